This design comes from an exercise in tuning for small area on the open sky130 flow, not from production work.
Where RTL was checked, it was by simulation tests only, not by an equivalence proof against the original.
Runs are listed by start time; runs that overlapped did not see each other's results, and the first one shown may already differ from the original design.
Not every run is shown, and edits may drop behaviour that the tests do not exercise.
The RTL of runs 3 to 8 was laid out without a check of its function.
In runs 10 to 18 the design's own scripts or RTL, not TritonCTS, make the clock network.
The flow treats the clock pin as an ideal source. Dropping or thinning the clock tree relies on that and would not hold on a real chip.
Power is estimated from default activity; no workload was simulated.

==> design/flow/design.v <==
`timescale 1ns/1ps
module uart_rx (
    input clk_i,
    input rst_ni,
    input rx_i,
    input [13:0] divider_i,
    output [7:0] data_o,
    output ready_o
);
logic [7:0] data_out, data_out_next;
always_ff @(posedge clk_i or negedge rst_ni) begin
    if (!rst_ni) begin
        data_out <= 8'b0;
    end else begin
        data_out <= data_out_next;
    end
end
assign data_o = data_out;
logic ready, ready_next;
always_ff @(posedge clk_i or negedge rst_ni) begin
    if (!rst_ni) begin
        ready <= 1'b0;
    end else begin
        ready <= ready_next;
    end
end
assign ready_o = ready;
logic [2:0] data_clean;
always_ff @(posedge clk_i or negedge rst_ni) begin
    if (!rst_ni) begin
        data_clean <= 3'b0;
    end else begin
        data_clean <= {data_clean[1:0], rx_i};
    end
end
logic [13:0] count, count_next;
always_ff @(posedge clk_i or negedge rst_ni) begin
    if (!rst_ni) begin
        count <= 14'd0;
    end else begin
        count <= count_next;
    end
end
logic [2:0] bit_count, bit_count_next;
always_ff @(posedge clk_i or negedge rst_ni) begin
    if (!rst_ni) begin
        bit_count <= 3'b0;
    end else begin
       bit_count <= bit_count_next;
    end
end
typedef enum {
    IDLE,
    START,
    DATA,
    STOP
} state_t;
state_t state, state_next;
always_ff @(posedge clk_i or negedge rst_ni) begin
    if (!rst_ni) begin
        state <= IDLE;
    end else begin
        state <= state_next;
    end
end
always_comb begin
    state_next = state;
    data_out_next = data_out;
    count_next = count;
    bit_count_next = bit_count;
    ready_next = 1'b0;
    case (state)
        IDLE: begin
            if (data_clean[2:1] == 2'b10) begin
                state_next = START;
                count_next = divider_i >> 1;
            end
        end
        START: begin
            count_next = count - 1;
            if (count == 0) begin            
                state_next = DATA;
                count_next = divider_i;
                bit_count_next = 3'b0;
                if (data_clean[2:1] != 2'b00) begin
                    state_next = IDLE;
                end
            end
        end
        DATA: begin
            count_next = count - 1;
            if (count == 0) begin
                data_out_next = {data_clean[2], data_out[7:1]};
                bit_count_next = bit_count + 1;
                count_next = divider_i;
                if (bit_count == 7) begin
                    state_next = STOP;
                    count_next = divider_i;
                end
            end
        end
        STOP: begin
            count_next = count - 1;
            if (count == 0) begin
                state_next = IDLE;
                count_next = 0;
                ready_next = 1'b1;
            end
        end
        default: begin
            state_next = IDLE;
        end
    endcase
end
endmodule
`timescale 1ns/1ps
module uart_tx (
    input clk_i,
    input rst_ni,
    input [13:0] divider_i,
    input [7:0] data_i,
    input ready_i,
    output busy_o,
    output tx_o
);
logic [9:0] data_out, data_out_next;
always_ff @(posedge clk_i or negedge rst_ni) begin
    if (!rst_ni) begin
        data_out <= 10'b1;
    end else begin
        data_out <= data_out_next;
    end
end
assign tx_o = data_out[0];
logic [13:0] count, count_next;
always_ff @(posedge clk_i or negedge rst_ni) begin
    if (!rst_ni) begin
        count <= 14'b0;
    end else begin
        count <= count_next;
    end
end
logic [3:0] bit_count, bit_count_next;
always_ff @(posedge clk_i or negedge rst_ni) begin
    if (!rst_ni) begin
        bit_count <= 4'b0;
    end else begin
       bit_count <= bit_count_next;
    end
end
typedef enum {
    IDLE,
    SEND
} state_t;
state_t state, state_next;
always_ff @(posedge clk_i or negedge rst_ni) begin
    if (!rst_ni) begin
        state <= IDLE;
    end else begin
        state <= state_next;
    end
end
assign busy_o = (state != IDLE);
always_comb begin
    state_next = state;
    data_out_next = data_out;
    count_next = count;
    bit_count_next = bit_count;
    case (state)
        IDLE: begin
            if (ready_i) begin
                data_out_next = {1'b1, data_i, 1'b0};
                state_next = SEND;
                count_next = divider_i;
                bit_count_next = 4'b0;
            end
        end
        SEND: begin
            count_next = count - 1;
            if (count == 0) begin
                data_out_next = data_out >> 1;
                bit_count_next = bit_count + 1;
                count_next = divider_i;
                if (bit_count == 9) begin
                    state_next = IDLE;
                    data_out_next = 10'b1;
                end
            end
        end
        default: begin
            state_next = IDLE;
        end
    endcase
end
endmodule
`timescale 1ns/1ps
module uart (
    input clk_i,
    input rst_ni,
    input [13:0] divider_i,
    input rx_i,
    output tx_o,
    input [7:0] data_i,
    input ready_i,
    output [7:0] data_o,
    output ready_o
);
logic [7:0] data_out;
logic data_ready;
logic empty;
logic rd_enable;
logic ready;
assign rd_enable = !empty;
assign ready_o = ready;
always_ff @(posedge clk_i or negedge rst_ni) begin
    if (!rst_ni) begin
        ready <= 1'b0;
    end else begin
        ready <= rd_enable;
    end
end
uart_rx uart_rx (
    .clk_i(clk_i),
    .rst_ni(rst_ni),
    .rx_i(rx_i),
    .divider_i(divider_i),
    .data_o(data_out),
    .ready_o(data_ready)
);
fifo fifo_rx (
    .clk_i(clk_i),
    .rst_ni(rst_ni),
    .wr_en_i(data_ready),
    .rd_en_i(rd_enable),
    .data_i(data_out),
    .data_o(data_o),
    .empty_o(empty),
    .full_o()
);
logic uart_tx_busy;
logic [7:0] fifo_tx_data;
logic uart_tx_ready, uart_tx_ready2;
logic fifo_tx_empty;
always_ff @(posedge clk_i or negedge rst_ni) begin
    if (!rst_ni) begin
        uart_tx_ready <= 1'b0;
    end else begin
        uart_tx_ready <= !fifo_tx_empty && !uart_tx_busy;
    end
end
assign uart_tx_ready2 = uart_tx_ready && !uart_tx_busy;
uart_tx uart_tx (
    .clk_i(clk_i),
    .rst_ni(rst_ni),
    .divider_i(divider_i),
    .data_i(fifo_tx_data),
    .ready_i(uart_tx_ready2),
    .busy_o(uart_tx_busy),
    .tx_o(tx_o)
);
fifo fifo_tx (
    .clk_i(clk_i),
    .rst_ni(rst_ni),
    .wr_en_i(ready_i),
    .rd_en_i(uart_tx_ready2),
    .data_i(data_i),
    .data_o(fifo_tx_data),
    .empty_o(fifo_tx_empty),
    .full_o()
);
endmodule
`timescale 1ns/1ps
module top (
  input clk_i,
  input rst_ni,
  input uart_rx_i,
  output uart_tx_o,
  output LED_R,
  output LED_G,
  output LED_B
);
logic [7:0] uart_data_out;
logic uart_ready_out;
logic uart_ready_in;
logic [7:0] data_out;
uart uart (
  .clk_i(clk_i),
  .rst_ni(rst_ni),
  .divider_i(14'd104),
  .rx_i(uart_rx_i),
  .tx_o(uart_tx_o),
  .data_o(uart_data_out),
  .ready_o(uart_ready_out),
  .data_i(data_out),
  .ready_i(uart_ready_in)
);
always_ff @(posedge clk_i or negedge rst_ni) begin
  if (!rst_ni) begin
    data_out <= 8'h00;
    uart_ready_in <= 1'b0;
  end else begin
    uart_ready_in <= 1'b0;
    if (uart_ready_out) begin
      data_out <= uart_data_out;
      uart_ready_in <= 1'b1;
    end
  end
end
assign LED_R = data_out[2];
assign LED_G = data_out[1];
assign LED_B = data_out[0];
endmodule
`timescale 1ns/1ps
`default_nettype none
module fifo #(parameter DATA_WIDTH = 8, parameter DEPTH = 16) (
    input logic clk_i,
    input logic rst_ni,
    input logic [DATA_WIDTH-1:0] data_i,
    input logic wr_en_i,
    output logic full_o,
    output logic [DATA_WIDTH-1:0] data_o,
    input logic rd_en_i,
    output logic empty_o
);
logic [DATA_WIDTH-1:0] mem [DEPTH-1:0];
logic [$clog2(DEPTH)-1:0] wr_ptr;
logic [$clog2(DEPTH)-1:0] rd_ptr;
logic [$clog2(DEPTH):0] count;
logic wr_en, rd_en;
assign wr_en = wr_en_i && !full_o;
assign rd_en = rd_en_i && !empty_o;
always_ff @(posedge clk_i or negedge rst_ni) begin
    if (!rst_ni) begin
        wr_ptr <= 0;
        rd_ptr <= 0;
    end else begin
        if (wr_en) begin
            wr_ptr <= wr_ptr + 1;
        end
        if (rd_en) begin
            rd_ptr <= rd_ptr + 1;
        end
    end
end
always_ff @(posedge clk_i or negedge rst_ni) begin
    if (!rst_ni) begin
       count <= 0;
    end else begin
        if (wr_en && !rd_en) begin
            count <= count + 1;
        end else if (rd_en && !wr_en) begin
            count <= count - 1;
        end else begin 
            count <= count;
        end
    end
end
always @(posedge clk_i) begin
    if (wr_en) begin
        mem[wr_ptr] <= data_i;
    end
end
always @(posedge clk_i) begin
    data_o <= mem[rd_ptr];
end
always_comb begin
    empty_o = (count == 0);
    full_o = (count == DEPTH);
end
endmodule
==> design/flow/run.sh <==
#!/bin/bash
# synth_recipe.tcl (not shown) runs the flow's synth.tcl, then flattens the netlist and writes it again
# the make line also repeats each setting of config.mk as NAME=value (left out here)
make -C /OpenROAD-flow-scripts/flow DESIGN_CONFIG=/design/flow/config.mk WORK_HOME=/design/flow/orfs CLKGATE_MAP_FILE= SYNTH_SCRIPT=/design/flow/synth_recipe.tcl finish
==> design/flow/config.mk <==
export PLATFORM = sky130hd
export DESIGN_NAME = top
export DESIGN_NICKNAME = top
export VERILOG_FILES = /design/flow/design.v
export SDC_FILE = /design/flow/constraint.sdc
export NUM_CORES = 4
export LEC_CHECK = 0
export CAP_MARGIN = 20
export CORE_MARGIN = 2
export CORE_UTILIZATION = 40
export SLEW_MARGIN = 20
==> design/flow/constraint.sdc <==
create_clock -name core_clock -period 10.0 [get_ports {clk_i}]
set_input_delay 2.0000 -clock core_clock [delete_from_list [all_inputs] [get_ports {clk_i}]]
set_output_delay 2.0000 -clock core_clock [all_outputs]
set_load 0.01 [all_outputs]
==> results.txt, run 1 <==
Net Count, Synth=909; Net Sw Power=roughly 1.4 mW; DP Area=between 0.015 and 0.02 mm2; CP Launch Point=data_out[0]; Primary FF master, synth=edfxtp_1; Die W=between 150 and 200 um; Starting Density=40.7%; number of synthesis warnings=5; 1st-iter DRT viols=472; DRT antenna net count=0; top cell type by total area after synthesis=edfxtp_1; via count=between 7000 and 8000; normalized max-slew margin=around a quarter; WS Path Type=reg2out; clock skew=about 0.018 ns; share of cells above drive strength 1=12.8%; Power Density=around 280 mW/mm2; worst skew pair latency=roughly 0.52 ns; DRC violations left=0; Total Wirelength=28500 um; most frequent cells after synthesis=edfxtp_1 (256), dfrtp_1 (96), mux4_1 (60), nand2_1 (44), nor2_1 (44); cell area after synthesis=0.0153 mm2; area grow syn2layout=11.6%; crit path DAT=between 1.5 and 2 ns; drt via density=5.28; max-cap check violation count=0; Placer Congestion=about 0.8; # port buffers=6; total area of sequential cells=0.0104 mm2; Syn Inst Count=between 800 and 900; I/O pin total=7; CTS tree=built; total of fill cells in the finished design=approximately 3300; critical path, cell by cell=clkdlybuf4s50_1; DP Cell Count=between 1000 and 1500; Seq cells post-synth=approximately 370; switching fraction of total power=between 20 and 30%; number of core rows=71; clock power share=29.0%; met1 track demand over resource=a little over a fifth; Max Buffers Root-to-Sink=3; Worst Setup Start Kind=register; worst r2r src=uart.fifo_tx.count[0]; setup TNS=0 ns; fraction of the yosys area taken by sequential cells=between 60% and 70%; ANT cells=0; TritonCTS buffer count=39; cell family with most CP delay=flip-flops; RSZ-0062 raised after global routing=no; root buf cell=clkbuf_16; logic gate share of total power=around 22%; CP Capture Type=output pin; Die Ht=approximately 200 um; peak supply drop=160 uV; Syn Area/Cell=17.5 um2; Synth area leaders=edfxtp_1 (50%), dfrtp_1 (16%), mux4_1 (10%), mux4_2 (2.9%), ha_1 (2.4%); Synth cell types=between 70 and 80; number of synthesized flops with an enable pin=roughly 260; clk slew on worst S/H paths=approximately 0.060 ns; worst hold path type=reg2reg; CTS resizes=0; fin util=around 45%; Worst Hold Launch=uart.uart_rx.data_clean[0]; Buf+Inv Stages, Crit Path=1; CP max-delay cell=dfrtp_1; CTS sink cnt=369; multi-input logic area=about 0.0046 mm2; CTS H-tree lvls=2; Reg power frac=about 49%; status=complete, no violations; # hold bufs at CTS=0; initial antenna violation count=0; first-pass GRT wire length=about 45000 um; final hold slack=around 0.35 ns; Leak=6.16 nW; Critical Path RT=~8.0 ns; WL/cell=about 20 um; vias in the first global route=between 7000 and 8000; met2 global-route usage=24.4%; post-CTS setup buffers=0; final hold vios=0; Worst path max stage delay=between 0.6 and 0.7 ns; Final Setup Violations=0; fin crit share=38.1%; Nets=about 900; most frequent cell after synthesis=edfxtp_1; die area=between 0.03 and 0.04 mm2; final instance count without filler cells=1432; Peak Freq=around 260 MHz; met3 GRT Util=around 2.6%; gr usage total=14.9%; DR pass1 iterations=4; GR peak layer=met2; actual slew at the worst max-slew pin=approximately 1.1 ns; ys async rst share=26.3%; Congestion Overflow GR=0; fin crit period=approximately 3.8 ns; Int Pwr=3.36 mW; fin. max-slew vios=0; largest fanout on the critical path=18; largest net degree at the start of global routing=70; detailed placement HPWL=between 15000 and 20000 um; post-route cell area=roughly 0.017 mm2; Core Region=0.0377 mm2; Yosys top cell area share=between 50% and 60%
[power groups by stage]
stage | combinational [mW] | sequential [mW] | clock [mW]
after floorplan | 0.945 | 2.19 | 0
after global placement | 1.04 | 2.38 | 0
after detailed placement | 1.05 | 2.40 | 0
after CTS | 1.05 | 2.37 | 1.42
after global routing | 1.15 | 2.42 | 1.49
final | 1.04 | 2.36 | 1.39
[stage by stage]
stage | worst slack [ns] | power, mW
5_1_grt | 6.10 | 5.06
3_5_place_dp | 6.64 | 3.45
4_1_cts | 6.17 | 4.85
3_3_place_gp | 6.64 | 3.41
6_report | 6.19 | 4.78
2_1_floorplan | 7.37 | 3.13
[worst paths after layout]
kind	to	slack [ns]	cells after the start
worst max-delay path	LED_B	6.19	1
worst min-delay path	uart.uart_rx.data_clean[1]	0.35	0
worst max register to register	uart.fifo_tx.count[4]	7.13	10
worst min register to register	uart.uart_rx.data_clean[1]	0.35	0
max in group asynchronous	uart.fifo_rx.rd_ptr[1]	7.31	2
min in group asynchronous	uart.uart_tx.data_out[1]	1.40	1
[cell type report]
cell class | count | area share [%]
Timing Repair Buffer | 13 | 0.644
Clock inverter | 16 | 0.929
Sequential cell | 369 | 61.1
Clock buffer | 54 | 6.22
Tap cell | 511 | 3.74
Multi-Input combinational cell | 444 | 26.9
Inverter | 25 | 0.549
[per-layer routing]
layer	part of all wire [%]	routed length (um)
met1	46	13100
met5	0	0
met2	49	13900
met4	1.7	486
met3	3.7	1060
[flip-flops by register name, indices dropped and copies added (netlist names), 5 cells and up]
| register | count |
|---|---|
| uart.uart_tx.count | 14 |
| uart.uart_rx.count | 14 |
| uart.fifo_rx.data_o | 8 |
| data_out | 8 |
| uart.fifo_tx.count | 5 |
| uart.uart_tx.data_out | 10 |
| uart.fifo_rx.mem | 128 |
| uart.fifo_tx.mem | 128 |
| uart.fifo_tx.data_o | 8 |
| uart.fifo_rx.count | 5 |
| uart.uart_rx.data_out | 8 |
[placed cells by master (no fill, tap or decap), drive strengths merged, types with 13 or more instances in the layout]
cell type | Yosys | layout
dfxtp | 16 | 16
dfrtp | 96 | 96
edfxtp | 256 | 256
inv | 25 | 27
nor2 | 44 | 44
nor4 | 16 | 16
mux4 | 80 | 80
ha | 29 | 29
o21ai | 27 | 27
a21oi | 16 | 16
clkbuf | 20 | 54
xnor2 | 18 | 18
mux2 | 18 | 18
nor3 | 21 | 21
nand2 | 45 | 45
o22ai | 13 | 13
[logic make-up (layout without fill, tap and decap cells)]
group,after synthesis,count (layout),share of synthesized area (%)
AO/OA/AOI/OAI,111,111,4.98
buffers and inverters,63,108,2.05
XOR/XNOR,24,24,1.37
AND/OR/NAND/NOR,175,175,6.06
flip-flops,369,369,68.1
adder cells (fa/ha/maj),30,30,2.50
multiplexers,104,104,14.9
==> run 2: changes to the inputs <==
==> design/flow/design.v (replaced) <==
`timescale 1ns/1ps
module top (
  input clk_i,
  input rst_ni,
  input uart_rx_i,
  output uart_tx_o,
  output LED_R,
  output LED_G,
  output LED_B
);
logic [2:0] sync;
always_ff @(posedge clk_i or negedge rst_ni) begin
  if (!rst_ni) sync <= 3'b0;
  else         sync <= {sync[1:0], uart_rx_i};
end
localparam logic [1:0] R_IDLE = 2'd0, R_START = 2'd1, R_DATA = 2'd2, R_STOP = 2'd3;
logic [1:0] rstate;
logic [6:0] rcnt;
logic [2:0] rbit;
logic [7:0] rdata;
logic       rzero;
assign rzero = (rcnt == 7'd0);
always_ff @(posedge clk_i or negedge rst_ni) begin
  if (!rst_ni) begin
    rstate <= R_IDLE;
  end else begin
    case (rstate)
      R_IDLE:  if (sync[2:1] == 2'b10) rstate <= R_START;
      R_START: if (rzero) rstate <= (sync[2:1] == 2'b00) ? R_DATA : R_IDLE;
      R_DATA:  if (rzero && rbit == 3'd7) rstate <= R_STOP;
      R_STOP:  if (rzero) rstate <= R_IDLE;
    endcase
  end
end
always_ff @(posedge clk_i) begin
  if (rstate == R_IDLE) rcnt <= 7'd52;
  else if (rzero)       rcnt <= 7'd104;
  else                  rcnt <= rcnt - 7'd1;
  if (rstate == R_START)                rbit <= 3'd0;
  else if (rstate == R_DATA && rzero)   rbit <= rbit + 3'd1;
  if (rstate == R_DATA && rzero) rdata <= {sync[2], rdata[7:1]};
end
logic p1, p2, p3, p4;
logic [2:0] led;
always_ff @(posedge clk_i or negedge rst_ni) begin
  if (!rst_ni) begin
    {p1, p2, p3, p4} <= 4'b0;
    led <= 3'b0;
  end else begin
    p1 <= (rstate == R_STOP) && rzero;
    p2 <= p1;
    p3 <= p2;
    p4 <= p3;
    if (p3) led <= rdata[2:0];
  end
end
assign LED_R = led[2];
assign LED_G = led[1];
assign LED_B = led[0];
logic [7:0] ring [0:16];
logic [4:0] wdist, rdist, wdist_dec, rdist_dec;
logic empty, full, commit, load, ins;
assign wdist_dec = (wdist == 5'd0) ? 5'd16 : wdist - 5'd1;
assign rdist_dec = (rdist == 5'd0) ? 5'd16 : rdist - 5'd1;
assign empty  = (wdist == rdist);
assign full   = (wdist == rdist_dec);
assign commit = p4 && !full;
logic wvalid;
assign ins    = wvalid && (wdist == 5'd1);
always_ff @(posedge clk_i) begin
  ring[0] <= ins ? rdata : ring[16];
  for (int i = 1; i < 17; i++) ring[i] <= ring[i-1];
end
always_ff @(posedge clk_i or negedge rst_ni) begin
  if (!rst_ni) begin
    wdist <= 5'd0;
    rdist <= 5'd0;
    wvalid <= 1'b0;
  end else begin
    if (commit) wvalid <= 1'b1;
    else if (rstate == R_DATA && rzero) wvalid <= 1'b0;
    if (!commit) wdist <= wdist_dec;
    if (!load)   rdist <= rdist_dec;
  end
end
logic tbusy, tready, txo, pre;
logic [6:0] tcnt;
logic [3:0] tbit;
logic tzero;
assign tzero = (tcnt == 7'd0);
assign load  = tready && !tbusy;
always_ff @(posedge clk_i) begin
  if (rdist == 5'd1) pre <= ring[16][tbit[2:0]];
  if (!tbusy || tzero) tcnt <= 7'd104;
  else                 tcnt <= tcnt - 7'd1;
  if (!tbusy)     tbit <= 4'd0;
  else if (tzero) tbit <= tbit + 4'd1;
end
always_ff @(posedge clk_i or negedge rst_ni) begin
  if (!rst_ni) begin
    tbusy  <= 1'b0;
    tready <= 1'b0;
    txo    <= 1'b1;
  end else begin
    tready <= !empty && !tbusy;
    if (!tbusy) begin
      if (load) begin
        tbusy <= 1'b1;
        txo   <= 1'b0;
      end
    end else if (tzero) begin
      txo <= tbit[3] ? 1'b1 : pre;
      if (tbit == 4'd9) tbusy <= 1'b0;
    end
  end
end
assign uart_tx_o = txo;
endmodule
==> run 2 against run 1 <==
Net effect: maximum frequency grew 9.4%; sequential power shrank 61%; synthesized area shrank 64%; utilization grew 1.2 points; critical path depth is the same; clock power shrank 52%; first-iteration DRC count shrank 75%; sequential cell count shrank 177; count of clock-buffer cells in the layout shrank 37; worst hold slack lost 0.026 ns; critical path type unchanged; critical endpoint is now uart_tx_o.
==> results.txt, run 2 <==
status=complete, no violations; drt via density=between 4 and 5; TritonCTS buffer count=17; Max Buffers Root-to-Sink=2; max-cap check violation count=0; dpl ws=6.96 ns; Nets=between 400 and 500; cell family with most CP delay=flip-flops; Largest Register=ring; crit path DAT=between 1 and 1.5 ns; biggest regs=ring (136), rdata (8); I/O pin total=7; top cell type by total area after synthesis=dfxtp_1; final hold vios=0; Primary FF master, synth=dfxtp_1; number of synthesis warnings=2; post-CTS setup buffers=0; Final Setup Violations=0; Buf+Inv Stages, Crit Path=1; detailed placement HPWL=roughly 4800 um; area grow syn2layout=15.0%; Synth cell types=55; fin. max-slew vios=0; worst hold path type=reg2reg; largest fanout on the critical path=2; WL/cell=12.5 um; final hold slack=about 0.32 ns; RSZ-0062 raised after global routing=no; largest net degree at the start of global routing=27; normalized max-slew margin=37.5%; DRC violations left=0; total power=around 1.9 mW; DR pass1 iterations=4; # hold bufs at CTS=0; critical path, cell by cell=clkdlybuf4s50_1; leading cell type in the layout, fill and taps excluded=dfxtp_1; share of cells above drive strength 1=13.5%; Worst path max stage delay=between 0.5 and 0.6 ns; root buf cell=clkbuf_16; Leak=roughly 2.6 nW; clock skew=0.00909 ns; Congestion Overflow GR=0; clk slew on worst S/H paths=about 0.080 ns; CTS H-tree lvls=4; fraction of the yosys area taken by sequential cells=73.2%; die area=roughly 0.015 mm2; gr usage total=a little under an eighth; Worst Setup Start Kind=register; CP Capture Type=output pin; Core Region=roughly 0.014 mm2; worst skew pair latency=0.42 ns; vias in the first global route=about 2700; Net Count, Synth=between 400 and 500; Syn Area/Cell=about 14 um2; Peak Freq=roughly 290 MHz; Die W=roughly 120 um; via count=approximately 2800; number of synthesized flops with an enable pin=9; CTS tree=built; most frequent cells after synthesis=dfxtp_1 (157), dfrtp_1 (25), nand2_1 (19), nor2_1 (15), mux2_2 (13); fin crit share=a little over a third; initial antenna violation count=0; number of core rows=43; Starting Density=approximately two fifths; Total Wirelength=approximately 7500 um; # port buffers=6; actual slew at the worst max-slew pin=between 0.9 and 1 ns; commonest non-fill, non-tap cells in the layout=dfxtp_1 (157), dfrtp_1 (25), nand2_1 (19), clkbuf_16 (17), nor2_1 (15); ANT cells=0; Synth area leaders=dfxtp_1 (57%), dfrtp_1 (11%), edfxtp_1 (4.9%), ha_1 (2.7%), mux2_2 (2.6%); Yosys top cell area share=a little under three fifths; CTS sink cnt=roughly 190; ys async rst share=roughly 14%; Die Ht=between 100 and 150 um; Syn Inst Count=approximately 400; CP max-delay cell=dfstp_2; peak supply drop=132 uV; WS Path Type=reg2out; cell area after synthesis=0.00555 mm2; Largest register FFs=136; setup TNS=0 ns; DRT antenna net count=0; fin crit period=around 3.5 ns; CTS resizes=0; 1st-iter DRT viols=~120; Final WS setup=~6.5 ns; first-pass GRT wire length=approximately 13000 um; Power Density=about 290 mW/mm2; Seq cells post-synth=192; most frequent cell after synthesis=dfxtp_1; Placer Congestion=slightly below 0.8; Critical Path RT=about 8.0 ns
run 2: cell types whose count changed after synthesis, moves of 17 or more:
cell	before	now
dfrtp_1	96	25
dfxtp_1	16	157
edfxtp_1	256	9
ha_1	29	12
mux4_1	60	0
mux4_2	20	2
nand2_1	44	19
nor2_1	44	15
o21ai_0	23	3
run 2: metrics by stage:
stage	instances	util, %	area, um2
CTS	603	46.6	6390
global route	603	46.6	6390
detailed placement	571	42.2	5780
global placement	571	42.2	5780
floorplan	398	-	5550
finish	603	46.6	6390
run 2: worst reg2reg max path, cell delays in order (launching register included):
cell     delay (ns)
dfrtp_1        0.46
inv_1          0.17
ha_1           0.20
or4b_1         0.58
a21oi_1        0.21
o32ai_2        0.17
o31ai_4        0.34
mux2_1         0.35
run 2: worst paths after layout:
path,endpoint,from,slack [ns],cells after the start
worst max register to register,wdist[0],rdist[0],7.40,7
worst min register to register,ring[16][3],ring[15][3],0.32,0
min in group asynchronous,rdist[2],rst_ni,1.95,2
worst min-delay path,ring[16][3],ring[15][3],0.32,0
worst max-delay path,uart_tx_o,txo,6.52,1
max in group asynchronous,txo,rst_ni,7.75,2
run 2: metal layers:
layer | global-route usage (%) | vias to the layer above | wire length [um]
li1 | - | 1408 | -
met1 | 15.6 | 1354 | 3820
met2 | 16.4 | 25 | 3370
met3 | 4.35 | 9 | 228
met4 | 5.82 | 0 | 123
met5 | 0 | - | 0
run 2: logic make-up (layout without fill, tap and decap cells):
logic type	after synthesis	in the layout	synth area share, %
AO/OA/AOI/OAI	47	47	6.76
XOR/XNOR	19	19	3.00
adder cells (fa/ha/maj)	12	12	2.70
buffers and inverters	26	51	2.01
flip-flops	192	192	73.2
multiplexers	18	18	4.05
AND/OR/NAND/NOR	84	84	8.29
run 2: final cells by class:
class	count	area, um2
clock inverter	15	178
fill	1219	7330
multi-input combinational	180	1380
inverter	11	41.3
timing repair buffer	8	75.1
tap	180	225
clock buffer	17	425
sequential	192	4070
run 2: where the power goes:
group	internal, mW	switching [mW]	total, mW
clock	0.341	0.320	0.661
sequential	0.829	0.0928	0.922
combinational	0.143	0.152	0.294
total	1.31	0.565	1.88
==> run 3: changes to the inputs <==
==> design/flow/design.v (replaced) <==
`timescale 1ns/1ps
module top (
  input clk_i,
  input rst_ni,
  input uart_rx_i,
  output uart_tx_o,
  output LED_R,
  output LED_G,
  output LED_B
);
localparam logic [6:0] LF_END = 7'b0000001;
localparam logic [6:0] LF_104 = 7'b0111100;   
localparam logic [6:0] LF_52  = 7'b1101011;   
function automatic logic [6:0] lf_next(input logic [6:0] x);
  lf_next = {x[5:0], x[6] ^ x[5]};
endfunction
logic [2:0] sync;
always_ff @(posedge clk_i or negedge rst_ni) begin
  if (!rst_ni) sync <= 3'b0;
  else         sync <= {sync[1:0], uart_rx_i};
end
localparam logic [1:0] R_IDLE = 2'd0, R_START = 2'd1, R_DATA = 2'd2, R_STOP = 2'd3;
logic [1:0] rstate;
logic [6:0] rcnt;
logic [2:0] rbit;
logic [7:0] rdata;
logic       rzero, offer, wpulse;
assign rzero  = (rcnt == LF_END);
assign offer  = !rstate[1] && (rbit == 3'd6);
assign wpulse = !rstate[1] && (rbit == 3'd7);
always_ff @(posedge clk_i or negedge rst_ni) begin
  if (!rst_ni) begin
    rstate <= R_IDLE;
    rbit   <= 3'd0;
  end else begin
    case (rstate)
      R_IDLE:  if (sync[2:1] == 2'b10) rstate <= R_START;
      R_START: if (rzero) rstate <= (sync[2:1] == 2'b00) ? R_DATA : R_IDLE;
      R_DATA:  if (rzero && rbit == 3'd7) rstate <= R_STOP;
      R_STOP:  if (rzero) rstate <= R_IDLE;
    endcase
    if (rstate == R_STOP) begin
      if (rzero) rbit <= 3'd4;
    end else if (rstate == R_DATA) begin
      if (rzero) rbit <= rbit + 3'd1;
    end else if (rbit != 3'd0) begin
      rbit <= rbit + 3'd1;
    end
  end
end
always_ff @(posedge clk_i) begin
  if (rstate == R_IDLE) rcnt <= LF_52;
  else if (rzero)       rcnt <= LF_104;
  else                  rcnt <= lf_next(rcnt);
  if (rstate == R_DATA && rzero) rdata <= {sync[2], rdata[7:1]};
end
logic [2:0] led;
always_ff @(posedge clk_i or negedge rst_ni) begin
  if (!rst_ni)    led <= 3'b0;
  else if (offer) led <= rdata[2:0];
end
assign LED_R = led[2];
assign LED_G = led[1];
assign LED_B = led[0];
logic [7:0] ring [0:15];
logic [3:0] wdist, rdist;
logic same, lastw, full, empty, commit, load, ins, wvalid, startbit;
assign same   = (wdist == rdist);
assign full   = same && lastw;
assign empty  = same && !lastw;
assign commit = wpulse && !full;
assign ins    = wvalid && (wdist == 4'd1) && !(full && startbit);
always_ff @(posedge clk_i) begin
  ring[0] <= ins ? rdata : ring[15];
  for (int i = 1; i < 16; i++) ring[i] <= ring[i-1];
end
always_ff @(posedge clk_i or negedge rst_ni) begin
  if (!rst_ni) begin
    wdist  <= 4'd0;
    rdist  <= 4'd0;
    lastw  <= 1'b0;
    wvalid <= 1'b0;
  end else begin
    if (commit) wvalid <= 1'b1;
    else if (rstate == R_DATA && rzero) wvalid <= 1'b0;
    if (commit)    lastw <= 1'b1;
    else if (load) lastw <= 1'b0;
    if (!commit) wdist <= wdist - 4'd1;
    if (!load)   rdist <= rdist - 4'd1;
  end
end
logic tbusy, tready, txo;
logic [7:0] tbyte;
logic [6:0] tcnt;
logic [3:0] tbit;
logic tzero;
assign tzero    = (tcnt == LF_END);
assign load     = tready && !tbusy;
assign startbit = tbusy && (tbit == 4'd0);
always_ff @(posedge clk_i) begin
  if (startbit && rdist == 4'd1) tbyte <= ring[15];
  if (!tbusy || tzero) tcnt <= LF_104;
  else                 tcnt <= lf_next(tcnt);
  if (!tbusy)     tbit <= 4'd0;
  else if (tzero) tbit <= tbit + 4'd1;
end
always_ff @(posedge clk_i or negedge rst_ni) begin
  if (!rst_ni) begin
    tbusy  <= 1'b0;
    tready <= 1'b0;
    txo    <= 1'b1;
  end else begin
    tready <= !empty && !tbusy;
    if (!tbusy) begin
      if (load) begin
        tbusy <= 1'b1;
        txo   <= 1'b0;
      end
    end else if (tzero) begin
      txo <= tbit[3] ? 1'b1 : tbyte[tbit[2:0]];
      if (tbit == 4'd9) tbusy <= 1'b0;
    end
  end
end
assign uart_tx_o = txo;
endmodule
--- a/design/flow/config.mk
+++ b/design/flow/config.mk
@@ -7,5 +7,9 @@
 export LEC_CHECK = 0
+export ABC_AREA = 1
 export CAP_MARGIN = 20
 export CORE_MARGIN = 2
-export CORE_UTILIZATION = 40
+export CORE_UTILIZATION = 60
+export CTS_BUF_LIST = sky130_fd_sc_hd__clkbuf_4 sky130_fd_sc_hd__clkbuf_8 sky130_fd_sc_hd__clkbuf_16
+export CTS_CLUSTER_DIAMETER = 80
+export CTS_CLUSTER_SIZE = 30
 export SLEW_MARGIN = 20
==> run 3 against run 2 <==
Net effect: worst hold slack gained 0.0040 ns; sequential cell count fell by 6; maximum frequency decreased by 2.7%; non-clock buffer count shrank 2; clock skew about the same; largest power group unchanged; utilization grew 25 points; sequential share of layout area grew 3.7 points.
==> results.txt, run 3 <==
status=complete, no violations; fin. max-slew vios=0; Total Wirelength=between 6000 and 7000 um; ys async rst share=about an eighth; top cell type by total area after synthesis=dfxtp_1; Power Density=about 320 mW/mm2; number of synthesized flops with an enable pin=16; logic gate share of total power=roughly 15%; initial antenna violation count=0; critical path, cell by cell=clkdlybuf4s50_1; clock power share=about a third; most frequent cell after synthesis=dfxtp_1; actual slew at the worst max-slew pin=around 1 ns; M1 WL=approximately 3400 um; CP max-delay cell=dfstp_2; Int Pwr=1.34 mW; number of core rows=33; Synth area leaders=dfxtp_1 (57%), dfrtp_1 (11%), edfxtp_1 (9.3%), nand2_1 (6.0%), ha_1 (2.7%); CP Capture Type=output pin; DR pass1 iterations=4; area grow syn2layout=15.2%; crit path DAT=about 1.6 ns; WHS Path Cells=0; Largest register FFs=between 100 and 150; Top Layer Used=met4; WS Path Type=reg2out; post-route cell area=0.00595 mm2; Placer Congestion=a little under 0.8; biggest regs=ring (128), rdata (8), tbyte (8); met3 wire length=195 um; CTS H-tree lvls=4; most frequent cells after synthesis=dfxtp_1 (146), nand2_1 (82), inv_1 (35), nand3_1 (24), dfrtp_1 (23); Net Count, Synth=about 430; worst r2r src=tbit[0]; Worst Hold Launch=ring[4][3]; DRC violations left=0; I/O pin total=7; Synth cell types=26; Final Setup Violations=0; switching fraction of total power=approximately 30%; drt via density=approximately 4.8; CTS tree=built; number of synthesis warnings=2; normalized max-slew margin=~33%; Buf+Inv Stages, Crit Path=1; Syn Area/Cell=~13 um2; Primary FF master, synth=dfxtp_1; DRT antenna net count=0; ANT cells=0; Post-Synth Adder-Cell Area=approximately 2.7%; hold worst-path end=ring[5][3]; Peak Freq=279 MHz; final hold vios=0; Synth Area in XOR/XNOR=slightly above 1%; Reg power frac=just over 50%; via count=between 2000 and 3000; largest fanout on the critical path=2; Critical Path RT=about 8 ns; worst skew pair latency=about 0.52 ns; clock skew=around 0.0095 ns; Core Region=0.00830 mm2; Largest Register=ring; Seq cells post-synth=about 190; max-cap check violation count=0; fraction of the yosys area taken by sequential cells=around 78%; cell area after synthesis=0.00516 mm2; clk slew on worst S/H paths=about 0.080 ns; post-CTS setup buffers=0; cell family with most CP delay=flip-flops; worst hold path type=reg2reg; Yosys top cell area share=56.6%; peak supply drop=171 uV; Leak=2.64 nW; die area=about 0.0094 mm2; fin crit period=roughly 3.6 ns; simple logic cell fraction of the synthesized area=13.5%; commonest non-fill, non-tap cells in the layout=dfxtp_1 (146), nand2_1 (82), inv_1 (35), nand3_1 (24), dfrtp_1 (23); Nets=451; TritonCTS buffer count=17; mux contribution to synthesized area=0.654%; WL/cell=around 13 um; setup TNS=0 ns; root buf cell=clkbuf_8; largest net degree at the start of global routing=25; Congestion Overflow GR=0; # hold bufs at CTS=0; Worst Setup Start Kind=register; Die W=~97 um; Net Sw Power=about 0.57 mW; Worst Reg2Reg Path Length in Cells=4; share of cells above drive strength 1=12.4%; vias in the first global route=about 2700; Syn Inst Count=413; fin crit share=roughly 36%; RR Endpoint=tbyte[4]; Max Buffers Root-to-Sink=2; Starting Density=between 60% and 70%; gr usage total=17.0%; first-pass GRT wire length=12500 um; Worst path max stage delay=between 0.5 and 0.6 ns; detailed placement HPWL=4380 um; Synth Area in Compound Gates=roughly 1.7%; leading cell type in the layout, fill and taps excluded=dfxtp_1; CTS resizes=0; 1st-iter DRT viols=between 80 and 90; # port buffers=6; Die Ht=96.8 um; DP Area=around 0.0054 mm2; met2 wire len=3260 um; flop2flop setup slack=around 8.0 ns; final hold slack=0.326 ns; main combinational cell family by area after synthesis=simple AND/OR/NAND/NOR gates; RSZ-0062 raised after global routing=no; CTS sink cnt=between 150 and 200
==> run 3: changes by cell type after synthesis, sizes merged, moves of 11 or more <==
| cell | previous run | this run |
|---|---|---|
| nand2 | 19 | 85 |
| inv | 11 | 38 |
| nand3 | 6 | 26 |
| mux2 | 16 | 3 |
| dfxtp | 157 | 146 |
| o21ai | 3 | 14 |
==> run 3: layout make-up <==
cell class	instances	area, um2
clock inverters	15	190
inverters	38	143
clock buffers	17	414
flip-flops and latches	186	4010
fillers	568	2350
well taps	105	131
repair buffers	6	55.1
multi-input cells	188	1010
==> run 3: per-layer routing <==
layer / up-vias / global-route usage [%]
met3: 13 / 4.77
met1: 1236 / 22.6
met2: 35 / 26.3
met4: 0 / 7.48
li1: 1357 / -
met5: - / 0
==> run 3: worst register-to-register path, cell delays in order (launching register included) <==
cell and delay (ns):
dfxtp_1 0.38, inv_1 0.19, ha_1 0.17, nand2_1 0.08, nor3_1 0.81
==> run 3: power by group through the flow <==
stage / clock network (mW) / registers [mW] / logic [mW]
after floorplan: 0 / 0.959 / 0.233
after global placement: 0 / 0.975 / 0.286
after detailed placement: 0 / 0.979 / 0.295
after CTS: 0.668 / 0.966 / 0.297
after global routing: 0.694 / 0.982 / 0.343
final: 0.653 / 0.965 / 0.292
==> run 3: cells by family after synthesis <==
| family | Yosys count |
|---|---|
| flip-flops | 186 |
| AND/OR/NAND/NOR | 150 |
| buffers and inverters | 39 |
| AO/OA/AOI/OAI | 18 |
| adder cells (fa/ha/maj) | 11 |
| XOR/XNOR | 6 |
| multiplexers | 3 |
==> run 3: how the worst max path moves through the flow <==
stage                       from        end  slack [ns]  depth (start not counted)
after floorplan              txo  uart_tx_o        7.47                          0
after global placement    rst_ni      tbusy        6.67                          1
after detailed placement  rst_ni      tbusy        6.64                          1
after CTS                    txo  uart_tx_o        6.40                          1
after global routing         txo  uart_tx_o        6.37                          1
final                        txo  uart_tx_o        6.42                          1
==> run 3: metrics by stage <==
stage | setup WS (ns) | util (%) | cells | total power, mW
6_report | 6.42 | 71.7 | 555 | 1.91
5_1_grt | 6.37 | 71.7 | 555 | 2.02
4_1_cts | 6.40 | 71.7 | 555 | 1.93
3_5_place_dp | 6.64 | 64.5 | 523 | 1.27
3_3_place_gp | 6.67 | 64.5 | 523 | 1.26
2_1_floorplan | 7.47 | - | 413 | 1.19
==> run 4: changes to the inputs <==
--- a/design/flow/config.mk
+++ b/design/flow/config.mk
@@ -11,5 +11,5 @@
 export CORE_UTILIZATION = 60
-export CTS_BUF_LIST = sky130_fd_sc_hd__clkbuf_4 sky130_fd_sc_hd__clkbuf_8 sky130_fd_sc_hd__clkbuf_16
-export CTS_CLUSTER_DIAMETER = 80
-export CTS_CLUSTER_SIZE = 30
+export CTS_BUF_LIST = sky130_fd_sc_hd__clkbuf_8
+export CTS_CLUSTER_DIAMETER = 100
+export CTS_CLUSTER_SIZE = 40
 export SLEW_MARGIN = 20
==> run 4 against run 3 <==
Net effect: worst setup slack improved by 0.081 ns; still clean; highest routed layer unchanged; power fell by 8.6%; synthesized cell count did not move; sequential share of layout area rose by 2.1 points; worst hold slack got worse by 0.0029 ns; critical path type unchanged; clock skew rose by 0.0017 ns.
==> results.txt, run 4 <==
Largest Register=ring; Net Count, Synth=between 400 and 500; Die Ht=~97 um; I/O pin total=7; Syn Area/Cell=~13 um2; Primary FF master, synth=dfxtp_1; Total Wirelength=~6600 um; Buf+Inv Stages, Crit Path=1; fin crit share=a little over a third; Worst Setup Start Kind=register; Synth cell types=26; max-cap check violation count=0; # hold bufs at CTS=0; TritonCTS buffer count=17; CTS H-tree lvls=4; Worst Hold Launch=ring[11][6]; final hold slack=around 0.32 ns; worst r2r src=tbit[0]; biggest regs=ring (128), rdata (8), tbyte (8); Core Region=a little over 0.008 mm2; area grow syn2layout=11.7%; Int Pwr=roughly 1.2 mW; gr usage total=between 10% and 20%; leading cell type in the layout, fill and taps excluded=dfxtp_1; worst skew pair latency=between 0.4 and 0.5 ns; total power=1.75 mW; Peak Freq=approximately 290 MHz; CTS resizes=0; DP Cell Count=523; final hold vios=0; DRC violations left=0; drt via density=4.69; clock power share=about 28%; CTS tree=built; worst hold path type=reg2reg; Worst path max stage delay=approximately 0.55 ns; critical path, cell by cell=clkdlybuf4s50_1; normalized max-slew margin=around a third; number of synthesized flops with an enable pin=16; setup TNS=0 ns; top cell type by total area after synthesis=dfxtp_1; fraction of the yosys area taken by sequential cells=between 70% and 80%; peak supply drop=163 uV; Final Setup Violations=0; Final WS setup=~6.5 ns; via count=about 2600; CP Capture Type=output pin; met1 track demand over resource=22.2%; detailed placement HPWL=about 4400 um; most frequent cell after synthesis=dfxtp_1; number of synthesis warnings=2; status=complete, no violations; largest net degree at the start of global routing=25; Seq cells post-synth=approximately 190; actual slew at the worst max-slew pin=0.982 ns; most frequent cells after synthesis=dfxtp_1 (146), nand2_1 (82), inv_1 (35), nand3_1 (24), dfrtp_1 (23); dpl ws=roughly 6.6 ns; root buf cell=clkbuf_8; Die W=96.8 um; cell family with most CP delay=flip-flops; Synth area leaders=dfxtp_1 (57%), dfrtp_1 (11%), edfxtp_1 (9.3%), nand2_1 (6.0%), ha_1 (2.7%); share of cells above drive strength 1=about an eighth; Placer Congestion=around 0.79; logic gate share of total power=around 17%; Net Sw Power=about 0.54 mW; ys async rst share=about 13%; Starting Density=62.2%; CTS sink cnt=186; DP Area=~0.0054 mm2; Leak=approximately 2.6 nW; initial antenna violation count=0; post-route cell area=0.00577 mm2; Nets=approximately 450; first-pass GRT wire length=12000 um; final instance count without filler cells=555; fin util=69.5%; Critical Path RT=roughly 8.0 ns; 1st-iter DRT viols=80; DRT antenna net count=0; largest fanout on the critical path=2; Max Buffers Root-to-Sink=2; Yosys top cell area share=a little under three fifths; fin crit period=approximately 3.5 ns; cell area after synthesis=just over 0.005 mm2; Reg power frac=roughly 55%; GR peak layer=met2; number of core rows=33; CP Launch Point=txo; ANT cells=0; met2 global-route usage=24.1%; clk slew on worst S/H paths=approximately 0.11 ns; CP max-delay cell=dfstp_2; clock skew=between 0.01 and 0.015 ns; DR pass1 iterations=5; WL/cell=11.8 um; commonest non-fill, non-tap cells in the layout=dfxtp_1 (146), nand2_1 (82), inv_1 (35), nand3_1 (24), dfrtp_1 (23); switching fraction of total power=31.0%; crit path DAT=about 1.5 ns; post-CTS setup buffers=0; fin. max-slew vios=0; RSZ-0062 raised after global routing=no; Congestion Overflow GR=0; die area=~0.0094 mm2; # port buffers=6; vias in the first global route=around 2600; met3 GRT Util=approximately 4.8%; Largest register FFs=approximately 130; WS Path Type=reg2out; Syn Inst Count=413; Power Density=between 300 and 400 mW/mm2
[run 4: cell counts after synthesis]
No cell type changed its count.
[run 4: per-layer routing]
metal	wire, um	vias up
li1	-	1363
met1	3350	1211
met2	3010	28
met3	162	2
met4	46	0
met5	0	-
[run 4: path summary, 6_finish.rpt]
| kind | end | slack (ns) | cells past startpoint |
|---|---|---|---|
| max reg2reg | tbyte[3] | 7.99 | 4 |
| min reg2reg | ring[12][6] | 0.32 | 0 |
| max | uart_tx_o | 6.50 | 1 |
| max in group asynchronous | txo | 8.10 | 1 |
| min | ring[12][6] | 0.32 | 0 |
| min in group asynchronous | rbit[1] | 1.53 | 1 |
[run 4: cell type report]
type | instances | area (um2)
flip-flops and latches | 186 | 4010
clock inverters | 15 | 190
repair buffers | 6 | 55.1
well taps | 105 | 131
multi-input cells | 188 | 1010
clock buffers | 17 | 234
inverters | 38 | 143
fillers | 596 | 2530
[run 4: cells by family (layout without fill, tap and decap cells)]
kind of cell,count (synthesis),after routing,share of synthesized area (%)
muxes,3,3,0.654
xor gates and xnor gates,6,6,1.02
DFF,186,186,77.6
AOI/OAI and AO/OA,18,18,1.74
adders and majority gates,11,11,2.67
and+or+nand+nor,150,150,13.5
buffers and inverters,39,76,2.86
[run 4: power groups by stage]
stage | Combinational, mW | Clock, mW | Sequential, mW
2_1_floorplan | 0.233 | 0 | 0.959
3_3_place_gp | 0.286 | 0 | 0.975
3_5_place_dp | 0.295 | 0 | 0.979
4_1_cts | 0.296 | 0.506 | 0.964
5_1_grt | 0.344 | 0.534 | 0.980
6_report | 0.292 | 0.492 | 0.962
==> run 5: changes to the inputs <==
--- a/design/flow/design.v
+++ b/design/flow/design.v
@@ -10,7 +10,7 @@
 );
-localparam logic [6:0] LF_END = 7'b0000001;
-localparam logic [6:0] LF_104 = 7'b0111100;   
-localparam logic [6:0] LF_52  = 7'b1101011;   
-function automatic logic [6:0] lf_next(input logic [6:0] x);
-  lf_next = {x[5:0], x[6] ^ x[5]};
+localparam logic [6:0] BT_END  = 7'b0000001;
+localparam logic [6:0] BT_BIT  = 7'b0000011;   
+localparam logic [6:0] BT_HALF = 7'b0100110;   
+function automatic logic [6:0] bt_next(input logic [6:0] x);
+  bt_next = {x[5:0], x[6] ^ x[5] ^ x[1] ^ x[0]};
 endfunction
@@ -27,3 +27,3 @@
 logic       rzero, offer, wpulse;
-assign rzero  = (rcnt == LF_END);
+assign rzero  = (rcnt == BT_END);
 assign offer  = !rstate[1] && (rbit == 3'd6);
@@ -51,5 +51,4 @@
 always_ff @(posedge clk_i) begin
-  if (rstate == R_IDLE) rcnt <= LF_52;
-  else if (rzero)       rcnt <= LF_104;
-  else                  rcnt <= lf_next(rcnt);
+  if (rstate == R_IDLE) rcnt <= BT_HALF;
+  else                  rcnt <= bt_next(rcnt);
   if (rstate == R_DATA && rzero) rdata <= {sync[2], rdata[7:1]};
@@ -66,3 +65,3 @@
 logic [3:0] wdist, rdist;
-logic same, lastw, full, empty, commit, load, ins, wvalid, startbit;
+logic same, lastw, full, empty, commit, load, ins, wvalid, tstart;
 assign same   = (wdist == rdist);
@@ -71,3 +70,3 @@
 assign commit = wpulse && !full;
-assign ins    = wvalid && (wdist == 4'd1) && !(full && startbit);
+assign ins    = wvalid && (wdist == 4'd1) && !(full && tstart);
 always_ff @(posedge clk_i) begin
@@ -91,16 +90,14 @@
 end
-logic tbusy, tready, txo;
-logic [7:0] tbyte;
+logic tbusy, tready;
+logic [9:0] tsr;
 logic [6:0] tcnt;
-logic [3:0] tbit;
-logic tzero;
-assign tzero    = (tcnt == LF_END);
-assign load     = tready && !tbusy;
-assign startbit = tbusy && (tbit == 4'd0);
+logic tzero, tlast;
+assign tzero = (tcnt == BT_END);
+assign tlast = (tsr[9:1] == 9'd0);
+assign load  = tready && !tbusy;
 always_ff @(posedge clk_i) begin
-  if (startbit && rdist == 4'd1) tbyte <= ring[15];
-  if (!tbusy || tzero) tcnt <= LF_104;
-  else                 tcnt <= lf_next(tcnt);
-  if (!tbusy)     tbit <= 4'd0;
-  else if (tzero) tbit <= tbit + 4'd1;
+  if (tbusy && tzero)                tsr[9:1] <= {1'b0, tsr[9:2]};
+  else if (tstart && rdist == 4'd1)  tsr[9:1] <= {1'b1, ring[15]};
+  if (!tbusy) tcnt <= BT_BIT;
+  else        tcnt <= bt_next(tcnt);
 end
@@ -109,4 +106,5 @@
     tbusy  <= 1'b0;
+    tstart <= 1'b0;
     tready <= 1'b0;
-    txo    <= 1'b1;
+    tsr[0] <= 1'b1;
   end else begin
@@ -115,8 +113,10 @@
       if (load) begin
-        tbusy <= 1'b1;
-        txo   <= 1'b0;
+        tbusy  <= 1'b1;
+        tstart <= 1'b1;
+        tsr[0] <= 1'b0;
       end
     end else if (tzero) begin
-      txo <= tbit[3] ? 1'b1 : tbyte[tbit[2:0]];
-      if (tbit == 4'd9) tbusy <= 1'b0;
+      tstart <= 1'b0;
+      if (tlast) tbusy  <= 1'b0;
+      else       tsr[0] <= tsr[1];
     end
@@ -124,3 +124,3 @@
 end
-assign uart_tx_o = txo;
+assign uart_tx_o = tsr[0];
 endmodule
==> design/flow/flow/run.sh (new file) <==
#!/bin/bash
export CTS_ARGS="-sink_clustering_enable -repair_clock_nets -dont_use_dummy_load -buf_list sky130_fd_sc_hd__clkbuf_16 -sink_clustering_size 64 -sink_clustering_max_diameter 300"
bash standard.sh finish > standard.log 2>&1
==> design/flow/standard.sh (new file) <==
#!/bin/bash
# synth_recipe.tcl (not shown) runs the flow's synth.tcl, then flattens the netlist and writes it again
# the make line also repeats each setting of config.mk as NAME=value (left out here)
make -C /OpenROAD-flow-scripts/flow DESIGN_CONFIG=/design/flow/config.mk WORK_HOME=/design/flow/orfs CLKGATE_MAP_FILE= SYNTH_SCRIPT=/design/flow/synth_recipe.tcl "${@:-finish}"
--- a/design/flow/config.mk
+++ b/design/flow/config.mk
@@ -11,5 +11,2 @@
 export CORE_UTILIZATION = 60
-export CTS_BUF_LIST = sky130_fd_sc_hd__clkbuf_8
-export CTS_CLUSTER_DIAMETER = 100
-export CTS_CLUSTER_SIZE = 40
 export SLEW_MARGIN = 20
removed: design/flow/run.sh
==> run 5 against run 4 <==
Net effect: still clean; via count fell by 4.0%; power is 8.3% higher; synthesized cell count is 1.7% lower; combinational power increased by 8.9%; sequential power is 9% higher; utilization decreased by 0.52 points; cell area down 1.7%; synthesized area shrank 1.4%; global-route usage rose by 0.61 points; count of clock-buffer cells in the layout unchanged; clock skew is 0.018 ns higher; critical endpoint unchanged; largest power group unchanged.
==> results.txt, run 5 <==
Syn Area/Cell=about 13 um2; clk slew on worst S/H paths=approximately 0.07 ns; crit path DAT=around 1.4 ns; cell area after synthesis=about 0.0051 mm2; DRC violations left=0; fin crit share=between 30% and 40%; Peak Freq=291 MHz; critical path, cell by cell=clkdlybuf4s50_1; Placer Congestion=slightly above 0.8; Yosys top cell area share=56.2%; worst hold path type=reg2reg; Leak=2.51 nW; peak supply drop=about 210 uV; number of core rows=33; root buf cell=clkbuf_16; most frequent cells after synthesis=dfxtp_1 (143), nand2_1 (95), inv_1 (27), dfrtp_1 (24), nor2_1 (17); fraction of the yosys area taken by sequential cells=78.0%; fin crit period=around 3.4 ns; status=complete, no violations; Largest Register=ring; cell family with most CP delay=flip-flops; # port buffers=6; top cell type by total area after synthesis=dfxtp_1; Synth area leaders=dfxtp_1 (56%), dfrtp_1 (12%), edfxtp_1 (9.4%), nand2_1 (7.0%), inv_1 (2.0%); normalized max-slew margin=between 50% and 60%; Total Wirelength=around 6600 um; Die W=96.1 um; Largest register FFs=128; ANT cells=0; CTS H-tree lvls=4; Final Setup Violations=0; WS Path Type=reg2out; CP max-delay cell=dfstp_2; Power Density=333 mW/mm2; Worst Setup Start Kind=register; final hold vios=0; RSZ-0062 raised after global routing=no; CTS resizes=0; vias in the first global route=between 2000 and 2500; Nets=roughly 440; Synth cell types=30; total power=~1.9 mW; WL/cell=roughly 12 um; post-CTS setup buffers=0; Primary FF master, synth=dfxtp_1; Congestion Overflow GR=0; number of synthesis warnings=2; DR pass1 iterations=4; Final WS setup=6.56 ns; flop2flop setup slack=approximately 8 ns; die area=0.00924 mm2; actual slew at the worst max-slew pin=around 0.62 ns; CTS tree=built; initial antenna violation count=0; drt via density=between 4 and 5; Worst path max stage delay=0.52 ns; dpl ws=between 6 and 7 ns; CTS sink cnt=approximately 180; Core Region=0.00822 mm2; first-pass GRT wire length=approximately 11000 um; worst skew pair latency=around 0.42 ns; largest net degree at the start of global routing=26; max-cap check violation count=0; detailed placement HPWL=around 4100 um; WP depth=1; CP Capture Type=output pin; Seq cells post-synth=between 150 and 200; Worst Reg2Reg Path Length in Cells=6; Syn Inst Count=406; Max Buffers Root-to-Sink=2; setup TNS=0 ns; 1st-iter DRT viols=60; most frequent cell after synthesis=dfxtp_1; via count=around 2500; # hold bufs at CTS=0; I/O pin total=7; Buf+Inv Stages, Crit Path=1; fin. max-slew vios=0; Starting Density=62.0%; Critical Path RT=approximately 8 ns; Net Count, Synth=417; fin util=between 60% and 70%; Die Ht=roughly 96 um; ys async rst share=13.6%; DRT antenna net count=0; total of fill cells in the finished design=~600; biggest regs=ring (128), tsr (10), rdata (8); gr usage total=between 10% and 20%; clock skew=0.0292 ns; share of cells above drive strength 1=8.71%; largest fanout on the critical path=2; TritonCTS buffer count=17; WHS Path Cells=0; number of synthesized flops with an enable pin=16; commonest non-fill, non-tap cells in the layout=dfxtp_1 (143), nand2_1 (95), inv_1 (27), dfrtp_1 (24); leading cell type in the layout, fill and taps excluded=dfxtp_1; area grow syn2layout=11.3%
==> run 5: changes by cell type in the layout (fill, tap and decap cells not counted), moves of 4 or more <==
cell / previous run / this run
clkbuf_16: 0 / 17
clkinv_8: 4 / 0
nand2_1: 82 / 95
o21ai_1: 0 / 9
inv_2: 3 / 8
clkbuf_8: 17 / 0
o21ai_0: 14 / 3
inv_8: 4 / 0
inv_1: 35 / 27
nand3_1: 24 / 13
==> run 5: per-stage QoR <==
stage	hold WS, ns	std cells	area [um2]
2_1_floorplan	0.310	406	5090
3_3_place_gp	0.310	513	5250
3_5_place_dp	0.312	513	5240
4_1_cts	0.303	530	5670
5_1_grt	0.303	530	5670
6_report	0.301	530	5670
==> run 5: area by class of cell <==
cell class / instances / area, um2 / share of cell area, %
Clock buffer: 17 / 425 / 7.50
Inverter: 35 / 131 / 2.32
Multi-Input combinational cell: 183 / 956 / 16.9
Sequential cell: 184 / 3970 / 70.0
Tap cell: 105 / 131 / 2.32
Timing Repair Buffer: 6 / 55.1 / 0.971
==> run 5: power by group <==
group          internal [mW]  switching, mW  leakage [nW]  total, mW
sequential             0.962         0.0928          1.60       1.05
clock                  0.295          0.222         0.209      0.517
combinational          0.124          0.194         0.702      0.318
total                   1.38          0.509          2.51       1.89
==> run 5: path summary, 6_finish.rpt <==
kind,end,startpoint
worst max-delay path,uart_tx_o,tsr[0]
worst min-delay path,ring[4][0],ring[3][0]
worst max register to register,tsr[6],tbusy
worst min register to register,ring[4][0],ring[3][0]
max in group asynchronous,tsr[0],rst_ni
min in group asynchronous,rbit[0],rst_ni
==> run 5: logic make-up (layout without fill, tap and decap cells) <==
group	count (synthesis)	after routing	synth area share (%)
AOI/OAI and AO/OA	17	17	1.67
xor gates and xnor gates	7	7	1.20
adders and majority gates	8	8	1.97
buffers and inverters	39	58	3.27
DFF	184	184	78.0
muxes	3	3	0.663
and+or+nand+nor	148	148	13.3
==> run 5: layer usage <==
layer  global-route usage (%)  up-vias  share of wire (%)
met5                        0        -                  0
met4                     9.76        0                2.0
met3                     5.72       12                2.8
met2                     23.6       25                 43
met1                     22.4     1159                 52
li1                         -     1305                  -
==> run 6: changes to the inputs <==
==> design/flow/flow/run.sh (replaced) <==
#!/bin/bash
# Standard ORFS layout; clock tree built without dummy loads.
export CTS_ARGS="-sink_clustering_enable -repair_clock_nets -dont_use_dummy_load -buf_list sky130_fd_sc_hd__clkbuf_8 -sink_clustering_size 40 -sink_clustering_max_diameter 100"
bash standard.sh finish > standard.log 2>&1
==> run 6 against run 5 <==
Net effect: still clean on timing, DRC and antenna; sequential cell count unchanged; maximum frequency down 0.31%; synthesized cell count unchanged; critical path depth unchanged; cell area down 3.4%; clock power down 32%; global-route usage down 0.68 points; sequential power about the same; via count down 0.88%.
==> results.txt, run 6 <==
Largest Register=ring; CP Capture Type=output pin; Max Buffers Root-to-Sink=2; Congestion Overflow GR=0; RR Endpoint=tsr[6]; CTS tree=built; I/O pin total=7; clk slew on worst S/H paths=roughly 0.090 ns; Yosys top cell area share=a little under three fifths; CP Launch Point=tsr[0]; 1st-iter DRT viols=just under 90; initial antenna violation count=0; via count=2479; largest net degree at the start of global routing=26; worst setup path endpoint=uart_tx_o; die area=0.00924 mm2; fin. max-slew vios=0; CP max-delay cell=dfstp_2; root buf cell=clkbuf_8; vias in the first global route=~2300; # port buffers=6; max-cap check violation count=0; DRC violations left=0; Placer Congestion=between 0.8 and 0.9; first-pass GRT wire length=~11000 um; crit path DAT=1.45 ns; DR pass1 iterations=6; CTS resizes=0; cell area after synthesis=0.00509 mm2; worst skew pair latency=0.44 ns; CTS sink cnt=184; ys async rst share=a little over an eighth; post-CTS setup buffers=0; Primary FF master, synth=dfxtp_1; final hold vios=0; number of synthesized flops with an enable pin=16; Leak=between 2 and 2.5 nW; Final Setup Violations=0; WL/cell=12.0 um; Seq cells post-synth=roughly 180; Buf+Inv Stages, Crit Path=1; Peak Freq=a little under 300 MHz; status=complete, no violations; largest fanout on the critical path=2; CTS H-tree lvls=4; TritonCTS buffer count=17; commonest non-fill, non-tap cells in the layout=dfxtp_1 (143), nand2_1 (95), inv_1 (27), dfrtp_1 (24); normalized max-slew margin=between 50% and 60%; worst r2r src=tbusy; Worst Setup Start Kind=register; most frequent cell after synthesis=dfxtp_1; Net Count, Synth=around 420; RSZ-0062 raised after global routing=no; # hold bufs at CTS=0; top cell type by total area after synthesis=dfxtp_1; drt via density=between 4 and 5; fin util=between 60% and 70%; Starting Density=62.0%; Die W=~96 um; Worst path max stage delay=roughly 0.53 ns; Nets=438; gr usage total=16.0%; leading cell type in the layout, fill and taps excluded=dfxtp_1; biggest regs=ring (128), tsr (10), rdata (8); Synth cell types=30; critical path, cell by cell=clkdlybuf4s50_1; DRT antenna net count=0; Synth area leaders=dfxtp_1 (56%), dfrtp_1 (12%), edfxtp_1 (9.4%), nand2_1 (7.0%), inv_1 (2.0%); fin crit period=around 3.4 ns; clock skew=about 0.045 ns; worst hold path type=reg2reg; Largest register FFs=128; share of cells above drive strength 1=8.71%; ANT cells=0; Power Density=between 300 and 400 mW/mm2; Critical Path RT=~8.0 ns; detailed placement HPWL=4150 um; cell family with most CP delay=flip-flops; fraction of the yosys area taken by sequential cells=around 78%; setup TNS=0 ns; Core Region=0.00822 mm2; WS Path Type=reg2out; Die Ht=about 96 um; peak supply drop=163 uV; actual slew at the worst max-slew pin=0.634 ns; flop2flop setup slack=between 7 and 8 ns; most frequent cells after synthesis=dfxtp_1 (143), nand2_1 (95), inv_1 (27), dfrtp_1 (24), nor2_1 (17); Syn Area/Cell=12.5 um2; number of core rows=33; area grow syn2layout=7.57%; Total Wirelength=about 6400 um; WP depth=1; Worst Reg2Reg Path Length in Cells=6; fin crit share=34.5%; Syn Inst Count=around 410; number of synthesis warnings=2
==> run 6: cell counts after synthesis <==
No cell type changed its count.
==> run 6: worst min-delay path by stage <==
stage / slack [ns] / endpoint / depth (start not counted) / start
5_1_grt: 0.29 / ring[4][0] / 0 / ring[3][0]
3_3_place_gp: 0.31 / ring[10][7] / 0 / ring[9][7]
3_5_place_dp: 0.31 / ring[12][4] / 0 / ring[11][4]
6_report: 0.29 / ring[4][0] / 0 / ring[3][0]
4_1_cts: 0.29 / ring[4][0] / 0 / ring[3][0]
2_1_floorplan: 0.31 / ring[10][0] / 0 / ring[9][0]
==> run 6: stage by stage <==
| stage | std cells | power (mW) | cell area (um2) | setup WS, ns | hold slack, ns |
|---|---|---|---|---|---|
| final | 530 | 1.72 | 5480 | 6.55 | 0.290 |
| after detailed placement | 513 | 1.39 | 5240 | 6.97 | 0.312 |
| after CTS | 530 | 1.74 | 5480 | 6.52 | 0.293 |
| after global placement | 513 | 1.38 | 5250 | 6.61 | 0.310 |
| after global routing | 530 | 1.84 | 5480 | 6.49 | 0.294 |
| after floorplan | 406 | 1.30 | 5090 | 7.47 | 0.310 |
==> run 6: area by class of cell <==
type / count / area (um2)
Clock buffer: 17 / 234
Fill cell: 618 / 2740
Inverter: 35 / 131
Multi-Input combinational cell: 183 / 956
Sequential cell: 184 / 3970
Tap cell: 105 / 131
Timing Repair Buffer: 6 / 55.1
==> run 6: kinds of logic (layout without fill, tap and decap cells) <==
| logic type | count (synthesis) | in the layout | synth area share (%) |
|---|---|---|---|
| muxes | 3 | 3 | 0.663 |
| AOI/OAI and AO/OA | 17 | 17 | 1.67 |
| and+or+nand+nor | 148 | 148 | 13.3 |
| adders and majority gates | 8 | 8 | 1.97 |
| buffers and inverters | 39 | 58 | 3.27 |
| xor gates and xnor gates | 7 | 7 | 1.20 |
| DFF | 184 | 184 | 78.0 |
==> run 6: where the power goes <==
group          internal [mW]  leakage (nW)  switching (mW)
sequential             0.960          1.60          0.0915
clock                  0.151         0.122           0.199
combinational          0.124         0.702           0.195
==> run 6: routing by layer <==
metal  vias up  share of wire (%)  track usage, %
li1       1304                  -               -
met1      1142                 52            21.8
met2        23                 43            22.5
met3        10                3.1            6.34
met4         0                1.7            7.62
met5         -                  0               0
==> run 7: changes to the inputs <==
==> design/flow/flow/run.sh (replaced) <==
#!/bin/bash
export CTS_ARGS="-repair_clock_nets -dont_use_dummy_load -buf_list sky130_fd_sc_hd__clkbuf_16"
bash standard.sh finish > standard.log 2>&1
==> run 7 against run 6 <==
Net effect: still clean; cell area grew 3.5%; sequential share of layout area fell by 2.4 points; worst hold slack better by 0.012 ns; global-route usage is 0.68 points higher; critical path depth unchanged; worst setup slack better by 0.011 ns; clock skew is 0.015 ns lower; utilization increased by 2.3 points; wire length rose by 2.9%; critical path type unchanged.
==> results.txt, run 7 <==
Placer Congestion=slightly above 0.8; cell area after synthesis=0.00509 mm2; worst setup path endpoint=uart_tx_o; die area=0.00924 mm2; setup TNS=0 ns; worst skew pair latency=0.42 ns; normalized max-slew margin=58.2%; fin util=between 60% and 70%; number of synthesized flops with an enable pin=16; biggest regs=ring (128), tsr (10), rdata (8); Seq cells post-synth=roughly 180; final hold vios=0; Syn Area/Cell=about 13 um2; Die Ht=about 96 um; ANT cells=0; RSZ-0062 raised after global routing=no; clock skew=between 0.02 and 0.03 ns; CP Capture Type=output pin; area grow syn2layout=11.3%; largest fanout on the critical path=2; CTS tree=built; final hold slack=about 0.30 ns; detailed placement HPWL=4150 um; most frequent cells after synthesis=dfxtp_1 (143), nand2_1 (95), inv_1 (27), dfrtp_1 (24), nor2_1 (17); root buf cell=clkbuf_16; Worst Reg2Reg Path Length in Cells=6; Nets=approximately 440; first-pass GRT wire length=~11000 um; clk slew on worst S/H paths=roughly 0.070 ns; M1 WL=~3400 um; fin crit share=about a third; vias in the first global route=2396; actual slew at the worst max-slew pin=0.624 ns; ys async rst share=13.6%; Die W=96.1 um; Starting Density=62.0%; # port buffers=6; top cell type by total area after synthesis=dfxtp_1; flop2flop setup slack=8.01 ns; TritonCTS buffer count=17; RR Endpoint=tsr[6]; drt via density=approximately 4.7; Worst Setup Start Kind=register; Syn Inst Count=between 400 and 500; worst r2r src=tbusy; fin crit period=between 3 and 4 ns; Worst path max stage delay=roughly 0.52 ns; gr usage total=16.7%; CP Launch Point=tsr[0]; Synth area leaders=dfxtp_1 (56%), dfrtp_1 (12%), edfxtp_1 (9.4%), nand2_1 (7.0%), inv_1 (2.0%); Critical Path RT=~8 ns; DP Cell Count=slightly above 500; Power Density=roughly 330 mW/mm2; Final WS setup=around 6.6 ns; Leak=2.51 nW; Max Buffers Root-to-Sink=2; crit path DAT=about 1.4 ns; final instance count without filler cells=530; initial antenna violation count=0; commonest non-fill, non-tap cells in the layout=dfxtp_1 (143), nand2_1 (95), inv_1 (27), dfrtp_1 (24); WS Path Type=reg2out; via count=around 2500; WL/cell=12.4 um; Congestion Overflow GR=0; I/O pin total=7; Largest Register=ring; WP depth=1; fin. max-slew vios=0; 1st-iter DRT viols=60; DP Area=between 0.005 and 0.006 mm2; DRC violations left=0; DRT antenna net count=0; worst hold path type=reg2reg; Primary FF master, synth=dfxtp_1; number of synthesis warnings=2; leading cell type in the layout, fill and taps excluded=dfxtp_1; CP max-delay cell=dfstp_2; critical path, cell by cell=clkdlybuf4s50_1; dpl ws=about 7 ns; CTS resizes=0; Buf+Inv Stages, Crit Path=1; cell family with most CP delay=flip-flops; largest net degree at the start of global routing=26; Top Layer Used=met4; CTS H-tree lvls=4; # hold bufs at CTS=0; max-cap check violation count=0; post-CTS setup buffers=0; CTS sink cnt=between 150 and 200; most frequent cell after synthesis=dfxtp_1; Final Setup Violations=0; met3 wire length=approximately 190 um; Peak Freq=~290 MHz; Yosys top cell area share=a little under three fifths; met2 wire len=2850 um; status=complete, no violations; share of cells above drive strength 1=slightly below 9%; Total Wirelength=6570 um; Largest register FFs=roughly 130; peak supply drop=approximately 210 uV; DR pass1 iterations=4; number of core rows=33; Synth cell types=30; Net Count, Synth=around 420; fraction of the yosys area taken by sequential cells=78.0%; total power=between 1.5 and 2 mW; post-route cell area=about 0.0057 mm2; Core Region=0.00822 mm2
-- run 7: cell counts after synthesis --
No cell type changed its count.
-- run 7: area by class of cell --
cell class	count	area [um2]
Multi-Input combinational cell	183	956
Timing Repair Buffer	6	55.1
Fill cell	603	2550
Sequential cell	184	3970
Tap cell	105	131
Clock buffer	17	425
Inverter	35	131
-- run 7: cells by family after synthesis --
kind of cell | after synthesis | synth area share [%]
adder cells (fa/ha/maj) | 8 | 1.97
multiplexers | 3 | 0.663
flip-flops | 184 | 78.0
buffers and inverters | 39 | 3.27
AND/OR/NAND/NOR | 148 | 13.3
AO/OA/AOI/OAI | 17 | 1.67
XOR/XNOR | 7 | 1.20
-- run 7: metal layers --
metal | vias to the layer above | track usage [%]
li1 | 1305 | -
met1 | 1159 | 22.4
met2 | 25 | 23.6
met3 | 12 | 5.72
met4 | 0 | 9.76
met5 | - | 0
-- run 7: worst min path at each step --
| stage | startpoint | end | slack [ns] | cells past startpoint |
|---|---|---|---|---|
| floorplan | ring[9][0] | ring[10][0] | 0.31 | 0 |
| global placement | ring[9][7] | ring[10][7] | 0.31 | 0 |
| detailed placement | ring[11][4] | ring[12][4] | 0.31 | 0 |
| CTS | ring[3][0] | ring[4][0] | 0.30 | 0 |
| global route | ring[3][0] | ring[4][0] | 0.30 | 0 |
| finish | ring[3][0] | ring[4][0] | 0.30 | 0 |
-- run 7: report_power, final --
part | switching [mW] | leakage [nW] | total [mW] | internal (mW)
logic | 0.194 | 0.702 | 0.318 | 0.124
clock network | 0.222 | 0.209 | 0.517 | 0.295
registers | 0.0928 | 1.60 | 1.05 | 0.962
==> run 8: changes to the inputs <==
==> design/flow/flow/run.sh (replaced) <==
#!/bin/bash
export CTS_ARGS="-repair_clock_nets -dont_use_dummy_load -buf_list sky130_fd_sc_hd__clkbuf_8 -sink_clustering_levels 1"
bash standard.sh finish > standard.log 2>&1
==> run 8 against run 7 <==
Net effect: largest cell class unchanged; global-route usage fell by 0.68 points; utilization is 2.3 points lower; register-to-register slack lost 0.02 ns; non-clock buffer count did not move; cell area down 3.4%; wire length decreased by 2.8%; sequential cell count stayed put; cell count unchanged; critical endpoint unchanged; die area unchanged; worst setup slack worse by 0.011 ns; largest power group unchanged; first-iteration DRC count increased by 47%; maximum frequency is 0.31% lower.
==> results.txt, run 8 <==
status=complete, no violations; CP max-delay cell=dfstp_2; Synth area leaders=dfxtp_1 (56%), dfrtp_1 (12%), edfxtp_1 (9.4%), nand2_1 (7.0%), inv_1 (2.0%); cell area after synthesis=0.00509 mm2; 1st-iter DRT viols=between 80 and 90; via count=2479; number of synthesized flops with an enable pin=16; Die Ht=just under 100 um; root buf cell=clkbuf_8; Net Sw Power=slightly below 0.5 mW; actual slew at the worst max-slew pin=~0.63 ns; fin. max-slew vios=0; final instance count without filler cells=530; Final Setup Violations=0; normalized max-slew margin=a little under three fifths; DP Cell Count=513; first-pass GRT wire length=10800 um; CTS sink cnt=~180; most frequent cell after synthesis=dfxtp_1; flop2flop setup slack=between 7 and 8 ns; crit path DAT=about 1.5 ns; Total Wirelength=~6400 um; biggest regs=ring (128), tsr (10), rdata (8); dpl ws=about 7.0 ns; Starting Density=just over 60%; Buf+Inv Stages, Crit Path=1; ANT cells=0; Seq cells post-synth=roughly 180; Primary FF master, synth=dfxtp_1; DR pass1 iterations=6; cell family with most CP delay=flip-flops; Net Count, Synth=~420; RR Endpoint=tsr[6]; RSZ-0062 raised after global routing=no; CTS H-tree lvls=4; fraction of the yosys area taken by sequential cells=78.0%; vias in the first global route=2329; clk slew on worst S/H paths=0.09 ns; hold worst-path end=ring[4][0]; leading cell type in the layout, fill and taps excluded=dfxtp_1; largest fanout on the critical path=2; Worst Hold Launch=ring[3][0]; gr usage total=~16%; DRC violations left=0; Max Buffers Root-to-Sink=2; fin crit period=around 3.4 ns; drt via density=4.68; initial antenna violation count=0; worst hold path type=reg2reg; Worst Setup Start Kind=register; number of synthesis warnings=2; final hold vios=0; Worst path max stage delay=approximately 0.53 ns; WS Path Type=reg2out; CTS tree=built; Peak Freq=290 MHz; largest net degree at the start of global routing=26; I/O pin total=7; Congestion Overflow GR=0; Synth cell types=30; total power=roughly 1.7 mW; Largest Register=ring; Placer Congestion=~0.82; logic gate share of total power=18.5%; area grow syn2layout=7.57%; Power Density=about 310 mW/mm2; die area=0.00924 mm2; Core Region=between 0.008 and 0.009 mm2; critical path, cell by cell=clkdlybuf4s50_1; # hold bufs at CTS=0; setup TNS=0 ns; peak supply drop=163 uV; fin crit share=34.5%; switching fraction of total power=28.2%; Syn Area/Cell=between 10 and 15 um2; top cell type by total area after synthesis=dfxtp_1; worst skew pair latency=0.44 ns; detailed placement HPWL=4150 um; Die W=96.1 um; most frequent cells after synthesis=dfxtp_1 (143), nand2_1 (95), inv_1 (27), dfrtp_1 (24), nor2_1 (17); fin util=between 60 and 70%; CP Capture Type=output pin; max-cap check violation count=0; DRT antenna net count=0; Syn Inst Count=about 400; Final WS setup=~6.6 ns; WHS Path Cells=0; post-CTS setup buffers=0; ys async rst share=between 10 and 15%; Nets=438; clock power share=around 20%; Critical Path RT=8.00 ns; Int Pwr=~1.2 mW; CTS resizes=0; number of core rows=33; TritonCTS buffer count=17; # port buffers=6; Worst Reg2Reg Path Length in Cells=6; commonest non-fill, non-tap cells in the layout=dfxtp_1 (143), nand2_1 (95), inv_1 (27), dfrtp_1 (24); Yosys top cell area share=between 50 and 60%; clock skew=0.0445 ns; WL/cell=around 12 um; Reg power frac=between 60% and 70%; share of cells above drive strength 1=8.71%; Leak=approximately 2.4 nW; worst r2r src=tbusy; Largest register FFs=~130
run 8: cell count changes in the layout (fill, tap and decap cells not counted):
cell / before / now
clkbuf_8: 0 / 17
clkbuf_16: 17 / 0
run 8: area by class of cell:
cell class	instances	area (um2)
clock buffers	17	234
fillers	618	2740
inverters	35	131
multi-input cells	183	956
flip-flops and latches	184	3970
well taps	105	131
repair buffers	6	55.1
run 8: power groups by stage:
| stage | combinational [mW] | sequential [mW] | clock (mW) |
|---|---|---|---|
| after detailed placement | 0.323 | 1.07 | 0 |
| after CTS | 0.324 | 1.05 | 0.365 |
| final | 0.319 | 1.05 | 0.350 |
| after global routing | 0.373 | 1.07 | 0.390 |
| after global placement | 0.313 | 1.06 | 0 |
| after floorplan | 0.259 | 1.04 | 0 |
run 8: how the worst max path moves through the flow:
stage / start / end / slack [ns] / depth (start not counted)
final: tsr[0] / uart_tx_o / 6.55 / 1
after global routing: tsr[0] / uart_tx_o / 6.49 / 1
after CTS: tsr[0] / uart_tx_o / 6.52 / 1
after detailed placement: tsr[0] / uart_tx_o / 6.97 / 1
after global placement: rst_ni / tbusy / 6.61 / 1
after floorplan: tsr[0] / uart_tx_o / 7.47 / 0
run 8: stage by stage:
step / area [um2] / hold slack (ns)
global placement: 5250 / 0.310
detailed placement: 5240 / 0.312
finish: 5480 / 0.290
CTS: 5480 / 0.293
floorplan: 5090 / 0.310
global route: 5480 / 0.294
run 8: cell families (layout without fill, tap and decap cells):
| logic type | Yosys count | after routing | synth area share [%] |
|---|---|---|---|
| buf+inv | 39 | 58 | 3.27 |
| compound gates | 17 | 17 | 1.67 |
| mux | 3 | 3 | 0.663 |
| fa+ha+maj | 8 | 8 | 1.97 |
| xor+xnor | 7 | 7 | 1.20 |
| simple gates | 148 | 148 | 13.3 |
| flops | 184 | 184 | 78.0 |
run 8: layer usage:
layer / global-route usage [%] / vias up / share of wire, %
met2: 22.5 / 23 / 43
met5: 0 / - / 0
met3: 6.34 / 10 / 3.1
li1: - / 1304 / -
met4: 7.62 / 0 / 1.7
met1: 21.8 / 1142 / 52
==> run 9: changes to the inputs <==
--- a/design/flow/design.v
+++ b/design/flow/design.v
@@ -70,3 +70,3 @@
 assign commit = wpulse && !full;
-assign ins    = wvalid && (wdist == 4'd1) && !(full && tstart);
+assign ins    = wvalid && (wdist == 4'd1) && !(lastw && tstart);
 always_ff @(posedge clk_i) begin
==> design/flow/flow/run.sh (replaced) <==
#!/bin/bash
# Standard ORFS layout; clock tree built without dummy loads.
export CTS_ARGS="-sink_clustering_enable -repair_clock_nets -dont_use_dummy_load -buf_list sky130_fd_sc_hd__clkbuf_8 -sink_clustering_size 40 -sink_clustering_max_diameter 100"
bash standard.sh finish > standard.log 2>&1
==> run 9 against run 8 <==
Net effect: cell area up 0.21%; combinational power down 9.1%; clock power about the same; wire length up 0.31%; sequential cell count unchanged; global-route usage down 0.16 points; clock skew up 0.0020 ns; via count up 0.12%; sequential share of layout area down 0.15 points; count of clock-buffer cells in the layout unchanged; register-to-register slack better by 0.28 ns; critical path type unchanged.
==> results.txt, run 9 <==
Congestion Overflow GR=0; ANT cells=0; CTS tree=built; commonest non-fill, non-tap cells in the layout=dfxtp_1 (143), nand2_1 (80), inv_1 (39), dfrtp_1 (24), nor2_1 (19); WS Path Type=reg2out; drt via density=about 4.7; fin crit share=34.6%; normalized max-slew margin=between 50% and 60%; number of core rows=33; worst skew pair latency=0.44 ns; Worst Reg2Reg Path Length in Cells=4; DR pass1 iterations=4; Critical Path RT=around 8.0 ns; most frequent cells after synthesis=dfxtp_1 (143), nand2_1 (80), inv_1 (39), dfrtp_1 (24), nor2_1 (19); DRT antenna net count=0; Core Region=between 0.008 and 0.009 mm2; Power Density=295 mW/mm2; WHS Path Cells=0; DRC violations left=0; Die Ht=a little under 100 um; Max Buffers Root-to-Sink=2; dpl ws=6.97 ns; status=complete, no violations; top cell type by total area after synthesis=dfxtp_1; 1st-iter DRT viols=69; cell area after synthesis=0.00509 mm2; RSZ-0062 raised after global routing=no; setup TNS=0 ns; crit path DAT=around 1.5 ns; # hold bufs at CTS=0; Final WS setup=6.54 ns; # port buffers=6; fin. max-slew vios=0; first-pass GRT wire length=approximately 11000 um; via count=around 2500; detailed placement HPWL=between 4000 and 5000 um; Worst Setup Start Kind=register; final hold slack=around 0.29 ns; ys async rst share=between 10% and 20%; largest fanout on the critical path=2; WL/cell=between 10 and 15 um; final hold vios=0; Primary FF master, synth=dfxtp_1; Yosys top cell area share=between 50% and 60%; post-route cell area=about 0.0055 mm2; most frequent cell after synthesis=dfxtp_1; fin crit period=roughly 3.5 ns; number of synthesis warnings=2; Seq cells post-synth=about 180; TritonCTS buffer count=17; Largest register FFs=approximately 130; biggest regs=ring (128), tsr (10), rdata (8); root buf cell=clkbuf_8; Die W=slightly below 100 um; vias in the first global route=~2400; Total Wirelength=between 6000 and 7000 um; max-cap check violation count=0; clock skew=between 0.04 and 0.05 ns; peak supply drop=146 uV; DP Area=between 0.005 and 0.006 mm2; die area=0.00923 mm2; Starting Density=slightly above 60%; Placer Congestion=0.760; gr usage total=about 16%; initial antenna violation count=0; CTS resizes=0; post-CTS setup buffers=0; Net Count, Synth=about 410; share of cells above drive strength 1=roughly a tenth; area grow syn2layout=7.87%; Final Setup Violations=0; largest net degree at the start of global routing=26; CP Capture Type=output pin; Syn Inst Count=~400; DP Cell Count=roughly 510; Worst path max stage delay=approximately 0.53 ns; Synth cell types=33; Nets=434; leading cell type in the layout, fill and taps excluded=dfxtp_1; Buf+Inv Stages, Crit Path=1; CTS sink cnt=between 150 and 200; critical path, cell by cell=clkdlybuf4s50_1; Syn Area/Cell=12.7 um2; fraction of the yosys area taken by sequential cells=a little under 80%; cell family with most CP delay=flip-flops; Synth area leaders=dfxtp_1 (56%), dfrtp_1 (12%), edfxtp_1 (9.4%), nand2_1 (5.9%), inv_1 (2.9%); CP max-delay cell=dfstp_2; actual slew at the worst max-slew pin=0.708 ns; clk slew on worst S/H paths=around 0.12 ns; number of synthesized flops with an enable pin=16; Leak=roughly 2.5 nW; CTS H-tree lvls=4; WP depth=1; Largest Register=ring; Peak Freq=around 290 MHz; worst hold path type=reg2reg; final instance count without filler cells=around 530; I/O pin total=7
run 9: changes by cell type after synthesis, sizes merged:
cell    previous run  this run
or2                3         1
nand2             96        84
nand4              8         4
nand3b             1         0
inv               35        42
a21oi              5         4
nor2              21        23
xnor2              0         2
mux2               3         5
a31oi              0         1
nand3             15        12
nor3               3         1
o22a               0         1
o21ai             12        17
run 9: path summary, 6_finish.rpt:
check | from | endpoint | slack (ns)
worst min register to register | ring[3][2] | ring[4][2] | 0.29
worst max-delay path | tsr[0] | uart_tx_o | 6.54
worst max register to register | wdist[1] | ring[0][2] | 8.27
min in group asynchronous | rst_ni | led[2] | 1.94
worst min-delay path | ring[3][2] | ring[4][2] | 0.29
max in group asynchronous | rst_ni | tsr[0] | 7.75
run 9: layer usage:
metal / part of all wire [%] / vias up / routed length, um / global-route usage (%)
li1: - / 1274 / - / -
met1: 51 / 1168 / 3270 / 20.8
met2: 44 / 27 / 2830 / 24.1
met3: 2.7 / 13 / 176 / 4.93
met4: 1.9 / 0 / 124 / 7.86
met5: 0 / - / 0 / 0
run 9: stage by stage:
stage / power [mW] / utilization [%]
6_report: 1.62 / 66.8
5_1_grt: 1.73 / 66.8
4_1_cts: 1.64 / 66.8
3_5_place_dp: 1.29 / 64.0
3_3_place_gp: 1.28 / 64.0
2_1_floorplan: 1.21 / -
run 9: layout make-up:
type                       count  area, um2
multi-input combinational    171        921
inverter                      42        165
clock buffer                  17        234
sequential                   184       3970
timing repair buffer           7       67.6
fill                         633       2730
tap                          105        131
run 9: where the power goes:
part           internal [mW]  leakage, nW  total (mW)  switching [mW]
clock network          0.151        0.122       0.350           0.199
registers              0.901         1.59       0.981          0.0800
logic                  0.119        0.736       0.290           0.171
total                   1.17         2.45        1.62           0.451
run 9: cells by family (layout without fill, tap and decap cells):
logic type	Yosys count	after routing	share of synthesized area (%)
multiplexers	5	5	1.11
XOR/XNOR	9	9	1.55
adder cells (fa/ha/maj)	8	8	1.97
buffers and inverters	46	66	3.88
AO/OA/AOI/OAI	23	23	2.61
flip-flops	184	184	78.0
AND/OR/NAND/NOR	126	126	10.9
==> run 10: changes to the inputs <==
==> design/flow/flow/run.sh (replaced) <==
#!/bin/bash
# Standard ORFS layout, except that the clock tree is a small hand-built one
# (flow/clock_tree.tcl) instead of TritonCTS's.
set -e
here=$(pwd)
cp -r "$FLOW_HOME/scripts" "$here/scripts"
python3 - "$here/scripts/cts.tcl" "$here/flow/clock_tree.tcl" <<'PY'
import sys
p, tree = sys.argv[1], sys.argv[2]
s = open(p).read()
old = "log_cmd clock_tree_synthesis {*}$cts_args"
assert old in s
s = s.replace(old, "source " + tree)
open(p, "w").write(s)
PY
export CT_LEAVES=10 CT_ROOT_CELL=sky130_fd_sc_hd__clkbuf_16
bash standard.sh SCRIPTS_DIR="$here/scripts" finish > standard.log 2>&1
==> design/flow/flow/clock_tree.tcl (new file) <==
# Small clock tree in place of TritonCTS: one root buffer next to the clock
# port driving a few leaf buffers, each at the centre of a k-means cluster of
# the flip-flops it clocks.
proc my_clock_tree {} {
  set nleaf [expr {[info exists ::env(CT_LEAVES)] ? $::env(CT_LEAVES) : 4}]
  set leafcell [expr {[info exists ::env(CT_LEAF_CELL)] ? $::env(CT_LEAF_CELL) : "sky130_fd_sc_hd__clkbuf_8"}]
  set rootcell [expr {[info exists ::env(CT_ROOT_CELL)] ? $::env(CT_ROOT_CELL) : "sky130_fd_sc_hd__clkbuf_8"}]
  set db [ord::get_db]
  set block [ord::get_db_block]
  set clk [$block findNet clk_i]
  set sinks {}
  foreach it [$clk getITerms] {
    set bb [[$it getInst] getBBox]
    lappend sinks [list $it [expr {([$bb xMin] + [$bb xMax]) / 2.0}] [expr {([$bb yMin] + [$bb yMax]) / 2.0}]]
  }
  set n [llength $sinks]
  puts "my_clock_tree: $n sinks, $nleaf leaves"
  # k-means, seeded along the x order
  set sorted [lsort -real -index 1 $sinks]
  set cx {}; set cy {}
  for {set k 0} {$k < $nleaf} {incr k} {
    set s [lindex $sorted [expr {int(($k + 0.5) * $n / $nleaf)}]]
    lappend cx [lindex $s 1]; lappend cy [lindex $s 2]
  }
  for {set iter 0} {$iter < 30} {incr iter} {
    set sx [lrepeat $nleaf 0.0]; set sy [lrepeat $nleaf 0.0]; set sn [lrepeat $nleaf 0]
    set assign {}
    foreach s $sinks {
      set best 0; set bd 1e30
      for {set k 0} {$k < $nleaf} {incr k} {
        set d [expr {abs([lindex $s 1] - [lindex $cx $k]) + abs([lindex $s 2] - [lindex $cy $k])}]
        if {$d < $bd} { set bd $d; set best $k }
      }
      lappend assign $best
      lset sx $best [expr {[lindex $sx $best] + [lindex $s 1]}]
      lset sy $best [expr {[lindex $sy $best] + [lindex $s 2]}]
      lset sn $best [expr {[lindex $sn $best] + 1}]
    }
    for {set k 0} {$k < $nleaf} {incr k} {
      if {[lindex $sn $k] > 0} {
        lset cx $k [expr {[lindex $sx $k] / [lindex $sn $k]}]
        lset cy $k [expr {[lindex $sy $k] / [lindex $sn $k]}]
      }
    }
  }
  # root buffer at the centroid of the leaves
  set rx 0.0; set ry 0.0
  for {set k 0} {$k < $nleaf} {incr k} { set rx [expr {$rx + [lindex $cx $k]}]; set ry [expr {$ry + [lindex $cy $k]}] }
  set rx [expr {int($rx / $nleaf)}]; set ry [expr {int($ry / $nleaf)}]
  set root [odb::dbInst_create $block [$db findMaster $rootcell] clkbuf_root]
  set rnet [odb::dbNet_create $block clknet_root]
  $rnet setSigType CLOCK
  [$root findITerm A] connect $clk
  [$root findITerm X] connect $rnet
  $root setLocation $rx $ry
  $root setPlacementStatus PLACED
  set leaves {}
  for {set k 0} {$k < $nleaf} {incr k} {
    set inst [odb::dbInst_create $block [$db findMaster $leafcell] clkbuf_leaf_$k]
    set net [odb::dbNet_create $block clknet_leaf_$k]
    $net setSigType CLOCK
    [$inst findITerm A] connect $rnet
    [$inst findITerm X] connect $net
    $inst setLocation [expr {int([lindex $cx $k])}] [expr {int([lindex $cy $k])}]
    $inst setPlacementStatus PLACED
    lappend leaves $net
  }
  foreach s $sinks a $assign {
    set it [lindex $s 0]
    $it disconnect
    $it connect [lindex $leaves $a]
  }
  puts "my_clock_tree: cluster sizes [lrepeat 1 $sn]"
  set_propagated_clock [all_clocks]
}
my_clock_tree
--- a/design/flow/config.mk
+++ b/design/flow/config.mk
@@ -10,3 +10,3 @@
 export CORE_MARGIN = 2
-export CORE_UTILIZATION = 60
+export CORE_UTILIZATION = 70
 export SLEW_MARGIN = 20
==> run 10 against run 9 <==
Net effect: synthesized cell count is the same; power is 3.1% lower; cell area is 1.4% lower; sequential power about the same; synthesized area unchanged; highest routed layer unchanged; wire length is essentially flat; still clean on timing, DRC and antenna; worst hold slack improved by 0.016 ns; clock skew shrank 0.0087 ns.
==> results.txt, run 10 <==
die area=~0.0080 mm2; clock skew=approximately 0.038 ns; Worst Reg2Reg Path Length in Cells=4; WS Path Type=reg2out; most frequent cell after synthesis=dfxtp_1; total of fill cells in the finished design=about 490; Worst path max stage delay=0.54 ns; number of core rows=31; WL/cell=~12 um; most frequent cells after synthesis=dfxtp_1 (143), nand2_1 (80), inv_1 (39), dfrtp_1 (24), nor2_1 (19); RSZ-0062 raised after global routing=no; clk slew on worst S/H paths=0.11 ns; ys async rst share=a little over an eighth; I/O pin total=7; Yosys top cell area share=between 50% and 60%; CP max-delay cell=dfstp_2; Peak Freq=just under 300 MHz; Largest register FFs=128; Congestion Overflow GR=0; max-cap check violation count=0; # hold bufs at CTS=0; # port buffers=6; setup TNS=0 ns; Primary FF master, synth=dfxtp_1; CP Capture Type=output pin; Die Ht=approximately 90 um; status=complete, no violations; critical path, cell by cell=clkdlybuf4s50_1; CTS resizes=0; largest fanout on the critical path=2; 1st-iter DRT viols=just under 80; cell family with most CP delay=flip-flops; cell area after synthesis=0.00509 mm2; total area of sequential cells=a little under 0.004 mm2; hold worst-path end=ring[9][6]; final hold vios=0; WHS Path Cells=0; Final Setup Violations=0; top cell type by total area after synthesis=dfxtp_1; fin crit share=34.1%; Starting Density=between 70% and 80%; leading cell type in the layout, fill and taps excluded=dfxtp_1; vias in the first global route=2246; Synth area leaders=dfxtp_1 (56%), dfrtp_1 (12%), edfxtp_1 (9.4%), nand2_1 (5.9%), inv_1 (2.9%); drt via density=between 4 and 5; RR Endpoint=rdata[3]; fin. max-slew vios=0; area grow syn2layout=6.32%; gr usage total=17.1%; Syn Inst Count=between 400 and 500; flop2flop setup slack=8.27 ns; Placer Congestion=~0.8; detailed placement HPWL=4330 um; Net Count, Synth=approximately 410; peak supply drop=slightly below 200 uV; commonest non-fill, non-tap cells in the layout=dfxtp_1 (143), nand2_1 (80), inv_1 (39), dfrtp_1 (24), nor2_1 (19); fin crit period=between 3 and 4 ns; Buf+Inv Stages, Crit Path=1; first-pass GRT wire length=about 11000 um; Worst Hold Launch=ring[8][6]; ANT cells=0; DRT antenna net count=0; crit path DAT=between 1 and 1.5 ns; Power Density=290 mW/mm2; post-CTS setup buffers=0; largest net degree at the start of global routing=26; normalized max-slew margin=54.4%; Worst Setup Start Kind=register; via count=between 2000 and 2500; Die W=slightly below 90 um; worst skew pair latency=~0.36 ns; Nets=428; initial antenna violation count=0; Largest Register=ring; Syn Area/Cell=12.7 um2; actual slew at the worst max-slew pin=0.682 ns; DRC violations left=0; Critical Path RT=8.00 ns; Synth cell types=33; multi-input logic area=approximately 920 um2; number of synthesized flops with an enable pin=16; worst hold path type=reg2reg; Leak=between 2 and 2.5 nW; Total Wirelength=approximately 6400 um; number of synthesis warnings=2; biggest regs=ring (128), tsr (10), rdata (8); total power=roughly 1.6 mW; fraction of the yosys area taken by sequential cells=78.0%; DR pass1 iterations=4; share of cells above drive strength 1=about 8.4%; Core Region=between 0.007 and 0.008 mm2; Seq cells post-synth=184
==> run 10: cell count changes in the layout (fill, tap and decap cells not counted), sizes merged <==
cell	before	now
clkbuf	17	11
==> run 10: worst max path at each step <==
stage,start,endpoint,cells after the start
global route,tsr[0],uart_tx_o,1
global placement,tsr[0],uart_tx_o,1
finish,tsr[0],uart_tx_o,1
floorplan,tsr[0],uart_tx_o,0
detailed placement,tsr[0],uart_tx_o,1
CTS,tsr[0],uart_tx_o,1
==> run 10: cell families after synthesis <==
kind of cell	count (synthesis)	share of synthesized area, %
AO/OA/AOI/OAI	23	2.61
XOR/XNOR	9	1.55
adder cells (fa/ha/maj)	8	1.97
buffers and inverters	46	3.88
flip-flops	184	78.0
multiplexers	5	1.11
AND/OR/NAND/NOR	126	10.9
==> run 10: metrics by stage <==
stage / hold WS, ns / worst slack [ns] / instance area [um2] / util (%) / cells
after floorplan: 0.310 / 7.47 / 5090 / - / 401
after global placement: 0.311 / 6.97 / 5250 / 73.5 / 503
after detailed placement: 0.312 / 6.97 / 5250 / 73.5 / 503
after CTS: 0.315 / 6.57 / 5410 / 75.8 / 514
after global routing: 0.319 / 6.54 / 5410 / 75.8 / 514
final: 0.308 / 6.59 / 5410 / 75.8 / 514
==> run 10: where the power goes <==
part	switching, mW	internal [mW]
clock network	0.189	0.109
logic	0.171	0.119
registers	0.0819	0.901
==> run 10: area by class of cell <==
| cell class | count | share of cell area, % |
|---|---|---|
| plain buffers | 11 | 3.01 |
| inverters | 42 | 3.05 |
| multi-input cells | 171 | 17.0 |
| flip-flops and latches | 184 | 73.4 |
| well taps | 99 | 2.29 |
| repair buffers | 7 | 1.25 |
==> run 10: layer usage <==
layer  vias up  share of wire, %  global-route usage [%]  wire length (um)
met5         -                 0                       0                 0
met4         0               1.0                    2.17                65
met3         6               3.8                    2.86               241
met2        20                45                    26.6              2870
met1      1155                50                    26.7              3220
li1       1268                 -                       -                 -
==> run 11: changes to the inputs <==
--- a/design/flow/flow/run.sh
+++ b/design/flow/flow/run.sh
@@ -15,3 +15,3 @@
 PY
-export CT_LEAVES=10 CT_ROOT_CELL=sky130_fd_sc_hd__clkbuf_16
+export CT_LEAVES=10 BUFFER_PORTS_ARGS="-buffer_cell sky130_fd_sc_hd__buf_1"
 bash standard.sh SCRIPTS_DIR="$here/scripts" finish > standard.log 2>&1
==> design/flow/flow/clock_tree.tcl (replaced) <==
# Small clock tree in place of TritonCTS: one root buffer driving a few leaf
# buffers, each at the centre of a group of flip-flops. The groups come from
# recursive bisection of the flip-flop positions, so they are of equal size.
proc my_ct_split {sinks k} {
  if {$k <= 1} { return [list $sinks] }
  set xs {}; set ys {}
  foreach s $sinks { lappend xs [lindex $s 1]; lappend ys [lindex $s 2] }
  set xs [lsort -real $xs]; set ys [lsort -real $ys]
  set dx [expr {[lindex $xs end] - [lindex $xs 0]}]
  set dy [expr {[lindex $ys end] - [lindex $ys 0]}]
  set idx [expr {$dx >= $dy ? 1 : 2}]
  set sorted [lsort -real -index $idx $sinks]
  set k1 [expr {$k / 2}]
  set n1 [expr {int(round([llength $sinks] * double($k1) / $k))}]
  return [concat [my_ct_split [lrange $sorted 0 [expr {$n1 - 1}]] $k1] \
                 [my_ct_split [lrange $sorted $n1 end] [expr {$k - $k1}]]]
}
proc my_clock_tree {} {
  set nleaf [expr {[info exists ::env(CT_LEAVES)] ? $::env(CT_LEAVES) : 8}]
  set leafcell [expr {[info exists ::env(CT_LEAF_CELL)] ? $::env(CT_LEAF_CELL) : "sky130_fd_sc_hd__clkbuf_8"}]
  set rootcell [expr {[info exists ::env(CT_ROOT_CELL)] ? $::env(CT_ROOT_CELL) : "sky130_fd_sc_hd__clkbuf_16"}]
  set db [ord::get_db]
  set block [ord::get_db_block]
  set clk [$block findNet clk_i]
  set sinks {}
  foreach it [$clk getITerms] {
    set bb [[$it getInst] getBBox]
    lappend sinks [list $it [expr {([$bb xMin] + [$bb xMax]) / 2.0}] [expr {([$bb yMin] + [$bb yMax]) / 2.0}]]
  }
  puts "my_clock_tree: [llength $sinks] sinks, $nleaf leaves"
  set groups [my_ct_split $sinks $nleaf]
  set root [odb::dbInst_create $block [$db findMaster $rootcell] clkbuf_root]
  set rnet [odb::dbNet_create $block clknet_root]
  $rnet setSigType CLOCK
  [$root findITerm A] connect $clk
  [$root findITerm X] connect $rnet
  set rx 0.0; set ry 0.0
  set k 0
  foreach g $groups {
    set sx 0.0; set sy 0.0
    foreach s $g { set sx [expr {$sx + [lindex $s 1]}]; set sy [expr {$sy + [lindex $s 2]}] }
    set cx [expr {$sx / [llength $g]}]; set cy [expr {$sy / [llength $g]}]
    set rx [expr {$rx + $cx}]; set ry [expr {$ry + $cy}]
    set inst [odb::dbInst_create $block [$db findMaster $leafcell] clkbuf_leaf_$k]
    set net [odb::dbNet_create $block clknet_leaf_$k]
    $net setSigType CLOCK
    [$inst findITerm A] connect $rnet
    [$inst findITerm X] connect $net
    $inst setLocation [expr {int($cx)}] [expr {int($cy)}]
    $inst setPlacementStatus PLACED
    foreach s $g {
      set it [lindex $s 0]
      $it disconnect
      $it connect $net
    }
    puts "my_clock_tree: leaf $k drives [llength $g] sinks"
    incr k
  }
  $root setLocation [expr {int($rx / $k)}] [expr {int($ry / $k)}]
  $root setPlacementStatus PLACED
  set_propagated_clock [all_clocks]
}
my_clock_tree
==> run 11 against run 10 <==
Net effect: die area did not move; utilization fell by 0.53 points; via count fell by 0.12%; combinational power fell by 3%; register-to-register slack improved by 0.03 ns; sequential cell count did not move; critical path depth did not move; clock power rose by 2%; first-iteration DRC count rose by 58%; worst setup slack improved by 0.37 ns.
==> results.txt, run 11 <==
Largest Register=ring; CP Capture Type=output pin; max-cap check violation count=0; Buf+Inv Stages, Crit Path=1; # hold bufs at CTS=0; number of core rows=31; Worst Reg2Reg Path Length in Cells=6; Power Density=between 200 and 300 mW/mm2; fin. max-slew vios=0; WHS Path Cells=0; Die Ht=roughly 89 um; Congestion Overflow GR=0; GR peak layer=met2; met2 global-route usage=between 30% and 40%; peak supply drop=213 uV; Final Setup Violations=0; post-CTS setup buffers=0; setup TNS=0 ns; WP depth=1; clock skew=around 0.012 ns; dpl ws=7.35 ns; biggest regs=ring (128), tsr (10), rdata (8); Worst Hold Launch=ring[9][6]; worst hold path type=reg2reg; Worst path max stage delay=0.54 ns; CP max-delay cell=dfstp_2; met3 GRT Util=1.48%; met1 track demand over resource=about 27%; via count=between 2000 and 2500; die area=~0.0080 mm2; Die W=between 80 and 90 um; Core Region=between 0.007 and 0.008 mm2; gr usage total=about 18%; Leak=between 2 and 2.5 nW; most frequent cell after synthesis=dfxtp_1; Net Count, Synth=approximately 410; actual slew at the worst max-slew pin=0.643 ns; worst r2r src=tbusy; number of synthesis warnings=2; clk slew on worst S/H paths=around 0.11 ns; Peak Freq=about 330 MHz; area grow syn2layout=5.58%; fin crit period=3.04 ns; first-pass GRT wire length=roughly 11000 um; DR pass1 iterations=4; total of fill cells in the finished design=506; I/O pin total=7; Critical Path RT=about 8 ns; DP Area=around 0.0052 mm2; drt via density=4.76; top cell type by total area after synthesis=dfxtp_1; # port buffers=6; fin crit share=~30%; share of cells above drive strength 1=8.43%; Synth area leaders=dfxtp_1 (56%), dfrtp_1 (12%), edfxtp_1 (9.4%), nand2_1 (5.9%), inv_1 (2.9%); Syn Inst Count=around 400; initial antenna violation count=0; final hold slack=around 0.33 ns; largest fanout on the critical path=2; RSZ-0062 raised after global routing=no; status=complete, no violations; 1st-iter DRT viols=approximately 120; Nets=roughly 430; Final WS setup=approximately 7 ns; critical path, cell by cell=buf_1; largest net degree at the start of global routing=26; ys async rst share=a little over an eighth; Largest register FFs=128; cell family with most CP delay=flip-flops; leading cell type in the layout, fill and taps excluded=dfxtp_1; commonest non-fill, non-tap cells in the layout=dfxtp_1 (143), nand2_1 (80), inv_1 (39), dfrtp_1 (24), nor2_1 (19); most frequent cells after synthesis=dfxtp_1 (143), nand2_1 (80), inv_1 (39), dfrtp_1 (24), nor2_1 (19); Starting Density=approximately 70%; final hold vios=0; Total Wirelength=6740 um; CTS resizes=0; vias in the first global route=between 2000 and 2500; Synth cell types=33; ANT cells=0; cell area after synthesis=~0.005 mm2; DRC violations left=0; DRT antenna net count=0; Placer Congestion=0.771; Worst Setup Start Kind=register; detailed placement HPWL=roughly 4400 um; WS Path Type=reg2out; normalized max-slew margin=between 50% and 60%; Seq cells post-synth=between 150 and 200; Yosys top cell area share=56.3%; crit path DAT=between 1 and 1.5 ns; WL/cell=between 10 and 15 um; worst skew pair latency=0.36 ns; number of synthesized flops with an enable pin=16; Primary FF master, synth=dfxtp_1; fraction of the yosys area taken by sequential cells=about four fifths; post-route cell area=approximately 0.0054 mm2; CP Launch Point=tsr[0]; Syn Area/Cell=about 13 um2
run 11: cell families after synthesis:
kind of cell | Yosys count | synth area share, %
xor gates and xnor gates | 9 | 1.55
buffers and inverters | 46 | 3.88
and+or+nand+nor | 126 | 10.9
adders and majority gates | 8 | 1.97
muxes | 5 | 1.11
AOI/OAI and AO/OA | 23 | 2.61
DFF | 184 | 78.0
run 11: area by class of cell:
cell class	instances	area, um2	share of cell area, %
sequential	184	3970	73.9
multi-input combinational	171	921	17.1
inverter	42	165	3.07
buffer	11	163	3.03
tap	99	124	2.31
timing repair buffer	7	30.0	0.559
run 11: worst paths after layout:
check	end	slack, ns
worst max-delay path	uart_tx_o	6.96
worst min-delay path	ring[10][6]	0.33
worst max register to register	tsr[5]	8.30
worst min register to register	ring[10][6]	0.33
max in group asynchronous	tsr[0]	8.10
min in group asynchronous	wdist[0]	1.61
run 11: per-layer routing:
| layer | up-vias | wire [um] |
|---|---|---|
| li1 | 1266 | - |
| met1 | 1148 | 3270 |
| met2 | 22 | 3180 |
| met3 | 10 | 148 |
| met4 | 0 | 133 |
| met5 | - | 0 |
run 11: stage by stage:
stage / util, % / power [mW] / cells
2_1_floorplan: - / 1.21 / 401
3_3_place_gp: 73.0 / 1.26 / 503
3_5_place_dp: 73.0 / 1.29 / 503
4_1_cts: 75.3 / 1.59 / 514
5_1_grt: 75.3 / 1.67 / 514
6_report: 75.3 / 1.57 / 514
run 11: where the power goes:
group	total [mW]	switching (mW)	internal, mW
registers	0.984	0.0832	0.900
clock network	0.303	0.193	0.109
logic	0.282	0.172	0.110
total	1.57	0.448	1.12
==> run 12: changes to the inputs <==
--- a/design/flow/flow/run.sh
+++ b/design/flow/flow/run.sh
@@ -15,3 +15,3 @@
 PY
-export CT_LEAVES=10 BUFFER_PORTS_ARGS="-buffer_cell sky130_fd_sc_hd__buf_1"
+export CT_LEAVES=8
 bash standard.sh SCRIPTS_DIR="$here/scripts" finish > standard.log 2>&1
==> run 12 against run 11 <==
Net effect: still clean on timing, DRC and antenna; die area is the same; sequential share of layout area fell by 0.14 points; maximum frequency fell by 11%; worst setup slack worse by 0.38 ns; sequential power barely moved; clock power decreased by 8.3%; largest cell class unchanged; register-to-register slack got worse by 0.03 ns; combinational power grew 4%; synthesized cell count is the same; wire length down 4.0%.
==> results.txt, run 12 <==
status=complete, no violations; Reg power frac=between 60% and 70%; met1 track demand over resource=27.2%; Primary FF master, synth=dfxtp_1; Die W=between 80 and 90 um; Buf+Inv Stages, Crit Path=1; # port buffers=6; gr usage total=between 10% and 20%; Syn Area/Cell=between 10 and 15 um2; most frequent cell after synthesis=dfxtp_1; RSZ-0062 raised after global routing=no; Worst Setup Start Kind=register; worst hold path type=reg2reg; CP max-delay cell=dfstp_2; WHS Path Cells=0; commonest non-fill, non-tap cells in the layout=dfxtp_1 (143), nand2_1 (80), inv_1 (39), dfrtp_1 (24), nor2_1 (19); leading cell type in the layout, fill and taps excluded=dfxtp_1; WS Path Type=reg2out; Synth area leaders=dfxtp_1 (56%), dfrtp_1 (12%), edfxtp_1 (9.4%), nand2_1 (5.9%), inv_1 (2.9%); ys async rst share=between 10 and 15%; met2 global-route usage=26.5%; Seq cells post-synth=about 180; number of core rows=31; fin crit share=roughly 34%; Critical Path RT=approximately 8.0 ns; setup TNS=0 ns; final hold vios=0; Worst Hold Launch=ring[2][2]; worst r2r src=tbusy; Peak Freq=around 290 MHz; Largest register FFs=approximately 130; area grow syn2layout=5.78%; flop2flop setup slack=between 8 and 9 ns; DRT antenna net count=0; cell area after synthesis=0.00509 mm2; Worst path max stage delay=between 0.5 and 0.6 ns; Core Region=~0.007 mm2; detailed placement HPWL=~4300 um; max-cap check violation count=0; final instance count without filler cells=a little over 500; actual slew at the worst max-slew pin=between 0.6 and 0.7 ns; met3 GRT Util=approximately 1.9%; DRC violations left=0; crit path DAT=approximately 1.4 ns; peak supply drop=between 150 and 200 uV; switching fraction of total power=28.4%; DP Area=roughly 0.0052 mm2; via count=~2500; # hold bufs at CTS=0; clock skew=approximately 0.012 ns; Yosys top cell area share=a little under three fifths; Starting Density=71.3%; Net Count, Synth=approximately 410; ANT cells=0; Syn Inst Count=roughly 400; I/O pin total=7; Total Wirelength=6470 um; Power Density=approximately 290 mW/mm2; DP Cell Count=around 500; WP depth=1; fin crit period=3.42 ns; fin util=approximately three quarters; Synth cell types=33; CTS resizes=0; cell family with most CP delay=flip-flops; die area=between 0.007 and 0.008 mm2; worst setup path endpoint=uart_tx_o; number of synthesis warnings=2; GR peak layer=met1; largest net degree at the start of global routing=26; first-pass GRT wire length=10700 um; drt via density=between 4 and 5; fin. max-slew vios=0; share of cells above drive strength 1=7.99%; initial antenna violation count=0; Leak=between 2 and 2.5 nW; normalized max-slew margin=53.5%; post-route cell area=0.00538 mm2; logic gate share of total power=a little under a fifth; DR pass1 iterations=4; worst skew pair latency=0.35 ns; Die Ht=~89 um; post-CTS setup buffers=0; Int Pwr=between 1 and 1.5 mW; Nets=426; Net Sw Power=approximately 0.44 mW; largest fanout on the critical path=2; top cell type by total area after synthesis=dfxtp_1; biggest regs=ring (128), tsr (10), rdata (8); WL/cell=approximately 13 um; Largest Register=ring; Placer Congestion=0.780; most frequent cells after synthesis=dfxtp_1 (143), nand2_1 (80), inv_1 (39), dfrtp_1 (24), nor2_1 (19); clock power share=approximately 18%; RR Endpoint=tsr[3]; Worst Reg2Reg Path Length in Cells=6; Final Setup Violations=0; fraction of the yosys area taken by sequential cells=78.0%; clk slew on worst S/H paths=0.13 ns; vias in the first global route=2251; CP Capture Type=output pin; Congestion Overflow GR=0; 1st-iter DRT viols=101; number of synthesized flops with an enable pin=16; critical path, cell by cell=clkdlybuf4s50_1; CP Launch Point=tsr[0]
==> run 12: cell counts after synthesis <==
No cell type changed its count.
==> run 12: worst min path at each step <==
stage / end
after global placement: ring[4][0]
after CTS: ring[13][7]
final: ring[3][2]
after global routing: ring[7][0]
after detailed placement: ring[15][4]
after floorplan: ring[10][0]
==> run 12: cell type report <==
class	instances	area, um2
well taps	99	124
repair buffers	7	67.6
inverters	42	165
flip-flops and latches	184	3970
fillers	486	1750
plain buffers	9	135
multi-input cells	171	921
==> run 12: logic make-up (layout without fill, tap and decap cells) <==
kind of cell / count (synthesis) / count (layout) / synth area share (%)
mux: 5 / 5 / 1.11
simple gates: 126 / 126 / 10.9
compound gates: 23 / 23 / 2.61
fa+ha+maj: 8 / 8 / 1.97
buf+inv: 46 / 58 / 3.88
xor+xnor: 9 / 9 / 1.55
flops: 184 / 184 / 78.0
==> run 12: through the flow <==
step / setup WS, ns / hold slack, ns / total power, mW
finish: 6.58 / 0.332 / 1.55
detailed placement: 6.97 / 0.312 / 1.29
floorplan: 7.47 / 0.310 / 1.21
global placement: 6.97 / 0.311 / 1.27
global route: 6.52 / 0.337 / 1.66
CTS: 6.55 / 0.333 / 1.57
==> run 12: power by group through the flow <==
stage          Clock [mW]  Combinational [mW]  Sequential, mW
2_1_floorplan           0               0.238           0.973
3_3_place_gp            0               0.279           0.992
3_5_place_dp            0               0.295           0.999
4_1_cts             0.288               0.297           0.984
5_1_grt             0.310               0.343            1.00
6_report            0.278               0.293           0.982
==> run 12: metal layers <==
metal | up-vias | wire length (um)
met5 | - | 0
met4 | 0 | 110
met3 | 8 | 172
met2 | 25 | 2820
met1 | 1160 | 3360
li1 | 1262 | -
==> run 12: worst register-to-register path, delay by kind of cell, from the launching register on <==
| kind | cells | cell delay (ns) |
|---|---|---|
| AND/OR/NAND/NOR | 4 | 0.64 |
| flip-flops | 1 | 0.59 |
| buffers and inverters | 2 | 0.18 |
==> run 13: changes to the inputs <==
--- a/design/flow/flow/run.sh
+++ b/design/flow/flow/run.sh
@@ -15,3 +15,3 @@
 PY
-export CT_LEAVES=8
+export CT_LEAVES=9 BUFFER_PORTS_ARGS="-buffer_cell sky130_fd_sc_hd__buf_1"
 bash standard.sh SCRIPTS_DIR="$here/scripts" finish > standard.log 2>&1
==> run 13 against run 12 <==
Net effect: still clean on timing, DRC and antenna; utilization down 0.33 points; clock power grew 4%; critical path type unchanged; power about the same; critical path depth did not move; die area unchanged.
==> results.txt, run 13 <==
Syn Inst Count=~400; switching fraction of total power=between 20 and 30%; Total Wirelength=6630 um; Placer Congestion=about 0.77; Seq cells post-synth=roughly 180; biggest regs=ring (128), tsr (10), rdata (8); setup TNS=0 ns; Largest register FFs=around 130; cell area after synthesis=just over 0.005 mm2; Buf+Inv Stages, Crit Path=1; Starting Density=roughly 70%; status=complete, no violations; post-CTS setup buffers=0; CP max-delay cell=dfstp_2; Peak Freq=between 300 and 400 MHz; WS Path Type=reg2out; met3 wire length=~190 um; Nets=approximately 430; Leak=2.39 nW; Largest Register=ring; 1st-iter DRT viols=between 80 and 90; gr usage total=around 18%; Synth area leaders=dfxtp_1 (56%), dfrtp_1 (12%), edfxtp_1 (9.4%), nand2_1 (5.9%), inv_1 (2.9%); drt via density=4.77; die area=between 0.007 and 0.008 mm2; Power Density=a little under 300 mW/mm2; number of synthesized flops with an enable pin=16; Congestion Overflow GR=0; flop2flop setup slack=between 8 and 9 ns; Die Ht=89.3 um; M1 WL=~3200 um; Yosys top cell area share=between 50 and 60%; number of synthesis warnings=2; Synth cell types=33; fraction of the yosys area taken by sequential cells=between 70 and 80%; RSZ-0062 raised after global routing=no; DRT antenna net count=0; actual slew at the worst max-slew pin=roughly 0.65 ns; Final Setup Violations=0; CP Capture Type=output pin; cell family with most CP delay=flip-flops; # port buffers=6; # hold bufs at CTS=0; DRC violations left=0; normalized max-slew margin=56.8%; fin util=between 70% and 80%; largest net degree at the start of global routing=26; fin. max-slew vios=0; Int Pwr=roughly 1.1 mW; vias in the first global route=between 2000 and 2500; crit path DAT=between 1 and 1.5 ns; DR pass1 iterations=4; Primary FF master, synth=dfxtp_1; ANT cells=0; commonest non-fill, non-tap cells in the layout=dfxtp_1 (143), nand2_1 (80), inv_1 (39), dfrtp_1 (24), nor2_1 (19); Top Layer Used=met4; initial antenna violation count=0; fin crit period=approximately 3.0 ns; Reg power frac=63.2%; first-pass GRT wire length=~11000 um; Worst Setup Start Kind=register; logic gate share of total power=between 10% and 20%; most frequent cells after synthesis=dfxtp_1 (143), nand2_1 (80), inv_1 (39), dfrtp_1 (24), nor2_1 (19); most frequent cell after synthesis=dfxtp_1; number of core rows=31; top cell type by total area after synthesis=dfxtp_1; met2 wire len=about 3100 um; leading cell type in the layout, fill and taps excluded=dfxtp_1; peak supply drop=~220 uV; Syn Area/Cell=~13 um2; Core Region=about 0.007 mm2; largest fanout on the critical path=2; detailed placement HPWL=4410 um; I/O pin total=7; clk slew on worst S/H paths=approximately 0.11 ns; Critical Path RT=8.00 ns; clock skew=0.00769 ns; max-cap check violation count=0; Worst path max stage delay=between 0.5 and 0.6 ns; Die W=slightly below 90 um; via count=2449; CTS resizes=0; clock power share=between 10% and 20%; WL/cell=around 13 um; share of cells above drive strength 1=under 10%; ys async rst share=13.6%; worst skew pair latency=approximately 0.36 ns; fin crit share=between 30% and 40%; critical path, cell by cell=buf_1; final hold vios=0; Net Sw Power=0.442 mW; worst hold path type=reg2reg; area grow syn2layout=5.31%; Net Count, Synth=412
run 13: changes by cell type in the layout (fill, tap and decap cells not counted), sizes merged:
cell and delta:
clkdlybuf4s50 -6, buf +6, clkbuf +1
run 13: layer usage:
layer	global-route usage (%)	vias up
li1	-	1267
met1	26.9	1146
met2	28.8	25
met3	1.75	11
met4	3.39	0
met5	0	-
run 13: path summary, 6_finish.rpt:
kind / startpoint / to / depth (start not counted)
min in group asynchronous: rst_ni / sync[0] / 2
worst min register to register: ring[12][6] / ring[13][6] / 0
worst max-delay path: tsr[0] / uart_tx_o / 1
worst min-delay path: ring[12][6] / ring[13][6] / 0
max in group asynchronous: rst_ni / tsr[0] / 2
worst max register to register: tbusy / tsr[2] / 6
run 13: metrics by stage:
step | cells | hold slack [ns] | worst slack, ns | instance area (um2) | total power, mW
finish | 513 | 0.329 | 6.95 | 5360 | 1.55
global route | 513 | 0.337 | 6.90 | 5360 | 1.66
CTS | 513 | 0.330 | 6.93 | 5360 | 1.57
detailed placement | 503 | 0.312 | 7.35 | 5210 | 1.29
global placement | 503 | 0.310 | 7.35 | 5210 | 1.26
floorplan | 401 | 0.310 | 7.47 | 5090 | 1.21
run 13: cell type report:
cell class | count | area (um2)
fill | 515 | 1780
buffer | 10 | 149
tap | 99 | 124
multi-input combinational | 171 | 921
timing repair buffer | 7 | 30.0
sequential | 184 | 3970
inverter | 42 | 165
run 13: power by group through the flow:
stage | sequential [mW] | combinational, mW | clock (mW)
2_1_floorplan | 0.973 | 0.238 | 0
3_3_place_gp | 0.993 | 0.272 | 0
3_5_place_dp | 0.998 | 0.287 | 0
4_1_cts | 0.984 | 0.288 | 0.298
5_1_grt | 1.00 | 0.335 | 0.323
6_report | 0.982 | 0.282 | 0.288
run 13: cell families (layout without fill, tap and decap cells):
kind of cell | Yosys count | after routing | synth area share [%]
xor+xnor | 9 | 9 | 1.55
fa+ha+maj | 8 | 8 | 1.97
buf+inv | 46 | 59 | 3.88
mux | 5 | 5 | 1.11
compound gates | 23 | 23 | 2.61
flops | 184 | 184 | 78.0
simple gates | 126 | 126 | 10.9
run 13: worst reg2reg max path, delay by kind of cell, from the launching register on:
| kind | cells | cell delay, ns |
|---|---|---|
| DFF | 1 | 0.58 |
| buffers and inverters | 2 | 0.18 |
| and+or+nand+nor | 4 | 0.63 |
==> run 14: changes to the inputs <==
--- a/design/flow/config.mk
+++ b/design/flow/config.mk
@@ -10,3 +10,3 @@
 export CORE_MARGIN = 2
-export CORE_UTILIZATION = 70
+export CORE_UTILIZATION = 85
 export SLEW_MARGIN = 20
==> run 14 against run 13 <==
Net effect: clock power grew 5%; sequential cell count unchanged; worst hold slack about the same; synthesized area did not move; wire length increased by 69%; sequential power barely moved.
==> results.txt, run 14 <==
share of cells above drive strength 1=~8.2%; Worst Setup Start Kind=register; worst skew pair latency=roughly 0.36 ns; I/O pin total=7; total power=1.68 mW; ys async rst share=13.6%; die area=around 0.0066 mm2; Primary FF master, synth=dfxtp_1; WL/cell=22.9 um; fin crit share=a little under a third; Leak=2.39 nW; gr usage total=between 30 and 40%; Die Ht=about 81 um; top cell type by total area after synthesis=dfxtp_1; Die W=slightly above 80 um; fin. max-slew vios=0; clock skew=about 0.018 ns; DP Cell Count=between 400 and 500; status=complete, no violations; initial antenna violation count=0; Starting Density=about 87%; fin util=91.1%; actual slew at the worst max-slew pin=just under 0.8 ns; CP Capture Type=output pin; first-pass GRT wire length=17200 um; number of synthesized flops with an enable pin=16; critical path, cell by cell=buf_1; normalized max-slew margin=a little under half; DP Area=~0.0052 mm2; fraction of the yosys area taken by sequential cells=approximately four fifths; ANT cells=0; Net Count, Synth=between 400 and 500; DRC violations left=0; biggest regs=ring (128), tsr (10), rdata (8); Final WS setup=between 6 and 7 ns; peak supply drop=292 uV; commonest non-fill, non-tap cells in the layout=dfxtp_1 (143), nand2_1 (80), inv_1 (39), dfrtp_1 (24), nor2_1 (19); vias in the first global route=slightly above 3000; Buf+Inv Stages, Crit Path=1; Synth area leaders=dfxtp_1 (56%), dfrtp_1 (12%), edfxtp_1 (9.4%), nand2_1 (5.9%), inv_1 (2.9%); post-CTS setup buffers=0; CP max-delay cell=dfstp_2; fin crit period=3.10 ns; Power Density=approximately 310 mW/mm2; most frequent cell after synthesis=dfxtp_1; final hold slack=between 0.3 and 0.4 ns; setup TNS=0 ns; worst hold path type=reg2reg; Total Wirelength=between 10000 and 15000 um; CTS resizes=0; number of synthesis warnings=2; Core Region=0.00585 mm2; DR pass1 iterations=5; WS Path Type=reg2out; max-cap check violation count=0; clk slew on worst S/H paths=around 0.11 ns; 1st-iter DRT viols=about 330; post-route cell area=~0.0053 mm2; Congestion Overflow GR=0; Syn Inst Count=around 400; largest fanout on the critical path=2; crit path DAT=1.10 ns; drt via density=slightly above 6; # port buffers=6; Final Setup Violations=0; final hold vios=0; RSZ-0062 raised after global routing=no; Peak Freq=approximately 320 MHz; cell area after synthesis=approximately 0.0051 mm2; number of core rows=28; Syn Area/Cell=about 13 um2; leading cell type in the layout, fill and taps excluded=dfxtp_1; via count=~3000; dpl ws=around 7.3 ns; Nets=about 430; flop2flop setup slack=7.87 ns; # hold bufs at CTS=0; Largest Register=ring; Worst path max stage delay=approximately 0.56 ns; Critical Path RT=approximately 8 ns; most frequent cells after synthesis=dfxtp_1 (143), nand2_1 (80), inv_1 (39), dfrtp_1 (24), nor2_1 (19); Synth cell types=33; cell family with most CP delay=flip-flops; area grow syn2layout=4.72%; Placer Congestion=roughly 0.77; DRT antenna net count=0; Largest register FFs=approximately 130; largest net degree at the start of global routing=26; Yosys top cell area share=56.3%; Seq cells post-synth=~180; detailed placement HPWL=around 6300 um; final instance count without filler cells=slightly below 500
[run 14: cell counts after synthesis]
Identical to the previous run, type by type.
[run 14: worst paths after layout]
check | start | endpoint | cells past startpoint
min reg2reg | ring[9][1] | ring[10][1] | 0
min | ring[9][1] | ring[10][1] | 0
min in group asynchronous | rst_ni | sync[0] | 2
max reg2reg | register | rdata[1] | 4
max in group asynchronous | rst_ni | tsr[0] | 2
max | tsr[0] | uart_tx_o | 1
[run 14: layout make-up]
cell class                      instances  area [um2]
Multi-Input combinational cell        171         921
Tap cell                               75        93.8
Fill cell                             178         522
Timing Repair Buffer                    7        30.0
Inverter                               42         165
Sequential cell                       184        3970
Buffer                                 10         149
[run 14: layer usage]
layer | share of wire (%) | track usage (%) | up-vias
met3 | 6.6 | 4.33 | 52
li1 | - | - | 1268
met1 | 36 | 42.9 | 1485
met4 | 5.9 | 17.5 | 0
met2 | 52 | 66.9 | 186
met5 | 0 | 0 | -
[run 14: report_power, final]
group	total, mW	internal (mW)	leakage (nW)	switching, mW
clock network	0.302	0.101	0.0770	0.201
logic	0.363	0.115	0.720	0.248
registers	1.01	0.901	1.59	0.110
total	1.68	1.12	2.39	0.559
[run 14: cell families (layout without fill, tap and decap cells)]
kind of cell             count (synthesis)  after routing  share of synthesized area (%)
AO/OA/AOI/OAI                           23             23                           2.61
XOR/XNOR                                 9              9                           1.55
adder cells (fa/ha/maj)                  8              8                           1.97
buffers and inverters                   46             59                           3.88
flip-flops                             184            184                           78.0
multiplexers                             5              5                           1.11
AND/OR/NAND/NOR                        126            126                           10.9
==> run 15: changes to the inputs <==
--- a/design/flow/design.v
+++ b/design/flow/design.v
@@ -16,7 +16,9 @@
 endfunction
-logic [2:0] sync;
+logic rxd;
 always_ff @(posedge clk_i or negedge rst_ni) begin
-  if (!rst_ni) sync <= 3'b0;
-  else         sync <= {sync[1:0], uart_rx_i};
+  if (!rst_ni) rxd <= 1'b0;
+  else         rxd <= uart_rx_i;
 end
+logic [1:0] line;
+assign line = {rxd, uart_rx_i};
 localparam logic [1:0] R_IDLE = 2'd0, R_START = 2'd1, R_DATA = 2'd2, R_STOP = 2'd3;
@@ -36,4 +38,4 @@
     case (rstate)
-      R_IDLE:  if (sync[2:1] == 2'b10) rstate <= R_START;
-      R_START: if (rzero) rstate <= (sync[2:1] == 2'b00) ? R_DATA : R_IDLE;
+      R_IDLE:  if (line == 2'b10) rstate <= R_START;
+      R_START: if (rzero) rstate <= (line == 2'b00) ? R_DATA : R_IDLE;
       R_DATA:  if (rzero && rbit == 3'd7) rstate <= R_STOP;
@@ -42,3 +44,3 @@
     if (rstate == R_STOP) begin
-      if (rzero) rbit <= 3'd4;
+      if (rzero) rbit <= 3'd2;
     end else if (rstate == R_DATA) begin
@@ -53,3 +55,3 @@
   else                  rcnt <= bt_next(rcnt);
-  if (rstate == R_DATA && rzero) rdata <= {sync[2], rdata[7:1]};
+  if (rstate == R_DATA && rzero) rdata <= {rxd, rdata[7:1]};
 end
--- a/design/flow/config.mk
+++ b/design/flow/config.mk
@@ -10,3 +10,3 @@
 export CORE_MARGIN = 2
-export CORE_UTILIZATION = 85
+export CORE_UTILIZATION = 70
 export SLEW_MARGIN = 20
==> run 15 against run 14 <==
Net effect: die area rose by 20%; clock skew down 0.0039 ns; cell count up 4.3%; highest routed layer unchanged.
==> results.txt, run 15 <==
status=complete, no violations; worst hold path type=reg2reg; Critical Path RT=about 8 ns; number of synthesis warnings=2; area grow syn2layout=5.27%; biggest regs=ring (128), tsr (10), rdata (8); Worst Reg2Reg Path Length in Cells=4; largest net degree at the start of global routing=24; commonest non-fill, non-tap cells in the layout=dfxtp_1 (143), nand2_1 (78), inv_1 (40), dfrtp_1 (22), nor2_1 (19); ANT cells=0; Net Count, Synth=412; CP Capture Type=output pin; RSZ-0062 raised after global routing=no; I/O pin total=7; Largest Register=ring; Final Setup Violations=0; WS Path Type=reg2out; Congestion Overflow GR=0; # hold bufs at CTS=0; first-pass GRT wire length=10900 um; most frequent cell after synthesis=dfxtp_1; gr usage total=~18%; initial antenna violation count=0; Seq cells post-synth=around 180; Synth area leaders=dfxtp_1 (57%), dfrtp_1 (11%), edfxtp_1 (9.5%), nand2_1 (5.8%), inv_1 (3.0%); number of core rows=30; Die Ht=89.0 um; share of cells above drive strength 1=around 8%; cell area after synthesis=0.00505 mm2; fin crit period=between 3 and 4 ns; Core Region=around 0.007 mm2; vias in the first global route=~2300; Primary FF master, synth=dfxtp_1; actual slew at the worst max-slew pin=~0.71 ns; leading cell type in the layout, fill and taps excluded=dfxtp_1; worst skew pair latency=between 0.3 and 0.4 ns; WHS Path Cells=0; die area=between 0.007 and 0.008 mm2; Syn Inst Count=approximately 400; setup TNS=0 ns; post-CTS setup buffers=0; Syn Area/Cell=about 13 um2; clock skew=around 0.014 ns; flop2flop setup slack=roughly 8 ns; normalized max-slew margin=around 53%; Largest register FFs=between 100 and 150; Starting Density=roughly three quarters; cell family with most CP delay=flip-flops; max-cap check violation count=0; largest fanout on the critical path=2; RR Endpoint=rdata[6]; fraction of the yosys area taken by sequential cells=77.5%; 1st-iter DRT viols=92; DR pass1 iterations=4; fin. max-slew vios=0; fin crit share=between 30% and 40%; Worst Setup Start Kind=register; detailed placement HPWL=4370 um; DRC violations left=0; total of fill cells in the finished design=442; CP max-delay cell=dfstp_2; number of synthesized flops with an enable pin=16; Worst path max stage delay=0.55 ns; WL/cell=around 13 um; # port buffers=6; Buf+Inv Stages, Crit Path=1; Peak Freq=between 300 and 400 MHz; Total Wirelength=~6700 um; hold worst-path end=ring[14][4]; Die W=about 89 um; DRT antenna net count=0; Placer Congestion=0.792; critical path, cell by cell=buf_1; CTS resizes=0; ys async rst share=12.6%; drt via density=4.72; top cell type by total area after synthesis=dfxtp_1; Synth cell types=34; final hold vios=0; via count=about 2400; clk slew on worst S/H paths=around 0.12 ns; Yosys top cell area share=56.6%; most frequent cells after synthesis=dfxtp_1 (143), nand2_1 (78), inv_1 (40), dfrtp_1 (22), nor2_1 (19); Worst Hold Launch=ring[13][4]; crit path DAT=1.05 ns; Nets=around 430
==> run 15: final cells by class <==
| cell class | instances | area, um2 | share of cell area, % |
|---|---|---|---|
| Sequential cell | 182 | 3920 | 73.7 |
| Multi-Input combinational cell | 172 | 933 | 17.5 |
| Inverter | 43 | 169 | 3.17 |
| Buffer | 10 | 149 | 2.80 |
| Tap cell | 96 | 120 | 2.26 |
| Timing Repair Buffer | 7 | 30.0 | 0.564 |
==> run 15: kinds of logic (layout without fill, tap and decap cells) <==
group                    Yosys count  after routing  synth area share [%]
flip-flops                       182            182                  77.5
AND/OR/NAND/NOR                  129            129                  11.3
buffers and inverters             47             60                  3.99
AO/OA/AOI/OAI                     21             21                  2.48
XOR/XNOR                           9              9                  1.56
adder cells (fa/ha/maj)            8              8                  1.98
multiplexers                       5              5                  1.11
==> run 15: layer usage <==
| layer | track usage, % | up-vias | part of all wire, % |
|---|---|---|---|
| met5 | 0 | - | 0 |
| met4 | 2.44 | 0 | 1.6 |
| met3 | 1.94 | 9 | 4.1 |
| met2 | 28.1 | 33 | 44 |
| met1 | 27.1 | 1098 | 51 |
| li1 | - | 1268 | - |
==> run 15: per-stage QoR <==
stage               cells  area [um2]  worst slack [ns]  hold slack, ns  util (%)
detailed placement    500        5170              7.34           0.312      74.9
global route          510        5320              6.90           0.333      77.0
global placement      500        5170              7.36           0.311      74.9
finish                510        5320              6.95           0.334      77.0
floorplan             401        5050              7.47           0.310         -
CTS                   510        5320              6.94           0.330      77.0
==> run 15: worst max-delay path by stage <==
stage	startpoint	end	depth (start not counted)	slack, ns
detailed placement	uart_rx_i	rstate[0]	6	7.34
finish	tsr[0]	uart_tx_o	1	6.95
global placement	tsr[0]	uart_tx_o	1	7.36
CTS	tsr[0]	uart_tx_o	1	6.94
global route	tsr[0]	uart_tx_o	1	6.90
floorplan	tsr[0]	uart_tx_o	0	7.47
Power of run 15 is not shown: the default activity estimate is doubtful for this run.
==> run 16: changes to the inputs <==
--- a/design/flow/flow/run.sh
+++ b/design/flow/flow/run.sh
@@ -15,3 +15,3 @@
 PY
-export CT_LEAVES=9 BUFFER_PORTS_ARGS="-buffer_cell sky130_fd_sc_hd__buf_1"
+export PRE_FLOORPLAN_TCL="$here/flow/downsize.tcl" CT_LEAVES=9 BUFFER_PORTS_ARGS="-buffer_cell sky130_fd_sc_hd__buf_1"
 bash standard.sh SCRIPTS_DIR="$here/scripts" finish > standard.log 2>&1
==> design/flow/flow/downsize.tcl (new file) <==
# Before floorplanning: give every cell the smallest-area drive strength of
# its function (ABC sizes cells for speed; the clock period leaves lots of
# slack). Later repair steps still fix any slew or capacitance violation.
proc my_downsize {} {
  set db [ord::get_db]
  set masters {}
  foreach lib [$db getLibs] {
    foreach m [$lib getMasters] { lappend masters [$m getName] }
  }
  set dont_use [expr {[info exists ::env(DONT_USE_CELLS)] ? $::env(DONT_USE_CELLS) : {}}]
  set n 0
  foreach inst [[ord::get_db_block] getInsts] {
    set cur [[$inst getMaster] getName]
    if {![regexp {^(sky130_fd_sc_hd__[a-z0-9]+)_([0-9]+)$} $cur -> base size]} { continue }
    set best $cur
    set best_area [expr {[[$inst getMaster] getWidth] * [[$inst getMaster] getHeight]}]
    foreach m [lsearch -all -inline -regexp $masters "^${base}_\[0-9\]+\$"] {
      if {[lsearch -exact $dont_use $m] >= 0} { continue }
      set mm [$db findMaster $m]
      set a [expr {[$mm getWidth] * [$mm getHeight]}]
      if {$a < $best_area} { set best $m; set best_area $a }
    }
    if {$best ne $cur} {
      replace_cell [$inst getName] $best
      incr n
    }
  }
  puts "my_downsize: resized $n cells"
}
my_downsize
==> run 16 against run 15 <==
Net effect: clock skew fell by 0.0053 ns; global-route usage grew 0.44 points; via count up 1.5%; cell count did not move.
==> results.txt, run 16 <==
status=complete, no violations; total of fill cells in the finished design=between 400 and 500; Net Count, Synth=approximately 400; CP Launch Point=tsr[0]; first-pass GRT wire length=between 10000 and 15000 um; number of synthesis warnings=2; DR pass1 iterations=4; commonest non-fill, non-tap cells in the layout=dfxtp_1 (143), nand2_1 (82), inv_1 (42), nor2_1 (23), dfrtp_1 (22); biggest regs=ring (128), tsr (10), rdata (8); Starting Density=between 70% and 80%; vias in the first global route=about 2400; clock skew=approximately 0.0084 ns; Largest Register=ring; Placer Congestion=roughly 0.80; largest fanout on the critical path=2; Worst Hold Launch=ring[4][2]; ANT cells=0; flop2flop setup slack=7.67 ns; worst skew pair latency=0.35 ns; Worst Setup Start Kind=register; # hold bufs at CTS=0; max-cap check violation count=0; largest net degree at the start of global routing=24; fin crit share=30.5%; Worst Reg2Reg Path Length in Cells=6; WS Path Type=reg2out; die area=~0.008 mm2; via count=around 2400; crit path DAT=1.05 ns; Die Ht=approximately 88 um; Peak Freq=328 MHz; Critical Path RT=~8 ns; WP depth=1; gr usage total=approximately 18%; worst r2r src=tbusy; DRC violations left=0; detailed placement HPWL=about 4500 um; Largest register FFs=about 130; Core Region=a little under 0.007 mm2; clk slew on worst S/H paths=about 0.11 ns; fin. max-slew vios=0; setup TNS=0 ns; DRT antenna net count=0; Congestion Overflow GR=0; actual slew at the worst max-slew pin=just under 0.7 ns; Buf+Inv Stages, Crit Path=1; number of core rows=30; fin crit period=~3.0 ns; critical path, cell by cell=buf_1; cell family with most CP delay=flip-flops; 1st-iter DRT viols=between 100 and 150; CP Capture Type=output pin; Syn Inst Count=around 400; Final Setup Violations=0; Nets=427; drt via density=about 4.8; I/O pin total=7; leading cell type in the layout, fill and taps excluded=dfxtp_1; initial antenna violation count=0; WHS Path Cells=0; worst hold path type=reg2reg; CP max-delay cell=dfstp_2; Total Wirelength=6560 um; Worst path max stage delay=about 0.55 ns; CTS resizes=0; normalized max-slew margin=54.7%; # port buffers=6; RSZ-0062 raised after global routing=no; share of cells above drive strength 1=approximately 4.6%; Die W=88.3 um; final hold vios=0; post-CTS setup buffers=0; WL/cell=between 10 and 15 um
run 16: path summary, 6_finish.rpt:
check,end
hold / removal,ring[5][2]
setup reg to reg,tsr[6]
max in group asynchronous,tsr[0]
setup / recovery,uart_tx_o
hold reg to reg,ring[5][2]
min in group asynchronous,rxd
run 16: worst register-to-register path, cell delays in order, from the launching register on:
cell,delay [ns]
dfrtp_1,0.49
inv_1,0.13
nor2_1,0.10
nand2_1,0.05
nor2_1,0.50
inv_1,0.36
nand2_1,0.37
run 16: cell type report:
class | instances | area, um2 | area share, %
Buffer | 10 | 149 | 2.83
Inverter | 43 | 161 | 3.07
Multi-Input combinational cell | 172 | 872 | 16.6
Sequential cell | 182 | 3920 | 74.6
Tap cell | 96 | 120 | 2.29
Timing Repair Buffer | 7 | 30.0 | 0.572
run 16: stage by stage:
step,area (um2),std cells,setup slack [ns],util [%],hold WS [ns]
3_5_place_dp,5100,500,7.33,74.7,0.312
2_1_floorplan,4970,401,7.47,-,0.310
5_1_grt,5250,510,6.88,76.9,0.334
3_3_place_gp,5100,500,7.35,74.7,0.311
4_1_cts,5250,510,6.92,76.9,0.332
6_report,5250,510,6.95,76.9,0.332
run 16: layer usage:
layer  up-vias  global-route usage, %  wire, um  part of all wire, %
met5         -                      0         0                    0
met4         0                   2.89       145                  2.2
met3        11                   1.77       166                  2.5
met2        24                   30.1      3000                   46
met1      1142                   26.4      3250                   50
li1       1268                      -         -                    -
Power of run 16 is not shown: the default activity estimate is doubtful for this run.
==> run 17: changes to the inputs <==
--- a/design/flow/design.v
+++ b/design/flow/design.v
@@ -23,3 +23,3 @@
 assign line = {rxd, uart_rx_i};
-localparam logic [1:0] R_IDLE = 2'd0, R_START = 2'd1, R_DATA = 2'd2, R_STOP = 2'd3;
+localparam logic [1:0] R_IDLE = 2'd0, R_START = 2'd2, R_DATA = 2'd3, R_STOP = 2'd1;
 logic [1:0] rstate;
@@ -30,4 +30,4 @@
 assign rzero  = (rcnt == BT_END);
-assign offer  = !rstate[1] && (rbit == 3'd6);
-assign wpulse = !rstate[1] && (rbit == 3'd7);
+assign offer  = !rstate[0] && (rbit == 3'd6);
+assign wpulse = !rstate[0] && (rbit == 3'd7);
 always_ff @(posedge clk_i or negedge rst_ni) begin
@@ -93,3 +93,3 @@
 logic tbusy, tready;
-logic [9:0] tsr;
+logic [8:0] tsr;
 logic [6:0] tcnt;
@@ -97,7 +97,7 @@
 assign tzero = (tcnt == BT_END);
-assign tlast = (tsr[9:1] == 9'd0);
+assign tlast = !tstart && (tsr[8:1] == 8'd0);
 assign load  = tready && !tbusy;
 always_ff @(posedge clk_i) begin
-  if (tbusy && tzero)                tsr[9:1] <= {1'b0, tsr[9:2]};
-  else if (tstart && rdist == 4'd1)  tsr[9:1] <= {1'b1, ring[15]};
+  if (tbusy && tzero)                tsr[8:1] <= {tstart, tsr[8:2]};
+  else if (tstart && rdist == 4'd1)  tsr[8:1] <= ring[15];
   if (!tbusy) tcnt <= BT_BIT;
==> design/flow/flow/run.sh (replaced) <==
#!/bin/bash
# Standard ORFS layout (standard.sh) with a copy of the ORFS scripts
# changed in three places:
#  - synthesis maps the logic with ABC's area mapper (flow/abc_area.script);
#    registers are mapped before ABC, so they are the standard synthesis's;
#  - before floorplanning every cell gets its smallest drive strength
#    (flow/downsize.tcl); later repair steps fix slew and load as usual;
#  - the clock tree is a small hand-built one (flow/clock_tree.tcl) instead
#    of TritonCTS's. Every tool writes its log under orfs/logs as usual.
set -e
here=$(pwd)
cp -r "$FLOW_HOME/scripts" "$here/scripts"
cp "$here/flow/abc_area.script" "$here/scripts/abc_area.script"
python3 - "$here/scripts/cts.tcl" "$here/flow/clock_tree.tcl" <<'PY'
import sys
p, tree = sys.argv[1], sys.argv[2]
s = open(p).read()
old = "log_cmd clock_tree_synthesis {*}$cts_args"
assert old in s
s = s.replace(old, "source " + tree)
open(p, "w").write(s)
PY
export PRE_FLOORPLAN_TCL="$here/flow/downsize.tcl"
export CT_LEAVES=9
export BUFFER_PORTS_ARGS="-buffer_cell sky130_fd_sc_hd__buf_1"
bash standard.sh SCRIPTS_DIR="$here/scripts" finish > standard.log 2>&1
==> design/flow/flow/abc_area.script (new file) <==
strash
dch -f
amap -m
topo
==> run 17 against run 16 <==
Net effect: still clean on timing, DRC and antenna; synthesized cell count decreased by 16%; register-to-register slack got worse by 0.15 ns; sequential cell count decreased by 1; maximum frequency increased by 0.36%; wire length decreased by 6.4%; worst setup slack improved by 0.011 ns; critical path depth unchanged; cell area decreased by 3.9%; first-iteration DRC count decreased by 12%; utilization decreased by 1.3 points; clock skew about the same; via count decreased by 6.1%; critical endpoint unchanged; largest cell class unchanged.
==> results.txt, run 17 <==
I/O pin total=7; max-cap check violation count=0; Synth area leaders=dfxtp_1 (60%), dfrtp_1 (12%), edfxtp_1 (10%), clkinv_1 (2.7%), ha_1 (2.1%); total of fill cells in the finished design=420; worst skew pair latency=approximately 0.35 ns; WHS Path Cells=0; Synth Area in XOR/XNOR=0%; most frequent cell after synthesis=dfxtp_1; Largest Register=ring; Net Count, Synth=about 350; crit path DAT=approximately 1.0 ns; post-CTS setup buffers=0; CTS resizes=0; Core Region=~0.0067 mm2; Worst Setup Start Kind=register; # hold bufs at CTS=0; normalized max-slew margin=between 20 and 30%; Placer Congestion=0.746; drt via density=approximately 5.3; Die Ht=about 87 um; RSZ-0062 raised after global routing=no; CP Capture Type=output pin; fin crit period=around 3.0 ns; Synth Area in Compound Gates=7.84%; # port buffers=6; biggest regs=ring (128), tsr (9), rdata (8); ANT cells=0; largest net degree at the start of global routing=24; gr usage total=~17%; mux contribution to synthesized area=0%; Largest register FFs=128; WP depth=1; total area of sequential cells=between 0.003 and 0.004 mm2; Critical Path RT=8.00 ns; number of synthesis warnings=2; clock skew=0.00836 ns; simple logic cell fraction of the synthesized area=between 5 and 6%; Synth cell types=26; fraction of the yosys area taken by sequential cells=81.8%; total power=around 1.6 mW; die area=0.00749 mm2; largest fanout on the critical path=2; final hold slack=approximately 0.33 ns; setup TNS=0 ns; Starting Density=71.4%; cell area after synthesis=0.00477 mm2; via count=~2300; Syn Inst Count=between 300 and 400; Yosys top cell area share=59.6%; detailed placement HPWL=just over 4000 um; peak supply drop=~220 uV; number of core rows=30; multi-input logic area=742 um2; first-pass GRT wire length=around 10000 um; critical path, cell by cell=buf_1; Worst Reg2Reg Path Length in Cells=7; WS Path Type=reg2out; vias in the first global route=~2300; DRT antenna net count=0; final hold vios=0; fin. max-slew vios=0; WL/cell=between 10 and 15 um; CP max-delay cell=dfstp_2; number of synthesized flops with an enable pin=16; DR pass1 iterations=4; actual slew at the worst max-slew pin=around 1.1 ns; main combinational cell family by area after synthesis=compound AO/OA/AOI/OAI gates; top cell type by total area after synthesis=dfxtp_1; cell family with most CP delay=flip-flops; Power Density=324 mW/mm2; Final Setup Violations=0; leading cell type in the layout, fill and taps excluded=dfxtp_1; Nets=roughly 370; Peak Freq=around 330 MHz; Syn Area/Cell=14.1 um2; share of cells above drive strength 1=under 10%; worst hold path type=reg2reg; area grow syn2layout=5.85%; Primary FF master, synth=dfxtp_1; Buf+Inv Stages, Crit Path=1; Seq cells post-synth=approximately 180; 1st-iter DRT viols=89; Post-Synth Adder-Cell Area=between 2 and 2.5%; commonest non-fill, non-tap cells in the layout=dfxtp_1 (142), clkinv_1 (34), nor2_1 (24), dfrtp_1 (22), edfxtp_1 (16); Congestion Overflow GR=0; Total Wirelength=around 6100 um; most frequent cells after synthesis=dfxtp_1 (142), clkinv_1 (34), nor2_1 (24), dfrtp_1 (22), edfxtp_1 (16); initial antenna violation count=0; DRC violations left=0; clk slew on worst S/H paths=0.11 ns; ys async rst share=about an eighth; Leak=around 2.0 nW; fin crit share=between 30% and 40%; Die W=86.5 um; Worst path max stage delay=roughly 0.55 ns; status=complete, no violations
-- run 17: worst reg2reg max path, stage by stage, from the launching register on --
cell and delay [ns]:
dfxtp_1 0.32, clkinv_1 0.06, nand2_1 0.08, nor3_1 0.14, nand4_1 0.15, nor2_1 0.47
clkinv_1 0.40, o21ai_0 0.50
-- run 17: layout make-up --
| cell class | count | share of cell area [%] |
|---|---|---|
| flip-flops and latches | 181 | 77.2 |
| inverters | 34 | 2.53 |
| plain buffers | 10 | 2.95 |
| well taps | 80 | 1.98 |
| repair buffers | 7 | 0.595 |
| multi-input cells | 123 | 14.7 |
-- run 17: per-stage QoR --
step	instance area (um2)	utilization, %	cells	worst slack [ns]
final	5050	75.6	435	6.96
after global routing	5050	75.6	435	6.92
after CTS	5050	75.6	435	6.94
after detailed placement	4900	73.3	425	7.22
after global placement	4900	73.3	425	7.30
after floorplan	4770	-	338	7.46
-- run 17: routing by layer --
metal  share of wire, %  track usage [%]  vias to the layer above  wire length [um]
met5                  0                0                        -                 0
li1                   -                -                     1168                 -
met4                2.1             3.55                        0               127
met2                 45             28.0                       21              2790
met3                2.3             1.52                       12               140
met1                 50             25.9                     1096              3090
-- run 17: path summary, 6_finish.rpt --
kind / from / endpoint / slack [ns]
worst max-delay path: tsr[0] / uart_tx_o / 6.96
worst min-delay path: ring[12][3] / ring[13][3] / 0.33
worst max register to register: tcnt[1] / tsr[1] / 7.52
worst min register to register: ring[12][3] / ring[13][3] / 0.33
max in group asynchronous: rst_ni / tsr[0] / 8.12
min in group asynchronous: rst_ni / rbit[1] / 1.60
-- run 17: logic make-up after synthesis --
group,Yosys count
compound gates,56
fa+ha+maj,8
buf+inv,34
flops,181
simple gates,59
-- run 17: where the power goes --
group	switching, mW	internal [mW]
clock network	0.184	0.101
logic	0.138	0.104
registers	0.101	1.01
==> run 18: changes to the inputs <==
--- a/design/flow/flow/run.sh
+++ b/design/flow/flow/run.sh
@@ -23,3 +23,3 @@
 export PRE_FLOORPLAN_TCL="$here/flow/downsize.tcl"
-export CT_LEAVES=9
+export CT_LEAVES=8
 export BUFFER_PORTS_ARGS="-buffer_cell sky130_fd_sc_hd__buf_1"
==> run 18 against run 17 <==
Net effect: largest power group unchanged; still clean on timing, DRC and antenna; clock power decreased by 5%; first-iteration DRC count up 7.9%; sequential share of layout area grew 0.21 points; sequential power barely moved; critical path type unchanged; wire length is 1.2% lower; critical endpoint unchanged; maximum frequency down 0.16%.
==> results.txt, run 18 <==
1st-iter DRT viols=96; Critical Path RT=approximately 8.0 ns; largest fanout on the critical path=2; Worst Hold Launch=ring[8][5]; number of synthesized flops with an enable pin=16; mux contribution to synthesized area=0%; clock skew=0.00975 ns; Primary FF master, synth=dfxtp_1; Starting Density=a little under three quarters; Largest register FFs=about 130; max-cap check violation count=0; cell area after synthesis=between 0.004 and 0.005 mm2; fin util=75.4%; Nets=367; worst r2r src=tcnt[1]; crit path DAT=1.04 ns; fin. max-slew vios=0; Total Wirelength=approximately 6000 um; CP max-delay cell=dfstp_2; RR Endpoint=tsr[6]; Core Region=between 0.006 and 0.007 mm2; cell family with most CP delay=flip-flops; WHS Path Cells=0; die area=0.00749 mm2; CP Capture Type=output pin; via count=2305; Synth cell types=26; gr usage total=approximately 17%; # hold bufs at CTS=0; normalized max-slew margin=27.0%; Buf+Inv Stages, Crit Path=1; ANT cells=0; CTS resizes=0; share of cells above drive strength 1=3.11%; biggest regs=ring (128), tsr (9), rdata (8); final hold vios=0; # port buffers=6; number of synthesis warnings=2; post-CTS setup buffers=0; leading cell type in the layout, fill and taps excluded=dfxtp_1; drt via density=between 5 and 6; hold worst-path end=ring[9][5]; largest net degree at the start of global routing=24; Placer Congestion=about 0.75; Seq cells post-synth=roughly 180; critical path, cell by cell=buf_1; WS Path Type=reg2out; Final Setup Violations=0; commonest non-fill, non-tap cells in the layout=dfxtp_1 (142), clkinv_1 (34), nor2_1 (24), dfrtp_1 (22), edfxtp_1 (16); first-pass GRT wire length=10300 um; fin crit period=a little over 3 ns; peak supply drop=about 230 uV; Net Count, Synth=between 300 and 400; fin crit share=a little over 30%; detailed placement HPWL=a little over 4000 um; most frequent cell after synthesis=dfxtp_1; simple logic cell fraction of the synthesized area=5.61%; DRT antenna net count=0; Synth area leaders=dfxtp_1 (60%), dfrtp_1 (12%), edfxtp_1 (10%), clkinv_1 (2.7%), ha_1 (2.1%); clk slew on worst S/H paths=~0.12 ns; number of core rows=30; Post-Synth Adder-Cell Area=2.10%; Die W=around 87 um; setup TNS=0 ns; initial antenna violation count=0; DR pass1 iterations=4; Worst Reg2Reg Path Length in Cells=7; status=complete, no violations; worst hold path type=reg2reg; Syn Area/Cell=around 14 um2; fraction of the yosys area taken by sequential cells=a little over 80%; Peak Freq=~330 MHz; Power Density=322 mW/mm2; WL/cell=approximately 14 um; Worst path max stage delay=0.55 ns; main combinational cell family by area after synthesis=compound AO/OA/AOI/OAI gates; actual slew at the worst max-slew pin=about 1.1 ns; DRC violations left=0; Leak=between 1.5 and 2 nW; Syn Inst Count=338; Synth Area in XOR/XNOR=0%; top cell type by total area after synthesis=dfxtp_1; Largest Register=ring; Yosys top cell area share=about three fifths; Congestion Overflow GR=0; vias in the first global route=2205; I/O pin total=7; ys async rst share=12.7%; flop2flop setup slack=7.53 ns; RSZ-0062 raised after global routing=no; Die Ht=roughly 87 um; area grow syn2layout=5.56%; most frequent cells after synthesis=dfxtp_1 (142), clkinv_1 (34), nor2_1 (24), dfrtp_1 (22), edfxtp_1 (16); worst skew pair latency=approximately 0.35 ns; Synth Area in Compound Gates=7.84%; Worst Setup Start Kind=register
==> run 18: cell counts after synthesis <==
No cell type changed its count.
==> run 18: layout make-up <==
class	count	area, um2
timing repair buffer	7	30.0
sequential	181	3900
fill	429	1650
inverter	34	128
tap	80	100
buffer	9	135
multi-input combinational	123	742
==> run 18: per-stage QoR <==
| stage | hold WS (ns) | total power, mW | worst slack, ns | cells | instance area (um2) |
|---|---|---|---|---|---|
| 2_1_floorplan | 0.310 | 1.28 | 7.46 | 338 | 4770 |
| 3_3_place_gp | 0.311 | 1.34 | 7.30 | 425 | 4900 |
| 3_5_place_dp | 0.312 | 1.37 | 7.22 | 425 | 4900 |
| 4_1_cts | 0.333 | 1.64 | 6.93 | 434 | 5030 |
| 5_1_grt | 0.341 | 1.72 | 6.91 | 434 | 5030 |
| 6_report | 0.337 | 1.62 | 6.96 | 434 | 5030 |
==> run 18: kinds of logic (layout without fill, tap and decap cells) <==
logic type | Yosys count | after routing
AOI/OAI and AO/OA | 56 | 56
adders and majority gates | 8 | 8
buffers and inverters | 34 | 50
DFF | 181 | 181
and+or+nand+nor | 59 | 59
==> run 18: power breakdown <==
part / internal, mW / total [mW] / switching (mW) / leakage, nW
logic: 0.104 / 0.241 / 0.137 / 0.329
clock network: 0.0919 / 0.270 / 0.178 / 0.0698
registers: 1.01 / 1.11 / 0.101 / 1.57
==> run 18: how the worst max path moves through the flow <==
| stage | start | end | cells after the start |
|---|---|---|---|
| final | tsr[0] | uart_tx_o | 1 |
| after global routing | tsr[0] | uart_tx_o | 1 |
| after CTS | tsr[0] | uart_tx_o | 1 |
| after detailed placement | uart_rx_i | rstate[0] | 5 |
| after global placement | uart_rx_i | rstate[0] | 5 |
| after floorplan | uart_rx_i | rstate[0] | 4 |
==> run 18: layer usage <==
metal  share of wire (%)  track usage (%)
met5                   0                0
met4                0.97             2.27
met3                 3.5             2.00
met2                  46             27.8
met1                  50             25.9

==> what the ideal ports hide <==
The results above use ideal ports. As a check the final layouts listed here were re-extracted and re-timed, cells and wires unchanged. Step 1: set_driving_cell puts a clkbuf_16 on clk_i and a buf_2 on each other input, an assumption about the parent block. Step 2 moves the port delays by t, midway between the first and last clock arrival at a register: inputs arrive t later, outputs are due t later. That takes back most of the time a late clock gives input paths. a / b / c = no drivers / after step 1 / after step 2; a / b = the first two.
run	t (ns)	setup WS [ns]	clock arrival spread, ns	slew at the worst register clock pin (ns)
run 1	0.568	6.192 / 6.139 / 6.707	0.020 / 0.020	0.06 / 0.06
run 2	0.456	6.520 / 6.482 / 6.938	0.016 / 0.016	0.08 / 0.08
run 3	0.548	6.421 / 6.388 / 6.935	0.011 / 0.011	0.08 / 0.08
run 4	0.462	6.502 / 6.468 / 6.930	0.015 / 0.015	0.11 / 0.11
run 5	0.445	6.565 / 6.527 / 6.972	0.032 / 0.032	0.08 / 0.08
run 6	0.449	6.554 / 6.521 / 6.970	0.046 / 0.046	0.11 / 0.11
run 7	0.445	6.565 / 6.527 / 6.972	0.032 / 0.032	0.08 / 0.08
run 8	0.449	6.554 / 6.521 / 6.970	0.046 / 0.046	0.11 / 0.11
run 9	0.450	6.536 / 6.505 / 6.955	0.049 / 0.050	0.12 / 0.12
run 10	0.378	6.587 / 6.553 / 6.931	0.038 / 0.038	0.11 / 0.11
run 11	0.382	6.959 / 6.926 / 7.308	0.014 / 0.014	0.11 / 0.11
run 12	0.381	6.576 / 6.541 / 6.922	0.013 / 0.013	0.13 / 0.13
run 13	0.384	6.953 / 6.920 / 7.304	0.012 / 0.012	0.11 / 0.11
run 14	0.390	6.902 / 6.867 / 7.257	0.018 / 0.018	0.12 / 0.12
run 15	0.381	6.953 / 6.919 / 7.300	0.015 / 0.015	0.12 / 0.12
run 16	0.380	6.952 / 6.919 / 7.299	0.011 / 0.010	0.11 / 0.11
run 17	0.375	6.963 / 6.929 / 7.219	0.012 / 0.012	0.11 / 0.11
run 18	0.376	6.958 / 6.924 / 7.221	0.014 / 0.013	0.12 / 0.12
After both steps every run listed still meets setup and hold.
